Background: an optimization exercise with open tools, aiming at small area. Do not read the settings as production practice. Where RTL was checked, it was by simulation tests only, not by an equivalence proof against the original. The runs stand in the order in which they began. Some may have run side by side, so a run need not build on the results above it, and the first need not be the original design. Not every run is shown, and edits may drop behaviour that the tests do not exercise. Only the layout flow was run in runs 4 and 21; the RTL was not checked for function there. In runs 12 to 21 the design's own scripts or RTL, not TritonCTS, make the clock network. No driver is modelled on the clock port, so clock power and skew are understated where the tree is cut down; a real chip needs a root buffer or a tree. Power figures rest on the tool's default switching activity, not on a simulated workload.

### design/flow/run.sh
#!/bin/bash
# synth_recipe.tcl (not shown) runs the flow's synth.tcl, then flattens the netlist and writes it again
# the make line also repeats each setting of config.mk as NAME=value (left out here)
make -C /OpenROAD-flow-scripts/flow DESIGN_CONFIG=/design/flow/config.mk WORK_HOME=/design/flow/orfs CLKGATE_MAP_FILE= SYNTH_SCRIPT=/design/flow/synth_recipe.tcl finish
### design/flow/config.mk
export PLATFORM = sky130hd
export DESIGN_NAME = mtm_Alu
export DESIGN_NICKNAME = mtm_Alu
export VERILOG_FILES = /design/flow/design.v
export SDC_FILE = /design/flow/constraint.sdc
export NUM_CORES = 4
export LEC_CHECK = 0
export CAP_MARGIN = 20
export CORE_MARGIN = 2
export CORE_UTILIZATION = 40
export SLEW_MARGIN = 20
### design/flow/constraint.sdc
create_clock -name core_clock -period 5.0 [get_ports {clk}]
set_input_delay 1.0000 -clock core_clock [delete_from_list [all_inputs] [get_ports {clk}]]
set_output_delay 1.0000 -clock core_clock [all_outputs]
set_load 0.01 [all_outputs]
### design/flow/design.v
module mtm_Alu_deserializer (
	input wire clk,
	input wire rst_n,
	input wire in,
	input wire data_ready_in,
	output reg [71:0] out,
	output wire data_ready_out,
	output reg [6:0] err_flags
);
reg [3:0] counter;
reg [3:0] frame_counter;
reg [3:0] crc;
reg drdy;
reg [6:0] err_flags_n;
reg [71:0] out_n;
reg drdy_n;
reg [3:0] counter_n;
reg [3:0] frame_counter_n;
reg [3:0] crc_n;
assign data_ready_out = drdy;
always @(posedge clk or negedge rst_n)
    begin
        if(!rst_n)
            begin
                err_flags <= 7'b0;
                out <= 72'b0;
                drdy <= 1'b0;
                counter <= 4'b0;
                frame_counter <= 4'b0;
                crc <= 4'b0;
            end
        else 
		begin	
			err_flags_n = err_flags;
			out_n = out;
			drdy_n = drdy;
			counter_n = counter;
			frame_counter_n = frame_counter;
			crc_n = crc;
			if(data_ready_in)
			    begin
				drdy_n = 1'b0;
				counter_n = 4'b0;
				frame_counter_n = 4'b0;
				crc_n = 4'b0;
				err_flags_n = 7'b0;
			    end
			if(!drdy_n)
			    begin
			    if((in == 1'b0) || (counter_n != 4'b0))
				begin
				    if (counter_n == 4'h0) counter_n = counter_n + 1'b1;
				    else if (counter_n == 4'h1)
				        begin
				            if((in == 1'b1) && (frame_counter_n != 4'h8))  err_flags_n = 7'b1100100;
				            else if ((in == 1'b0) && (frame_counter_n == 4'h8)) err_flags_n =7'b1100100;
				            counter_n = counter_n + 1'b1;
				        end
				    else if (counter_n == 4'b1010)
				        begin
				            if(frame_counter_n == 4'h8)
				                begin
				                    frame_counter_n = 4'b0;
				                    if (crc_n != out_n[3:0]) err_flags_n =7'b1010010;
				                    if (out_n[6:4] != 3'b0 && out_n[6:4] != 3'b001 && out_n[6:4] != 3'b100 && out_n[6:4] != 3'b101) err_flags_n =7'b1001001;
				                    drdy_n = 1'b1;
				                end
				            else if(err_flags_n != 7'b0) drdy_n = 1'b1;
				            else frame_counter_n = frame_counter_n + 1'b1;
				            counter_n = 4'h0;
				        end
				    else
				        begin
				            if((frame_counter_n != 4'h8) || (counter_n < 4'h6))
				                begin
				                    crc_n[3]  = crc_n[2] ^ in ^ crc_n[3];
				                    crc_n[2]  = crc_n[1];
				                    crc_n[1]  = crc_n[0];
				                    crc_n[0]  = in ^ crc_n[3];
				                end
				            counter_n = counter_n + 1'b1;
				            out_n = out_n << 1;
				            out_n[0] = in;
				        end
				end
			    end
			err_flags <= err_flags_n;
			out <= out_n;
			drdy <= drdy_n;
			counter <= counter_n;
			frame_counter <= frame_counter_n;
			crc <= crc_n;
		end
    end
endmodule
module mtm_Alu_core(
	input wire [32:0] A,
	input wire [32:0] B,
	input wire [2:0] OP,
	input wire clk,
	input wire rst_n,
	input wire data_ready_in,
	input wire [6:0] err_flags,
	output wire data_ready_out,
	output reg [32:0] C,
	output reg [7:0] CTL  
);
localparam AND = 0;
localparam OR = 1;
localparam ADD = 4;
localparam SUB = 5;
assign data_ready_out = data_ready_in;
always @*
        begin
            CTL = 8'b0;
            C = 33'b0;
            if(err_flags == 7'b0)
                begin
                    case(OP)
                        AND: 
                            C = A & B; 
                        OR: 
                            C = A | B; 
                        ADD: 
                            begin
                                C = A + B; 
                                CTL[6] = C[32];
                                CTL[5] = (~(A[31] ^ B[31])) & (A[31] ^ C[31]);
                            end
                        SUB: 
                            begin
                                C = A - B; 
                                CTL[6] = C[32];
                                CTL[5] = ((A[31] ^ B[31]) & ~(B[31] ^ C[31]));
                            end
                        default: CTL = CTL | 8'b10010010;
                    endcase
                    CTL[4] = (C[31:0] == 32'b0)? 1'b1 : 1'b0;
                    CTL[3] = C[31];
                end
            else
                begin
                    CTL[7:1] = err_flags;
                end
        end
endmodule
module mtm_Alu_serializer (
	input wire clk,
	input wire rst_n,
	input wire [39:0] in,
	input wire data_ready,
	output reg out
);
wire out_nxt;
reg [2:0] set_counter;
reg [3:0] counter;
reg [39:0] data;
reg data_case;
reg [2:0] crc;
reg parity;
always @(posedge clk or negedge rst_n)
begin
    if(!rst_n)
        begin
            set_counter <= 3'b0;
            counter <= 4'b0;
            data <= 40'b0;
            data_case <= 1'b0;
            crc <= 3'b0;
            parity <= 1'b1;
        end
    else
	begin
	if(data_ready)
		    begin
			set_counter <= (in[7]) ? 3'h5 : 3'h1;
			data_case <= in[7];
			data <= (in[7])? {in[0+:8],32'b0}:in;
			counter <= 4'h0;
			parity <= 1'b1;
			crc <= 3'b0;
		    end
        else if(set_counter != 3'b0)
            begin
                if(counter == 4'h0a) 
                    begin
                        set_counter <= (set_counter == 3'h5)? 3'h0 : (set_counter + 1'b1);    
                    end
                else if(counter != 4'h0 && counter != 4'h1)
                    begin
                        if(data_case)
                            parity <= data[39] ^ parity;
                        else
                            begin
                                crc[2]  <= crc[1] ^ data[39] ^ crc[0];
                                crc[1]  <= crc[0];
                                crc[0]  <= data[39] ^ crc[2];
                            end
                        data <= data << 1;
                        if(data_case && (counter == 4'h8))
                            data[39] <= ~(data[39] ^ parity);
                        if(!data_case && (set_counter == 3'h5) && (counter == 4'h6))
                            data[39:37] <= {crc[1] ^ data[39] ^ crc[0], crc[0], data[39] ^ crc[2]};
                    end
                counter <= (counter == 4'ha)? 4'b0 : counter + 1'b1;
            end
	end
end
assign out_nxt = (set_counter == 3'b0)? 1'b1:
	(counter == 4'h0)? 1'b0:
	((counter == 4'h1) && (set_counter == 3'h5))? 1'b1:
 	(counter == 4'h1)? 1'b0:
	(counter == 4'ha)? 1'b1: data[39];
always @(posedge clk)
	out <= out_nxt;
endmodule
module mtm_Alu (
    input  wire clk,    
    input  wire rst_n,  
    input  wire sin,    
    output wire sout    
);
wire [71:0] pout1;
wire [6:0] err_flags;
wire data_ready1, data_ready2;
wire [32:0] result;
wire [7:0] CTL;
mtm_Alu_deserializer u_mtm_Alu_deserializer(
	.clk(clk),
	.rst_n(rst_n),
	.in(sin),
	.data_ready_in(data_ready2),
	.out(pout1),
	.data_ready_out(data_ready1),
	.err_flags(err_flags)
);
mtm_Alu_core u_mtm_Alu_core(
	.B({1'b0,pout1[71:40]}),
	.A({1'b0,pout1[39:8]}),
	.OP(pout1[6:4]),
	.rst_n(rst_n),
	.data_ready_in(data_ready1),
	.err_flags(err_flags),
	.data_ready_out(data_ready2),
	.C(result),
	.CTL(CTL)
);
mtm_Alu_serializer u_mtm_Alu_serializer(
	.clk(clk),
	.rst_n(rst_n),
	.in({result[31:0],CTL}),
	.data_ready(data_ready2),
	.out(sout)
);
endmodule
==> results of run 1 <==
[state kept, by name, indices dropped and copies added, names as in the netlist]
signal,flops
u_mtm_Alu_serializer.parity,1
u_mtm_Alu_serializer.data,39
u_mtm_Alu_serializer.data_case,1
u_mtm_Alu_deserializer.err_flags,7
u_mtm_Alu_deserializer.drdy,1
u_mtm_Alu_serializer.counter,4
u_mtm_Alu_deserializer.counter,4
u_mtm_Alu_deserializer.out,72
u_mtm_Alu_serializer.set_counter,3
u_mtm_Alu_deserializer.crc,4
u_mtm_Alu_serializer.out,1
u_mtm_Alu_deserializer.frame_counter,4
u_mtm_Alu_serializer.crc,3
[tightest hold or removal path, stage by stage, from the launching register on]
cell     delay (ns)
dfrtp_1        0.36
nand2_1        0.05
o21ai_0        0.06
[layer usage]
metal,GRT usage,vias to the layer above,part of all wire
met1,0.312,5327,0.46
met2,0.350,423,0.45
met3,0.0388,83,0.066
li1,-,5395,-
met5,0,-,0
met4,0.0864,0,0.031
[final timing paths]
path                                           startpoint                             end  cells after the start  slack, ns
setup reg to reg           u_mtm_Alu_deserializer.out[25]    u_mtm_Alu_serializer.data[4]                     13       0.67
hold / removal             u_mtm_Alu_deserializer.out[51]  u_mtm_Alu_deserializer.out[51]                      2       0.51
hold reg to reg            u_mtm_Alu_deserializer.out[51]  u_mtm_Alu_deserializer.out[51]                      2       0.51
max in group asynchronous                           rst_n     u_mtm_Alu_serializer.parity                      2       3.46
setup / recovery           u_mtm_Alu_deserializer.out[25]    u_mtm_Alu_serializer.data[4]                     13       0.67
min in group asynchronous                           rst_n  u_mtm_Alu_deserializer.out[50]                      1       0.55
[power groups by stage]
stage	clock (W)	combinational, W	sequential, W
after floorplan	0	0.00397	0.00172
after global placement	0	0.00502	0.00187
after detailed placement	0	0.00510	0.00189
after CTS	0.00138	0.00513	0.00187
after global routing	0.00142	0.00574	0.00193
final	0.00135	0.00521	0.00187
[kinds of logic after synthesis]
group	count (synthesis)
compound gates	481
xor+xnor	27
fa+ha+maj	112
buf+inv	205
flops	144
mux	57
simple gates	503
[through the flow]
| step | total power [W] | cells | util |
|---|---|---|---|
| final | 0.00843 | 1874 | 0.438 |
| after global routing | 0.00909 | 1874 | 0.438 |
| after CTS | 0.00837 | 1874 | 0.438 |
| after detailed placement | 0.00699 | 1842 | 0.417 |
| after global placement | 0.00689 | 1841 | 0.416 |
| after floorplan | 0.00570 | 1529 | - |
[layout by cell type, fill, tap and decap left out, types with 11 or more instances in the layout]
cell type,instances
a211oi_1,21
inv_1,106
o31ai_1,17
nand2_1,170
nor2_1,123
nor3_1,44
nor2b_1,18
dfrtp_1,140
ha_1,110
o211ai_1,20
nand4_1,22
mux2i_1,47
o21a_1,11
a21oi_1,109
nor4_1,20
o22ai_1,23
o21ai_0,149
nand3_1,40
buf_4,16
a31oi_1,18
xnor2_1,24
clkbuf_16,17
[final cells by class]
type                       instances  area (um^2)
sequential                       144         3600
clock buffer                      18          439
tap                              390          488
multi-input combinational       1180         7720
timing repair buffer              20          179
clock inverter                    14          169
inverter                         108          405
fill                            2955        16700
==> out/metrics.yaml, run 1 <==
cts_tree: "built"
grt_max_degree: 82
drv_slew: 0
netlist_instances: 1529
critPathRequiredTime_ns: 5.37
yosysTopAreaCell: "dfrtp_1"
finalCritPeriodShare: 0.866
start_util: 0.407
synth_area_mm2: 0.0121
status: "complete, no violations"
power_density_mw_per_mm2: 648
power.share.combinational: 0.618
ctsHoldBuffers: 0
yosysMostFrequentCell: "nand2_1"
maxCapViolations: 0
tightest_slew_ns: 0.940
dr.pass1.iters: 6
fin_area_mm2: 0.0130
synth_enable_flop_cells: 0
grt_first_pass_wirelength_um: 56600
syn_avg_cell_area_um2: 7.91
cp_slowest_cell: "or4_4"
ys_top_cells_by_count: "171 x nand2_1, 149 x o21ai_0, 142 x dfrtp_1, 124 x nor2_1, 110 x ha_1"
antenna_found_initial: 0
num_antenna_cells: 0
p_sw_w: 0.00427
cts_resized: 0
rows: 63
worstSetupPathType: "flip-flop to flip-flop"
fin_skew_ns: 0.0153
endpoint_kind: "flip-flop"
intPower_w: 0.00416
ys.flop_type: "dfrtp_1"
synth_top_family_by_area: "compound AO/OA/AOI/OAI gates"
clockPowerShare: 0.160
die_y_um: 178
post_cts_buffers: 0
placed_area_mm2: 0.0124
critPathArrivalTime_ns: 4.70
ys_ff_latch: 144
cts_buffer_depth: 2
swShare: 0.507
drt-wirelength-per-cell_um: 18.4
slowest_delay_ns: 0.60
final-setup-viol-count: 0
clock_sinks: 144
synth-xor-area-share: 0.0195
cp_cell_sequence: "inv_1 -> ha_1 -> or4_4 -> or3_4 -> a2111oi_4 -> o21ai_2 -> and4_4 -> o21a_1 -> nor4b_2 -> o2111ai_1 -> nor4_2 -> nand2_1 -> a31oi_1"
remaining_drc_errors: 0
detail-route-antenna-nets: 0
setup_ws_ns: 0.669
drt_wl_total_um: 34400
vias: 11200
min_path_type: "flip-flop to flip-flop"
vdd_drop_max_uv: 326
syn_nets: 1644
min_period_ns: 4.33
first_global_vias: 10500
path_buf_inv: 1
start_kind: "flip-flop"
synth-warning-count: 3
synth_compound_area_frac: 0.254
viasPerCell: 5.99
cts-root-buf: "clkbuf_16"
yosys.area_share.adder: 0.117
die_w_um: 178
yosys-top-cells-area: "dfrtp_1 29%, ha_1 11%, o21ai_0 6.2%"
worst-path-max-fanout: 16
synth_mux_area_frac: 0.0482
cts_buffers: 17
synthArstFlopShare: 0.993
hpwlAfterDp_um: 25000
relSlewSlack: 0.371
finalHoldViolations: 0
io_pins: 4
power.leakage_nw: 5.41
grt_setup_unrepaired: "no"
htreeDepth: 4
area_growth_pct: 7.47
tns_ns: 0
grt_overflow: 0
drive_above_1_share: 0.0593
cp_top_family: "simple AND/OR/NAND/NOR gates"
dp_slack_ns: 0.738
gp_congestion: 1.04
nNetsFinal: 1586
whs_ns: 0.512
dr.first_iter.drc_count: 1081
io_buffers: 3
seqPwrFrac: 0.222
grt_use_total: 0.225
yosys.area_share.simple: 0.198
ys_types: 90
die-area_mm2: 0.0317
synth_top_area_share: 0.294
clkLatencyLatePin_ns: 0.45
fmax_ghz: 0.231
coreArea_mm2: 0.0297
synth-seq-area-share: 0.298
cts.clk_slew.worst_paths_ns: 0.07
==> run 2, diff against run 1 <==
==> design/flow/design.v (replaced) <==
module mtm_Alu (
    input  wire clk,    
    input  wire rst_n,  
    input  wire sin,    
    output reg  sout    
);
reg [3:0] rc;     
reg [3:0] rf;     
reg       rdy;    
reg       terr;   
reg [3:0] crc;
reg [2:0] op;
reg [31:0] L, U;
wire rx_bit = (rc >= 4'd2) && (rc <= 4'd9);
wire cmp    = rf[3] && (rc >= 4'd6);      
always @(posedge clk or negedge rst_n)
    if (!rst_n) begin
        rc  <= 4'd0;
        rf  <= 4'd0;
        rdy <= 1'b0;
    end else begin
        rdy <= (rc == 4'd10) && (rf[3] || terr);
        if (rdy)
            rf <= 4'd0;
        else if ((rc == 4'd10) && !terr && !rf[3])
            rf <= rf + 4'd1;
        if (rc == 4'd10)
            rc <= 4'd0;
        else if ((rc != 4'd0) || !sin)
            rc <= rc + 4'd1;
    end
always @(posedge clk) begin
    if (rc == 4'd1)
        terr <= sin ^ rf[3];
    if ((rf == 4'd0) && (rc[3:1] == 3'd0))
        crc <= 4'd0;
    else if (rx_bit)
        crc <= {crc[3] ^ crc[2] ^ sin, crc[1], crc[0], crc[3] ^ (cmp ? sin : crc[2])};
    if (rx_bit && !cmp)
        op <= {op[1:0], sin};
    if (rx_bit && !rf[3])
        L <= {L[30:0], sin};
end
wire sub   = op[0];
wire arith = op[2];
wire [31:0] Bx = U ^ {32{sub}};
wire [32:0] cy;
reg k8, k16, k24;
wire [31:0] C;
assign cy[0] = sub;
genvar i;
generate
    for (i = 0; i < 32; i = i + 1) begin : g_alu
        wire cin = (i == 8) ? k8 : (i == 16) ? k16 : (i == 24) ? k24 : cy[i];
        assign cy[i+1] = (L[i] & Bx[i]) | (L[i] & cin) | (Bx[i] & cin);
        assign C[i] = arith ? (L[i] ^ Bx[i] ^ cin) : (sub ? (L[i] | U[i]) : (L[i] & U[i]));
    end
endgenerate
always @(posedge clk) begin
    k8  <= cy[8];
    k16 <= cy[16];
    k24 <= cy[24];
end
wire flag_c = arith & (cy[32] ^ sub);
wire flag_v = arith & (cy[32] ^ cy[31]);
wire full    = rf[3];
wire crc_bad = |crc;
wire err_op  = full & op[1];
wire err_crc = full & ~op[1] & crc_bad;
wire err_dat = ~full | (~op[1] & ~crc_bad & terr);
wire is_err  = ~full | op[1] | crc_bad | terr;
reg [2:0] tf;     
reg [3:0] tc;     
reg       terr_tx;
reg [3:0] F;      
reg [2:0] tcrc;
wire tx_on  = (tf != 3'd0);
wire ctl_fr = (tf == 3'd5);
wire tx_bit = tx_on && (tc >= 4'd2) && (tc <= 4'd9);
wire c_bit  = tx_bit && !ctl_fr;           
wire k0     = (tc == 4'd2);
wire k7     = (tc == 4'd9);
wire k_hi   = (tc >= 4'd7);                
reg pay;
always @* begin
    if (!ctl_fr)
        pay = U[31];
    else if (k0)
        pay = terr_tx;
    else if (k7)
        pay = terr_tx | tcrc[2];
    else if (k_hi && !terr_tx)
        pay = tcrc[2];
    else
        pay = F[3];
end
wire out_nxt = !tx_on ? 1'b1 :
               (tc == 4'd0) ? 1'b0 :
               (tc == 4'd1) ? ctl_fr :
               (tc == 4'd10) ? 1'b1 : pay;
always @(posedge clk or negedge rst_n)
    if (!rst_n)
        tf <= 3'd0;
    else if (rdy)
        tf <= is_err ? 3'd5 : 3'd1;
    else if (tx_on && (tc == 4'd10))
        tf <= ctl_fr ? 3'd0 : tf + 3'd1;
wire tcrc_d = (ctl_fr && k_hi) ? tcrc[0] : pay;
always @(posedge clk) begin
    if (rdy)
        tc <= 4'd0;
    else if (tx_on)
        tc <= (tc == 4'd10) ? 4'd0 : tc + 4'd1;
    if (rdy) begin
        terr_tx <= is_err;
        tcrc    <= 3'd0;
        F       <= is_err ? {err_dat, err_crc, err_op, 1'b0} : {flag_c, flag_v, 1'b1, C[31]};
    end else begin
        if (tx_bit)
            tcrc <= {tcrc[1] ^ tcrc_d ^ tcrc[0], tcrc[0], tcrc_d ^ tcrc[2]};
        if (c_bit)
            F[1] <= F[1] & ~U[31];
        else if (ctl_fr && tx_bit && !k0)
            F <= {F[2], F[1], terr_tx ? F[3] : F[0], F[0]};
    end
    if (rdy)
        U <= C;
    else if ((rx_bit && rf[2]) || c_bit)
        U <= {U[30:0], L[31]};
    sout <= out_nxt;
end
endmodule
--- a/design/flow/config.mk
+++ b/design/flow/config.mk
@@ -6,6 +6,7 @@
 export NUM_CORES = 4
 export LEC_CHECK = 0
+export ABC_AREA = 1
 export CAP_MARGIN = 20
 export CORE_MARGIN = 2
-export CORE_UTILIZATION = 40
+export CORE_UTILIZATION = 60
 export SLEW_MARGIN = 20
==> out/metrics.yaml, run 2 <==
cp_num_cells: 14  # was 13
cts_buffer_depth: 2  # unchanged
detail-route-antenna-nets: 0  # unchanged
cts_buffers: 9  # was 17
cp_common_cell: "fa_1"
synth_area_mm2: 0.00581  # was 0.0121 mm^2
cp_cell_sequence: "nor2_1 -> nor2_1 -> fa_1 -> inv_1 -> fa_1 -> fa_1 -> fa_1 -> fa_1 -> fa_1 -> fa_1 -> inv_1 -> fa_1 -> o211ai_1 -> o21ai_0"  # was inv_1 -> ha_1 -> or4_4 -> or3_4 -> a2111oi_4 -> o21ai_2 -> and4_4 -> o21a_1 -> nor4b_2 -> o2111ai_1 -> nor4_2 -> nand2_1 -> a31oi_1
post_cts_buffers: 0  # unchanged
die_y_um: 102  # was 178 um
drt_wl_total_um: 10900  # was 34,400 um
cts-root-buf: "clkbuf_8"  # was clkbuf_16
antenna_found_initial: 0  # unchanged
fillers: 742  # was 2,955
start_kind: "flip-flop"  # unchanged
netlist_instances: 654  # was 1,529
rows: 35  # was 63
num_antenna_cells: 0  # unchanged
min_period_ns: 4.59  # was 4.33 ns
grt_use_total: 0.232  # was 0.225
yosysMostFrequentCell: "nand2_1"  # unchanged
min_path_type: "flip-flop to flip-flop"  # unchanged
vias: 4229  # was 11,200
maxCapViolations: 0  # unchanged
viasPerCell: 5.37  # was 5.99
coreArea_mm2: 0.00933  # was 0.0297 mm^2
cp_top_family: "adder cells"  # was simple AND/OR/NAND/NOR gates
dr.first_iter.drc_count: 228  # was 1,081
path_buf_inv: 2  # was 1
final-setup-viol-count: 0  # unchanged
io_buffers: 3  # unchanged
grt_first_pass_wirelength_um: 19000  # was 56,600 um
yosys-top-cells-area: "edfxtp_1 38%, fa_1 10%, nand2_1 9.4%"  # was dfrtp_1 29%, ha_1 11%, o21ai_0 6.2%
slowest_delay_ns: 0.67  # was 0.60 ns
hpwlAfterDp_um: 7330  # was 25,000 um
r2r_slack_ns: 0.41  # was 0.67 ns
ctsHoldBuffers: 0  # unchanged
ys_types: 41  # was 90
remaining_drc_errors: 0  # unchanged
fmax_ghz: 0.218  # was 0.231 GHz
ys_top_cells_by_count: "145 x nand2_1, 86 x inv_1, 73 x edfxtp_1, 71 x nor2_1, 65 x o21ai_0"  # was 171 x nand2_1, 149 x o21ai_0, 142 x dfrtp_1, 124 x nor2_1, 110 x ha_1
first_global_vias: 4193  # was 10,500
grt_max_degree: 63  # was 82
synth-warning-count: 1  # was 3
cts.clk_slew.worst_paths_ns: 0.09  # was 0.07 ns
drt-wirelength-per-cell_um: 13.8  # was 18.4 um
placed_area_mm2: 0.00598  # was 0.0124 mm^2
grt_overflow: 0  # unchanged
ys_ff_latch: 100  # was 144
tns_ns: 0  # unchanged
io_pins: 4  # unchanged
fin_skew_ns: 0.0115  # was 0.0153 ns
yosysTopAreaCell: "edfxtp_1"  # was dfrtp_1
nNetsFinal: 690  # was 1,586
endpoint_kind: "flip-flop"  # unchanged
area_growth_pct: 6.89  # was 7.47%
synth-seq-area-share: 0.481  # was 0.298
mostFrequentLayoutCell: "nand2_1"  # unchanged
syn_avg_cell_area_um2: 8.88  # was 7.91 um^2
drive_above_1_share: 0.0821  # was 0.0593
fin_area_mm2: 0.00621  # was 0.0130 mm^2
cp_slowest_cell: "edfxtp_1"  # was or4_4
drv_slew: 0  # unchanged
layout_common_cells: "145 x nand2_1, 86 x inv_1, 73 x edfxtp_1"  # was 170 x nand2_1, 149 x o21ai_0, 140 x dfrtp_1
ys.flop_type: "edfxtp_1"  # was dfrtp_1
relSlewSlack: 0.397  # was 0.371
syn_nets: 691  # was 1,644
synthArstFlopShare: 0.120  # was 0.993
synth_enable_flop_cells: 73  # was 0
rr_worst_depth: 14  # was 13
gp_congestion: 0.801  # was 1.04
setup_ws_ns: 0.407  # was 0.669 ns
critPathArrivalTime_ns: 4.69  # was 4.70 ns
clkLatencyLatePin_ns: 0.37  # was 0.45 ns
cts_tree: "built"  # unchanged
dr.pass1.iters: 5  # was 6
grt_setup_unrepaired: "no"  # unchanged
start_util: 0.623  # was 0.407
status: "complete, no violations"  # unchanged
finalHoldViolations: 0  # unchanged
worstSetupPathType: "flip-flop to flip-flop"  # unchanged
finalCritPeriodShare: 0.919  # was 0.866
critPathRequiredTime_ns: 5.10  # was 5.37 ns
cts_resized: 0  # unchanged
worst-path-max-fanout: 14  # was 16
clock_sinks: 100  # was 144
die-area_mm2: 0.0105  # was 0.0317 mm^2
tightest_slew_ns: 0.904  # was 0.940 ns
hold_depth: 0  # was 2
synth_top_area_share: 0.377  # was 0.294
htreeDepth: 3  # was 4
reg_top3: "L x32, U x32"  # was u_mtm_Alu_deserializer.out x72, u_mtm_Alu_serializer.data x39, u_mtm_Alu_deserializer.err_flags x7
dp_slack_ns: 0.459  # was 0.738 ns
die_w_um: 102  # was 178 um
==> run 2: changes by cell type after synthesis, sizes merged, moves of 23 or more <==
cell    change
dfrtp     -130
o21ai      -90
ha        -106
nor2       -45
a21oi      -62
edfxtp     +73
nand3      -23
fa         +28
clkbuf     -61
nor3       -38
xnor2      -23
mux2i      -47
==> run 2: layout make-up <==
class	instances	area (um^2)	area share
sequential	100	2790	0.450
timing repair buffer	10	82.6	0.0133
clock buffer	11	151	0.0244
tap	129	161	0.0260
multi-input combinational	438	2580	0.416
clock inverter	5	82.6	0.0133
inverter	94	355	0.0572
==> run 2: per-stage QoR <==
| step | utilization | instances | hold WS [ns] |
|---|---|---|---|
| after global routing | 0.666 | 787 | 0.469 |
| final | 0.666 | 787 | 0.458 |
| after detailed placement | 0.641 | 771 | 0.434 |
| after CTS | 0.666 | 787 | 0.463 |
| after floorplan | - | 654 | 0.421 |
| after global placement | 0.641 | 771 | 0.430 |
==> run 2: path summary, 6_finish.rpt <==
kind,from,endpoint
setup / recovery,op[0],U[23]
hold / removal,L[12],L[13]
setup reg to reg,op[0],U[23]
hold reg to reg,L[12],L[13]
max in group asynchronous,rst_n,rdy
min in group asynchronous,rst_n,tf[1]
==> run 2: worst reg2reg max path: stages, from the launching register on <==
cell	delay, ns
edfxtp_1	0.67
nor2_1	0.13
nor2_1	0.16
fa_1	0.18
inv_1	0.05
fa_1	0.39
fa_1	0.40
fa_1	0.42
fa_1	0.41
fa_1	0.40
fa_1	0.36
inv_1	0.08
fa_1	0.41
o211ai_1	0.16
o21ai_0	0.11
==> run 2: cells by family after synthesis <==
| group | synth area share |
|---|---|
| AOI/OAI and AO/OA | 0.125 |
| buffers and inverters | 0.0771 |
| xor gates and xnor gates | 0.0106 |
| adders and majority gates | 0.114 |
| and+or+nand+nor | 0.193 |
| DFF | 0.481 |
==> run 2: metal layers <==
metal  global-route usage  up-vias  wire, um  share of wire
met5                    0        -         0              0
li1                     -     2128         -              -
met3               0.0431       17       405          0.037
met1                0.325     2001      5210           0.48
met2                0.364       83      5100           0.47
met4               0.0841        0       170          0.016
Power of run 2 is not shown: the default activity estimate is doubtful for this run.
==> run 3, diff against run 2 <==
--- a/design/flow/design.v
+++ b/design/flow/design.v
@@ -44,24 +44,33 @@
 wire sub   = op[0];
 wire arith = op[2];
-wire [31:0] Bx = U ^ {32{sub}};
-wire [32:0] cy;
-reg k8, k16, k24;
-wire [31:0] C;
-assign cy[0] = sub;
+wire pass  = rf[3] & (rc[3] | rdy);           
+wire [1:0] sel = {rc[1] | rdy, rc[0] | rdy};    
+reg  [7:0] La;
+always @*
+    case (sel)
+        2'd0: La = L[7:0];
+        2'd1: La = L[15:8];
+        2'd2: La = L[23:16];
+        default: La = L[31:24];
+    endcase
+wire [7:0] Ub = U[7:0];
+wire [7:0] Bx = Ub ^ {8{sub & arith}};
+reg        kc;                                  
+wire [8:0] cy;
+wire [7:0] C8;
+assign cy[0] = kc;
 genvar i;
 generate
-    for (i = 0; i < 32; i = i + 1) begin : g_alu
-        wire cin = (i == 8) ? k8 : (i == 16) ? k16 : (i == 24) ? k24 : cy[i];
-        assign cy[i+1] = (L[i] & Bx[i]) | (L[i] & cin) | (Bx[i] & cin);
-        assign C[i] = arith ? (L[i] ^ Bx[i] ^ cin) : (sub ? (L[i] | U[i]) : (L[i] & U[i]));
+    for (i = 0; i < 8; i = i + 1) begin : g_alu
+        wire cin = arith ? cy[i] : sub;
+        wire co  = (La[i] & Bx[i]) | (La[i] & cin) | (Bx[i] & cin);
+        assign cy[i+1] = co;
+        assign C8[i] = arith ? (La[i] ^ Bx[i] ^ cin) : co;
     end
 endgenerate
-always @(posedge clk) begin
-    k8  <= cy[8];
-    k16 <= cy[16];
-    k24 <= cy[24];
-end
-wire flag_c = arith & (cy[32] ^ sub);
-wire flag_v = arith & (cy[32] ^ cy[31]);
+always @(posedge clk)
+    kc <= pass ? cy[8] : sub;
+wire flag_c = arith & (cy[8] ^ sub);
+wire flag_v = arith & (cy[8] ^ cy[7]);
 wire full    = rf[3];
 wire crc_bad = |crc;
@@ -115,5 +124,5 @@
         terr_tx <= is_err;
         tcrc    <= 3'd0;
-        F       <= is_err ? {err_dat, err_crc, err_op, 1'b0} : {flag_c, flag_v, 1'b1, C[31]};
+        F       <= is_err ? {err_dat, err_crc, err_op, 1'b0} : {flag_c, flag_v, 1'b1, C8[7]};
     end else begin
         if (tx_bit)
@@ -124,6 +133,6 @@
             F <= {F[2], F[1], terr_tx ? F[3] : F[0], F[0]};
     end
-    if (rdy)
-        U <= C;
+    if (pass)
+        U <= {C8, U[31:8]};
     else if ((rx_bit && rf[2]) || c_bit)
         U <= {U[30:0], L[31]};
==> out/metrics.yaml, run 3 <==
so_faults: "setup timing"
ys_ff_latch: 98  # was 100
cts_buffers: 9  # unchanged
layout_common_cells: "160 x nand2_1, 73 x edfxtp_1, 31 x inv_1"  # was 145 x nand2_1, 86 x inv_1, 73 x edfxtp_1
synth-seq-area-share: 0.579  # was 0.481
slowest_delay_ns: 0.47  # was 0.67 ns
cts.clk_slew.worst_paths_ns: 0.10  # was 0.09 ns
hpwlAfterDp_um: 6370  # was 7330 um
syn_nets: 506  # was 691
cts-root-buf: "clkbuf_8"  # unchanged
fin_skew_ns: 0.0101  # was 0.0115 ns
grt_use_total: 0.232  # about the same
drt_wl_total_um: 9180  # was 10,900 um
multiInputGateArea_mm2: 0.00188  # was 0.00258 mm^2
min_path_type: "flip-flop to flip-flop"  # unchanged
die_y_um: 93.0  # was 102 um
worst-path-max-fanout: 4  # was 14
min_period_ns: 5.41  # was 4.59 ns
setup_ws_ns: -0.408  # was 0.407 ns
reg_top3: "L x32, U x32"  # unchanged
worstSetupPathType: "flip-flop to flip-flop"  # unchanged
dr.pass1.iters: 4  # was 5
yosysMostFrequentCell: "nand2_1"  # unchanged
synth_top_area_share: 0.461  # was 0.377
final_core_util: 0.695  # was 0.666
path_buf_inv: 3  # was 2
fmax_ghz: 0.185  # was 0.218 GHz
die-area_mm2: 0.00866  # was 0.0105 mm^2
grt_overflow: 0  # unchanged
cp_top_family: "adder cells"  # unchanged
synth_enable_flop_cells: 73  # unchanged
relSlewSlack: 0.600  # was 0.397
nNetsFinal: 534  # was 690
ys_types: 37  # was 41
detail-route-antenna-nets: 0  # unchanged
dr.first_iter.drc_count: 186  # was 228
ys_top_cells_by_count: "173 x nand2_1, 73 x edfxtp_1, 34 x inv_1, 28 x a21oi_1, 24 x nor2_1"  # was 145 x nand2_1, 86 x inv_1, 73 x edfxtp_1, 71 x nor2_1, 65 x o21ai_0
maxCapViolations: 0  # unchanged
yosysTopAreaCell: "edfxtp_1"  # unchanged
status: "complete, but fails checks"  # was complete, no violations
coreArea_mm2: 0.00769  # was 0.00933 mm^2
yosys-top-cells-area: "edfxtp_1 46%, nand2_1 14%, dfrtp_1 6.3%"  # was edfxtp_1 38%, fa_1 10%, nand2_1 9.4%
syn_avg_cell_area_um2: 9.67  # was 8.88 um^2
synth_area_mm2: 0.00476  # was 0.00581 mm^2
final-seq-area_mm2: 0.00276  # was 0.00279 mm^2
cp_num_cells: 34  # was 14
fin_area_mm2: 0.00535  # was 0.00621 mm^2
placed_area_mm2: 0.00509  # was 0.00598 mm^2
finalHoldViolations: 0  # unchanged
rr_worst_depth: 34  # was 14
remaining_drc_errors: 0  # unchanged
cts_buffer_depth: 2  # unchanged
mostFrequentLayoutCell: "nand2_1"  # unchanged
rows: 32  # was 35
grt_max_degree: 37  # was 63
synthArstFlopShare: 0.122  # was 0.120
gp_congestion: 0.817  # was 0.801
grt_setup_unrepaired: "yes"  # was no
hold_depth: 0  # unchanged
drt-wirelength-per-cell_um: 14.6  # was 13.8 um
vias: 3356  # was 4,229
grt_first_pass_wirelength_um: 15600  # was 19,000 um
final-setup-viol-count: 5  # was 0
critPathArrivalTime_ns: 5.53  # was 4.69 ns
fillers: 597  # was 742
endpoint_kind: "flip-flop"  # unchanged
critPathRequiredTime_ns: 5.12  # was 5.10 ns
io_pins: 4  # unchanged
cts_tree: "built"  # unchanged
cp_slowest_cell: "dfrtp_2"  # was edfxtp_1
start_kind: "flip-flop"  # unchanged
ctsHoldBuffers: 0  # unchanged
clkLatencyLatePin_ns: 0.37  # about the same
synth-warning-count: 1  # unchanged
netlist_instances: 492  # was 654
io_buffers: 3  # unchanged
first_global_vias: 3365  # was 4,193
ys.flop_type: "edfxtp_1"  # unchanged
antenna_found_initial: 0  # unchanged
num_antenna_cells: 0  # unchanged
clock_sinks: 98  # was 100
tightest_slew_ns: 0.599  # was 0.904 ns
drive_above_1_share: 0.211  # was 0.0821
viasPerCell: 5.35  # was 5.37
htreeDepth: 3  # unchanged
finalCritPeriodShare: 1.08  # was 0.919
die_w_um: 93.0  # was 102 um
area_growth_pct: 12.4  # was 6.89%
drv_slew: 0  # unchanged
start_util: 0.619  # was 0.623
cp_common_cell: "nand2_2"  # was fa_1
-- run 3: metrics by stage --
| stage | cells | setup TNS (ns) | setup WS, ns | hold slack [ns] |
|---|---|---|---|---|
| floorplan | 492 | -1.04 | -0.300 | 0.426 |
| global placement | 610 | -0.925 | -0.264 | 0.427 |
| detailed placement | 610 | -1.44 | -0.379 | 0.434 |
| CTS | 626 | -1.07 | -0.290 | 0.459 |
| global route | 627 | -3.18 | -0.726 | 0.466 |
| finish | 627 | -1.58 | -0.408 | 0.456 |
-- run 3: final cells by class --
cell class / count / share of cell area
Sequential cell: 98 / 0.515
Inverter: 47 / 0.0335
Timing Repair Buffer: 29 / 0.0421
Tap cell: 102 / 0.0239
Clock inverter: 7 / 0.0101
Multi-Input combinational cell: 335 / 0.352
Clock buffer: 9 / 0.0232
-- run 3: final timing paths --
kind | endpoint | startpoint | slack (ns)
max | F[2] | rc[1] | -0.41
min | L[29] | L[28] | 0.46
max reg2reg | F[2] | rc[1] | -0.41
min reg2reg | L[29] | L[28] | 0.46
max in group asynchronous | rc[1] | rst_n | 3.61
min in group asynchronous | rc[3] | rst_n | 0.98
-- run 3: cell families after synthesis --
kind of cell | share of synthesized area
xor+xnor | 0.0239
simple gates | 0.225
buf+inv | 0.0494
flops | 0.579
compound gates | 0.0810
fa+ha+maj | 0.0416
-- run 3: timing repair --
item | 4_1_cts | 5_1_grt
gates resized for setup | 13 | 15
pin swaps | 7 | 22
endpoints found under the setup margin | 5 | 6
setup buffers | 0 | 1
-- run 3: metal layers --
layer / wire (um) / global-route usage
met1: 4300 / 0.312
met2: 4440 / 0.385
met3: 308 / 0.0387
met4: 128 / 0.0821
met5: 0 / 0
Power of run 3 is not shown: the default activity estimate is doubtful for this run.
==> run 4, diff against run 3 <==
==> design/flow/design.v (replaced) <==
module mtm_Alu (
    input  wire clk,    
    input  wire rst_n,  
    input  wire sin,    
    output reg  sout    
);
localparam R_IDLE = 4'b0110, R_TYPE = 4'b0111, R_STOP = 4'b0000, R_RDY = 4'b0010;
reg [3:0] rs;
reg [3:0] rf;     
reg       terr;   
reg [3:0] crc;
reg [2:0] op;
reg [31:0] L, U;
wire rx_bit = rs[3];
wire r_type = ~rs[3] & rs[0];
wire r_stop = ~rs[3] & ~rs[1];
wire r_wait = ~rs[3] & rs[1] & ~rs[0];
wire rdy    = ~rs[3] & ~rs[2] & rs[1];
wire full   = rf[3];
wire cmp    = full & rs[3] & rs[2];       
wire r_end  = full | terr;
always @(posedge clk or negedge rst_n)
    if (!rst_n) begin
        rs <= R_IDLE;
        rf <= 4'd0;
    end else begin
        if (rdy)
            rf <= 4'd0;
        else if (r_stop && !r_end)
            rf <= rf + 4'd1;
        if (r_stop)
            rs <= r_end ? R_RDY : R_IDLE;
        else if (r_wait)
            rs <= sin ? R_IDLE : R_TYPE;
        else
            rs <= rs + 4'd1;
    end
always @(posedge clk) begin
    if (r_type)
        terr <= sin ^ full;
    if ((rf == 4'd0) && !rs[3] && rs[2])
        crc <= 4'd0;
    else if (rx_bit)
        crc <= {crc[3] ^ crc[2] ^ sin, crc[1], crc[0], crc[3] ^ (cmp ? sin : crc[2])};
    if (rx_bit && !cmp)
        op <= {op[1:0], sin};
    if (rx_bit && !full)
        L <= {L[30:0], sin};
end
wire sub   = op[0];
wire arith = op[2];
wire pass  = cmp;
wire [1:0] sel = rs[1:0];                       
reg  [7:0] La;
always @*
    case (sel)
        2'd0: La = L[7:0];
        2'd1: La = L[15:8];
        2'd2: La = L[23:16];
        default: La = L[31:24];
    endcase
wire [7:0] Bx = U[7:0] ^ {8{sub & arith}};
reg        kc;                                  
wire [8:0] cy;
wire [7:0] C8;
assign cy[0] = (sel == 2'd0) ? sub : kc;
genvar i;
generate
    for (i = 0; i < 8; i = i + 1) begin : g_alu
        wire cin = arith ? cy[i] : sub;
        wire co  = (La[i] & Bx[i]) | (La[i] & cin) | (Bx[i] & cin);
        assign cy[i+1] = co;
        assign C8[i] = arith ? (La[i] ^ Bx[i] ^ cin) : co;
    end
endgenerate
always @(posedge clk)
    kc <= cy[8];
wire flag_c = arith & (cy[8] ^ sub);
wire flag_v = arith & (cy[8] ^ cy[7]);
wire crc_bad = |crc;
wire err_op  = full & op[1];
wire err_crc = full & ~op[1] & crc_bad;
wire err_dat = ~full | (~op[1] & ~crc_bad & terr);
wire is_err  = ~full | op[1] | crc_bad | terr;
localparam T_START = 4'b0110;
reg [2:0] tf;
reg [3:0] ts;
reg [3:0] F;      
reg [2:0] tcrc;
wire tx_on  = (tf != 3'd0);
wire ctl_fr = tf[2] & tf[0];
wire t_err  = tf[1];                       
wire tx_bit = tx_on & ts[3];
wire c_bit  = tx_bit & ~ctl_fr;            
wire t_stop = ~ts[3] & ~ts[1];
wire k0     = (ts[2:0] == 3'd0);
wire k_hi   = ts[2] & (ts[1] | ts[0]);     
wire pay = !ctl_fr ? U[31] : k0 ? t_err : k_hi ? tcrc[2] : F[3];
wire out_nxt = !tx_on ? 1'b1 :
               ts[3] ? pay :
               ~ts[1] | (ts[0] & ctl_fr);
always @(posedge clk or negedge rst_n)
    if (!rst_n)
        tf <= 3'd0;
    else if (rdy)
        tf <= is_err ? 3'd7 : 3'd1;
    else if (tx_on && t_stop)
        tf <= ctl_fr ? 3'd0 : tf + 3'd1;
wire tcrc_d = (ctl_fr && k_hi) ? tcrc[0] : pay;
always @(posedge clk) begin
    if (rdy || t_stop)
        ts <= T_START;
    else
        ts <= ts + 4'd1;
    if (rdy)
        tcrc <= {err_crc, err_op, is_err};
    else if (tx_bit && !(ctl_fr && t_err && !k_hi))
        tcrc <= {tcrc[1] ^ tcrc_d ^ tcrc[0], tcrc[0], tcrc_d ^ tcrc[2]};
    if (rdy) begin
        if (is_err)
            F <= {err_dat, err_crc, err_op, err_dat};
    end else if (pass && (sel == 2'd3))
        F <= {flag_c, flag_v, 1'b1, C8[7]};
    else if (c_bit)
        F[1] <= F[1] & ~U[31];
    else if (ctl_fr && tx_bit && !k0)
        F <= {F[2:0], 1'b0};
    if (pass)
        U <= {C8, U[31:8]};
    else if ((rx_bit && rf[2]) || c_bit)
        U <= {U[30:0], L[31]};
    sout <= out_nxt;
end
endmodule
--- a/design/flow/config.mk
+++ b/design/flow/config.mk
@@ -6,5 +6,5 @@
 export NUM_CORES = 4
 export LEC_CHECK = 0
-export ABC_AREA = 1
+export ABC_AREA = 0
 export CAP_MARGIN = 20
 export CORE_MARGIN = 2
==> out/metrics.yaml, run 4 <==
ys_top_cells_by_count: "108 x nand2_1, 75 x edfxtp_1, 23 x nor2_1, 21 x a21oi_1, 17 x mux2i_1"  # was 173 x nand2_1, 73 x edfxtp_1, 34 x inv_1, 28 x a21oi_1, 24 x nor2_1
drv_slew: 0  # unchanged
hold_depth: 0  # unchanged
start_kind: "flip-flop"  # unchanged
die_w_um: 92.0  # was 93.0 um
synth_top_family_by_area: "simple AND/OR/NAND/NOR gates"  # unchanged
rr_worst_depth: 26  # was 34
io_pins: 4  # unchanged
die_y_um: 92.0  # was 93.0 um
viasPerCell: 5.52  # was 5.35
startpoint: "rs[1]"  # was rc[1]
layout_common_cells: "102 x nand2_1, 75 x edfxtp_1, 25 x buf_4"  # was 160 x nand2_1, 73 x edfxtp_1, 31 x inv_1
mostFrequentLayoutCell: "nand2_1"  # unchanged
yosysTopAreaCell: "edfxtp_1"  # unchanged
ys_types: 49  # was 37
coreArea_mm2: 0.00761  # was 0.00769 mm^2
r2r-start: "rs[1]"  # was rc[1]
clkLatencyLatePin_ns: 0.36  # was 0.37 ns
ys_ff_latch: 96  # was 98
yosys-top-cells-area: "edfxtp_1 48%, nand2_1 8.7%, dfrtp_1 4.8%"  # was edfxtp_1 46%, nand2_1 14%, dfrtp_1 6.3%
clock_sinks: 96  # was 98
final-setup-viol-count: 4  # was 5
finalCritPeriodShare: 1.09  # was 1.08
netlist_instances: 411  # was 492
syn_avg_cell_area_um2: 11.3  # was 9.67 um^2
status: "complete, but fails checks"  # unchanged
min_path_type: "flip-flop to flip-flop"  # unchanged
nNetsFinal: 453  # was 534
hpwlAfterDp_um: 5720  # was 6370 um
drt_wl_total_um: 8510  # was 9180 um
antenna_found_initial: 0  # unchanged
finalHoldViolations: 0  # unchanged
synth_top_area_share: 0.484  # was 0.461
synth_area_mm2: 0.00465  # was 0.00476 mm^2
grt_first_pass_wirelength_um: 14400  # was 15,600 um
min_period_ns: 5.43  # was 5.41 ns
io_buffers: 3  # unchanged
ctsHoldBuffers: 0  # unchanged
remaining_drc_errors: 0  # unchanged
drt-wirelength-per-cell_um: 15.8  # was 14.6 um
so_faults: "setup timing"  # unchanged
fin_skew_ns: 0.00952  # was 0.0101 ns
cts-root-buf: "clkbuf_8"  # unchanged
vias: 2969  # was 3,356
drive_above_1_share: 0.172  # was 0.211
yosys.area_share.adder: 0.0640  # was 0.0416
endpoint_kind: "flip-flop"  # unchanged
r2r_slack_ns: -0.43  # was -0.41 ns
fillers: 605  # was 597
synth-warning-count: 1  # unchanged
worst-path-max-fanout: 3  # was 4
gp_congestion: 0.790  # was 0.817
min-delay-start: "L[3]"  # was L[28]
synth-seq-area-share: 0.587  # was 0.579
critPathArrivalTime_ns: 5.52  # was 5.53 ns
critPathRequiredTime_ns: 5.09  # was 5.12 ns
synth_enable_flop_cells: 75  # was 73
syn_nets: 433  # was 506
worstSetupPathType: "flip-flop to flip-flop"  # unchanged
cts.clk_slew.worst_paths_ns: 0.09  # was 0.10 ns
htreeDepth: 3  # unchanged
dr.pass1.iters: 5  # was 4
cts_buffer_depth: 2  # unchanged
reg_top3: "L x32, U x32"  # unchanged
grt_max_degree: 42  # was 37
dr.first_iter.drc_count: 205  # was 186
yosys.area_share.simple: 0.152  # was 0.225
tns_ns: -1.61  # was -1.58 ns
tightest_slew_ns: 0.730  # was 0.599 ns
detail-route-antenna-nets: 0  # unchanged
first_global_vias: 2986  # was 3,365
grt_overflow: 0  # unchanged
grt_setup_unrepaired: "yes"  # unchanged
synth_mux_area_frac: 0.0390  # was 0
maxCapViolations: 0  # unchanged
rows: 32  # unchanged
relSlewSlack: 0.509  # was 0.600
setup_ws_ns: -0.428  # was -0.408 ns
num_antenna_cells: 0  # unchanged
yosysMostFrequentCell: "nand2_1"  # unchanged
area_growth_pct: 11.1  # was 12.4%
grt_use_total: 0.220  # was 0.232
cts_buffers: 9  # unchanged
synthArstFlopShare: 0.115  # was 0.122
worstReg2RegEnd: "F[3]"  # was F[2]
holdPathEnd: "L[4]"  # was L[29]
fmax_ghz: 0.184  # was 0.185 GHz
cts_tree: "built"  # unchanged
ys.flop_type: "edfxtp_1"  # unchanged
synth-xor-area-share: 0.0414  # was 0.0239
die-area_mm2: 0.00847  # was 0.00866 mm^2
start_util: 0.611  # was 0.619
synth_compound_area_frac: 0.0837  # was 0.0810
## run 4: changes by cell type after synthesis, sizes merged, moves of 12 or more
cell   change
inv       -31
mux2i     +17
nand2     -69
nand3     -20
xnor2     +12
## run 4: how the worst max path moves through the flow
stage	endpoint	slack, ns	cells past startpoint
detailed placement	F[2]	-0.43	27
CTS	F[3]	-0.43	26
finish	F[3]	-0.43	26
floorplan	F[2]	-0.33	28
global placement	F[2]	-0.29	27
global route	F[3]	-0.81	26
## run 4: through the flow
| step | hold slack, ns | area (um^2) | setup WS (ns) | std cells | util |
|---|---|---|---|---|---|
| CTS | 0.453 | 5130 | -0.425 | 536 | 0.675 |
| floorplan | 0.421 | 4700 | -0.333 | 411 | - |
| finish | 0.452 | 5160 | -0.428 | 538 | 0.679 |
| detailed placement | 0.437 | 4910 | -0.426 | 517 | 0.646 |
| global placement | 0.427 | 4910 | -0.290 | 517 | 0.646 |
| global route | 0.460 | 5160 | -0.809 | 538 | 0.679 |
## run 4: critical path: stages (launching register included)
cell and delay, ns:
dfstp_2 0.56, inv_4 0.05, ha_4 0.15, a222oi_1 0.31
a21oi_1 0.14, fa_2 0.37, a21oi_2 0.15, fa_2 0.22
o21ai_2 0.06, fa_2 0.35, nand2_1 0.07, nand2_1 0.06
fa_2 0.36, nand2_2 0.08, nand2_2 0.05, fa_2 0.36
nand2_2 0.09, nand2_2 0.06, fa_2 0.35, nand2_2 0.07
nand2_2 0.05, fa_2 0.37, a21oi_2 0.15, fa_2 0.25
xor2_1 0.18, o311a_1 0.20, a21oi_2 0.03
## run 4: final cells by class
| class | instances | area (um^2) | share of cell area |
|---|---|---|---|
| flip-flops and latches | 96 | 2730 | 0.529 |
| clock inverters | 6 | 60.1 | 0.0116 |
| repair buffers | 28 | 218 | 0.0422 |
| clock buffers | 10 | 128 | 0.0247 |
| multi-input cells | 280 | 1840 | 0.356 |
| inverters | 16 | 62.6 | 0.0121 |
| well taps | 102 | 128 | 0.0247 |
## run 4: kinds of logic (layout without fill, tap and decap cells)
logic type | after synthesis | count (layout)
AOI/OAI and AO/OA | 62 | 62
xor gates and xnor gates | 22 | 22
adders and majority gates | 19 | 19
buffers and inverters | 35 | 60
DFF | 96 | 96
muxes | 18 | 18
and+or+nand+nor | 159 | 159
## run 4: per-layer routing
layer / track usage / share of wire / vias to the layer above
li1: - / - / 1473
met1: 0.294 / 0.46 / 1450
met2: 0.367 / 0.50 / 37
met3: 0.0534 / 0.030 / 9
met4: 0.0560 / 0.0094 / 0
met5: 0 / 0 / -
## run 4: timing repair
item / CTS / global route
pin swaps: 4 / 1
endpoints found under the setup margin: 5 / 6
resized for setup: 3 / 8
hold endpoints to repair: 0 / 0
setup buffers: 3 / 2
Power of run 4 is not shown: the default activity estimate is doubtful for this run.
==> run 5, diff against run 4 <==
--- a/design/flow/design.v
+++ b/design/flow/design.v
@@ -60,5 +60,6 @@
         default: La = L[31:24];
     endcase
-wire [7:0] Bx = U[7:0] ^ {8{sub & arith}};
+wire [7:0] Ub = U[7:0];
+wire [7:0] Bx = Ub ^ {8{sub}};
 reg        kc;                                  
 wire [8:0] cy;
@@ -68,8 +69,6 @@
 generate
     for (i = 0; i < 8; i = i + 1) begin : g_alu
-        wire cin = arith ? cy[i] : sub;
-        wire co  = (La[i] & Bx[i]) | (La[i] & cin) | (Bx[i] & cin);
-        assign cy[i+1] = co;
-        assign C8[i] = arith ? (La[i] ^ Bx[i] ^ cin) : co;
+        assign cy[i+1] = (La[i] & Bx[i]) | (La[i] & cy[i]) | (Bx[i] & cy[i]);
+        assign C8[i] = arith ? (La[i] ^ Bx[i] ^ cy[i]) : sub ? (La[i] | Ub[i]) : (La[i] & Ub[i]);
     end
 endgenerate
--- a/design/flow/config.mk
+++ b/design/flow/config.mk
@@ -6,5 +6,5 @@
 export NUM_CORES = 4
 export LEC_CHECK = 0
-export ABC_AREA = 0
+export ABC_AREA = 1
 export CAP_MARGIN = 20
 export CORE_MARGIN = 2
==> out/metrics.yaml, run 5 <==
status: "complete, no violations"  # was complete, but fails checks
yosys-top-cells-area: "edfxtp_1 46%, nand2_1 11%, dfrtp_1 4.6%"  # was edfxtp_1 48%, nand2_1 8.7%, dfrtp_1 4.8%
cts.clk_slew.worst_paths_ns: 0.10  # was 0.09 ns
synth_area_mm2: 0.00488  # was 0.00465 mm^2
finalCritPeriodShare: 0.923  # was 1.09
placed_area_mm2: 0.00496  # was 0.00491 mm^2
grt_setup_unrepaired: "no"  # was yes
worst-path-max-fanout: 8  # was 3
layout.cells.non_filler: 618  # was 538
die_y_um: 94.2  # was 92.0 um
grt_use_total: 0.225  # was 0.220
netlist_instances: 510  # was 411
ys.flop_type: "edfxtp_1"  # unchanged
synth-warning-count: 1  # unchanged
clkLatencyLatePin_ns: 0.36  # about the same
tightest_slew_ns: 0.580  # was 0.730 ns
io_pins: 4  # unchanged
first_global_vias: 3218  # was 2,986
fin_skew_ns: 0.0103  # was 0.00952 ns
coreArea_mm2: 0.00781  # was 0.00761 mm^2
ys_types: 43  # was 49
ctsHoldBuffers: 0  # unchanged
cts-root-buf: "clkbuf_8"  # unchanged
clock_sinks: 96  # unchanged
maxCapViolations: 0  # unchanged
drt-wirelength-per-cell_um: 14.3  # was 15.8 um
rows: 32  # unchanged
drive_above_1_share: 0.103  # was 0.172
place_inst: 601  # was 517
nNetsFinal: 532  # was 453
final-setup-viol-count: 0  # was 4
drv_slew: 0  # unchanged
whs_ns: 0.458  # was 0.452 ns
start_kind: "flip-flop"  # unchanged
gp_congestion: 0.807  # was 0.790
layout_common_cells: "143 x nand2_1, 75 x edfxtp_1, 51 x inv_1"  # was 102 x nand2_1, 75 x edfxtp_1, 25 x buf_4
dr.pass1.iters: 5  # unchanged
area_growth_pct: 5.99  # was 11.1%
die_w_um: 94.2  # was 92.0 um
drt_wl_total_um: 8840  # was 8510 um
yosysMostFrequentCell: "nand2_1"  # unchanged
dr.first_iter.drc_count: 215  # was 205
io_buffers: 3  # unchanged
critPathRequiredTime_ns: 5.10  # was 5.09 ns
tns_ns: 0  # was -1.61 ns
grt_first_pass_wirelength_um: 15200  # was 14,400 um
synth_top_area_share: 0.461  # was 0.484
synth-seq-area-share: 0.559  # was 0.587
min_path_type: "flip-flop to flip-flop"  # unchanged
htreeDepth: 3  # unchanged
remaining_drc_errors: 0  # unchanged
endpoint_kind: "flip-flop"  # unchanged
cts_buffer_depth: 2  # unchanged
mostFrequentLayoutCell: "nand2_1"  # unchanged
reg_top3: "L x32, U x32"  # unchanged
grt_max_degree: 48  # was 42
synthArstFlopShare: 0.115  # unchanged
cts_tree: "built"  # unchanged
cts_buffers: 9  # unchanged
start_util: 0.626  # was 0.611
grt_overflow: 0  # unchanged
finalHoldViolations: 0  # unchanged
min_period_ns: 4.62  # was 5.43 ns
synth_enable_flop_cells: 75  # unchanged
fin_area_mm2: 0.00518  # was 0.00516 mm^2
syn_avg_cell_area_um2: 9.58  # was 11.3 um^2
die-area_mm2: 0.00888  # was 0.00847 mm^2
detail-route-antenna-nets: 0  # unchanged
vias: 3330  # was 2,969
relSlewSlack: 0.613  # was 0.509
fmax_ghz: 0.217  # was 0.184 GHz
worstSetupPathType: "flip-flop to flip-flop"  # unchanged
num_antenna_cells: 0  # unchanged
hpwlAfterDp_um: 6250  # was 5720 um
critPathArrivalTime_ns: 4.72  # was 5.52 ns
antenna_found_initial: 0  # unchanged
viasPerCell: 5.39  # was 5.52
syn_nets: 531  # was 433
ys_top_cells_by_count: "143 x nand2_1, 75 x edfxtp_1, 51 x inv_1, 31 x nand3_1, 29 x nor2_1"  # was 108 x nand2_1, 75 x edfxtp_1, 23 x nor2_1, 21 x a21oi_1, 17 x mux2i_1
ys_ff_latch: 96  # unchanged
yosysTopAreaCell: "edfxtp_1"  # unchanged
run 5: cell count changes after synthesis, moves of 12 or more:
cell / previous run / this run
inv_1: 14 / 51
mux2i_1: 17 / 0
nand2_1: 108 / 143
nand3_1: 4 / 31
o21ai_1: 4 / 27
xnor2_1: 14 / 2
run 5: stage by stage:
step | utilization | worst slack, ns
final | 0.663 | 0.384
after global routing | 0.663 | 0.00855
after CTS | 0.660 | 0.301
after detailed placement | 0.636 | 0.311
after global placement | 0.636 | 0.455
after floorplan | - | 0.623
run 5: path summary, 6_finish.rpt:
path / from / to / slack (ns) / cells after the start
hold / removal: L[25] / L[26] / 0.46 / 0
max in group asynchronous: rst_n / rs[2] / 3.68 / 1
setup reg to reg: rs[1] / F[3] / 0.38 / 21
hold reg to reg: L[25] / L[26] / 0.46 / 0
min in group asynchronous: rst_n / rs[3] / 0.96 / 1
setup / recovery: rs[1] / F[3] / 0.38 / 21
run 5: logic make-up after synthesis:
family | synth area share
simple gates | 0.210
flops | 0.559
compound gates | 0.0917
buf+inv | 0.0684
fa+ha+maj | 0.0569
xor+xnor | 0.0143
run 5: area by class of cell:
class                   count  area [um^2]
flip-flops and latches     96         2730
multi-input cells         337         1840
inverters                  59          221
repair buffers              8         67.6
clock buffers              11          151
clock inverters             5         37.5
fillers                   654         2630
well taps                 102          128
run 5: timing repair:
item,4_1_cts,5_1_grt
setup buffers,0,1
setup endpoints to repair,0,2
gates resized for setup,0,5
run 5: layer usage:
metal	global-route usage	vias to the layer above	part of all wire
met5	0	-	0
met4	0.0845	0	0.023
met3	0.0361	18	0.028
met2	0.350	60	0.47
met1	0.320	1561	0.48
li1	-	1691	-
run 5: worst max-delay path, stage by stage, from the launching register on:
cell,delay (ns)
dfstp_2,0.63
inv_1,0.09
ha_2,0.23
nand2_1,0.10
nand3_1,0.08
nand2_1,0.08
nand3_1,0.11
nand2_1,0.08
nand2_1,0.08
fa_1,0.40
fa_1,0.40
fa_1,0.39
fa_1,0.39
fa_1,0.38
inv_1,0.07
fa_1,0.23
fa_1,0.24
nand2_1,0.06
nand3_1,0.06
nor2_1,0.06
a21oi_1,0.12
o21ai_1,0.08
Power of run 5 is not shown: the default activity estimate is doubtful for this run.
==> run 6, diff against run 5 <==
--- a/design/flow/design.v
+++ b/design/flow/design.v
@@ -95,5 +95,6 @@
 wire k0     = (ts[2:0] == 3'd0);
 wire k_hi   = ts[2] & (ts[1] | ts[0]);     
-wire pay = !ctl_fr ? U[31] : k0 ? t_err : k_hi ? tcrc[2] : F[3];
+wire k7     = ts[2] & ts[1] & ts[0];
+wire pay = !ctl_fr ? U[31] : (k0 | (k7 & t_err)) ? t_err : (k_hi & ~t_err) ? tcrc[2] : F[3];
 wire out_nxt = !tx_on ? 1'b1 :
                ts[3] ? pay :
@@ -113,6 +114,6 @@
         ts <= ts + 4'd1;
     if (rdy)
-        tcrc <= {err_crc, err_op, is_err};
-    else if (tx_bit && !(ctl_fr && t_err && !k_hi))
+        tcrc <= 3'd0;
+    else if (tx_bit)
         tcrc <= {tcrc[1] ^ tcrc_d ^ tcrc[0], tcrc[0], tcrc_d ^ tcrc[2]};
     if (rdy) begin
@@ -124,5 +125,5 @@
         F[1] <= F[1] & ~U[31];
     else if (ctl_fr && tx_bit && !k0)
-        F <= {F[2:0], 1'b0};
+        F <= {F[2:0], F[2]};
     if (pass)
         U <= {C8, U[31:8]};
==> out/metrics.yaml, run 6 <==
status: "complete, no violations"  # unchanged
clock_sinks: 96  # unchanged
endpoint_kind: "flip-flop"  # unchanged
drive_above_1_share: 0.0813  # was 0.103
cts-root-buf: "clkbuf_8"  # unchanged
worstSetupPathType: "flip-flop to flip-flop"  # unchanged
synth-seq-area-share: 0.573  # was 0.559
cts_tree: "built"  # unchanged
rows: 32  # unchanged
tightest_slew_ns: 0.812  # was 0.580 ns
start_util: 0.613  # was 0.626
cts_buffers: 9  # unchanged
grt_overflow: 0  # unchanged
yosysMostFrequentCell: "nand2_1"  # unchanged
maxCapViolations: 0  # unchanged
die_w_um: 92.6  # was 94.2 um
fmax_ghz: 0.214  # was 0.217 GHz
final-seq-area_mm2: 0.00270  # was 0.00273 mm^2
ys.flop_type: "edfxtp_1"  # unchanged
start_kind: "flip-flop"  # unchanged
area_growth_pct: 6.21  # was 5.99%
remaining_drc_errors: 0  # unchanged
critPathArrivalTime_ns: 4.77  # was 4.72 ns
reg_top3: "L x32, U x32"  # unchanged
die_y_um: 92.6  # was 94.2 um
gp_congestion: 0.839  # was 0.807
fin_skew_ns: 0.0102  # was 0.0103 ns
mostFrequentLayoutCell: "nand2_1"  # unchanged
io_pins: 4  # unchanged
critPathRequiredTime_ns: 5.09  # was 5.10 ns
dr.first_iter.drc_count: 226  # was 215
relSlewSlack: 0.458  # was 0.613
grt_setup_unrepaired: "no"  # unchanged
fillers: 650  # was 654
yosysTopAreaCell: "edfxtp_1"  # unchanged
yosys-top-cells-area: "edfxtp_1 46%, nand2_1 7.9%, dfxtp_1 5.5%"  # was edfxtp_1 46%, nand2_1 11%, dfrtp_1 4.6%
synthArstFlopShare: 0.115  # unchanged
detail-route-antenna-nets: 0  # unchanged
dr.pass1.iters: 5  # unchanged
ys_top_cells_by_count: "99 x nand2_1, 72 x edfxtp_1, 51 x inv_1, 48 x o21ai_0, 39 x nor2_1"  # was 143 x nand2_1, 75 x edfxtp_1, 51 x inv_1, 31 x nand3_1, 29 x nor2_1
grt_max_degree: 44  # was 48
syn_avg_cell_area_um2: 9.90  # was 9.58 um^2
viasPerCell: 5.60  # was 5.39
coreArea_mm2: 0.00769  # was 0.00781 mm^2
vias: 3262  # was 3,330
multiInputGateArea_mm2: 0.00172  # was 0.00184 mm^2
die-area_mm2: 0.00858  # was 0.00888 mm^2
ys_types: 39  # was 43
grt_first_pass_wirelength_um: 14800  # was 15,200 um
nNetsFinal: 496  # was 532
min_path_type: "flip-flop to flip-flop"  # unchanged
cts_buffer_depth: 2  # unchanged
synth_top_area_share: 0.459  # was 0.461
clkLatencyLatePin_ns: 0.36  # about the same
synth-warning-count: 1  # unchanged
synth_enable_flop_cells: 72  # was 75
final-setup-viol-count: 0  # unchanged
worst-path-max-fanout: 8  # unchanged
finalCritPeriodShare: 0.936  # was 0.923
drt-wirelength-per-cell_um: 15.4  # was 14.3 um
htreeDepth: 3  # unchanged
first_global_vias: 3057  # was 3,218
cts.clk_slew.worst_paths_ns: 0.09  # was 0.10 ns
min_period_ns: 4.68  # was 4.62 ns
grt_use_total: 0.225  # about the same
ctsHoldBuffers: 0  # unchanged
r2r_slack_ns: 0.32  # was 0.38 ns
syn_nets: 497  # was 531
antenna_found_initial: 0  # unchanged
hpwlAfterDp_um: 6170  # was 6250 um
num_antenna_cells: 0  # unchanged
ys_ff_latch: 96  # unchanged
drv_slew: 0  # unchanged
synth_area_mm2: 0.00471  # was 0.00488 mm^2
netlist_instances: 476  # was 510
drt_wl_total_um: 8940  # was 8840 um
io_buffers: 3  # unchanged
layout_common_cells: "99 x nand2_1, 72 x edfxtp_1, 51 x inv_1"  # was 143 x nand2_1, 75 x edfxtp_1, 51 x inv_1
finalHoldViolations: 0  # unchanged
tns_ns: 0  # unchanged
## run 6: cell count changes after synthesis, moves of 4 or more
cell      delta
nand2_1     -44
o21ai_0     +34
o21ai_1     -24
nor2_1      +10
nand3_1      -9
o22ai_1      +8
clkbuf_1     +5
a21boi_1     -4
or2_2        -4
## run 6: timing repair
action | CTS | global route
endpoints found under the setup margin | 0 | 1
setup buffers | 0 | 0
endpoints found under the hold margin | 0 | 0
resized for setup | 0 | 4
## run 6: critical path, cell delays in order (launching register included)
cell and delay, ns:
dfstp_2 0.60, inv_2 0.08, ha_2 0.22, a22o_1 0.21, o22ai_1 0.19, inv_1 0.10
fa_1 0.46, fa_1 0.39, fa_1 0.39, fa_1 0.38, fa_1 0.36, inv_1 0.08
fa_2 0.23, fa_1 0.21, inv_1 0.07, o21ai_0 0.16, a211oi_1 0.08, a21oi_1 0.12
o21ai_0 0.09
## run 6: layout make-up
type                            instances  share of cell area
Timing Repair Buffer                    6              0.0105
Tap cell                              102              0.0255
Inverter                               57              0.0427
Sequential cell                        96               0.539
Clock inverter                          7              0.0140
Clock buffer                            9              0.0247
Multi-Input combinational cell        305               0.343
## run 6: layer usage
| layer | share of wire | GRT usage | wire length [um] | vias to the layer above |
|---|---|---|---|---|
| met2 | 0.48 | 0.357 | 4250 | 104 |
| met5 | 0 | 0 | 0 | - |
| met4 | 0.016 | 0.0662 | 147 | 0 |
| met1 | 0.46 | 0.311 | 4070 | 1537 |
| met3 | 0.052 | 0.0537 | 467 | 13 |
| li1 | - | - | - | 1608 |
## run 6: path summary, 6_finish.rpt
| path | cells after the start | to | start |
|---|---|---|---|
| max | 18 | F[3] | rs[1] |
| min | 0 | L[1] | L[0] |
| max reg2reg | 18 | F[3] | rs[1] |
| min reg2reg | 0 | L[1] | L[0] |
| max in group asynchronous | 1 | rs[1] | rst_n |
| min in group asynchronous | 1 | rf[0] | rst_n |
## run 6: metrics by stage
| step | area (um^2) | worst slack (ns) | util | hold slack, ns | cells |
|---|---|---|---|---|---|
| CTS | 5000 | 0.202 | 0.650 | 0.453 | 582 |
| floorplan | 4710 | 0.555 | - | 0.424 | 476 |
| global placement | 4800 | 0.398 | 0.625 | 0.439 | 566 |
| finish | 5010 | 0.322 | 0.651 | 0.450 | 582 |
| detailed placement | 4800 | 0.246 | 0.625 | 0.439 | 566 |
| global route | 5010 | 0.00985 | 0.651 | 0.461 | 582 |
## run 6: cells by family after synthesis
logic type | share of synthesized area
and+or+nand+nor | 0.154
DFF | 0.573
xor gates and xnor gates | 0.0260
adders and majority gates | 0.0589
buffers and inverters | 0.0650
AOI/OAI and AO/OA | 0.123
Power of run 6 is not shown: the default activity estimate is doubtful for this run.
==> run 7, diff against run 6 <==
==> design/flow/flow/run.sh (new file) <==
#!/bin/bash
# Own layout flow: the standard synthesis, then the combinational logic between the
# registers is mapped again by ABC with an area-oriented script (registers, full adders
# and the design's ports are kept as they are), then the standard layout from the
# floorplan on. Each tool's output goes to a log file of its own in this folder.
set -euo pipefail
HERE=$(pwd)
FLOWDIR=$HERE/flow
RES=$HERE/orfs/results/${FLOW_PLATFORM}/mtm_Alu/base
LIB=$FLOW_HOME/platforms/${FLOW_PLATFORM}/lib/sky130_fd_sc_hd__tt_025C_1v80.lib
YOSYS=$FLOW_HOME/../tools/install/yosys/bin/yosys
[[ -x $YOSYS ]] || YOSYS=$(command -v yosys)

# 1. standard synthesis
bash standard.sh synth > $HERE/log_1_standard_synth.txt 2>&1

# 2. re-map the combinational logic
cp $RES/1_2_yosys.v $HERE/standard_1_2_yosys.v
python3 $FLOWDIR/unmap.py $LIB $HERE/standard_1_2_yosys.v $HERE/unmapped.v fa_ > $HERE/log_2_unmap.txt 2>&1
DONTUSE=""
for c in $(sed -n '/DONT_USE_CELLS/,/^$/p' $FLOW_HOME/platforms/${FLOW_PLATFORM}/config.mk | grep -o 'sky130_fd_sc_hd__[a-z0-9_]*'); do
  DONTUSE="$DONTUSE -dont_use $c"
done
cat > $HERE/resynth.ys <<EOY
read_liberty -lib $LIB
read_verilog $HERE/unmapped.v
hierarchy -check -top $FLOW_TOP
techmap
opt -fast
opt_clean
abc -liberty $LIB $DONTUSE -script $FLOWDIR/abc_area.scr -D 5000
opt_clean -purge
hilomap -singleton -hicell sky130_fd_sc_hd__conb_1 HI -locell sky130_fd_sc_hd__conb_1 LO
splitnets
opt_clean -purge
insbuf -buf sky130_fd_sc_hd__buf_4 A X
check -assert
tee -o $HERE/resynth_stat.txt stat -liberty $LIB
write_verilog -noattr -noexpr -nohex -nodec $HERE/resynth.v
EOY
$YOSYS -s $HERE/resynth.ys > $HERE/log_3_resynth.txt 2>&1
cp $HERE/resynth.v $RES/1_2_yosys.v
touch $RES/1_2_yosys.v

# 3. standard layout from the floorplan on
bash standard.sh > $HERE/log_4_standard_layout.txt 2>&1
==> design/flow/flow/abc_area.scr (new file) <==
strash; dch -f; amap; topo; stime -c
==> design/flow/flow/unmap.py (new file) <==
#!/usr/bin/env python3
"""Turn a mapped sky130hd netlist back into generic logic: combinational cells become
assign statements from their liberty functions; sequential cells stay as instances."""
import re,sys
lib, src, dst = sys.argv[1], sys.argv[2], sys.argv[3]
KEEP=tuple(sys.argv[4].split(",")) if len(sys.argv)>4 else ("@",)
cells={}
cur=None; pin=None; depth=0
text=open(lib).read()
for m in re.finditer(r'cell\s*\(\s*"?(\w+)"?\s*\)\s*\{', text):
    pass
# crude block parser
i=0
cellre=re.compile(r'\bcell\s*\(\s*"?(\w+)"?\s*\)\s*\{')
pos=0
while True:
    m=cellre.search(text,pos)
    if not m: break
    name=m.group(1); j=m.end(); d=1
    while d:
        c=text[j]
        if c=='{': d+=1
        elif c=='}': d-=1
        j+=1
    body=text[m.end():j]; pos=j
    seq = bool(re.search(r'\b(ff|latch|statetable)\s*\(',body))
    funcs={}
    for pm in re.finditer(r'\bpin\s*\(\s*"?(\w+)"?\s*\)\s*\{',body):
        k=pm.end(); dd=1
        while dd:
            c=body[k]
            if c=='{': dd+=1
            elif c=='}': dd-=1
            k+=1
        pb=body[pm.end():k]
        f=re.search(r'\bfunction\s*:\s*"([^"]*)"',pb)
        dirm=re.search(r'\bdirection\s*:\s*"?(\w+)"?',pb)
        if dirm and dirm.group(1)=='output' and f: funcs[pm.group(1)]=f.group(1)
    cells[name]=(seq,funcs)
net=open(src).read()
out=[]
inst=re.compile(r'^\s*(sky130_fd_sc_hd__\w+)\s+(\S+)\s*\((.*?)\);',re.S|re.M)
last=0; body=[]
def conv(expr,pins):
    e=expr.replace('!','~')
    def sub(mm):
        p=mm.group(0)
        return '('+pins[p]+' )' if p in pins else p
    return re.sub(r'\b[A-Za-z_]\w*\b',sub,e)
res=[]
for m in inst.finditer(net):
    res.append(net[last:m.start()])
    typ,name,pbody=m.group(1),m.group(2),m.group(3)
    pins={k:v.strip() for k,v in re.findall(r'\.(\w+)\(([^()]*?)\)\s*,?',pbody)}
    seq,funcs=cells[typ]
    if seq or not funcs or typ.split("__")[1].startswith(KEEP):
        res.append(m.group(0))
    else:
        for o,f in funcs.items():
            if o in pins and pins[o]:
                res.append(f'  assign {pins[o]}  = {conv(f,pins)};\n')
    last=m.end()
res.append(net[last:])
open(dst,'w').write(''.join(res))
==> design/flow/standard.sh (new file) <==
#!/bin/bash
# synth_recipe.tcl (not shown) runs the flow's synth.tcl, then flattens the netlist and writes it again
# the make line also repeats each setting of config.mk as NAME=value (left out here)
make -C /OpenROAD-flow-scripts/flow DESIGN_CONFIG=/design/flow/config.mk WORK_HOME=/design/flow/orfs CLKGATE_MAP_FILE= SYNTH_SCRIPT=/design/flow/synth_recipe.tcl "${@:-finish}"
removed: design/flow/run.sh
==> out/metrics.yaml, run 7 <==
status: "complete, no violations"  # unchanged
netlist_instances: 371  # was 476
cts_buffers: 9  # unchanged
io_buffers: 3  # unchanged
multiInputGateArea_mm2: 0.00142  # was 0.00172 mm^2
syn_avg_cell_area_um2: 11.5  # was 9.90 um^2
synth_area_mm2: 0.00425  # was 0.00471 mm^2
cts_buffer_depth: 2  # unchanged
antenna_found_initial: 0  # unchanged
clkLatencyLatePin_ns: 0.36  # about the same
worstSetupPathType: "flip-flop to flip-flop"  # unchanged
clock_sinks: 96  # unchanged
viasPerCell: 5.98  # was 5.60
min_path_type: "flip-flop to flip-flop"  # unchanged
fillers: 518  # was 650
start_util: 0.622  # was 0.613
worst-path-max-fanout: 4  # was 8
finalHoldViolations: 0  # unchanged
gp_congestion: 0.846  # was 0.839
min-delay-start: "L[30]"  # was L[0]
final-setup-viol-count: 0  # unchanged
remaining_drc_errors: 0  # unchanged
maxCapViolations: 0  # unchanged
post_cts_buffers: 0  # unchanged
cts.clk_slew.worst_paths_ns: 0.09  # about the same
start_kind: "flip-flop"  # unchanged
hpwlAfterDp_um: 5990  # was 6170 um
grt_first_pass_wirelength_um: 14000  # was 14,800 um
die-area_mm2: 0.00777  # was 0.00858 mm^2
drt-wirelength-per-cell_um: 17.0  # was 15.4 um
cts-root-buf: "clkbuf_8"  # unchanged
mostFrequentLayoutCell: "edfxtp_1"  # was nand2_1
tns_ns: 0  # unchanged
final-seq-area_mm2: 0.00270  # about the same
area_growth_pct: 11.1  # was 6.21%
die_w_um: 88.2  # was 92.6 um
drt_wl_total_um: 8460  # was 8940 um
fin_skew_ns: 0.0140  # was 0.0102 ns
vias: 2976  # was 3,262
min_period_ns: 4.64  # was 4.68 ns
tightest_slew_ns: 0.538  # was 0.812 ns
first_global_vias: 2916  # was 3,057
fmax_ghz: 0.216  # was 0.214 GHz
grt_overflow: 0  # unchanged
detail-route-antenna-nets: 0  # unchanged
io_pins: 4  # unchanged
dr.pass1.iters: 7  # was 5
endpoint_kind: "flip-flop"  # unchanged
num_antenna_cells: 0  # unchanged
coreArea_mm2: 0.00683  # was 0.00769 mm^2
critPathRequiredTime_ns: 5.10  # was 5.09 ns
finalCritPeriodShare: 0.928  # was 0.936
grt_use_total: 0.240  # was 0.225
synth-warning-count: 1  # unchanged
nNetsFinal: 407  # was 496
die_y_um: 88.2  # was 92.6 um
drv_slew: 0  # unchanged
grt_max_degree: 44  # unchanged
reg_top3: "L x32, U x32"  # unchanged
r2r-start: "rs[1]"  # unchanged
grt_setup_unrepaired: "no"  # unchanged
relSlewSlack: 0.641  # was 0.458
critPathArrivalTime_ns: 4.73  # was 4.77 ns
drive_above_1_share: 0.0746  # was 0.0813
cts_tree: "built"  # unchanged
dr.first_iter.drc_count: 230  # was 226
htreeDepth: 3  # unchanged
layout_common_cells: "72 x edfxtp_1, 53 x nor2_1, 39 x clkinv_1"  # was 99 x nand2_1, 72 x edfxtp_1, 51 x inv_1
rows: 30  # was 32
syn_nets: 381  # was 497
startpoint: "rs[1]"  # unchanged
-- run 7: cell count changes in the layout (fill, tap and decap cells not counted), sizes merged, moves of 9 or more --
| cell | previous run | this run |
|---|---|---|
| o22a | 0 | 15 |
| nand3 | 23 | 3 |
| o21ai | 51 | 18 |
| buf | 3 | 12 |
| clkinv | 4 | 40 |
| ha | 11 | 0 |
| xor2 | 9 | 0 |
| nand2 | 100 | 36 |
| inv | 59 | 2 |
| nor2 | 39 | 54 |
| a21oi | 22 | 32 |
-- run 7: final cells by class --
class,instances,share of cell area
Tap cell,96,0.0254
Clock inverter,6,0.0191
Sequential cell,96,0.572
Inverter,38,0.0302
Multi-Input combinational cell,237,0.301
Timing Repair Buffer,15,0.0254
Clock buffer,10,0.0270
-- run 7: worst paths after layout --
path	endpoint	slack [ns]	cells past startpoint
setup / recovery	F[2]	0.36	17
hold / removal	L[31]	0.45	0
setup reg to reg	F[2]	0.36	17
hold reg to reg	L[31]	0.45	0
max in group asynchronous	rs[1]	3.66	1
min in group asynchronous	tf[2]	0.97	1
-- run 7: layer usage --
metal  share of wire  vias up  GRT usage
li1                -     1457          -
met1            0.44     1445      0.324
met2            0.50       60      0.396
met3           0.044       14     0.0462
met4           0.015        0     0.0799
met5               0        -          0
-- run 7: what timing repair did --
| item | in CTS | in global routing |
|---|---|---|
| hold buffers | 0 | 0 |
| setup endpoints to repair | 0 | 1 |
| gates resized for setup | 0 | 1 |
-- run 7: stage by stage --
stage / hold WS (ns) / util / cell area [um^2] / instances / setup slack, ns
6_report: 0.454 / 0.691 / 4720 / 498 / 0.362
5_1_grt: 0.461 / 0.691 / 4720 / 498 / 0.00988
4_1_cts: 0.454 / 0.691 / 4720 / 498 / 0.350
3_5_place_dp: 0.434 / 0.659 / 4500 / 482 / 0.382
3_3_place_gp: 0.424 / 0.659 / 4500 / 482 / 0.459
2_1_floorplan: 0.421 / - / 4260 / 371 / 0.451
-- run 7: worst max-delay path, cell delays in order (launching register included) --
cell      delay (ns)
dfstp_2         0.57
nor2_1          0.06
a222oi_1        0.34
nand2_1         0.14
and2_0          0.19
nor2_1          0.10
nor2_1          0.06
fa_1            0.37
fa_1            0.39
fa_1            0.40
fa_1            0.40
fa_1            0.37
clkinv_1        0.07
fa_1            0.24
fa_1            0.27
a21oi_1         0.11
a32oi_1         0.21
o21ai_0         0.11
Power of run 7 is not shown: the default activity estimate is doubtful for this run.
==> run 8, diff against run 7 <==
--- a/design/flow/flow/run.sh
+++ b/design/flow/flow/run.sh
@@ -43,4 +43,4 @@
 touch $RES/1_2_yosys.v
 
-# 3. standard layout from the floorplan on
-bash standard.sh > $HERE/log_4_standard_layout.txt 2>&1
+# 3. standard layout from the floorplan on; the clock tree without dummy loads
+bash standard.sh finish "CTS_ARGS=-sink_clustering_enable -repair_clock_nets -dont_use_dummy_load" > $HERE/log_4_standard_layout.txt 2>&1
==> out/metrics.yaml, run 8 <==
syn_avg_cell_area_um2: 11.5  # unchanged
grt_first_pass_wirelength_um: 14000  # about the same
endpoint_kind: "flip-flop"  # unchanged
die-area_mm2: 0.00777  # unchanged
gp_congestion: 0.846  # unchanged
coreArea_mm2: 0.00683  # unchanged
final-setup-viol-count: 0  # unchanged
synth_area_mm2: 0.00425  # unchanged
worstSetupPathType: "flip-flop to flip-flop"  # unchanged
worst-path-max-fanout: 4  # unchanged
start_kind: "flip-flop"  # unchanged
cts.clk_slew.worst_paths_ns: 0.09  # about the same
grt_setup_unrepaired: "no"  # unchanged
grt_max_degree: 44  # unchanged
maxCapViolations: 0  # unchanged
syn_nets: 381  # unchanged
cts-root-buf: "clkbuf_8"  # unchanged
cts_buffer_depth: 2  # unchanged
grt_use_total: 0.241  # was 0.240
cp_slowest_cell: "dfstp_2"  # unchanged
clkLatencyLatePin_ns: 0.36  # about the same
cp_cell_sequence: "nor2_1 -> a222oi_1 -> nand2_1 -> and2_0 -> nor2_1 -> nor2_1 -> fa_1 -> fa_1 -> fa_1 -> fa_1 -> fa_1 -> clkinv_1 -> fa_1 -> fa_1 -> a21oi_1 -> a32oi_1 -> o21ai_0"  # unchanged
tns_ns: 0  # unchanged
critPathArrivalTime_ns: 4.72  # was 4.73 ns
reg_top3: "L x32, U x32"  # unchanged
layout_common_cells: "72 x edfxtp_1, 53 x nor2_1, 38 x clkinv_1"  # was 72 x edfxtp_1, 53 x nor2_1, 39 x clkinv_1
cts_tree: "built"  # unchanged
synth-warning-count: 1  # unchanged
finalCritPeriodShare: 0.928  # about the same
status: "complete, no violations"  # unchanged
htreeDepth: 3  # unchanged
relSlewSlack: 0.642  # was 0.641
grt_overflow: 0  # unchanged
drt_wl_total_um: 8480  # was 8460 um
hpwlAfterDp_um: 5990  # unchanged
num_antenna_cells: 0  # unchanged
dr.first_iter.drc_count: 209  # was 230
start_util: 0.622  # unchanged
rows: 30  # unchanged
fmax_ghz: 0.216  # about the same
cp_common_cell: "fa_1"  # unchanged
slowest_delay_ns: 0.55  # was 0.57 ns
hold_depth: 0  # unchanged
min_period_ns: 4.64  # about the same
rr_worst_depth: 17  # unchanged
io_buffers: 3  # unchanged
drv_slew: 0  # unchanged
vias: 2965  # was 2,976
dr.pass1.iters: 5  # was 7
detail-route-antenna-nets: 0  # unchanged
area_growth_pct: 8.89  # was 11.1%
fin_skew_ns: 0.0265  # was 0.0140 ns
die_y_um: 88.2  # unchanged
critPathRequiredTime_ns: 5.08  # was 5.10 ns
min_path_type: "flip-flop to flip-flop"  # unchanged
netlist_instances: 371  # unchanged
cp_top_family: "adder cells"  # unchanged
drt-wirelength-per-cell_um: 17.3  # was 17.0 um
tightest_slew_ns: 0.537  # was 0.538 ns
die_w_um: 88.2  # unchanged
drive_above_1_share: 0.0633  # was 0.0746
io_pins: 4  # unchanged
mostFrequentLayoutCell: "edfxtp_1"  # unchanged
cts_buffers: 9  # unchanged
ctsHoldBuffers: 0  # unchanged
finalHoldViolations: 0  # unchanged
antenna_found_initial: 0  # unchanged
viasPerCell: 6.04  # was 5.98
clock_sinks: 96  # unchanged
cp_num_cells: 17  # unchanged
nNetsFinal: 407  # unchanged
path_buf_inv: 1  # unchanged
first_global_vias: 2909  # was 2,916
remaining_drc_errors: 0  # unchanged
-- run 8: cell count changes in the layout (fill, tap and decap cells not counted), sizes merged --
cell | before | now
bufinv | 2 | 0
inv | 2 | 0
clkinv | 40 | 38
clkbuf | 10 | 9
-- run 8: cell type report --
type                       count  area (um^2)
multi-input combinational    237         1420
clock buffer                   9          124
tap                           96          120
sequential                    96         2700
fill                         528         2200
inverter                      38          143
timing repair buffer          15          120
-- run 8: routing by layer --
layer  vias up  global-route usage  share of wire
met1      1447               0.324           0.45
met4         0              0.0799          0.014
met2        54               0.395           0.50
met5         -                   0              0
li1       1451                   -              -
met3        13              0.0490          0.038
-- run 8: path summary, 6_finish.rpt --
| path | from | end | slack, ns |
|---|---|---|---|
| worst max register to register | rs[1] | F[2] | 0.36 |
| worst min register to register | L[22] | L[23] | 0.45 |
| min in group asynchronous | rst_n | tf[2] | 0.97 |
| max in group asynchronous | rst_n | rs[1] | 3.65 |
| worst min-delay path | L[22] | L[23] | 0.45 |
| worst max-delay path | rs[1] | F[2] | 0.36 |
-- run 8: stage by stage --
| step | setup WS (ns) | hold slack (ns) | utilization | area (um^2) | instances |
|---|---|---|---|---|---|
| final | 0.361 | 0.450 | 0.677 | 4630 | 491 |
| after global routing | 0.0183 | 0.453 | 0.677 | 4630 | 491 |
| after CTS | 0.359 | 0.451 | 0.677 | 4630 | 491 |
| after detailed placement | 0.382 | 0.434 | 0.659 | 4500 | 482 |
| after global placement | 0.459 | 0.424 | 0.659 | 4500 | 482 |
| after floorplan | 0.451 | 0.421 | - | 4260 | 371 |
-- run 8: repair_timing --
action,4_1_cts,5_1_grt
setup endpoints to repair,0,1
resized for setup,0,1
setup buffers,0,0
Power of run 8 is not shown: the default activity estimate is doubtful for this run.
==> run 9, diff against run 8 <==
--- a/design/flow/config.mk
+++ b/design/flow/config.mk
@@ -10,3 +10,4 @@
 export CORE_MARGIN = 2
 export CORE_UTILIZATION = 60
+export GPL_TIMING_DRIVEN = 0
 export SLEW_MARGIN = 20
==> out/metrics.yaml, run 9 <==
remaining_drc_errors: 0  # unchanged
detail-route-antenna-nets: 0  # unchanged
first_global_vias: 2818  # was 2,909
cts_tree: "built"  # unchanged
grt_overflow: 0  # unchanged
finalCritPeriodShare: 0.963  # was 0.928
relSlewSlack: 0.431  # was 0.642
area_growth_pct: 9.95  # was 8.89%
syn_nets: 381  # unchanged
clkLatencyLatePin_ns: 0.36  # about the same
ctsHoldBuffers: 0  # unchanged
drt_wl_total_um: 8420  # was 8480 um
worstReg2RegEnd: "F[0]"  # was F[2]
drv_slew: 0  # unchanged
synth-warning-count: 1  # unchanged
critPathArrivalTime_ns: 5.03  # was 4.72 ns
num_antenna_cells: 0  # unchanged
hold_depth: 0  # unchanged
gp_congestion: 0.865  # was 0.846
reg_top3: "L x32, U x32"  # unchanged
die-area_mm2: 0.00777  # unchanged
viasPerCell: 6.13  # was 6.04
grt_first_pass_wirelength_um: 13700  # was 14,000 um
r2r-start: "rs[1]"  # unchanged
rr_worst_depth: 17  # unchanged
min_period_ns: 4.82  # was 4.64 ns
start_kind: "flip-flop"  # unchanged
drive_above_1_share: 0.0641  # was 0.0633
worstSetupPathType: "flip-flop to flip-flop"  # unchanged
worst-path-max-fanout: 10  # was 4
holdPathEnd: "L[21]"  # was L[23]
r2r_slack_ns: 0.18  # was 0.36 ns
final_core_util: 0.684  # was 0.677
die_y_um: 88.2  # unchanged
antenna_found_initial: 0  # unchanged
final-setup-viol-count: 0  # unchanged
hpwlAfterDp_um: 5890  # was 5990 um
cts.clk_slew.worst_paths_ns: 0.09  # about the same
htreeDepth: 3  # unchanged
io_buffers: 3  # unchanged
dr.first_iter.drc_count: 203  # was 209
nNetsFinal: 402  # was 407
die_w_um: 88.2  # unchanged
rows: 30  # unchanged
fin_skew_ns: 0.0216  # was 0.0265 ns
cts-root-buf: "clkbuf_8"  # unchanged
endpoint_kind: "flip-flop"  # unchanged
vias: 2980  # was 2,965
critPathRequiredTime_ns: 5.21  # was 5.08 ns
cts_buffers: 9  # unchanged
clock_sinks: 96  # unchanged
status: "complete, no violations"  # unchanged
synth_area_mm2: 0.00425  # unchanged
layout_common_cells: "72 x edfxtp_1, 52 x nor2_1, 38 x clkinv_1"  # was 72 x edfxtp_1, 53 x nor2_1, 38 x clkinv_1
start_util: 0.622  # unchanged
maxCapViolations: 0  # unchanged
tightest_slew_ns: 0.849  # was 0.537 ns
finalHoldViolations: 0  # unchanged
grt_max_degree: 28  # was 44
mostFrequentLayoutCell: "edfxtp_1"  # unchanged
drt-wirelength-per-cell_um: 17.3  # about the same
min-delay-start: "L[20]"  # was L[22]
fmax_ghz: 0.208  # was 0.216 GHz
grt_use_total: 0.240  # was 0.241
min_path_type: "flip-flop to flip-flop"  # unchanged
coreArea_mm2: 0.00683  # unchanged
io_pins: 4  # unchanged
dr.pass1.iters: 5  # unchanged
netlist_instances: 371  # unchanged
syn_avg_cell_area_um2: 11.5  # unchanged
cts_buffer_depth: 2  # unchanged
-- run 9: metrics by stage --
step / TNS (ns) / instances / setup slack, ns / area [um^2] / hold slack [ns]
after floorplan: 0 / 371 / 0.451 / 4260 / 0.421
after global placement: -57.18 / 470 / -1.49 / 4410 / 0.428
after detailed placement: -0.278 / 474 / -0.140 / 4510 / 0.433
after CTS: 0 / 484 / 0.0361 / 4650 / 0.442
after global routing: -0.0118 / 486 / -0.00713 / 4670 / 0.467
final: 0 / 486 / 0.185 / 4670 / 0.444
-- run 9: worst max path at each step --
stage,depth (start not counted),endpoint,startpoint,slack [ns]
2_1_floorplan,17,F[0],op[0],0.45
3_3_place_gp,4,U[9],rs[3],-1.49
3_5_place_dp,17,F[0],op[0],-0.14
4_1_cts,17,F[0],rs[1],0.04
5_1_grt,17,F[3],rs[1],-0.007
6_report,17,F[0],rs[1],0.18
-- run 9: cell type report --
class,instances,area (um^2)
Clock buffer,9,124
Inverter,38,143
Timing Repair Buffer,10,143
Tap cell,96,120
Fill cell,536,2160
Multi-Input combinational cell,237,1440
Sequential cell,96,2700
-- run 9: critical path, stage by stage, from the launching register on --
cell and delay [ns]:
dfstp_2 0.58, nor2_2 0.11, a222oi_1 0.36, nand2_1 0.13
and2_0 0.19, nor2_1 0.11, nor2_1 0.06, fa_1 0.39
fa_1 0.42, fa_1 0.41, fa_1 0.41, fa_1 0.39
clkinv_1 0.07, fa_2 0.23, fa_2 0.42, nand2_1 0.06
o311ai_1 0.14, o21ai_1 0.16
-- run 9: routing by layer --
layer | up-vias | GRT usage | share of wire
met1 | 1451 | 0.330 | 0.45
met4 | 0 | 0.0937 | 0.018
li1 | 1446 | - | -
met5 | - | 0 | 0
met3 | 15 | 0.0537 | 0.043
met2 | 68 | 0.375 | 0.49
-- run 9: timing repair --
action	CTS	global route
resized for setup	0	5
pin swaps	0	2
endpoints found under the setup margin	4	4
buffers inserted	1	2
Power of run 9 is not shown: the default activity estimate is doubtful for this run.
==> run 10, diff against run 9 <==
--- a/design/flow/config.mk
+++ b/design/flow/config.mk
@@ -7,7 +7,7 @@
 export LEC_CHECK = 0
 export ABC_AREA = 1
-export CAP_MARGIN = 20
+export CAP_MARGIN = 0
 export CORE_MARGIN = 2
 export CORE_UTILIZATION = 60
 export GPL_TIMING_DRIVEN = 0
-export SLEW_MARGIN = 20
+export SLEW_MARGIN = 0
==> out/metrics.yaml, run 10 <==
dr.pass1.iters: 5  # unchanged
die-area_mm2: 0.00777  # unchanged
drive_above_1_share: 0.0617  # was 0.0641
fmax_ghz: 0.210  # was 0.208 GHz
hpwlAfterDp_um: 5760  # was 5890 um
whs_ns: 0.442  # was 0.444 ns
cts_buffers: 9  # unchanged
clock_sinks: 96  # unchanged
fillers: 535  # was 536
cts.clk_slew.worst_paths_ns: 0.09  # about the same
relSlewSlack: 0.296  # was 0.431
worstSetupPathType: "flip-flop to flip-flop"  # unchanged
cts-root-buf: "clkbuf_8"  # unchanged
status: "complete, no violations"  # unchanged
gp_congestion: 0.865  # unchanged
min_period_ns: 4.77  # was 4.82 ns
dr.first_iter.drc_count: 231  # was 203
coreArea_mm2: 0.00683  # unchanged
cp_cell_sequence: "nor2_2 -> a222oi_1 -> nand2_1 -> and2_0 -> nor2_1 -> nor2_1 -> fa_1 -> fa_1 -> fa_1 -> fa_2 -> fa_1 -> clkinv_1 -> fa_2 -> fa_2 -> nand2_1 -> o311ai_1 -> o21ai_1"  # was nor2_2 -> a222oi_1 -> nand2_1 -> and2_0 -> nor2_1 -> nor2_1 -> fa_1 -> fa_1 -> fa_1 -> fa_1 -> fa_1 -> clkinv_1 -> fa_2 -> fa_2 -> nand2_1 -> o311ai_1 -> o21ai_1
drv_slew: 0  # unchanged
synth-warning-count: 1  # unchanged
r2r_slack_ns: 0.23  # was 0.18 ns
final-setup-viol-count: 0  # unchanged
vias: 2956  # was 2,980
cts_buffer_depth: 2  # unchanged
layout.cells.non_filler: 485  # was 486
worst-path-max-fanout: 10  # unchanged
grt_max_degree: 33  # was 28
area_growth_pct: 8.92  # was 9.95%
mostFrequentLayoutCell: "edfxtp_1"  # unchanged
cp_slowest_cell: "dfstp_2"  # unchanged
start_kind: "flip-flop"  # unchanged
endpoint_kind: "flip-flop"  # unchanged
first_global_vias: 2757  # was 2,818
finalCritPeriodShare: 0.953  # was 0.963
layout_common_cells: "72 x edfxtp_1, 52 x nor2_1, 38 x clkinv_1"  # unchanged
die_y_um: 88.2  # unchanged
drt_wl_total_um: 8370  # was 8420 um
die_w_um: 88.2  # unchanged
fin_skew_ns: 0.0227  # was 0.0216 ns
critPathRequiredTime_ns: 5.21  # about the same
min_path_type: "flip-flop to flip-flop"  # unchanged
grt_first_pass_wirelength_um: 13600  # was 13,700 um
maxCapViolations: 0  # unchanged
cp_top_family: "adder cells"  # unchanged
drt-wirelength-per-cell_um: 17.2  # was 17.3 um
critPathArrivalTime_ns: 4.98  # was 5.03 ns
cts_tree: "built"  # unchanged
rows: 30  # unchanged
start_util: 0.622  # unchanged
io_buffers: 3  # unchanged
tightest_slew_ns: 1.05  # was 0.849 ns
remaining_drc_errors: 0  # unchanged
reg_top3: "L x32, U x32"  # unchanged
cp_common_cell: "fa_1"  # unchanged
nNetsFinal: 401  # was 402
slowest_delay_ns: 0.57  # was 0.58 ns
finalHoldViolations: 0  # unchanged
syn_avg_cell_area_um2: 11.5  # unchanged
synth_area_mm2: 0.00425  # unchanged
grt_overflow: 0  # unchanged
io_pins: 4  # unchanged
syn_nets: 381  # unchanged
place_inst: 473  # was 474
viasPerCell: 6.09  # was 6.13
clkLatencyLatePin_ns: 0.36  # about the same
ctsHoldBuffers: 0  # unchanged
netlist_instances: 371  # unchanged
detail-route-antenna-nets: 0  # unchanged
antenna_found_initial: 0  # unchanged
htreeDepth: 3  # unchanged
num_antenna_cells: 0  # unchanged
grt_use_total: 0.237  # was 0.240
path_buf_inv: 1  # unchanged
## run 10: cell count changes in the layout (fill, tap and decap cells not counted), sizes merged
cell  delta
buf      -1
## run 10: final cells by class
type,count,area [um^2],share of cell area
flip-flops and latches,96,2700,0.583
clock buffers,9,124,0.0268
repair buffers,9,106,0.0230
inverters,38,143,0.0308
multi-input cells,237,1440,0.310
well taps,96,120,0.0259
## run 10: metrics by stage
| stage | setup WS [ns] | setup TNS [ns] | instance area [um^2] | util |
|---|---|---|---|---|
| finish | 0.234 | 0 | 4630 | 0.678 |
| global route | -0.0143 | -0.0241 | 4630 | 0.678 |
| CTS | 0.0219 | 0 | 4600 | 0.674 |
| detailed placement | -0.143 | -0.348 | 4470 | 0.655 |
| global placement | -1.49 | -57.18 | 4410 | 0.645 |
| floorplan | 0.451 | 0 | 4260 | - |
## run 10: worst register-to-register path: cells and delay by family (launching register included)
| kind | cells | cell delay, ns |
|---|---|---|
| buffers and inverters | 1 | 0.07 |
| adder cells (fa/ha/maj) | 7 | 2.61 |
| flip-flops | 1 | 0.57 |
| AO/OA/AOI/OAI | 3 | 0.68 |
| AND/OR/NAND/NOR | 6 | 0.67 |
## run 10: path summary, 6_finish.rpt
| path | from | cells after the start | end |
|---|---|---|---|
| setup / recovery | rs[1] | 17 | F[0] |
| hold / removal | L[20] | 0 | L[21] |
| setup reg to reg | rs[1] | 17 | F[0] |
| hold reg to reg | L[20] | 0 | L[21] |
| max in group asynchronous | rst_n | 1 | tf[1] |
| min in group asynchronous | rst_n | 1 | rs[0] |
## run 10: what timing repair did
| action | 4_1_cts | 5_1_grt |
|---|---|---|
| setup endpoints to repair | 4 | 4 |
| setup buffers | 1 | 2 |
| gates resized for setup | 0 | 7 |
| pin swaps | 0 | 3 |
## run 10: per-layer routing
layer	track usage	share of wire
met5	0	0
met4	0.0937	0.021
met3	0.0509	0.038
met2	0.368	0.47
met1	0.328	0.47
Power of run 10 is not shown: the default activity estimate is doubtful for this run.
==> run 11, diff against run 10 <==
--- a/design/flow/design.v
+++ b/design/flow/design.v
@@ -5,5 +5,5 @@
     output reg  sout    
 );
-localparam R_IDLE = 4'b0110, R_TYPE = 4'b0111, R_STOP = 4'b0000, R_RDY = 4'b0010;
+localparam R_IDLE = 4'b0110, R_TYPE = 4'b0111, R_STOP = 4'b0000, R_RDY = 4'b0001;
 reg [3:0] rs;
 reg [3:0] rf;     
@@ -13,8 +13,8 @@
 reg [31:0] L, U;
 wire rx_bit = rs[3];
-wire r_type = ~rs[3] & rs[0];
-wire r_stop = ~rs[3] & ~rs[1];
-wire r_wait = ~rs[3] & rs[1] & ~rs[0];
-wire rdy    = ~rs[3] & ~rs[2] & rs[1];
+wire r_type = ~rs[3] & rs[2] & rs[0];
+wire r_stop = ~rs[3] & ~rs[2] & ~rs[0];
+wire r_wait = ~rs[3] & (rs[2] ^ rs[0]);
+wire rdy    = ~rs[3] & ~rs[2] & rs[0];
 wire full   = rf[3];
 wire cmp    = full & rs[3] & rs[2];       
@@ -48,33 +48,43 @@
         L <= {L[30:0], sin};
 end
-wire sub   = op[0];
-wire arith = op[2];
-wire pass  = cmp;
-wire [1:0] sel = rs[1:0];                       
-reg  [7:0] La;
+reg [2:0] tf;     
+reg [3:0] ts;     
+wire sub     = op[0];
+wire arith   = op[2];
+wire pass_rx = full & ~(rs[3] ^ rs[2]);                 
+wire pass_tx = (tf == 3'd1) & ~ts[3] & ts[2] & ts[1];   
+wire pass    = pass_rx | pass_tx;
+wire [2:0] sel = pass_rx ? {~rs[3], rs[1:0]} : {1'b1, ts[1:0]};    
+reg  [3:0] La;
 always @*
     case (sel)
-        2'd0: La = L[7:0];
-        2'd1: La = L[15:8];
-        2'd2: La = L[23:16];
-        default: La = L[31:24];
+        3'd0: La = L[3:0];
+        3'd1: La = L[7:4];
+        3'd2: La = L[11:8];
+        3'd3: La = L[15:12];
+        3'd4: La = L[19:16];
+        3'd5: La = L[23:20];
+        3'd6: La = L[27:24];
+        default: La = L[31:28];
     endcase
-wire [7:0] Ub = U[7:0];
-wire [7:0] Bx = Ub ^ {8{sub}};
+wire [3:0] Ub = U[3:0];
+wire [3:0] Bx = Ub ^ {4{sub & arith}};
 reg        kc;                                  
-wire [8:0] cy;
-wire [7:0] C8;
-assign cy[0] = (sel == 2'd0) ? sub : kc;
+wire [4:0] cy;
+wire [3:0] C4;
+assign cy[0] = (sel == 3'd0) ? sub : kc;
 genvar i;
 generate
-    for (i = 0; i < 8; i = i + 1) begin : g_alu
-        assign cy[i+1] = (La[i] & Bx[i]) | (La[i] & cy[i]) | (Bx[i] & cy[i]);
-        assign C8[i] = arith ? (La[i] ^ Bx[i] ^ cy[i]) : sub ? (La[i] | Ub[i]) : (La[i] & Ub[i]);
+    for (i = 0; i < 4; i = i + 1) begin : g_alu
+        wire cin = arith ? cy[i] : sub;
+        wire co  = (La[i] & Bx[i]) | (La[i] & cin) | (Bx[i] & cin);
+        assign cy[i+1] = co;
+        assign C4[i] = arith ? (La[i] ^ Bx[i] ^ cin) : co;
     end
 endgenerate
 always @(posedge clk)
-    kc <= cy[8];
-wire flag_c = arith & (cy[8] ^ sub);
-wire flag_v = arith & (cy[8] ^ cy[7]);
+    kc <= cy[4];
+wire flag_c = arith & (cy[4] ^ sub);
+wire flag_v = arith & (cy[4] ^ cy[3]);
 wire crc_bad = |crc;
 wire err_op  = full & op[1];
@@ -83,6 +93,4 @@
 wire is_err  = ~full | op[1] | crc_bad | terr;
 localparam T_START = 4'b0110;
-reg [2:0] tf;
-reg [3:0] ts;
 reg [3:0] F;      
 reg [2:0] tcrc;
@@ -120,6 +128,6 @@
         if (is_err)
             F <= {err_dat, err_crc, err_op, err_dat};
-    end else if (pass && (sel == 2'd3))
-        F <= {flag_c, flag_v, 1'b1, C8[7]};
+    end else if (pass_tx && ts[0])
+        F <= {flag_c, flag_v, 1'b1, C4[3]};
     else if (c_bit)
         F[1] <= F[1] & ~U[31];
@@ -127,5 +135,5 @@
         F <= {F[2:0], F[2]};
     if (pass)
-        U <= {C8, U[31:8]};
+        U <= {C4, U[31:4]};
     else if ((rx_bit && rf[2]) || c_bit)
         U <= {U[30:0], L[31]};
--- a/design/flow/config.mk
+++ b/design/flow/config.mk
@@ -7,7 +7,6 @@
 export LEC_CHECK = 0
 export ABC_AREA = 1
-export CAP_MARGIN = 0
+export CAP_MARGIN = 20
 export CORE_MARGIN = 2
 export CORE_UTILIZATION = 60
-export GPL_TIMING_DRIVEN = 0
-export SLEW_MARGIN = 0
+export SLEW_MARGIN = 20
==> out/metrics.yaml, run 11 <==
die_y_um: 87.6  # was 88.2 um
fmax_ghz: 0.211  # was 0.210 GHz
finalCritPeriodShare: 0.947  # was 0.953
drive_above_1_share: 0.144  # was 0.0617
post_cts_buffers: 0  # was 1
netlist_instances: 354  # was 371
syn_nets: 361  # was 381
rows: 30  # unchanged
reg_top3: "L x32, U x32"  # unchanged
critPathRequiredTime_ns: 5.05  # was 5.21 ns
grt_max_degree: 37  # was 33
critPathArrivalTime_ns: 4.79  # was 4.98 ns
htreeDepth: 3  # unchanged
syn_avg_cell_area_um2: 11.9  # was 11.5 um^2
layout_common_cells: "72 x edfxtp_1, 42 x nor2_1, 41 x clkinv_1"  # was 72 x edfxtp_1, 52 x nor2_1, 38 x clkinv_1
remaining_drc_errors: 0  # unchanged
drt_wl_total_um: 8090  # was 8370 um
r2r-start: "rs[2]"  # was rs[1]
worstReg2RegEnd: "F[0]"  # unchanged
fin_area_mm2: 0.00481  # was 0.00463 mm^2
antenna_found_initial: 0  # unchanged
clock_sinks: 96  # unchanged
hpwlAfterDp_um: 5780  # was 5760 um
finalHoldViolations: 0  # unchanged
relSlewSlack: 0.440  # was 0.296
io_buffers: 3  # unchanged
die_w_um: 87.6  # was 88.2 um
status: "complete, no violations"  # unchanged
detail-route-antenna-nets: 0  # unchanged
grt_first_pass_wirelength_um: 13500  # was 13,600 um
worstSetupPathType: "flip-flop to flip-flop"  # unchanged
io_pins: 4  # unchanged
fin_skew_ns: 0.0198  # was 0.0227 ns
whs_ns: 0.441  # was 0.442 ns
clkLatencyLatePin_ns: 0.35  # was 0.36 ns
worst-path-max-fanout: 5  # was 10
dr.first_iter.drc_count: 199  # was 231
min_path_type: "flip-flop to flip-flop"  # unchanged
layout.cells.non_filler: 484  # was 485
viasPerCell: 5.90  # was 6.09
grt_use_total: 0.235  # was 0.237
mostFrequentLayoutCell: "edfxtp_1"  # unchanged
cts.clk_slew.worst_paths_ns: 0.08  # was 0.09 ns
start_kind: "flip-flop"  # unchanged
die-area_mm2: 0.00768  # was 0.00777 mm^2
rr_worst_depth: 21  # was 17
drt-wirelength-per-cell_um: 16.7  # was 17.2 um
min_period_ns: 4.74  # was 4.77 ns
start_util: 0.617  # was 0.622
tightest_slew_ns: 0.837  # was 1.05 ns
endpoint_kind: "flip-flop"  # unchanged
maxCapViolations: 0  # unchanged
crit_end: "F[0]"  # unchanged
dr.pass1.iters: 5  # unchanged
cts_tree: "built"  # unchanged
placed_area_mm2: 0.00456  # was 0.00447 mm^2
cts_buffer_depth: 2  # unchanged
first_global_vias: 2787  # was 2,757
cts-root-buf: "clkbuf_8"  # unchanged
place_inst: 475  # was 473
synth-warning-count: 1  # unchanged
ctsHoldBuffers: 0  # unchanged
area_growth_pct: 14.6  # was 8.92%
coreArea_mm2: 0.00679  # was 0.00683 mm^2
tns_ns: 0  # unchanged
nNetsFinal: 397  # was 401
final-setup-viol-count: 0  # unchanged
drv_slew: 0  # unchanged
num_antenna_cells: 0  # unchanged
gp_congestion: 0.924  # was 0.865
cts_buffers: 9  # unchanged
r2r_slack_ns: 0.26  # was 0.23 ns
startpoint: "rs[2]"  # was rs[1]
grt_overflow: 0  # unchanged
vias: 2854  # was 2,956
synth_area_mm2: 0.00420  # was 0.00425 mm^2
[run 11: area by class of cell]
| class | instances | area (um^2) |
|---|---|---|
| multi-input combinational | 212 | 1480 |
| tap | 96 | 120 |
| clock buffer | 9 | 124 |
| inverter | 46 | 183 |
| timing repair buffer | 25 | 199 |
| fill | 480 | 1990 |
| sequential | 96 | 2700 |
[run 11: what timing repair did]
item / CTS / global route
setup endpoints to repair: 3 / 4
pin swaps: 1 / 2
gates resized for setup: 12 / 20
[run 11: worst max-delay path, stage by stage, from the launching register on]
cell	delay [ns]
dfstp_2	0.59
clkinvlp_4	0.15
a211oi_4	0.26
clkinv_2	0.16
o22ai_4	0.21
inv_4	0.09
nor3_4	0.21
a22oi_1	0.09
and3_1	0.19
fa_1	0.45
clkinv_1	0.05
o21ai_0	0.08
fa_1	0.39
clkinv_1	0.06
o21ai_1	0.06
fa_2	0.36
clkinv_1	0.07
o21ai_1	0.07
fa_2	0.53
o22ai_1	0.08
a22oi_1	0.17
o21ai_0	0.10
[run 11: per-stage QoR]
step,utilization,worst slack (ns)
after floorplan,-,0.0337
after global placement,0.671,0.135
after detailed placement,0.671,-0.0243
after CTS,0.696,0.0351
after global routing,0.708,-0.0277
final,0.708,0.263
[run 11: layer usage]
layer	routed length (um)	track usage
met5	0	0
met4	104	0.0741
met3	238	0.0688
met2	3920	0.364
met1	3820	0.324
[run 11: worst min path at each step]
| stage | from | endpoint | slack (ns) | cells past startpoint |
|---|---|---|---|---|
| after floorplan | L[25] | L[26] | 0.42 | 0 |
| after global placement | L[17] | L[18] | 0.42 | 0 |
| after detailed placement | L[25] | L[26] | 0.42 | 0 |
| after CTS | L[25] | L[26] | 0.44 | 0 |
| after global routing | L[25] | L[26] | 0.45 | 0 |
| final | L[25] | L[26] | 0.44 | 0 |
Power of run 11 is not shown: the default activity estimate is doubtful for this run.
==> run 12, diff against run 11 <==
--- a/design/flow/flow/run.sh
+++ b/design/flow/flow/run.sh
@@ -43,4 +43,6 @@
 touch $RES/1_2_yosys.v
 
-# 3. standard layout from the floorplan on; the clock tree without dummy loads
-bash standard.sh finish "CTS_ARGS=-sink_clustering_enable -repair_clock_nets -dont_use_dummy_load" > $HERE/log_4_standard_layout.txt 2>&1
+# 3. standard layout from the floorplan on; after clock_tree_synthesis the clock
+#    tree is rebuilt as one level of four buffers (flow/post_cts.tcl)
+bash standard.sh finish "CTS_ARGS=-sink_clustering_enable -repair_clock_nets -dont_use_dummy_load" \
+  "POST_CTS_TCL=$FLOWDIR/post_cts.tcl" > $HERE/log_4_standard_layout.txt 2>&1
==> design/flow/flow/post_cts.tcl (new file) <==
# POST_CTS_TCL hook: replace the clock tree that clock_tree_synthesis built with
# a single level of four clkbuf_16 driven by the clock port, each driving a
# quarter of the registers, grouped by position (two columns of two groups).
# Every register gets the same buffer type and the same number of buffers
# from the clock port.
set mt_block [ord::get_db_block]
set mt_db [ord::get_db]
set mt_clk [$mt_block findNet clk]
set mt_master [$mt_db findMaster sky130_fd_sc_hd__clkbuf_16]

# register clock pins
set mt_sinks {}
foreach mt_inst [$mt_block getInsts] {
  if {![[$mt_inst getMaster] isSequential]} { continue }
  set mt_it [$mt_inst findITerm CLK]
  if {$mt_it eq "NULL" || $mt_it eq ""} { continue }
  set mt_loc [$mt_inst getLocation]
  lappend mt_sinks [list [lindex $mt_loc 0] [lindex $mt_loc 1] $mt_it]
}
puts "post_cts: [llength $mt_sinks] register clock pins"

# take out the tree clock_tree_synthesis built
foreach mt_inst [$mt_block getInsts] {
  set mt_name [$mt_inst getName]
  set mt_mname [[$mt_inst getMaster] getName]
  if {([string match "clkbuf_*" $mt_name] && [string match "sky130_fd_sc_hd__clkbuf_*" $mt_mname])
      || ([string match "clkload*" $mt_name] && [string match "sky130_fd_sc_hd__clkinv*" $mt_mname])} {
    set mt_out [[$mt_inst findITerm X] getNet]
    foreach mt_it [$mt_inst getITerms] { if {[$mt_it getNet] ne "NULL"} { $mt_it disconnect } }
    odb::dbInst_destroy $mt_inst
    if {$mt_out ne "NULL" && $mt_out ne $mt_clk} {
      foreach mt_it [$mt_out getITerms] { $mt_it disconnect }
      odb::dbNet_destroy $mt_out
    }
  }
}
foreach mt_s $mt_sinks {
  set mt_it [lindex $mt_s 2]
  if {[$mt_it getNet] ne "NULL"} { $mt_it disconnect }
}

# four groups: split by x into two columns, each column by y into two groups
set mt_sinks [lsort -integer -index 0 $mt_sinks]
set mt_n [llength $mt_sinks]
set mt_groups {}
for {set c 0} {$c < 2} {incr c} {
  set mt_col [lsort -integer -index 1 [lrange $mt_sinks [expr {$c * $mt_n / 2}] [expr {($c + 1) * $mt_n / 2 - 1}]]]
  set mt_m [llength $mt_col]
  for {set r 0} {$r < 2} {incr r} {
    lappend mt_groups [lrange $mt_col [expr {$r * $mt_m / 2}] [expr {($r + 1) * $mt_m / 2 - 1}]]
  }
}
set mt_g 0
foreach mt_grp $mt_groups {
  set sx 0; set sy 0
  foreach s $mt_grp { set sx [expr {$sx + [lindex $s 0]}]; set sy [expr {$sy + [lindex $s 1]}] }
  set cx [expr {$sx / [llength $mt_grp]}]; set cy [expr {$sy / [llength $mt_grp]}]
  set mt_inst [odb::dbInst_create $mt_block $mt_master "clkbuf_leaf_$mt_g"]
  $mt_inst setLocation $cx $cy
  $mt_inst setPlacementStatus PLACED
  set mt_net [odb::dbNet_create $mt_block "clknet_leaf_$mt_g"]
  $mt_net setSigType CLOCK
  [$mt_inst findITerm A] connect $mt_clk
  [$mt_inst findITerm X] connect $mt_net
  foreach s $mt_grp { [lindex $s 2] connect $mt_net }
  incr mt_g
}
puts "post_cts: $mt_g clock buffers"

detailed_placement
estimate_parasitics -placement
if { [llength [info procs repair_timing_helper]] } {
  repair_timing_helper
  detailed_placement
}
check_placement -verbose
report_clock_skew
==> out/metrics.yaml, run 12 <==
status: "complete, no violations"  # unchanged
hpwlAfterDp_um: 5780  # unchanged
mostFrequentLayoutCell: "edfxtp_1"  # unchanged
drv_slew: 0  # unchanged
syn_nets: 361  # unchanged
drive_above_1_share: 0.133  # was 0.144
clock_sinks: 96  # unchanged
dr.first_iter.drc_count: 153  # was 199
dr.pass1.iters: 5  # unchanged
fin_area_mm2: 0.00476  # was 0.00481 mm^2
cp_cell_sequence: "clkinvlp_4 -> a211oi_4 -> buf_4 -> o22ai_2 -> buf_4 -> nor3_4 -> a222oi_1 -> and3_1 -> fa_1 -> clkinv_1 -> o21ai_0 -> fa_1 -> clkinv_1 -> o21ai_1 -> fa_2 -> clkinv_1 -> o21ai_1 -> fa_2 -> o22ai_1 -> a22oi_1 -> o21ai_0"  # was clkinvlp_4 -> a211oi_4 -> clkinv_2 -> o22ai_4 -> inv_4 -> nor3_4 -> a22oi_1 -> and3_1 -> fa_1 -> clkinv_1 -> o21ai_0 -> fa_1 -> clkinv_1 -> o21ai_1 -> fa_2 -> clkinv_1 -> o21ai_1 -> fa_2 -> o22ai_1 -> a22oi_1 -> o21ai_0
die_w_um: 87.6  # unchanged
nNetsFinal: 392  # was 397
cp_common_cell: "clkinv_1"  # unchanged
cp_slowest_cell: "dfstp_2"  # unchanged
worst-path-max-fanout: 5  # unchanged
start_util: 0.617  # unchanged
clkLatencyLatePin_ns: 0.15  # was 0.35 ns
tightest_slew_ns: 0.836  # was 0.837 ns
detail-route-antenna-nets: 0  # unchanged
synth-warning-count: 1  # unchanged
grt_use_total: 0.225  # was 0.235
viasPerCell: 5.96  # was 5.90
die-area_mm2: 0.00768  # unchanged
rows: 30  # unchanged
critPathRequiredTime_ns: 4.88  # was 5.05 ns
area_growth_pct: 13.5  # was 14.6%
start_kind: "flip-flop"  # unchanged
relSlewSlack: 0.441  # was 0.440
setup_ws_ns: 0.287  # was 0.263 ns
finalHoldViolations: 0  # unchanged
syn_avg_cell_area_um2: 11.9  # unchanged
cp_top_family: "adder cells"  # unchanged
worstSetupPathType: "flip-flop to flip-flop"  # unchanged
num_antenna_cells: 0  # unchanged
endpoint_kind: "flip-flop"  # unchanged
grt_max_degree: 37  # unchanged
reg_top3: "L x32, U x32"  # unchanged
fillers: 495  # was 480
fin_skew_ns: 0.00715  # was 0.0198 ns
antenna_found_initial: 0  # unchanged
critPathArrivalTime_ns: 4.59  # was 4.79 ns
remaining_drc_errors: 0  # unchanged
whs_ns: 0.445  # was 0.441 ns
final-setup-viol-count: 0  # unchanged
first_global_vias: 2725  # was 2,787
vias: 2855  # was 2,854
multiInputGateArea_mm2: 0.00146  # was 0.00148 mm^2
final-seq-area_mm2: 0.00270  # unchanged
synth_area_mm2: 0.00420  # unchanged
cts.clk_slew.worst_paths_ns: 0.09  # was 0.08 ns
drt_wl_total_um: 8080  # was 8090 um
layout_common_cells: "72 x edfxtp_1, 42 x nor2_1, 41 x clkinv_1"  # unchanged
drt-wirelength-per-cell_um: 16.9  # was 16.7 um
min_path_type: "flip-flop to flip-flop"  # unchanged
grt_setup_unrepaired: "no"
dp_slack_ns: -0.0243  # unchanged
fmax_ghz: 0.212  # was 0.211 GHz
slowest_delay_ns: 0.59  # about the same
min_period_ns: 4.71  # was 4.74 ns
io_buffers: 3  # unchanged
die_y_um: 87.6  # unchanged
coreArea_mm2: 0.00679  # unchanged
grt_first_pass_wirelength_um: 13300  # was 13,500 um
gp_congestion: 0.924  # unchanged
placed_area_mm2: 0.00456  # unchanged
finalCritPeriodShare: 0.943  # was 0.947
maxCapViolations: 0  # unchanged
grt_overflow: 0  # unchanged
path_buf_inv: 6  # unchanged
netlist_instances: 354  # unchanged
io_pins: 4  # unchanged
-- run 12: area by class of cell --
class	instances	share of cell area
plain buffers	4	0.0210
multi-input cells	212	0.307
flip-flops and latches	96	0.567
repair buffers	25	0.0410
well taps	96	0.0252
inverters	46	0.0384
-- run 12: worst paths after layout --
check	cells past startpoint	to	startpoint	slack (ns)
hold reg to reg	0	L[26]	L[25]	0.44
max in group asynchronous	1	rs[1]	rst_n	3.47
setup reg to reg	21	F[0]	rs[2]	0.29
min in group asynchronous	1	tf[0]	rst_n	1.17
setup / recovery	21	F[0]	rs[2]	0.29
hold / removal	0	L[26]	L[25]	0.44
-- run 12: layer usage --
metal	vias up	share of wire	global-route usage
met5	-	0	0
met1	1384	0.47	0.327
li1	1420	-	-
met2	41	0.48	0.359
met3	10	0.029	0.0264
met4	0	0.018	0.0741
-- run 12: metrics by stage --
step	setup TNS, ns	utilization	std cells
detailed placement	-0.0243	0.671	475
global route	0	0.701	479
global placement	0	0.671	475
floorplan	0	-	354
finish	0	0.701	479
-- run 12: worst register-to-register path, delay by kind of cell (launching register included) --
| family | cells | cell delay (ns) |
|---|---|---|
| compound gates | 9 | 1.02 |
| fa+ha+maj | 4 | 1.74 |
| buf+inv | 6 | 0.68 |
| flops | 1 | 0.59 |
| simple gates | 2 | 0.40 |
Power of run 12 is not shown: the default activity estimate is doubtful for this run.
==> run 13, diff against run 12 <==
==> design/flow/design.v: back to that of run 6 <==
==> out/metrics.yaml, run 13 <==
start_kind: "flip-flop"  # unchanged
gp_congestion: 0.846  # was 0.924
final_core_util: 0.674  # was 0.701
layout.cells.non_filler: 486  # was 479
layout_common_cells: "72 x edfxtp_1, 53 x nor2_1, 38 x clkinv_1"  # was 72 x edfxtp_1, 42 x nor2_1, 41 x clkinv_1
r2r_slack_ns: 0.34  # was 0.29 ns
vias: 2935  # was 2,855
nNetsFinal: 402  # was 392
min_period_ns: 4.66  # was 4.71 ns
tightest_slew_ns: 0.558  # was 0.836 ns
endpoint_kind: "flip-flop"  # unchanged
rows: 30  # unchanged
final-setup-viol-count: 0  # unchanged
antenna_found_initial: 0  # unchanged
die_y_um: 88.2  # was 87.6 um
mostFrequentLayoutCell: "edfxtp_1"  # unchanged
die-area_mm2: 0.00777  # was 0.00768 mm^2
remaining_drc_errors: 0  # unchanged
num_antenna_cells: 0  # unchanged
worst-path-max-fanout: 4  # was 5
fillers: 524  # was 495
syn_avg_cell_area_um2: 11.5  # was 11.9 um^2
clock_sinks: 96  # unchanged
place_inst: 482  # was 475
min_path_type: "flip-flop to flip-flop"  # unchanged
grt_setup_unrepaired: "no"  # unchanged
grt_use_total: 0.233  # was 0.225
synth_area_mm2: 0.00425  # was 0.00420 mm^2
drv_slew: 0  # unchanged
maxCapViolations: 0  # unchanged
critPathArrivalTime_ns: 4.55  # was 4.59 ns
hpwlAfterDp_um: 5990  # was 5780 um
grt_first_pass_wirelength_um: 13900  # was 13,300 um
drt_wl_total_um: 8400  # was 8080 um
rr_worst_depth: 17  # was 21
reg_top3: "L x32, U x32"  # unchanged
finalCritPeriodShare: 0.931  # was 0.943
tns_ns: 0  # unchanged
fmax_ghz: 0.215  # was 0.212 GHz
syn_nets: 381  # was 361
first_global_vias: 2865  # was 2,725
netlist_instances: 371  # was 354
grt_overflow: 0  # unchanged
viasPerCell: 6.04  # was 5.96
dr.first_iter.drc_count: 277  # was 153
clkLatencyLatePin_ns: 0.15  # about the same
coreArea_mm2: 0.00683  # was 0.00679 mm^2
grt_max_degree: 44  # was 37
drt-wirelength-per-cell_um: 17.3  # was 16.9 um
cts.clk_slew.worst_paths_ns: 0.09  # about the same
finalHoldViolations: 0  # unchanged
die_w_um: 88.2  # was 87.6 um
synth-warning-count: 1  # unchanged
io_pins: 4  # unchanged
critPathRequiredTime_ns: 4.90  # was 4.88 ns
relSlewSlack: 0.628  # was 0.441
status: "complete, no violations"  # unchanged
worstSetupPathType: "flip-flop to flip-flop"  # unchanged
io_buffers: 3  # unchanged
drive_above_1_share: 0.0513  # was 0.133
area_growth_pct: 8.33  # was 13.5%
detail-route-antenna-nets: 0  # unchanged
dr.pass1.iters: 4  # was 5
hold_depth: 0  # unchanged
start_util: 0.622  # was 0.617
fin_skew_ns: 0.00703  # was 0.00715 ns
## run 13: path summary, 6_finish.rpt
kind,endpoint,start
max,F[2],rs[1]
min,L[31],L[30]
max reg2reg,F[2],rs[1]
min reg2reg,L[31],L[30]
max in group asynchronous,rs[2],rst_n
min in group asynchronous,tf[0],rst_n
## run 13: routing by layer
| metal | track usage | part of all wire | vias to the layer above |
|---|---|---|---|
| li1 | - | - | 1438 |
| met1 | 0.319 | 0.45 | 1428 |
| met2 | 0.398 | 0.50 | 61 |
| met3 | 0.0405 | 0.044 | 8 |
| met4 | 0.0455 | 0.0091 | 0 |
| met5 | 0 | 0 | - |
## run 13: layout make-up
type	count	area (um^2)	area share
timing repair buffer	15	120	0.0261
tap	96	120	0.0261
buffer	4	100	0.0217
sequential	96	2700	0.586
inverter	38	143	0.0310
multi-input combinational	237	1420	0.309
## run 13: stage by stage
step / setup slack (ns) / cell area [um^2] / hold WS (ns)
2_1_floorplan: 0.451 / 4260 / 0.421
3_3_place_gp: 0.459 / 4500 / 0.424
3_5_place_dp: 0.382 / 4500 / 0.434
5_1_grt: 0.00629 / 4600 / 0.451
6_report: 0.343 / 4600 / 0.448
## run 13: worst max-delay path, cell delays in order, from the launching register on
cell      delay, ns
dfstp_2        0.56
nor2_1         0.06
a222oi_1       0.34
nand2_1        0.14
and2_0         0.19
nor2_1         0.10
nor2_1         0.06
fa_1           0.37
fa_1           0.39
fa_1           0.40
fa_1           0.40
fa_1           0.37
clkinv_1       0.07
fa_1           0.24
fa_1           0.27
a21oi_1        0.11
a32oi_1        0.22
o21ai_0        0.11
Power of run 13 is not shown: the default activity estimate is doubtful for this run.
==> run 14, diff against run 13 <==
==> design/flow/flow/abc_area.scr (replaced) <==
strash; dch -f; amap; topo; stime -c; buffer -c; upsize -c; dnsize -c
==> out/metrics.yaml, run 14 <==
dr.first_iter.drc_count: 213  # was 277
fmax_ghz: 0.216  # was 0.215 GHz
whs_ns: 0.445  # was 0.448 ns
grt_use_total: 0.225  # was 0.233
fin_skew_ns: 0.0143  # was 0.00703 ns
tns_ns: 0  # unchanged
rr_worst_depth: 17  # unchanged
grt_setup_unrepaired: "no"  # unchanged
drt_wl_total_um: 8310  # was 8400 um
die-area_mm2: 0.00791  # was 0.00777 mm^2
worst-path-max-fanout: 4  # unchanged
finalHoldViolations: 0  # unchanged
clkLatencyLatePin_ns: 0.16  # was 0.15 ns
final-seq-area_mm2: 0.00270  # unchanged
finalCritPeriodShare: 0.926  # was 0.931
synth_area_mm2: 0.00433  # was 0.00425 mm^2
placed_area_mm2: 0.00452  # was 0.00450 mm^2
endpoint_kind: "flip-flop"  # unchanged
coreArea_mm2: 0.00691  # was 0.00683 mm^2
drive_above_1_share: 0.0751  # was 0.0513
maxCapViolations: 0  # unchanged
antenna_found_initial: 0  # unchanged
dr.pass1.iters: 5  # was 4
io_buffers: 3  # unchanged
detail-route-antenna-nets: 0  # unchanged
slowest_delay_ns: 0.57  # was 0.56 ns
holdPathEnd: "L[8]"  # was L[31]
gp_congestion: 0.803  # was 0.846
start_kind: "flip-flop"  # unchanged
min_period_ns: 4.63  # was 4.66 ns
r2r-start: "rs[1]"  # unchanged
die_w_um: 88.9  # was 88.2 um
layout_common_cells: "72 x edfxtp_1, 51 x nor2_1, 36 x nand2_1"  # was 72 x edfxtp_1, 53 x nor2_1, 38 x clkinv_1
nNetsFinal: 398  # was 402
min-delay-start: "L[7]"  # was L[30]
mostFrequentLayoutCell: "edfxtp_1"  # unchanged
area_growth_pct: 6.71  # was 8.33%
cp_slowest_cell: "dfstp_2"  # unchanged
num_antenna_cells: 0  # unchanged
drv_slew: 0  # unchanged
worstSetupPathType: "flip-flop to flip-flop"  # unchanged
clock_sinks: 96  # unchanged
relSlewSlack: 0.627  # was 0.628
cts.clk_slew.worst_paths_ns: 0.10  # was 0.09 ns
cp_common_cell: "fa_1"  # unchanged
io_pins: 4  # unchanged
fin_area_mm2: 0.00462  # was 0.00460 mm^2
status: "complete, no violations"  # unchanged
remaining_drc_errors: 0  # unchanged
rows: 30  # unchanged
die_y_um: 88.9  # was 88.2 um
vias: 2902  # was 2,935
hpwlAfterDp_um: 5760  # was 5990 um
viasPerCell: 6.02  # was 6.04
multiInputGateArea_mm2: 0.00147  # was 0.00142 mm^2
start_util: 0.627  # was 0.622
netlist_instances: 379  # was 371
syn_avg_cell_area_um2: 11.4  # was 11.5 um^2
drt-wirelength-per-cell_um: 17.2  # was 17.3 um
worstReg2RegEnd: "F[0]"  # was F[2]
grt_overflow: 0  # unchanged
r2r_slack_ns: 0.37  # was 0.34 ns
min_path_type: "flip-flop to flip-flop"  # unchanged
grt_first_pass_wirelength_um: 13300  # was 13,900 um
final-setup-viol-count: 0  # unchanged
synth-warning-count: 1  # unchanged
cp_cell_sequence: "nor2_1 -> a222oi_1 -> nand2_1 -> and2_1 -> nor2_1 -> nor2_1 -> fa_1 -> fa_1 -> fa_1 -> fa_1 -> fa_1 -> inv_1 -> fa_2 -> fa_1 -> nand2_1 -> o311ai_0 -> o21ai_1"  # was nor2_1 -> a222oi_1 -> nand2_1 -> and2_0 -> nor2_1 -> nor2_1 -> fa_1 -> fa_1 -> fa_1 -> fa_1 -> fa_1 -> clkinv_1 -> fa_1 -> fa_1 -> a21oi_1 -> a32oi_1 -> o21ai_0
tightest_slew_ns: 0.560  # was 0.558 ns
critPathArrivalTime_ns: 4.65  # was 4.55 ns
grt_max_degree: 44  # unchanged
syn_nets: 389  # was 381
first_global_vias: 2762  # was 2,865
reg_top3: "L x32, U x32"  # unchanged
fillers: 566  # was 524
critPathRequiredTime_ns: 5.02  # was 4.90 ns
hold_depth: 0  # unchanged
## run 14: area by class of cell
class	instances	share of cell area
timing repair buffer	11	0.0195
inverter	38	0.0309
multi-input combinational	237	0.317
tap	96	0.0260
buffer	4	0.0217
sequential	96	0.585
## run 14: worst max-delay path, delay by kind of cell, from the launching register on
family	cells	cell delay, ns
flip-flops	1	0.57
buffers and inverters	1	0.08
adder cells (fa/ha/maj)	7	2.57
AND/OR/NAND/NOR	6	0.61
AO/OA/AOI/OAI	3	0.67
## run 14: per-layer routing
metal | track usage | vias to the layer above | part of all wire
li1 | - | 1420 | -
met1 | 0.310 | 1421 | 0.47
met2 | 0.366 | 49 | 0.48
met3 | 0.0416 | 12 | 0.027
met4 | 0.0719 | 0 | 0.020
met5 | 0 | - | 0
## run 14: worst max-delay path by stage
stage | startpoint | endpoint | slack, ns | cells after the start
after floorplan | rs[1] | F[0] | 0.57 | 17
after global placement | rs[1] | F[0] | 0.45 | 17
after detailed placement | rs[1] | F[0] | 0.34 | 17
after global routing | rs[1] | F[0] | 0.02 | 17
final | rs[1] | F[0] | 0.37 | 17
## run 14: through the flow
stage	setup WS, ns	cells	util
after floorplan	0.571	379	-
after global placement	0.448	478	0.654
after detailed placement	0.336	478	0.654
after global routing	0.0230	482	0.669
final	0.369	482	0.669
Power of run 14 is not shown: the default activity estimate is doubtful for this run.
==> run 15, diff against run 14 <==
==> design/flow/flow/abc_area.scr (replaced) <==
strash; dch -f; amap; topo; stime -c
--- a/design/flow/config.mk
+++ b/design/flow/config.mk
@@ -9,4 +9,4 @@
 export CAP_MARGIN = 20
 export CORE_MARGIN = 2
-export CORE_UTILIZATION = 60
+export CORE_UTILIZATION = 70
 export SLEW_MARGIN = 20
==> out/metrics.yaml, run 15 <==
status: "complete, no violations"  # unchanged
final-setup-viol-count: 0  # unchanged
coreArea_mm2: 0.00589  # was 0.00691 mm^2
die_y_um: 81.9  # was 88.9 um
vias: 3013  # was 2,902
startpoint: "rs[1]"  # unchanged
hold_depth: 0  # unchanged
grt_use_total: 0.275  # was 0.225
die-area_mm2: 0.00671  # was 0.00791 mm^2
grt_first_pass_wirelength_um: 13700  # was 13,300 um
fillers: 363  # was 566
grt_setup_unrepaired: "no"  # unchanged
r2r_slack_ns: 0.31  # was 0.37 ns
r2r-start: "rs[1]"  # unchanged
endpoint_kind: "flip-flop"  # unchanged
netlist_instances: 371  # was 379
nNetsFinal: 401  # was 398
finalCritPeriodShare: 0.939  # was 0.926
first_global_vias: 2852  # was 2,762
num_antenna_cells: 0  # unchanged
met1_usage: 0.373  # was 0.310
layout.cells.non_filler: 464  # was 482
rows: 28  # was 30
clkLatencyLatePin_ns: 0.15  # was 0.16 ns
cp_common_cell: "fa_1"  # unchanged
place_inst: 460  # was 478
hpwlAfterDp_um: 6000  # was 5760 um
globalRouteMet2Util: 0.461  # was 0.366
slowest_delay_ns: 0.57  # about the same
grt_max_degree: 43  # was 44
synth_area_mm2: 0.00425  # was 0.00433 mm^2
start_kind: "flip-flop"  # unchanged
io_buffers: 3  # unchanged
layout_common_cells: "72 x edfxtp_1, 53 x nor2_1, 38 x clkinv_1"  # was 72 x edfxtp_1, 51 x nor2_1, 36 x nand2_1
grt_overflow: 0  # unchanged
relSlewSlack: 0.634  # was 0.627
grt-busiest-layer: "met2"  # unchanged
synth-warning-count: 1  # unchanged
cts.clk_slew.worst_paths_ns: 0.09  # was 0.10 ns
min-delay-start: "L[23]"  # was L[7]
viasPerCell: 6.49  # was 6.02
tightest_slew_ns: 0.547  # was 0.560 ns
path_buf_inv: 2  # was 1
critPathRequiredTime_ns: 5.01  # was 5.02 ns
worstSetupPathType: "flip-flop to flip-flop"  # unchanged
cp_top_family: "adder cells"  # unchanged
start_util: 0.722  # was 0.627
min_period_ns: 4.69  # was 4.63 ns
dr.first_iter.drc_count: 277  # was 213
fmax_ghz: 0.213  # was 0.216 GHz
io_pins: 4  # unchanged
holdPathEnd: "L[24]"  # was L[8]
min_path_type: "flip-flop to flip-flop"  # unchanged
area_growth_pct: 7.60  # was 6.71%
drv_slew: 0  # unchanged
worst-path-max-fanout: 8  # was 4
remaining_drc_errors: 0  # unchanged
fin_skew_ns: 0.0114  # was 0.0143 ns
antenna_found_initial: 0  # unchanged
clock_sinks: 96  # unchanged
tns_ns: 0  # unchanged
critPathArrivalTime_ns: 4.71  # was 4.65 ns
worstReg2RegEnd: "F[0]"  # unchanged
detail-route-antenna-nets: 0  # unchanged
mostFrequentLayoutCell: "edfxtp_1"  # unchanged
drive_above_1_share: 0.0514  # was 0.0751
drt_wl_total_um: 8610  # was 8310 um
gr-usage-met3: 0.0286  # was 0.0416
cp_cell_sequence: "nor2_1 -> buf_4 -> a222oi_1 -> nand2_1 -> fa_1 -> fa_1 -> fa_1 -> fa_1 -> fa_1 -> clkinv_1 -> fa_2 -> fa_1 -> nand2_1 -> o311ai_0 -> o21ai_1"  # was nor2_1 -> a222oi_1 -> nand2_1 -> and2_1 -> nor2_1 -> nor2_1 -> fa_1 -> fa_1 -> fa_1 -> fa_1 -> fa_1 -> inv_1 -> fa_2 -> fa_1 -> nand2_1 -> o311ai_0 -> o21ai_1
finalHoldViolations: 0  # unchanged
cp_slowest_cell: "dfstp_2"  # unchanged
reg_top3: "L x32, U x32"  # unchanged
gp_congestion: 0.830  # was 0.803
rr_worst_depth: 15  # was 17
maxCapViolations: 0  # unchanged
drt-wirelength-per-cell_um: 18.6  # was 17.2 um
die_w_um: 81.9  # was 88.9 um
syn_nets: 381  # was 389
dr.pass1.iters: 5  # unchanged
syn_avg_cell_area_um2: 11.5  # was 11.4 um^2
## run 15: cell types whose count changed in the layout (fill, tap and decap cells not counted), sizes merged
| cell | delta |
|---|---|
| buf | +3 |
| clkinv | +38 |
| inv | -38 |
## run 15: layer usage
metal	vias to the layer above	wire [um]
met5	-	0
met4	0	238
met3	21	443
met2	112	4250
met1	1445	3680
li1	1435	-
## run 15: layout make-up
cell class                 count  area (um^2)  share of cell area
buffer                         4          100              0.0219
inverter                      38          143              0.0312
multi-input combinational    237         1420               0.311
sequential                    96         2700               0.590
tap                           75         93.8              0.0205
timing repair buffer          14          113              0.0246
## run 15: through the flow
stage	utilization	hold WS, ns	worst slack, ns	instance area, um^2
2_1_floorplan	-	0.421	0.451	4260
3_3_place_gp	0.760	0.427	0.472	4470
3_5_place_dp	0.760	0.436	0.321	4470
5_1_grt	0.777	0.468	0.00997	4570
6_report	0.777	0.454	0.306	4570
## run 15: how the worst max path moves through the flow
stage | end | slack (ns) | cells past startpoint
after global routing | F[0] | 0.01 | 17
final | F[0] | 0.31 | 15
after floorplan | F[0] | 0.45 | 17
after global placement | F[0] | 0.47 | 17
after detailed placement | F[0] | 0.32 | 17
Power of run 15 is not shown: the default activity estimate is doubtful for this run.
==> run 16, diff against run 15 <==
--- a/design/flow/flow/run.sh
+++ b/design/flow/flow/run.sh
@@ -46,3 +46,4 @@
 #    tree is rebuilt as one level of four buffers (flow/post_cts.tcl)
 bash standard.sh finish "CTS_ARGS=-sink_clustering_enable -repair_clock_nets -dont_use_dummy_load" \
-  "POST_CTS_TCL=$FLOWDIR/post_cts.tcl" > $HERE/log_4_standard_layout.txt 2>&1
+  "POST_CTS_TCL=$FLOWDIR/post_cts.tcl" "BUFFER_PORTS_ARGS=-buffer_cell sky130_fd_sc_hd__buf_1" \
+  > $HERE/log_4_standard_layout.txt 2>&1
--- a/design/flow/config.mk
+++ b/design/flow/config.mk
@@ -9,4 +9,4 @@
 export CAP_MARGIN = 20
 export CORE_MARGIN = 2
-export CORE_UTILIZATION = 70
+export CORE_UTILIZATION = 60
 export SLEW_MARGIN = 20
==> out/metrics.yaml, run 16 <==
vias: 2939  # was 3,013
syn_avg_cell_area_um2: 11.5  # unchanged
min-delay-start: "L[7]"  # was L[23]
maxCapViolations: 0  # unchanged
status: "complete, no violations"  # unchanged
min_period_ns: 4.73  # was 4.69 ns
drv_slew: 0  # unchanged
drt_wl_total_um: 8200  # was 8610 um
drt-wirelength-per-cell_um: 16.9  # was 18.6 um
finalHoldViolations: 0  # unchanged
netlist_instances: 371  # unchanged
io_pins: 4  # unchanged
io_buffers: 3  # unchanged
grt_overflow: 0  # unchanged
layout.cells.non_filler: 484  # was 464
first_global_vias: 2765  # was 2,852
grt_first_pass_wirelength_um: 13400  # was 13,700 um
final-setup-viol-count: 0  # unchanged
antenna_found_initial: 0  # unchanged
relSlewSlack: 0.603  # was 0.634
r2r-start: "rs[1]"  # unchanged
syn_nets: 381  # unchanged
fin_skew_ns: 0.00907  # was 0.0114 ns
worstReg2RegEnd: "F[2]"  # was F[0]
nNetsFinal: 400  # was 401
rr_worst_depth: 17  # was 15
min_path_type: "flip-flop to flip-flop"  # unchanged
endpoint_kind: "flip-flop"  # unchanged
start_kind: "flip-flop"  # unchanged
start_util: 0.622  # was 0.722
dr.first_iter.drc_count: 276  # was 277
grt_use_total: 0.229  # was 0.275
dr.pass1.iters: 5  # unchanged
grt_setup_unrepaired: "yes"  # was no
detail-route-antenna-nets: 0  # unchanged
cp_num_cells: 17  # was 15
tightest_slew_ns: 0.596  # was 0.547 ns
num_antenna_cells: 0  # unchanged
rows: 30  # was 28
holdPathEnd: "L[8]"  # was L[24]
viasPerCell: 6.07  # was 6.49
gp_congestion: 0.870  # was 0.830
cp_slowest_cell: "dfstp_2"  # unchanged
mostFrequentLayoutCell: "edfxtp_1"  # unchanged
cp_cell_sequence: "nor2_1 -> a222oi_1 -> nand2_1 -> and2_0 -> nor2_1 -> nor2_1 -> fa_1 -> fa_1 -> fa_1 -> fa_1 -> fa_1 -> clkinv_1 -> fa_1 -> fa_1 -> a21oi_1 -> a32oi_1 -> o21ai_0"  # was nor2_1 -> buf_4 -> a222oi_1 -> nand2_1 -> fa_1 -> fa_1 -> fa_1 -> fa_1 -> fa_1 -> clkinv_1 -> fa_2 -> fa_1 -> nand2_1 -> o311ai_0 -> o21ai_1
cp_common_cell: "fa_1"  # unchanged
critPathRequiredTime_ns: 4.89  # was 5.01 ns
clkLatencyLatePin_ns: 0.16  # was 0.15 ns
worstSetupPathType: "flip-flop to flip-flop"  # unchanged
grt_max_degree: 44  # was 43
coreArea_mm2: 0.00683  # was 0.00589 mm^2
cts.clk_slew.worst_paths_ns: 0.09  # about the same
cp_top_family: "adder cells"  # unchanged
drive_above_1_share: 0.0464  # was 0.0514
layout_common_cells: "72 x edfxtp_1, 53 x nor2_1, 38 x clkinv_1"  # unchanged
path_buf_inv: 1  # was 2
worst-path-max-fanout: 4  # was 8
fmax_ghz: 0.211  # was 0.213 GHz
critPathArrivalTime_ns: 4.62  # was 4.71 ns
slowest_delay_ns: 0.56  # was 0.57 ns
finalCritPeriodShare: 0.946  # was 0.939
hpwlAfterDp_um: 5830  # was 6000 um
r2r_slack_ns: 0.27  # was 0.31 ns
area_growth_pct: 7.54  # was 7.60%
die_w_um: 88.2  # was 81.9 um
remaining_drc_errors: 0  # unchanged
synth_area_mm2: 0.00425  # unchanged
reg_top3: "L x32, U x32"  # unchanged
die_y_um: 88.2  # was 81.9 um
die-area_mm2: 0.00777  # was 0.00671 mm^2
place_inst: 480  # was 460
synth-warning-count: 1  # unchanged
clock_sinks: 96  # unchanged
hold_depth: 0  # unchanged
run 16: area by class of cell:
class	instances	area (um^2)
buffer	4	100
tap	96	120
inverter	38	143
fill	555	2260
timing repair buffer	13	86.3
multi-input combinational	237	1420
sequential	96	2700
run 16: through the flow:
| stage | area [um^2] | util | TNS (ns) | setup slack [ns] | hold WS, ns |
|---|---|---|---|---|---|
| 3_5_place_dp | 4470 | 0.654 | 0 | 0.280 | 0.435 |
| 5_1_grt | 4570 | 0.669 | -0.00545 | -0.00545 | 0.461 |
| 2_1_floorplan | 4260 | - | 0 | 0.451 | 0.421 |
| 3_3_place_gp | 4470 | 0.654 | 0 | 0.441 | 0.429 |
| 6_report | 4570 | 0.669 | 0 | 0.268 | 0.445 |
run 16: layer usage:
layer | vias to the layer above | routed length [um] | GRT usage
li1 | 1445 | - | -
met1 | 1433 | 3860 | 0.323
met2 | 55 | 4000 | 0.380
met3 | 6 | 255 | 0.0377
met4 | 0 | 81 | 0.0455
met5 | - | 0 | 0
run 16: worst max path at each step:
| stage | startpoint | endpoint | slack [ns] |
|---|---|---|---|
| 6_report | rs[1] | F[2] | 0.27 |
| 5_1_grt | rs[1] | F[2] | -0.005 |
| 3_5_place_dp | rs[1] | F[0] | 0.28 |
| 3_3_place_gp | rs[1] | F[0] | 0.44 |
| 2_1_floorplan | op[0] | F[0] | 0.45 |
run 16: worst register-to-register path: stages, from the launching register on:
cell	delay, ns
dfstp_2	0.56
nor2_1	0.06
a222oi_1	0.36
nand2_1	0.15
and2_0	0.20
nor2_1	0.11
nor2_1	0.06
fa_1	0.37
fa_1	0.40
fa_1	0.39
fa_1	0.41
fa_1	0.38
clkinv_1	0.07
fa_1	0.24
fa_1	0.27
a21oi_1	0.11
a32oi_1	0.20
o21ai_0	0.12
Power of run 16 is not shown: the default activity estimate is doubtful for this run.
==> run 17, diff against run 16 <==
--- a/design/flow/flow/post_cts.tcl
+++ b/design/flow/flow/post_cts.tcl
@@ -72,6 +72,8 @@
 if { [llength [info procs repair_timing_helper]] } {
   repair_timing_helper
-  detailed_placement
 }
+# size down the gates that have slack to spare
+repair_timing -recover_power 100
+detailed_placement
 check_placement -verbose
 report_clock_skew
==> out/metrics.yaml, run 17 <==
status: "complete, no violations"  # unchanged
drt_wl_total_um: 8200  # about the same
fillers: 556  # was 555
finalHoldViolations: 0  # unchanged
hold_depth: 0  # unchanged
hpwlAfterDp_um: 5830  # unchanged
die_w_um: 88.2  # unchanged
r2r-start: "rs[1]"  # unchanged
viasPerCell: 6.07  # about the same
coreArea_mm2: 0.00683  # unchanged
critPathArrivalTime_ns: 4.75  # was 4.62 ns
finalCritPeriodShare: 0.947  # was 0.946
first_global_vias: 2755  # was 2,765
layout.cells.non_filler: 486  # was 484
grt_max_degree: 44  # unchanged
layout_common_cells: "72 x edfxtp_1, 53 x nor2_1, 38 x clkinv_1"  # unchanged
reg_top3: "L x32, U x32"  # unchanged
dr.first_iter.drc_count: 291  # was 276
antenna_found_initial: 0  # unchanged
min-delay-start: "L[7]"  # unchanged
remaining_drc_errors: 0  # unchanged
grt_first_pass_wirelength_um: 13500  # was 13,400 um
clock_sinks: 96  # unchanged
place_inst: 480  # unchanged
endpoint_kind: "flip-flop"  # unchanged
start_kind: "flip-flop"  # unchanged
synth_area_mm2: 0.00425  # unchanged
setup_ws_ns: 0.267  # was 0.268 ns
tns_ns: 0  # unchanged
r2r_slack_ns: 0.27  # about the same
grt_setup_unrepaired: "no"  # was yes
cts.clk_slew.worst_paths_ns: 0.09  # about the same
relSlewSlack: 0.430  # was 0.603
io_buffers: 3  # unchanged
worstReg2RegEnd: "F[0]"  # was F[2]
grt_use_total: 0.229  # about the same
drive_above_1_share: 0.0436  # was 0.0464
fmax_ghz: 0.211  # about the same
detail-route-antenna-nets: 0  # unchanged
drv_slew: 0  # unchanged
start_util: 0.622  # unchanged
num_antenna_cells: 0  # unchanged
dp_slack_ns: 0.280  # unchanged
netlist_instances: 371  # unchanged
io_pins: 4  # unchanged
die-area_mm2: 0.00777  # unchanged
worst-path-max-fanout: 4  # unchanged
clkLatencyLatePin_ns: 0.16  # about the same
tightest_slew_ns: 0.855  # was 0.596 ns
nNetsFinal: 402  # was 400
worstSetupPathType: "flip-flop to flip-flop"  # unchanged
fin_skew_ns: 0.0110  # was 0.00907 ns
holdPathEnd: "L[8]"  # unchanged
critPathRequiredTime_ns: 5.01  # was 4.89 ns
syn_avg_cell_area_um2: 11.5  # unchanged
dr.pass1.iters: 5  # unchanged
area_growth_pct: 8.10  # was 7.54%
drt-wirelength-per-cell_um: 16.9  # about the same
gp_congestion: 0.870  # unchanged
min_period_ns: 4.73  # about the same
syn_nets: 381  # unchanged
maxCapViolations: 0  # unchanged
vias: 2952  # was 2,939
synth-warning-count: 1  # unchanged
final-setup-viol-count: 0  # unchanged
min_path_type: "flip-flop to flip-flop"  # unchanged
rows: 30  # unchanged
grt_overflow: 0  # unchanged
mostFrequentLayoutCell: "edfxtp_1"  # unchanged
die_y_um: 88.2  # unchanged
rr_worst_depth: 17  # unchanged
## run 17: cell types whose count changed in the layout (fill, tap and decap cells not counted), sizes merged
cell / before / now
buf: 13 / 6
clkbuf: 4 / 13
## run 17: worst max-delay path by stage
stage	from	endpoint	slack (ns)	depth (start not counted)
2_1_floorplan	op[0]	F[0]	0.45	17
3_3_place_gp	rs[1]	F[0]	0.44	17
3_5_place_dp	rs[1]	F[0]	0.28	17
5_1_grt	rs[1]	F[0]	0.002	17
6_report	rs[1]	F[0]	0.27	17
## run 17: metal layers
layer  global-route usage  share of wire  vias up  wire length (um)
met1                0.327           0.46     1437              3790
met5                    0              0        -                 0
li1                     -              -     1452                 -
met3               0.0377          0.036        6               295
met2                0.378           0.49       57              4040
met4               0.0455         0.0095        0                78
## run 17: area by class of cell
cell class                 instances  area [um^2]  area share
buffer                             4          100      0.0218
tap                               96          120      0.0261
multi-input combinational        237         1430       0.310
timing repair buffer              15          105      0.0229
inverter                          38          143      0.0310
sequential                        96         2700       0.588
## run 17: metrics by stage
stage / hold slack (ns) / util / instance area (um^2)
floorplan: 0.421 / - / 4260
global placement: 0.429 / 0.654 / 4470
detailed placement: 0.435 / 0.654 / 4470
global route: 0.461 / 0.673 / 4590
finish: 0.444 / 0.673 / 4590
## run 17: worst max-delay path, cell delays in order (launching register included)
cell      delay, ns
dfstp_1        0.58
nor2_1         0.07
a222oi_1       0.35
nand2_1        0.14
and2_0         0.19
nor2_1         0.12
nor2_1         0.06
fa_1           0.37
fa_1           0.40
fa_1           0.40
fa_1           0.42
fa_1           0.38
clkinv_1       0.07
fa_2           0.23
fa_2           0.42
nand2_1        0.06
o311ai_0       0.15
o21ai_1        0.17
Power of run 17 is not shown: the default activity estimate is doubtful for this run.
==> run 18, diff against run 17 <==
--- a/design/flow/design.v
+++ b/design/flow/design.v
@@ -88,5 +88,5 @@
 reg [2:0] tcrc;
 wire tx_on  = (tf != 3'd0);
-wire ctl_fr = tf[2] & tf[0];
+wire ctl_fr = ~tf[2] & (tf[1] ^ tf[0]);
 wire t_err  = tf[1];                       
 wire tx_bit = tx_on & ts[3];
@@ -104,7 +104,7 @@
         tf <= 3'd0;
     else if (rdy)
-        tf <= is_err ? 3'd7 : 3'd1;
+        tf <= is_err ? 3'b010 : 3'b100;
     else if (tx_on && t_stop)
-        tf <= ctl_fr ? 3'd0 : tf + 3'd1;
+        tf <= ctl_fr ? 3'b000 : {~tf[0], tf[2], tf[1]};
 wire tcrc_d = (ctl_fr && k_hi) ? tcrc[0] : pay;
 always @(posedge clk) begin
--- a/design/flow/flow/post_cts.tcl
+++ b/design/flow/flow/post_cts.tcl
@@ -72,8 +72,6 @@
 if { [llength [info procs repair_timing_helper]] } {
   repair_timing_helper
+  detailed_placement
 }
-# size down the gates that have slack to spare
-repair_timing -recover_power 100
-detailed_placement
 check_placement -verbose
 report_clock_skew
==> out/metrics.yaml, run 18 <==
worst-path-max-fanout: 9  # was 4
area_growth_pct: 7.44  # was 8.10%
status: "complete, no violations"  # unchanged
grt_first_pass_wirelength_um: 13300  # was 13,500 um
start_kind: "flip-flop"  # unchanged
syn_avg_cell_area_um2: 11.5  # about the same
viasPerCell: 6.07  # about the same
grt_max_degree: 43  # was 44
cp_common_cell: "fa_1"  # unchanged
vias: 2912  # was 2,952
endpoint_kind: "flip-flop"  # unchanged
critPathArrivalTime_ns: 4.81  # was 4.75 ns
finalHoldViolations: 0  # unchanged
grt_setup_unrepaired: "no"  # unchanged
rr_worst_depth: 16  # was 17
wl_met1_um: 4000  # was 3790 um
clkLatencyLatePin_ns: 0.16  # about the same
layout_common_cells: "72 x edfxtp_1, 51 x nor2_1, 40 x clkinv_1"  # was 72 x edfxtp_1, 53 x nor2_1, 38 x clkinv_1
rows: 30  # unchanged
worstSetupPathType: "flip-flop to flip-flop"  # unchanged
final-setup-viol-count: 0  # unchanged
gp_congestion: 0.887  # was 0.870
tns_ns: 0  # unchanged
first_global_vias: 2668  # was 2,755
dr.first_iter.drc_count: 252  # was 291
wl_met2_um: 3650  # was 4040 um
drt-wirelength-per-cell_um: 16.7  # was 16.9 um
dr.max_layer_used: "met4"  # unchanged
wl_met3_um: 280  # was 295 um
die_y_um: 88.1  # was 88.2 um
crit_end: "F[0]"  # unchanged
synth-warning-count: 1  # unchanged
mostFrequentLayoutCell: "edfxtp_1"  # unchanged
fin_skew_ns: 0.0139  # was 0.0110 ns
die-area_mm2: 0.00776  # was 0.00777 mm^2
nNetsFinal: 396  # was 402
maxCapViolations: 0  # unchanged
tightest_slew_ns: 0.629  # was 0.855 ns
min_path_type: "flip-flop to flip-flop"  # unchanged
r2r-start: "rs[1]"  # unchanged
synth_area_mm2: 0.00424  # was 0.00425 mm^2
syn_nets: 378  # was 381
grt_use_total: 0.225  # was 0.229
io_pins: 4  # unchanged
die_w_um: 88.1  # was 88.2 um
netlist_instances: 368  # was 371
cts.clk_slew.worst_paths_ns: 0.09  # about the same
num_antenna_cells: 0  # unchanged
startpoint: "rs[1]"  # unchanged
cp_num_cells: 16  # was 17
reg_top3: "L x32, U x32"  # unchanged
finalCritPeriodShare: 0.959  # was 0.947
io_buffers: 3  # unchanged
path_buf_inv: 1  # unchanged
hpwlAfterDp_um: 5720  # was 5830 um
critPathRequiredTime_ns: 5.01  # about the same
cp_top_family: "adder cells"  # unchanged
drv_slew: 0  # unchanged
cp_slowest_cell: "dfstp_2"  # was dfstp_1
cp_cell_sequence: "nor2_1 -> a222oi_1 -> a21oi_1 -> nor2_1 -> o22ai_1 -> fa_1 -> fa_1 -> fa_1 -> fa_1 -> fa_1 -> clkinv_1 -> fa_2 -> fa_1 -> nand2_1 -> o311ai_0 -> o21ai_0"  # was nor2_1 -> a222oi_1 -> nand2_1 -> and2_0 -> nor2_1 -> nor2_1 -> fa_1 -> fa_1 -> fa_1 -> fa_1 -> fa_1 -> clkinv_1 -> fa_2 -> fa_2 -> nand2_1 -> o311ai_0 -> o21ai_1
grt_overflow: 0  # unchanged
coreArea_mm2: 0.00683  # unchanged
start_util: 0.621  # was 0.622
relSlewSlack: 0.580  # was 0.430
fmax_ghz: 0.208  # was 0.211 GHz
slowest_delay_ns: 0.58  # about the same
remaining_drc_errors: 0  # unchanged
drt_wl_total_um: 8020  # was 8200 um
worstReg2RegEnd: "F[0]"  # unchanged
dr.pass1.iters: 7  # was 5
r2r_slack_ns: 0.20  # was 0.27 ns
antenna_found_initial: 0  # unchanged
clock_sinks: 96  # unchanged
whs_ns: 0.454  # was 0.444 ns
detail-route-antenna-nets: 0  # unchanged
min_period_ns: 4.80  # was 4.73 ns
drive_above_1_share: 0.0469  # was 0.0436
[run 18: worst min-delay path by stage]
| stage | start | depth (start not counted) | end | slack [ns] |
|---|---|---|---|---|
| finish | L[27] | 0 | L[28] | 0.45 |
| global placement | L[23] | 0 | L[24] | 0.44 |
| global route | L[27] | 0 | L[28] | 0.47 |
| floorplan | L[30] | 0 | L[31] | 0.42 |
| detailed placement | L[25] | 0 | L[26] | 0.43 |
[run 18: area by class of cell]
type | instances | area, um^2
repair buffers | 12 | 78.8
multi-input cells | 232 | 1410
plain buffers | 4 | 100
inverters | 40 | 150
flip-flops and latches | 96 | 2700
fillers | 561 | 2280
well taps | 96 | 120
[run 18: worst register-to-register path: stages (launching register included)]
cell	delay, ns
dfstp_2	0.58
nor2_1	0.13
a222oi_1	0.39
a21oi_1	0.16
nor2_1	0.18
o22ai_1	0.13
fa_1	0.41
fa_1	0.41
fa_1	0.39
fa_1	0.39
fa_1	0.37
clkinv_1	0.06
fa_2	0.22
fa_1	0.40
nand2_1	0.06
o311ai_0	0.17
o21ai_0	0.20
[run 18: per-stage QoR]
| step | setup slack [ns] | std cells | utilization | cell area (um^2) |
|---|---|---|---|---|
| after floorplan | 0.225 | 368 | - | 4250 |
| after detailed placement | 0.316 | 476 | 0.652 | 4450 |
| after global routing | 0.0115 | 480 | 0.667 | 4560 |
| after global placement | 0.390 | 476 | 0.652 | 4450 |
| final | 0.203 | 480 | 0.667 | 4560 |
[run 18: per-layer routing]
layer	GRT usage	up-vias
li1	-	1431
met1	0.348	1404
met2	0.344	71
met3	0.0226	6
met4	0.0606	0
met5	0	-
Power of run 18 is not shown: the default activity estimate is doubtful for this run.
==> run 19, diff against run 18 <==
--- a/design/flow/flow/run.sh
+++ b/design/flow/flow/run.sh
@@ -46,4 +46,4 @@
 #    tree is rebuilt as one level of four buffers (flow/post_cts.tcl)
 bash standard.sh finish "CTS_ARGS=-sink_clustering_enable -repair_clock_nets -dont_use_dummy_load" \
-  "POST_CTS_TCL=$FLOWDIR/post_cts.tcl" "BUFFER_PORTS_ARGS=-buffer_cell sky130_fd_sc_hd__buf_1" \
+  "POST_CTS_TCL=$FLOWDIR/post_cts.tcl" "BUFFER_PORTS_ARGS=-buffer_cell sky130_fd_sc_hd__buf_1" "GPL_KEEP_OVERFLOW=0" \
   > $HERE/log_4_standard_layout.txt 2>&1
==> out/metrics.yaml, run 19 <==
remaining_drc_errors: 0  # unchanged
wl_met1_um: 4120  # was 4000 um
min_period_ns: 4.81  # was 4.80 ns
rows: 30  # unchanged
dr.first_iter.drc_count: 222  # was 252
drt_wl_total_um: 8350  # was 8020 um
layout.cells.non_filler: 478  # was 480
fmax_ghz: 0.208  # about the same
drive_above_1_share: 0.0550  # was 0.0469
status: "complete, no violations"  # unchanged
mostFrequentLayoutCell: "edfxtp_1"  # unchanged
antenna_found_initial: 0  # unchanged
cts.clk_slew.worst_paths_ns: 0.09  # about the same
io_buffers: 3  # unchanged
nNetsFinal: 394  # was 396
hpwlAfterDp_um: 6010  # was 5720 um
wl_met3_um: 378  # was 280 um
min_path_type: "flip-flop to flip-flop"  # unchanged
wl_met2_um: 3770  # was 3650 um
drv_slew: 0  # unchanged
dr.pass1.iters: 5  # was 7
place_inst: 471  # was 476
placed_area_mm2: 0.00448  # was 0.00445 mm^2
clkLatencyLatePin_ns: 0.16  # about the same
vias: 2930  # was 2,912
synth_area_mm2: 0.00424  # unchanged
gp_congestion: 0.838  # was 0.887
die_w_um: 88.1  # unchanged
grt_first_pass_wirelength_um: 13700  # was 13,300 um
dr.max_layer_used: "met4"  # unchanged
start_kind: "flip-flop"  # unchanged
critPathArrivalTime_ns: 4.82  # was 4.81 ns
area_growth_pct: 8.82  # was 7.44%
synth-warning-count: 1  # unchanged
critPathRequiredTime_ns: 5.01  # about the same
fin_area_mm2: 0.00461  # was 0.00456 mm^2
io_pins: 4  # unchanged
coreArea_mm2: 0.00683  # unchanged
worstSetupPathType: "flip-flop to flip-flop"  # unchanged
finalHoldViolations: 0  # unchanged
worst-path-max-fanout: 8  # was 9
viasPerCell: 6.13  # was 6.07
detail-route-antenna-nets: 0  # unchanged
finalCritPeriodShare: 0.963  # was 0.959
reg_top3: "L x32, U x32"  # unchanged
first_global_vias: 2665  # was 2,668
syn_nets: 378  # unchanged
syn_avg_cell_area_um2: 11.5  # unchanged
drt-wirelength-per-cell_um: 17.5  # was 16.7 um
die-area_mm2: 0.00776  # unchanged
grt_use_total: 0.232  # was 0.225
fin_skew_ns: 0.0110  # was 0.0139 ns
tightest_slew_ns: 0.891  # was 0.629 ns
die_y_um: 88.1  # unchanged
relSlewSlack: 0.403  # was 0.580
final-setup-viol-count: 0  # unchanged
layout_common_cells: "72 x edfxtp_1, 49 x nor2_1, 39 x clkinv_1"  # was 72 x edfxtp_1, 51 x nor2_1, 40 x clkinv_1
num_antenna_cells: 0  # unchanged
grt_max_degree: 32  # was 43
netlist_instances: 368  # unchanged
start_util: 0.621  # unchanged
grt_overflow: 0  # unchanged
endpoint_kind: "flip-flop"  # unchanged
clock_sinks: 96  # unchanged
maxCapViolations: 0  # unchanged
-- run 19: cell types whose count changed in the layout (fill, tap and decap cells not counted) --
cell      delta
nor2_4       +2
clkinv_2     +1
nand3_2      +1
buf_8        +2
nand3_1      -1
nor3_1       -1
buf_4        -6
buf_12       +1
nor3_2       +1
clkinv_1     -1
nor2_1       -2
buf_16       +1
-- run 19: cell type report --
class	count	area, um^2
multi-input cells	232	1430
flip-flops and latches	96	2700
repair buffers	10	111
plain buffers	4	100
inverters	40	151
well taps	96	120
fillers	528	2220
-- run 19: through the flow --
step / hold WS, ns / util / worst slack, ns / TNS, ns
floorplan: 0.421 / - / 0.225 / 0
global placement: 0.436 / 0.641 / -1.52 / -64.09
detailed placement: 0.444 / 0.655 / -0.166 / -0.385
global route: 0.474 / 0.675 / -0.0192 / -0.0192
finish: 0.463 / 0.675 / 0.185 / 0
-- run 19: worst paths after layout --
check                      start     to  slack, ns  depth (start not counted)
setup / recovery           rs[1]   F[0]       0.19                         18
hold / removal              L[7]   L[8]       0.46                          0
setup reg to reg           rs[1]   F[0]       0.19                         18
hold reg to reg             L[7]   L[8]       0.46                          0
max in group asynchronous  rst_n  rs[3]       3.78                          1
min in group asynchronous  rst_n  rf[2]       0.82                          1
-- run 19: routing by layer --
| layer | vias up | global-route usage |
|---|---|---|
| li1 | 1436 | - |
| met1 | 1421 | 0.359 |
| met2 | 65 | 0.348 |
| met3 | 8 | 0.0462 |
| met4 | 0 | 0.0455 |
| met5 | - | 0 |
-- run 19: critical path, cell delays in order (launching register included) --
cell      delay, ns
dfstp_2        0.58
clkinv_1       0.16
nor2_4         0.21
clkinv_2       0.15
nor2_1         0.11
a21oi_1        0.07
o21ai_0        0.13
o22ai_1        0.13
fa_1           0.42
fa_1           0.40
fa_1           0.40
fa_1           0.39
fa_1           0.38
clkinv_1       0.07
fa_2           0.23
fa_1           0.40
nand2_1        0.06
o311ai_0       0.16
o21ai_0        0.20
Power of run 19 is not shown: the default activity estimate is doubtful for this run.
==> run 20, diff against run 19 <==
--- a/design/flow/flow/run.sh
+++ b/design/flow/flow/run.sh
@@ -46,4 +46,4 @@
 #    tree is rebuilt as one level of four buffers (flow/post_cts.tcl)
 bash standard.sh finish "CTS_ARGS=-sink_clustering_enable -repair_clock_nets -dont_use_dummy_load" \
-  "POST_CTS_TCL=$FLOWDIR/post_cts.tcl" "BUFFER_PORTS_ARGS=-buffer_cell sky130_fd_sc_hd__buf_1" "GPL_KEEP_OVERFLOW=0" \
+  "POST_CTS_TCL=$FLOWDIR/post_cts.tcl" "BUFFER_PORTS_ARGS=-buffer_cell sky130_fd_sc_hd__buf_1" \
   > $HERE/log_4_standard_layout.txt 2>&1
--- a/design/flow/config.mk
+++ b/design/flow/config.mk
@@ -10,3 +10,4 @@
 export CORE_MARGIN = 2
 export CORE_UTILIZATION = 60
+export GPL_TIMING_DRIVEN = 0
 export SLEW_MARGIN = 20
==> out/metrics.yaml, run 20 <==
relSlewSlack: 0.415  # was 0.403
fmax_ghz: 0.209  # was 0.208 GHz
fillers: 528  # unchanged
detail-route-antenna-nets: 0  # unchanged
viasPerCell: 6.09  # was 6.13
finalHoldViolations: 0  # unchanged
hpwlAfterDp_um: 5790  # was 6010 um
reg_top3: "L x32, U x32"  # unchanged
cp_slowest_cell: "dfstp_2"  # unchanged
grt_setup_unrepaired: "no"
tns_ns: 0  # unchanged
drt_wl_total_um: 8250  # was 8350 um
gr-usage-met3: 0.0226  # was 0.0462
layout_common_cells: "72 x edfxtp_1, 48 x nor2_1, 39 x clkinv_1"  # was 72 x edfxtp_1, 49 x nor2_1, 39 x clkinv_1
clkLatencyLatePin_ns: 0.16  # about the same
dp_slack_ns: -0.497  # was -0.166 ns
grt_use_total: 0.226  # was 0.232
fin_skew_ns: 0.0103  # was 0.0110 ns
final-seq-area_mm2: 0.00270  # unchanged
die_w_um: 88.1  # unchanged
globalRouteMet2Util: 0.347  # was 0.348
num_antenna_cells: 0  # unchanged
start_kind: "flip-flop"  # unchanged
syn_avg_cell_area_um2: 11.5  # unchanged
path_buf_inv: 1  # was 3
cts.clk_slew.worst_paths_ns: 0.09  # about the same
die-area_mm2: 0.00776  # unchanged
finalCritPeriodShare: 0.958  # was 0.963
synth_area_mm2: 0.00424  # unchanged
drt-wirelength-per-cell_um: 17.3  # was 17.5 um
first_global_vias: 2636  # was 2,665
io_pins: 4  # unchanged
final-setup-viol-count: 0  # unchanged
critPathArrivalTime_ns: 4.81  # was 4.82 ns
maxCapViolations: 0  # unchanged
cp_common_cell: "fa_1"  # unchanged
dr.first_iter.drc_count: 232  # was 222
antenna_found_initial: 0  # unchanged
min_path_type: "flip-flop to flip-flop"  # unchanged
netlist_instances: 368  # unchanged
dr.pass1.iters: 5  # unchanged
clock_sinks: 96  # unchanged
setup_ws_ns: 0.209  # was 0.185 ns
mostFrequentLayoutCell: "edfxtp_1"  # unchanged
drv_slew: 0  # unchanged
rows: 30  # unchanged
syn_nets: 378  # unchanged
cp_top_family: "adder cells"  # unchanged
grt_max_degree: 30  # was 32
worst-path-max-fanout: 9  # was 8
multiInputGateArea_mm2: 0.00143  # unchanged
area_growth_pct: 8.65  # was 8.82%
nNetsFinal: 393  # was 394
slowest_delay_ns: 0.58  # about the same
min_period_ns: 4.79  # was 4.81 ns
status: "complete, no violations"  # unchanged
grt_first_pass_wirelength_um: 13300  # was 13,700 um
synth-warning-count: 1  # unchanged
remaining_drc_errors: 0  # unchanged
cp_cell_sequence: "nor2_2 -> a222oi_1 -> a21oi_1 -> nor2_1 -> o22ai_1 -> fa_1 -> fa_1 -> fa_1 -> fa_1 -> fa_1 -> clkinv_1 -> fa_1 -> fa_1 -> nand2_1 -> o311ai_1 -> o21ai_1"  # was clkinv_1 -> nor2_4 -> clkinv_2 -> nor2_1 -> a21oi_1 -> o21ai_0 -> o22ai_1 -> fa_1 -> fa_1 -> fa_1 -> fa_1 -> fa_1 -> clkinv_1 -> fa_2 -> fa_1 -> nand2_1 -> o311ai_0 -> o21ai_0
gp_congestion: 0.826  # was 0.838
coreArea_mm2: 0.00683  # unchanged
grt-busiest-layer: "met1"  # unchanged
die_y_um: 88.1  # unchanged
critPathRequiredTime_ns: 5.02  # was 5.01 ns
endpoint_kind: "flip-flop"  # unchanged
grt_overflow: 0  # unchanged
met1_usage: 0.350  # was 0.359
io_buffers: 3  # unchanged
start_util: 0.621  # unchanged
worstSetupPathType: "flip-flop to flip-flop"  # unchanged
vias: 2906  # was 2,930
tightest_slew_ns: 0.872  # was 0.891 ns
drive_above_1_share: 0.0525  # was 0.0550
## run 20: layer usage
layer  wire (um)  vias to the layer above
li1            -                     1437
met1        4100                     1416
met2        3800                       47
met3         251                        6
met4          98                        0
met5           0                        -
## run 20: worst paths after layout
path                       endpoint  slack (ns)  cells past startpoint  startpoint
max                            F[0]        0.21                     16       rs[1]
min                            L[7]        0.46                      0        L[6]
min reg2reg                    L[7]        0.46                      0        L[6]
max in group asynchronous     rs[3]        3.78                      1       rst_n
max reg2reg                    F[0]        0.21                     16       rs[1]
min in group asynchronous     rf[1]        0.82                      1       rst_n
## run 20: cell type report
class                      instances  area share
sequential                        96       0.586
buffer                             4      0.0217
timing repair buffer               9      0.0225
tap                               96      0.0261
multi-input combinational        232       0.311
inverter                          40      0.0329
## run 20: through the flow
stage | hold slack (ns) | cell area, um^2 | std cells | util
after floorplan | 0.421 | 4250 | 368 | -
after global placement | 0.431 | 4380 | 467 | 0.641
after detailed placement | 0.434 | 4480 | 471 | 0.655
after global routing | 0.470 | 4610 | 477 | 0.674
final | 0.456 | 4610 | 477 | 0.674
## run 20: worst reg2reg max path: stages, from the launching register on
cell,delay [ns]
dfstp_2,0.58
nor2_2,0.10
a222oi_1,0.41
a21oi_1,0.19
nor2_1,0.16
o22ai_1,0.12
fa_1,0.40
fa_1,0.41
fa_1,0.40
fa_1,0.41
fa_1,0.38
clkinv_1,0.07
fa_1,0.23
fa_1,0.41
nand2_1,0.07
o311ai_1,0.13
o21ai_1,0.17
Power of run 20 is not shown: the default activity estimate is doubtful for this run.
==> run 21, diff against run 20 <==
--- a/design/flow/design.v
+++ b/design/flow/design.v
@@ -8,5 +8,5 @@
 reg [3:0] rs;
 reg [3:0] rf;     
-reg       terr;   
+reg       ttype;  
 reg [3:0] crc;
 reg [2:0] op;
@@ -19,5 +19,5 @@
 wire full   = rf[3];
 wire cmp    = full & rs[3] & rs[2];       
-wire r_end  = full | terr;
+wire r_end  = full | ttype;               
 always @(posedge clk or negedge rst_n)
     if (!rst_n) begin
@@ -38,5 +38,5 @@
 always @(posedge clk) begin
     if (r_type)
-        terr <= sin ^ full;
+        ttype <= sin;
     if ((rf == 4'd0) && !rs[3] && rs[2])
         crc <= 4'd0;
@@ -80,6 +80,6 @@
 wire err_op  = full & op[1];
 wire err_crc = full & ~op[1] & crc_bad;
-wire err_dat = ~full | (~op[1] & ~crc_bad & terr);
-wire is_err  = ~full | op[1] | crc_bad | terr;
+wire err_dat = ~full | (~op[1] & ~crc_bad & ~ttype);
+wire is_err  = ~full | op[1] | crc_bad | ~ttype;
 localparam T_START = 4'b0110;
 reg [2:0] tf;
--- a/design/flow/config.mk
+++ b/design/flow/config.mk
@@ -10,4 +10,3 @@
 export CORE_MARGIN = 2
 export CORE_UTILIZATION = 60
-export GPL_TIMING_DRIVEN = 0
 export SLEW_MARGIN = 20
==> out/metrics.yaml, run 21 <==
status: "complete, no violations"  # unchanged
io_buffers: 3  # unchanged
grt_first_pass_wirelength_um: 13400  # was 13,300 um
r2r-start: "rs[1]"  # unchanged
drt_wl_total_um: 8230  # was 8250 um
rr_worst_depth: 18  # was 16
critPathArrivalTime_ns: 4.67  # was 4.81 ns
reg_top3: "L x32, U x32"  # unchanged
worst-path-max-fanout: 7  # was 9
drv_slew: 0  # unchanged
final-setup-viol-count: 0  # unchanged
drive_above_1_share: 0.0582  # was 0.0525
die-area_mm2: 0.00782  # was 0.00776 mm^2
antenna_found_initial: 0  # unchanged
relSlewSlack: 0.574  # was 0.415
finalHoldViolations: 0  # unchanged
drt-wirelength-per-cell_um: 16.8  # was 17.3 um
clkLatencyLatePin_ns: 0.15  # was 0.16 ns
num_antenna_cells: 0  # unchanged
remaining_drc_errors: 0  # unchanged
hold_depth: 0  # unchanged
fillers: 546  # was 528
cts.clk_slew.worst_paths_ns: 0.09  # about the same
syn_nets: 387  # was 378
netlist_instances: 377  # was 368
detail-route-antenna-nets: 0  # unchanged
synth_area_mm2: 0.00428  # was 0.00424 mm^2
tightest_slew_ns: 0.636  # was 0.872 ns
worstReg2RegEnd: "F[0]"  # unchanged
synth-warning-count: 1  # unchanged
cp_cell_sequence: "nor2_1 -> buf_4 -> a22o_1 -> a221oi_2 -> clkinv_1 -> fa_2 -> fa_1 -> fa_1 -> fa_1 -> fa_1 -> clkinv_1 -> fa_2 -> fa_1 -> nand2_1 -> o311ai_1 -> nor2_1 -> a21oi_1 -> o21ai_1"  # was nor2_2 -> a222oi_1 -> a21oi_1 -> nor2_1 -> o22ai_1 -> fa_1 -> fa_1 -> fa_1 -> fa_1 -> fa_1 -> clkinv_1 -> fa_1 -> fa_1 -> nand2_1 -> o311ai_1 -> o21ai_1
rows: 30  # unchanged
grt_use_total: 0.229  # was 0.226
clock_sinks: 96  # unchanged
grt_max_degree: 40  # was 30
endpoint_kind: "flip-flop"  # unchanged
grt_overflow: 0  # unchanged
start_util: 0.626  # was 0.621
min-delay-start: "L[5]"  # was L[6]
io_pins: 4  # unchanged
viasPerCell: 5.99  # was 6.09
slowest_delay_ns: 0.59  # was 0.58 ns
die_w_um: 88.5  # was 88.1 um
dr.pass1.iters: 7  # was 5
vias: 2940  # was 2,906
grt_setup_unrepaired: "no"  # unchanged
fmax_ghz: 0.215  # was 0.209 GHz
cp_slowest_cell: "dfstp_2"  # unchanged
holdPathEnd: "L[6]"  # was L[7]
critPathRequiredTime_ns: 5.01  # was 5.02 ns
tns_ns: 0  # unchanged
dr.first_iter.drc_count: 197  # was 232
maxCapViolations: 0  # unchanged
cp_common_cell: "fa_1"  # unchanged
hpwlAfterDp_um: 5840  # was 5790 um
min_period_ns: 4.66  # was 4.79 ns
mostFrequentLayoutCell: "edfxtp_1"  # unchanged
fin_skew_ns: 0.00538  # was 0.0103 ns
area_growth_pct: 8.01  # was 8.65%
min_path_type: "flip-flop to flip-flop"  # unchanged
syn_avg_cell_area_um2: 11.4  # was 11.5 um^2
layout_common_cells: "72 x edfxtp_1, 62 x nor2_1, 47 x clkinv_1"  # was 72 x edfxtp_1, 48 x nor2_1, 39 x clkinv_1
die_y_um: 88.5  # was 88.1 um
r2r_slack_ns: 0.34  # was 0.21 ns
worstSetupPathType: "flip-flop to flip-flop"  # unchanged
first_global_vias: 2817  # was 2,636
nNetsFinal: 407  # was 393
finalCritPeriodShare: 0.931  # was 0.958
coreArea_mm2: 0.00683  # unchanged
gp_congestion: 0.915  # was 0.826
start_kind: "flip-flop"  # unchanged
## run 21: final cells by class
cell class                      instances  area (um^2)  area share
Sequential cell                        96         2700       0.584
Buffer                                  4          100      0.0217
Tap cell                               96          120      0.0260
Inverter                               47          176      0.0382
Timing Repair Buffer                   14         93.8      0.0203
Multi-Input combinational cell        234         1430       0.310
## run 21: per-stage QoR
stage          utilization  instances  hold WS (ns)  instance area [um^2]  setup WS, ns
2_1_floorplan            -        377         0.421                  4280         0.332
3_3_place_gp         0.659        486         0.431                  4500         0.222
3_5_place_dp         0.659        486         0.440                  4500         0.140
5_1_grt              0.677        491         0.478                  4620        0.0306
6_report             0.677        491         0.461                  4620         0.345
## run 21: metal layers
| metal | GRT usage | up-vias | wire [um] | part of all wire |
|---|---|---|---|---|
| met5 | 0 | - | 0 | 0 |
| met4 | 0.0565 | 0 | 119 | 0.014 |
| met3 | 0.0513 | 13 | 322 | 0.039 |
| met2 | 0.383 | 66 | 4120 | 0.50 |
| met1 | 0.307 | 1409 | 3660 | 0.45 |
| li1 | - | 1452 | - | - |
## run 21: how the worst max path moves through the flow
stage,start,endpoint,slack (ns),cells past startpoint
5_1_grt,rs[1],F[0],0.03,18
3_3_place_gp,rs[1],F[0],0.22,18
6_report,rs[1],F[0],0.34,18
3_5_place_dp,rs[1],F[0],0.14,18
2_1_floorplan,rs[1],F[0],0.33,18
## run 21: worst max-delay path, delay by kind of cell, from the launching register on
family                   cells  cell delay [ns]
AO/OA/AOI/OAI                5             0.71
adder cells (fa/ha/maj)      7             2.57
buffers and inverters        3             0.36
flip-flops                   1             0.59
AND/OR/NAND/NOR              3             0.27
Power of run 21 is not shown: the default activity estimate is doubtful for this run.

separate check: timing with driven ports:
The flow's constraints put no driver on any port. The routed layouts listed below were extracted and timed again, unchanged, in two steps. Step 1: set_driving_cell puts a clkbuf_16 on clk and a buf_2 on each other input, an assumption about the parent block. Step 2 adds t to the input delays and takes it off the output delays; t is the mean of the earliest and latest rising clock arrival at the registers after step 1. Input paths then give back, and output paths get back, about the clock's delay inside the block. Three values: ideal, step 1, step 2; two values: the first two.
run	t, ns	setup slack, ns	worst setup path after step 2	worst data-port slew with drivers (ns)	pins driven straight from the clock port
run 1	0.494	0.669 / 0.669 / 0.669	register to register	0.04	1
run 2	0.398	0.407 / 0.407 / 0.407	register to register	0.03	1
run 3	0.401	-0.408 / -0.408 / -0.408	register to register	0.03	1
run 4	0.384	-0.428 / -0.428 / -0.428	register to register	0.03	1
run 5	0.383	0.384 / 0.384 / 0.384	register to register	0.03	1
run 6	0.385	0.322 / 0.322 / 0.322	register to register	0.03	1
run 7	0.382	0.362 / 0.362 / 0.362	register to register	0.03	1
run 8	0.381	0.361 / 0.361 / 0.361	register to register	0.03	1
run 9	0.382	0.185 / 0.185 / 0.185	register to register	0.03	1
run 10	0.379	0.234 / 0.234 / 0.234	register to register	0.03	1
run 11	0.377	0.263 / 0.263 / 0.263	register to register	0.03	1
run 12	0.231	0.287 / 0.287 / 0.287	register to register	0.03	4
run 13	0.228	0.343 / 0.344 / 0.344	register to register	0.03	4
run 14	0.232	0.369 / 0.369 / 0.369	register to register	0.03	4
run 15	0.224	0.306 / 0.306 / 0.306	register to register	0.03	4
run 16	0.230	0.268 / 0.268 / 0.268	register to register	0.03	4
run 17	0.230	0.267 / 0.267 / 0.267	register to register	0.03	4
run 18	0.228	0.203 / 0.203 / 0.203	register to register	0.03	4
run 19	0.230	0.185 / 0.185 / 0.185	register to register	0.03	4
run 20	0.230	0.209 / 0.209 / 0.209	register to register	0.03	4
run 21	0.230	0.345 / 0.345 / 0.345	register to register	0.03	4
